This is an optimization exercise on Yosys and OpenROAD, whose aim is small area, not a production implementation.
Where RTL was checked, it was by simulation tests only, not by an equivalence proof against the original.
The runs stand in the order in which they began. Some may have run side by side, so a run need not build on the results above it, and the first need not be the original design.
Not every run is shown, and edits may drop behaviour that the tests do not exercise.
No functional check of the RTL was part of runs 3 to 6 and 8 to 10.

==> config.mk <==
export PLATFORM = sky130hd
export DESIGN_NAME = data_loader
export DESIGN_NICKNAME = data_loader
export VERILOG_FILES = /design/flow/design.v
export SDC_FILE = /design/flow/constraint.sdc
export NUM_CORES = 4
export LEC_CHECK = 0
export CAP_MARGIN = 20
export CORE_MARGIN = 2
export CORE_UTILIZATION = 40
export SLEW_MARGIN = 20
==> constraint.sdc <==
create_clock -name core_clock -period 10.0 [get_ports {CLK}]
set_input_delay 2.0000 -clock core_clock [delete_from_list [all_inputs] [get_ports {CLK}]]
set_output_delay 2.0000 -clock core_clock [all_outputs]
set_load 0.01 [all_outputs]
==> design.v <==
`timescale 1 ns / 1 ps
module DflopX4(
    input wire CLK,
    input wire [7:0] a,
    output reg [7:0] x
    );
    always @(posedge CLK) begin
        x <= a;
    end
endmodule
`timescale 1 ns / 1 ps
module matrix(
    input  wire [15:0] acc,
    input  wire [7:0]  a,
    input  wire [7:0]  b,
    output wire [15:0] sum
);
    assign sum = acc + a * b;
endmodule
`timescale 1 ns / 1 ps
module data_loader(
    input wire CLK,
    input wire [7:0] data,
    input wire [1:0] ctrl_logic,
    output reg [255:0] res_mat
);
    wire [7:0] data_out;
    DflopX4 data_flop(CLK, data, data_out);
    reg n4, n3;
    reg [1:0] row, col;
    reg       phb;
    reg       done;
    wire cmd_data  = (ctrl_logic == 2'd0);
    wire cmd_head  = (ctrl_logic == 2'd1);
    wire cmd_clear = (ctrl_logic == 2'd2);
    wire [1:0] nm1 = n4 ? 2'd3 : (n3 ? 2'd2 : 2'd1);
    wire col_last = (col == nm1);
    wire row_last = (row == nm1);
    always @(posedge CLK) begin
        if (cmd_head) begin
            n4 <= data_out[2];
            n3 <= data_out[1] & data_out[0];
        end
    end
    always @(posedge CLK) begin
        done <= cmd_data & phb & col_last & row_last;
        if (cmd_clear) begin
            row <= 2'd0;
            col <= 2'd0;
            phb <= 1'b0;
        end else if (cmd_data) begin
            if (col_last) begin
                col <= 2'd0;
                if (row_last) begin
                    row <= 2'd0;
                    phb <= 1'b1;
                end else begin
                    row <= row + 2'd1;
                end
            end else begin
                col <= col + 2'd1;
            end
        end
    end
    reg [7:0] a [0:15];
    wire sh_a = cmd_data & (~phb | col_last);
    integer p;
    always @(posedge CLK) begin
        if (sh_a) begin
            for (p = 0; p < 15; p = p + 1)
                a[p] <= a[p + 1];
            a[15] <= data_out;
            if (n3) a[8] <= data_out;
            if (~n4 & ~n3) a[3] <= data_out;
        end
    end
    reg [15:0] ps [0:15];
    wire [7:0] a0 = a[0];
    wire [7:0] a1 = n4 ? a[4] : (n3 ? a[3] : a[2]);
    wire [7:0] a2 = n4 ? a[8] : a[6];
    wire [7:0] a3 = a[12];
    wire [15:0] t0 = n4 ? ps[15] : (n3 ? ps[8] : ps[3]);
    wire [15:0] t1 = n4 ? ps[11] : (n3 ? ps[5] : ps[1]);
    wire [15:0] t2 = n4 ? ps[7] : ps[2];
    wire [15:0] t3 = ps[3];
    wire first = (row == 2'd0);
    wire [15:0] s0, s1, s2, s3;
    matrix mac0(first ? 16'd0 : t0, a0, data_out, s0);
    matrix mac1(first ? 16'd0 : t1, a1, data_out, s1);
    matrix mac2(first ? 16'd0 : t2, a2, data_out, s2);
    matrix mac3(first ? 16'd0 : t3, a3, data_out, s3);
    wire sh_p = cmd_data & phb;
    always @(posedge CLK) begin
        if (sh_p) begin
            for (p = 1; p < 16; p = p + 1)
                ps[p] <= ps[p - 1];
            ps[0]  <= n4 ? s3 : (n3 ? s2 : s1);
            if (~n4 & ~n3) ps[2] <= s0;
            if (n3) ps[3] <= s1;
            if (n4) ps[4] <= s2;
            if (n3) ps[6] <= s0;
            if (n4) ps[8] <= s1;
            ps[12] <= s0;
        end
    end
    integer s;
    always @(posedge CLK) begin
        if (done) begin
            for (s = 0; s < 4; s = s + 1)
                res_mat[16 * s +: 16] <= ps[s];
            if (n4 | n3)
                for (s = 4; s < 9; s = s + 1)
                    res_mat[16 * s +: 16] <= ps[s];
            if (n4)
                for (s = 9; s < 16; s = s + 1)
                    res_mat[16 * s +: 16] <= ps[s];
        end
    end
endmodule
==> run.sh <==
#!/bin/bash
# synth_recipe.tcl (not shown) runs the flow's synth.tcl, then flattens the netlist and writes it again
# the make line also repeats each setting of config.mk as NAME=value (left out here)
make -C /OpenROAD-flow-scripts/flow DESIGN_CONFIG=/design/flow/config.mk WORK_HOME=/design/flow/orfs CLKGATE_MAP_FILE= SYNTH_SCRIPT=/design/flow/synth_recipe.tcl finish
==> results of run 1 <==
==> synthesized netlist by cell type, types with 7 or more instances <==
library cell	number	area, sq um
o21a_1	10	75.1
a21oi_1	49	245
xor2_1	10	87.6
edfxtp_1	642	19300
dfxtp_1	14	280
mux2_2	93	1050
nor3_1	14	70.1
mux2i_1	74	741
fa_1	200	4000
and2_1	123	769
buf_2	16	80.1
nand2_1	147	552
o21ai_1	10	50.1
o21ai_0	49	245
inv_1	328	1230
or2_2	11	68.8
nor2b_1	51	319
xnor2_1	36	315
clkbuf_1	44	165
a211oi_1	7	52.6
nor2_1	70	263
a21o_1	9	67.6
ha_1	141	1760
nand2b_1	50	313
==> worst min path at each step <==
stage               end  depth (start not counted)
2_1_floorplan   a[0][0]                          0
3_3_place_gp   a[13][1]                          0
3_5_place_dp    a[0][4]                          0
4_1_cts         a[9][2]                          0
5_1_grt         a[9][2]                          0
6_report        a[9][2]                          0
==> sequential cells by signal, indices dropped and copies added (netlist names) <==
signal / count
data_flop.x: 8
done: 1
n4: 1
n3: 1
res_mat: 256
col: 2
a: 128
ps: 256
row: 2
phb: 1
==> cells by family after synthesis <==
family | Yosys count
muxes | 168
xor gates and xnor gates | 47
DFF | 656
adders and majority gates | 341
and+or+nand+nor | 482
buffers and inverters | 394
AOI/OAI and AO/OA | 176
==> layout make-up <==
type / count / area share, %
flip-flops and latches: 656 / 49.9
multi-input cells: 1214 / 29.7
repair buffers: 293 / 7.39
clock buffers: 85 / 5.02
well taps: 1060 / 3.39
clock inverters: 50 / 1.41
inverters: 328 / 3.14
==> worst max-delay path: cells and delay by family (launching register included) <==
family	cells	cell delay (ns)
adder cells (fa/ha/maj)	5	2.19
AO/OA/AOI/OAI	6	1.50
buffers and inverters	4	0.85
AND/OR/NAND/NOR	3	0.60
flip-flops	1	0.34
multiplexers	1	0.26
XOR/XNOR	1	0.22
==> stage by stage <==
stage / setup WS, ns / hold slack (ns) / area [sq um] / util, % / cells
floorplan: 1.11 / 0.400 / 32700 / - / 2264
global placement: 3.73 / 0.401 / 36600 / 45.4 / 3551
detailed placement: 3.74 / 0.405 / 36600 / 45.4 / 3551
CTS: 3.71 / 0.403 / 39200 / 48.5 / 3686
global route: 3.30 / 0.405 / 39200 / 48.5 / 3686
finish: 3.74 / 0.407 / 39200 / 48.5 / 3686
==> per-layer routing <==
layer  part of all wire [%]  vias up  GRT usage [%]
li1                       -     8318              -
met1                     44     9270           25.0
met5                      0        -              0
met3                    4.0      124           2.94
met2                     50      377           32.7
met4                    2.5        0           5.86
==> summary.md, run 1 <==
| Metric | Value |
|---|---|
| Result of the run | `finished clean` |
| Syn_nets | `between 2k and 3k` |
| Clock tree from TritonCTS | `done` |
| Max-Slew Margin vs Limit | `roughly 37%` |
| Max Clock Skew | `0.0196 ns` |
| Leading cell type in the layout, fill and taps excluded | `edfxtp_1` |
| Sum of routed wire length over all layers | `just under 80000 um` |
| Reg2Reg Launch Point | `n3` |
| Share of cells above drive strength 1 | `a little over a tenth` |
| Register cell area after layout | `approximately 20000 sq um` |
| Layout overhead on the synthesized area | `19.8%` |
| Synthesized flop and latch total | `between 600 and 700` |
| Max Transition Viols Final | `0` |
| Capturing element of the worst setup path | `ps[0][15]` |
| Total of max-cap violations | `0` |
| Instance count of the mapped netlist | `~2.3k` |
| Cell-by-cell trace of the critical path | `buf_4 -> mux2i_1 -> nor2_1 -> a21oi_1 -> nand2b_1 -> fa_1 -> inv_1 -> fa_1 -> fa_1 -> inv_1 -> fa_1 -> inv_1 -> ha_1 -> o21a_1 -> o31a_2 -> o211ai_2 -> a21oi_1 -> nor2_1 -> xnor2_1 -> a221o_1` |
| NumNets Final | `about 3k` |
| Number of fill cells | `between 6k and 7k` |
| Xor-xnor portion of the synthesized cell area | `1.28%` |
| Overall Global Routing Usage | `19.1%` |
| Final ANT Viol Nets | `0` |
| Worst r2r dst | `ps[0][15]` |
| Asr flop ratio synth | `0%` |
| Worst Max-Slew Pin Slew | `0.925 ns` |
| Setup crit start | `n3` |
| Hold Violations, Final | `0` |
| DRC violation count after routing | `0` |
| Final Cycle Share | `62.6%` |
| Count of cells resized by post-cts repair | `0` |
| Largest incremental delay on the critical path | `approximately 0.67 ns` |
| Clk buf depth | `3` |
| Setup slack of the worst register-to-register path | `3.74 ns` |
| Worst Reg-to-Reg Cells | `20` |
| Crit path time final | `about 6.3 ns` |
| Initial Utilization | `roughly two fifths` |
| Worst Path Max Fanout | `43` |
| Largest family of logic cells by synthesized area | `adder cells` |
| Number of design-rule violations left by the first detailed-router iteration | `approximately 1.1k` |
| Post-synthesis average cell area | `between 10 and 15 sq um` |
| Min-Delay Startpoint | `a[10][2]` |
| Wire length of the first global-routing pass | `about 120000 um` |
| Initial DRT Pass Iterations | `5` |
| Total grt overflow | `0` |
| Type of the tightest min-delay check | `reg2reg` |
| Placeable core area | `between 80000 and 90000 sq um` |
| Estimated wirelength of the detail-placed design | `~57000 um` |
| TritonCTS Buffers | `between 70 and 80` |
| Number of global-route vias before repair | `a little under 20k` |
| Antenna violations before repair | `2` |
| Most Frequent Cell on Critical Path | `fa_1` |
| Sequential-to-total area share from yosys stat | `59.8%` |
| Setup repair after global routing missed its margin | `false` |
| Clk pin slew, worst setup/hold paths | `around 0.06 ns` |
| Type of the setup path with the least slack | `reg2reg` |
| Commonest cells after routing, fill and taps aside | `642 x edfxtp_1, 328 x inv_1, 266 x clkdlybuf4s50_1, 200 x fa_1, 147 x nand2_1` |
| Die Outline Area | `84000 sq um` |
| Cell area after technology mapping | `around 33000 sq um` |
| Master of the slowest instance on the critical path | `buf_4` |
| Share of the synthesized area in compound gates (AO/OA/AOI/OAI) | `around 3.5%` |
| Number of placed I/O pins | `267` |
| Highest Clock Rate | `0.160 GHz` |
| Post-synthesis share of cell area spent on full adders, half adders and majority gates | `~18%` |
| Die height | `just under 300 um` |
| Startpoint Class | `flop` |
| Clock tree sinks | `between 600 and 700` |
| Synthesis warning total | `4` |
| Post-synth EDFFs | `642` |
| Number of antenna repair diodes | `0` |
| Width of the die | `290 um` |
| Number of levels in the clock H-tree | `3` |
| Most instantiated flip-flop cell in the synthesis netlist | `edfxtp_1` |
| Per-cell via count in the routed design | `between 4 and 5` |
| Endpoint class of the critical path | `flop` |
| Count of hold buffers inserted by post-cts repair | `0` |
| Gp weighted congestion | `approximately 0.84` |
| Required arrival time at the worst endpoint | `10.37 ns` |
| Placement row count | `between 100 and 150` |
| Number of buffers inserted by port buffering | `266` |
| Vias after detailed routing | `roughly 18k` |
| Average wire per cell in the routed design | `21.6 um` |
| Share of synthesized area spent on multiplexers | `approximately 5.5%` |
| Area of combinational cells with multiple inputs | `11600 sq um` |
| Count of different cell masters after synthesis | `65` |
| Master cell of the clock root buffer | `clkbuf_16` |
| Setup Fix Bufs, Post-CTS | `0` |
| Simple-gate share of the synthesized area | `between 7 and 8%` |
| Final setup fails | `0` |
| Arrival @ worst endpoint | `6.63 ns` |
| Clock insertion delay at the later pin of the skew report | `0.63 ns` |
| Pin count of the biggest net entering global routing | `143` |
| Final total negative setup slack | `0 ns` |
Power of run 1 is not shown: the default activity estimate is doubtful for this run.
==> run 2: changes to the inputs <==
--- a/config.mk
+++ b/config.mk
@@ -6,4 +6,5 @@
 export NUM_CORES = 4
 export LEC_CHECK = 0
+export ABC_AREA = 1
 export CAP_MARGIN = 20
 export CORE_MARGIN = 2
==> run 2 against run 1 <==
Largest cell class unchanged. Critical endpoint is now ps[8][13]. Hold slack improved by 0.0057 ns. Clock-buffer cell count grew 6. Register-to-register slack worse by 0.43 ns. Highest routed layer is now met5. Still clean on timing, DRC and antenna. Final cell count up 16%. Critical path depth rose by 1.
==> summary.md, run 2 <==
| Metric | Value |
|---|---|
| Result of the run | `finished clean` |
| Sum of routed wire length over all layers | `84800 um (+6.8%)` |
| Layout overhead on the synthesized area | `18.5%` |
| Max Clock Skew | `0.0216 ns (+0.00197 ns)` |
| Number of buffers inserted by port buffering | `266 (unchanged)` |
| Leading cell type in the layout, fill and taps excluded | `nand2_1` |
| Vias after detailed routing | `20.9k (+16%)` |
| Die height | `292 um (+0.77%)` |
| Initial Utilization | `40.4% (-0.084 points)` |
| Final total negative setup slack | `0 ns (unchanged)` |
| Number of placed I/O pins | `267 (unchanged)` |
| Clk pin slew, worst setup/hold paths | `0.06 ns (about the same)` |
| Total of max-cap violations | `0 (unchanged)` |
| Clk buf depth | `3 (unchanged)` |
| Synthesis warning total | `4 (unchanged)` |
| Endpoint class of the critical path | `flop` |
| Simple-gate share of the synthesized area | `11.7% (+4.1 points)` |
| Syn_nets | `3220 (+23%)` |
| Wire length of the first global-routing pass | `129000 um (+6.4%)` |
| Antenna violations before repair | `2 (unchanged)` |
| Estimated wirelength of the detail-placed design | `61600 um (+7.9%)` |
| Clock tree sinks | `656 (unchanged)` |
| Setup slack of the worst register-to-register path | `3.31 ns (-0.43 ns)` |
| Largest registers | `ps: 256 flops, res_mat: 256 flops, a: 128 flops` |
| Largest family of logic cells by synthesized area | `adder cells` |
| Share of the synthesized area in compound gates (AO/OA/AOI/OAI) | `3.45% (-0.039 points)` |
| Final core utilization | `47.9% (-0.63 points)` |
| Xor-xnor portion of the synthesized cell area | `0.547% (-0.74 points)` |
| Worst-case setup slack after placement | `3.29 ns (-0.450 ns)` |
| Post-synthesis average cell area | `11.6 sq um (-20%)` |
| Initial DRT Pass Iterations | `5 (unchanged)` |
| Gp weighted congestion | `0.891 (+5.8%)` |
| Max-Slew Margin vs Limit | `29.8% (-6.8 points)` |
| Cell area after technology mapping | `33200 sq um (+1.6%)` |
| Required arrival time at the worst endpoint | `10.33 ns (-0.04 ns)` |
| Hold Violations, Final | `0 (unchanged)` |
| Share of synthesized area spent on multiplexers | `0% (-5.5 points)` |
| Most instantiated flip-flop cell in the synthesis netlist | `edfxtp_1` |
| Cell types with the largest area share after synthesis | `edfxtp_1 58%, fa_1 12%, nand2_1 7.5%` |
| TritonCTS Buffers | `70 (-5.4%)` |
| Pin count of the biggest net entering global routing | `142 (-0.70%)` |
| Synthesized flop and latch total | `656 (unchanged)` |
| DRC violation count after routing | `0 (unchanged)` |
| Count of hold buffers inserted by post-cts repair | `0 (unchanged)` |
| Capturing element of the worst setup path | `ps[8][13]` |
| Average wire per cell in the routed design | `19.9 um (-7.7%)` |
| Worst Reg-to-Reg Cells | `21 (+5.0%)` |
| NumNets Final | `3489 (+20%)` |
| Area fraction of the dominant cell type after synthesis | `58.1% (-0.91 points)` |
| Reg2Reg Launch Point | `n4` |
| Synth area leader | `edfxtp_1` |
| Final setup fails | `0 (unchanged)` |
| Setup repair after global routing missed its margin | `false` |
| Width of the die | `292 um (+0.77%)` |
| Crit path time final | `6.69 ns (+0.432 ns)` |
| Setup crit start | `n4` |
| Cell area after layout | `39300 sq um (+0.45%)` |
| Setup Fix Bufs, Post-CTS | `0 (unchanged)` |
| Max Transition Viols Final | `0 (unchanged)` |
| Largest incremental delay on the critical path | `0.59 ns (-0.08 ns)` |
| Number of design-rule violations left by the first detailed-router iteration | `1758 (+54%)` |
| Worst r2r dst | `ps[8][13]` |
| Arrival @ worst endpoint | `7.02 ns (+0.39 ns)` |
| Per-cell via count in the routed design | `4.91 (about the same)` |
| Final Cycle Share | `66.9% (+4.3 points)` |
| Post-synthesis share of cell area spent on full adders, half adders and majority gates | `17.4% (-0.27 points)` |
| Startpoint Class | `flop` |
| Count of different cell masters after synthesis | `45 (-31%)` |
| Master cell of the clock root buffer | `clkbuf_16` |
| Commonest cells after routing, fill and taps aside | `662 x nand2_1, 642 x edfxtp_1, 592 x inv_1, 266 x clkdlybuf4s50_1, 200 x fa_1` |
| Type of the tightest min-delay check | `reg2reg` |
| Share of cells above drive strength 1 | `5.14% (-5.3 points)` |
| Post-synth EDFFs | `642 (unchanged)` |
| Slack of the critical path | `3.31 ns (-0.432 ns)` |
| Worst Path Max Fanout | `37 (-14%)` |
| Most instantiated library cell after synthesis | `nand2_1` |
| Overall Global Routing Usage | `20.1% (+1.0 points)` |
| Clock insertion delay at the later pin of the skew report | `0.61 ns (-0.02 ns)` |
| Final ANT Viol Nets | `0 (unchanged)` |
| Placeable core area | `82100 sq um (+1.8%)` |
| Highest Clock Rate | `0.150 GHz (-6.5%)` |
| Number of global-route vias before repair | `21.0k (+8.6%)` |
| Type of the setup path with the least slack | `reg2reg` |
| Worst Max-Slew Pin Slew | `1.05 ns (+0.128 ns)` |
| Area of placed instances | `37000 sq um (+1.1%)` |
| Total grt overflow | `0 (unchanged)` |
| Instance count of the mapped netlist | `2868 (+27%)` |
| Placement row count | `105 (+0.96%)` |
| Sequential-to-total area share from yosys stat | `58.9% (-0.92 points)` |
| Die Outline Area | `85300 sq um (+1.5%)` |
| Master of the slowest instance on the critical path | `inv_2` |
| Count of cells resized by post-cts repair | `0 (unchanged)` |
| Clock tree from TritonCTS | `done` |
| Cell-by-cell trace of the critical path | `inv_2 -> nand2_2 -> inv_2 -> buf_4 -> nand2_1 -> nand2_1 -> nand2_1 -> fa_1 -> inv_1 -> fa_1 -> fa_1 -> inv_1 -> fa_1 -> inv_1 -> ha_1 -> nand2_1 -> a21oi_1 -> o21ai_0 -> nand4_1 -> nand3_1 -> o21ai_0` |
| Asr flop ratio synth | `0% (unchanged)` |
| Number of levels in the clock H-tree | `3 (unchanged)` |
| Most instantiated cells after synthesis | `662 x nand2_1, 642 x edfxtp_1, 594 x inv_1` |
==> run 2: how the worst min path moves through the flow <==
stage          endpoint      from  slack (ns)  cells after the start
6_report       a[10][1]  a[11][1]        0.41                      0
5_1_grt        a[10][1]  a[11][1]        0.41                      0
4_1_cts        a[10][1]  a[11][1]        0.41                      0
3_5_place_dp   a[12][3]  a[13][3]        0.40                      0
3_3_place_gp    a[4][7]   a[5][7]        0.40                      0
2_1_floorplan   a[0][0]   a[1][0]        0.40                      0
==> run 2: stage by stage <==
| stage | instances | hold slack (ns) |
|---|---|---|
| floorplan | 2868 | 0.400 |
| global placement | 4135 | 0.400 |
| detailed placement | 4135 | 0.405 |
| CTS | 4261 | 0.410 |
| global route | 4261 | 0.414 |
| finish | 4262 | 0.413 |
==> run 2: cells by family after synthesis <==
kind of cell / Yosys count
fa+ha+maj: 341
xor+xnor: 19
simple gates: 957
compound gates: 202
flops: 656
buf+inv: 693
==> run 2: layout make-up <==
type | count | area (sq um)
diodes | 1 | 2.50
clock buffers | 91 | 1930
clock inverters | 35 | 372
fillers | 7408 | 42800
inverters | 600 | 2250
multi-input cells | 1519 | 11000
flip-flops and latches | 656 | 19600
well taps | 1070 | 1340
repair buffers | 290 | 2880
==> run 2: metal layers <==
metal | vias to the layer above | track usage, % | routed length [um]
li1 | 9740 | - | -
met1 | 10390 | 27.5 | 36900
met2 | 666 | 33.5 | 41100
met3 | 109 | 3.02 | 5160
met4 | 2 | 5.10 | 1680
met5 | - | 0 | 13
==> run 2: critical path: cells and delay by family, from the launching register on <==
family,cells,cell delay [ns]
flops,1,0.49
compound gates,3,0.42
fa+ha+maj,5,2.37
buf+inv,6,1.61
simple gates,7,1.49
Power of run 2 is not shown: the default activity estimate is doubtful for this run.
==> run 3: changes to the inputs <==
--- a/design.v
+++ b/design.v
@@ -16,5 +16,229 @@
     output wire [15:0] sum
 );
-    assign sum = acc + a * b;
+    wire pp0_0 = a[0] & b[0];
+    wire pp0_1 = a[0] & b[1];
+    wire pp0_2 = a[0] & b[2];
+    wire pp0_3 = a[0] & b[3];
+    wire pp0_4 = a[0] & b[4];
+    wire pp0_5 = a[0] & b[5];
+    wire pp0_6 = a[0] & b[6];
+    wire pp0_7 = a[0] & b[7];
+    wire pp1_0 = a[1] & b[0];
+    wire pp1_1 = a[1] & b[1];
+    wire pp1_2 = a[1] & b[2];
+    wire pp1_3 = a[1] & b[3];
+    wire pp1_4 = a[1] & b[4];
+    wire pp1_5 = a[1] & b[5];
+    wire pp1_6 = a[1] & b[6];
+    wire pp1_7 = a[1] & b[7];
+    wire pp2_0 = a[2] & b[0];
+    wire pp2_1 = a[2] & b[1];
+    wire pp2_2 = a[2] & b[2];
+    wire pp2_3 = a[2] & b[3];
+    wire pp2_4 = a[2] & b[4];
+    wire pp2_5 = a[2] & b[5];
+    wire pp2_6 = a[2] & b[6];
+    wire pp2_7 = a[2] & b[7];
+    wire pp3_0 = a[3] & b[0];
+    wire pp3_1 = a[3] & b[1];
+    wire pp3_2 = a[3] & b[2];
+    wire pp3_3 = a[3] & b[3];
+    wire pp3_4 = a[3] & b[4];
+    wire pp3_5 = a[3] & b[5];
+    wire pp3_6 = a[3] & b[6];
+    wire pp3_7 = a[3] & b[7];
+    wire pp4_0 = a[4] & b[0];
+    wire pp4_1 = a[4] & b[1];
+    wire pp4_2 = a[4] & b[2];
+    wire pp4_3 = a[4] & b[3];
+    wire pp4_4 = a[4] & b[4];
+    wire pp4_5 = a[4] & b[5];
+    wire pp4_6 = a[4] & b[6];
+    wire pp4_7 = a[4] & b[7];
+    wire pp5_0 = a[5] & b[0];
+    wire pp5_1 = a[5] & b[1];
+    wire pp5_2 = a[5] & b[2];
+    wire pp5_3 = a[5] & b[3];
+    wire pp5_4 = a[5] & b[4];
+    wire pp5_5 = a[5] & b[5];
+    wire pp5_6 = a[5] & b[6];
+    wire pp5_7 = a[5] & b[7];
+    wire pp6_0 = a[6] & b[0];
+    wire pp6_1 = a[6] & b[1];
+    wire pp6_2 = a[6] & b[2];
+    wire pp6_3 = a[6] & b[3];
+    wire pp6_4 = a[6] & b[4];
+    wire pp6_5 = a[6] & b[5];
+    wire pp6_6 = a[6] & b[6];
+    wire pp6_7 = a[6] & b[7];
+    wire pp7_0 = a[7] & b[0];
+    wire pp7_1 = a[7] & b[1];
+    wire pp7_2 = a[7] & b[2];
+    wire pp7_3 = a[7] & b[3];
+    wire pp7_4 = a[7] & b[4];
+    wire pp7_5 = a[7] & b[5];
+    wire pp7_6 = a[7] & b[6];
+    wire pp7_7 = a[7] & b[7];
+    wire w1, w2, w3, w4, w5, w6, w7, w8, w9, w10, w11, w12, w13, w14, w15, w16, w17, w18, w19, w20, w21, w22, w23, w24, w25, w26, w27, w28, w29, w30, w31, w32, w33, w34, w35, w36, w37, w38, w39, w40, w41, w42, w43, w44, w45, w46, w47, w48, w49, w50, w51, w52, w53, w54, w55, w56, w57, w58, w59, w60, w61, w62, w63, w64, w65, w66, w67, w68, w69, w70, w71, w72, w73, w74, w75, w76, w77, w78, w79, w80, w81, w82, w83, w84, w85, w86, w87, w88, w89, w90, w91, w92, w93, w94, w95, w96, w97, w98, w99, w100, w101, w102, w103, w104, w105, w106, w107, w108, w109, w110, w111, w112, w113, w114, w115, w116, w117, w118, w119, w120, w121, w122, w123, w124, w125, w126, w127, w128, w129, w130, w131, w132, w133, w134, w135, w136, w137, w138, w139, w140, w141, w142, w143, w144;
+    assign w1 = pp0_0 ^ acc[0];
+    assign w2 = pp0_0 & acc[0];
+    assign sum[0] = w1;
+    assign w3 = pp0_1 ^ pp1_0 ^ acc[1];
+    assign w4 = (pp0_1 & pp1_0) | (pp0_1 & acc[1]) | (pp1_0 & acc[1]);
+    assign w5 = w2 ^ w3;
+    assign w6 = w2 & w3;
+    assign sum[1] = w5;
+    assign w7 = pp0_2 ^ pp1_1 ^ pp2_0;
+    assign w8 = (pp0_2 & pp1_1) | (pp0_2 & pp2_0) | (pp1_1 & pp2_0);
+    assign w9 = acc[2] ^ w7 ^ w4;
+    assign w10 = (acc[2] & w7) | (acc[2] & w4) | (w7 & w4);
+    assign w11 = w6 ^ w9;
+    assign w12 = w6 & w9;
+    assign sum[2] = w11;
+    assign w13 = pp0_3 ^ pp1_2 ^ pp2_1;
+    assign w14 = (pp0_3 & pp1_2) | (pp0_3 & pp2_1) | (pp1_2 & pp2_1);
+    assign w15 = pp3_0 ^ acc[3] ^ w8;
+    assign w16 = (pp3_0 & acc[3]) | (pp3_0 & w8) | (acc[3] & w8);
+    assign w17 = w13 ^ w15 ^ w10;
+    assign w18 = (w13 & w15) | (w13 & w10) | (w15 & w10);
+    assign w19 = w12 ^ w17;
+    assign w20 = w12 & w17;
+    assign sum[3] = w19;
+    assign w21 = pp0_4 ^ pp1_3 ^ pp2_2;
+    assign w22 = (pp0_4 & pp1_3) | (pp0_4 & pp2_2) | (pp1_3 & pp2_2);
+    assign w23 = pp3_1 ^ pp4_0 ^ acc[4];
+    assign w24 = (pp3_1 & pp4_0) | (pp3_1 & acc[4]) | (pp4_0 & acc[4]);
+    assign w25 = w14 ^ w21 ^ w23;
+    assign w26 = (w14 & w21) | (w14 & w23) | (w21 & w23);
+    assign w27 = w16 ^ w25 ^ w18;
+    assign w28 = (w16 & w25) | (w16 & w18) | (w25 & w18);
+    assign w29 = w20 ^ w27;
+    assign w30 = w20 & w27;
+    assign sum[4] = w29;
+    assign w31 = pp0_5 ^ pp1_4 ^ pp2_3;
+    assign w32 = (pp0_5 & pp1_4) | (pp0_5 & pp2_3) | (pp1_4 & pp2_3);
+    assign w33 = pp3_2 ^ pp4_1 ^ pp5_0;
+    assign w34 = (pp3_2 & pp4_1) | (pp3_2 & pp5_0) | (pp4_1 & pp5_0);
+    assign w35 = acc[5] ^ w22 ^ w31;
+    assign w36 = (acc[5] & w22) | (acc[5] & w31) | (w22 & w31);
+    assign w37 = w33 ^ w24 ^ w35;
+    assign w38 = (w33 & w24) | (w33 & w35) | (w24 & w35);
+    assign w39 = w26 ^ w37 ^ w28;
+    assign w40 = (w26 & w37) | (w26 & w28) | (w37 & w28);
+    assign w41 = w30 ^ w39;
+    assign w42 = w30 & w39;
+    assign sum[5] = w41;
+    assign w43 = pp0_6 ^ pp1_5 ^ pp2_4;
+    assign w44 = (pp0_6 & pp1_5) | (pp0_6 & pp2_4) | (pp1_5 & pp2_4);
+    assign w45 = pp3_3 ^ pp4_2 ^ pp5_1;
+    assign w46 = (pp3_3 & pp4_2) | (pp3_3 & pp5_1) | (pp4_2 & pp5_1);
+    assign w47 = pp6_0 ^ acc[6] ^ w32;
+    assign w48 = (pp6_0 & acc[6]) | (pp6_0 & w32) | (acc[6] & w32);
+    assign w49 = w34 ^ w43 ^ w45;
+    assign w50 = (w34 & w43) | (w34 & w45) | (w43 & w45);
+    assign w51 = w36 ^ w47 ^ w49;
+    assign w52 = (w36 & w47) | (w36 & w49) | (w47 & w49);
+    assign w53 = w38 ^ w51 ^ w40;
+    assign w54 = (w38 & w51) | (w38 & w40) | (w51 & w40);
+    assign w55 = w42 ^ w53;
+    assign w56 = w42 & w53;
+    assign sum[6] = w55;
+    assign w57 = pp0_7 ^ pp1_6 ^ pp2_5;
+    assign w58 = (pp0_7 & pp1_6) | (pp0_7 & pp2_5) | (pp1_6 & pp2_5);
+    assign w59 = pp3_4 ^ pp4_3 ^ pp5_2;
+    assign w60 = (pp3_4 & pp4_3) | (pp3_4 & pp5_2) | (pp4_3 & pp5_2);
+    assign w61 = pp6_1 ^ pp7_0 ^ acc[7];
+    assign w62 = (pp6_1 & pp7_0) | (pp6_1 & acc[7]) | (pp7_0 & acc[7]);
+    assign w63 = w44 ^ w46 ^ w57;
+    assign w64 = (w44 & w46) | (w44 & w57) | (w46 & w57);
+    assign w65 = w59 ^ w61 ^ w48;
+    assign w66 = (w59 & w61) | (w59 & w48) | (w61 & w48);
+    assign w67 = w50 ^ w63 ^ w65;
+    assign w68 = (w50 & w63) | (w50 & w65) | (w63 & w65);
+    assign w69 = w52 ^ w67 ^ w54;
+    assign w70 = (w52 & w67) | (w52 & w54) | (w67 & w54);
+    assign w71 = w56 ^ w69;
+    assign w72 = w56 & w69;
+    assign sum[7] = w71;
+    assign w73 = pp1_7 ^ pp2_6 ^ pp3_5;
+    assign w74 = (pp1_7 & pp2_6) | (pp1_7 & pp3_5) | (pp2_6 & pp3_5);
+    assign w75 = pp4_4 ^ pp5_3 ^ pp6_2;
+    assign w76 = (pp4_4 & pp5_3) | (pp4_4 & pp6_2) | (pp5_3 & pp6_2);
+    assign w77 = pp7_1 ^ acc[8] ^ w58;
+    assign w78 = (pp7_1 & acc[8]) | (pp7_1 & w58) | (acc[8] & w58);
+    assign w79 = w60 ^ w73 ^ w75;
+    assign w80 = (w60 & w73) | (w60 & w75) | (w73 & w75);
+    assign w81 = w62 ^ w64 ^ w77;
+    assign w82 = (w62 & w64) | (w62 & w77) | (w64 & w77);
+    assign w83 = w79 ^ w66 ^ w81;
+    assign w84 = (w79 & w66) | (w79 & w81) | (w66 & w81);
+    assign w85 = w68 ^ w83 ^ w70;
+    assign w86 = (w68 & w83) | (w68 & w70) | (w83 & w70);
+    assign w87 = w72 ^ w85;
+    assign w88 = w72 & w85;
+    assign sum[8] = w87;
+    assign w89 = pp2_7 ^ pp3_6 ^ pp4_5;
+    assign w90 = (pp2_7 & pp3_6) | (pp2_7 & pp4_5) | (pp3_6 & pp4_5);
+    assign w91 = pp5_4 ^ pp6_3 ^ pp7_2;
+    assign w92 = (pp5_4 & pp6_3) | (pp5_4 & pp7_2) | (pp6_3 & pp7_2);
+    assign w93 = acc[9] ^ w74 ^ w76;
+    assign w94 = (acc[9] & w74) | (acc[9] & w76) | (w74 & w76);
+    assign w95 = w89 ^ w91 ^ w78;
+    assign w96 = (w89 & w91) | (w89 & w78) | (w91 & w78);
+    assign w97 = w80 ^ w93 ^ w82;
+    assign w98 = (w80 & w93) | (w80 & w82) | (w93 & w82);
+    assign w99 = w95 ^ w84 ^ w97;
+    assign w100 = (w95 & w84) | (w95 & w97) | (w84 & w97);
+    assign w101 = w99 ^ w86 ^ w88;
+    assign w102 = (w99 & w86) | (w99 & w88) | (w86 & w88);
+    assign sum[9] = w101;
+    assign w103 = pp3_7 ^ pp4_6 ^ pp5_5;
+    assign w104 = (pp3_7 & pp4_6) | (pp3_7 & pp5_5) | (pp4_6 & pp5_5);
+    assign w105 = pp6_4 ^ pp7_3 ^ acc[10];
+    assign w106 = (pp6_4 & pp7_3) | (pp6_4 & acc[10]) | (pp7_3 & acc[10]);
+    assign w107 = w90 ^ w92 ^ w103;
+    assign w108 = (w90 & w92) | (w90 & w103) | (w92 & w103);
+    assign w109 = w105 ^ w94 ^ w107;
+    assign w110 = (w105 & w94) | (w105 & w107) | (w94 & w107);
+    assign w111 = w96 ^ w109 ^ w98;
+    assign w112 = (w96 & w109) | (w96 & w98) | (w109 & w98);
+    assign w113 = w100 ^ w111 ^ w102;
+    assign w114 = (w100 & w111) | (w100 & w102) | (w111 & w102);
+    assign sum[10] = w113;
+    assign w115 = pp4_7 ^ pp5_6 ^ pp6_5;
+    assign w116 = (pp4_7 & pp5_6) | (pp4_7 & pp6_5) | (pp5_6 & pp6_5);
+    assign w117 = pp7_4 ^ acc[11] ^ w104;
+    assign w118 = (pp7_4 & acc[11]) | (pp7_4 & w104) | (acc[11] & w104);
+    assign w119 = w115 ^ w106 ^ w108;
+    assign w120 = (w115 & w106) | (w115 & w108) | (w106 & w108);
+    assign w121 = w117 ^ w110 ^ w119;
+    assign w122 = (w117 & w110) | (w117 & w119) | (w110 & w119);
+    assign w123 = w121 ^ w112 ^ w114;
+    assign w124 = (w121 & w112) | (w121 & w114) | (w112 & w114);
+    assign sum[11] = w123;
+    assign w125 = pp5_7 ^ pp6_6 ^ pp7_5;
+    assign w126 = (pp5_7 & pp6_6) | (pp5_7 & pp7_5) | (pp6_6 & pp7_5);
+    assign w127 = acc[12] ^ w116 ^ w125;
+    assign w128 = (acc[12] & w116) | (acc[12] & w125) | (w116 & w125);
+    assign w129 = w118 ^ w127 ^ w120;
+    assign w130 = (w118 & w127) | (w118 & w120) | (w127 & w120);
+    assign w131 = w122 ^ w129 ^ w124;
+    assign w132 = (w122 & w129) | (w122 & w124) | (w129 & w124);
+    assign sum[12] = w131;
+    assign w133 = pp6_7 ^ pp7_6 ^ acc[13];
+    assign w134 = (pp6_7 & pp7_6) | (pp6_7 & acc[13]) | (pp7_6 & acc[13]);
+    assign w135 = w126 ^ w133 ^ w128;
+    assign w136 = (w126 & w133) | (w126 & w128) | (w133 & w128);
+    assign w137 = w135 ^ w130 ^ w132;
+    assign w138 = (w135 & w130) | (w135 & w132) | (w130 & w132);
+    assign sum[13] = w137;
+    assign w139 = pp7_7 ^ acc[14] ^ w134;
+    assign w140 = (pp7_7 & acc[14]) | (pp7_7 & w134) | (acc[14] & w134);
+    assign w141 = w139 ^ w136 ^ w138;
+    assign w142 = (w139 & w136) | (w139 & w138) | (w136 & w138);
+    assign sum[14] = w141;
+    assign w143 = acc[15] ^ w140;
+    assign w144 = w143 ^ w142;
+    assign sum[15] = w144;
 endmodule
 `timescale 1 ns / 1 ps
@@ -28,4 +252,5 @@
     DflopX4 data_flop(CLK, data, data_out);
     reg n4, n3;
+    wire n2 = ~n4 & ~n3;
     reg [1:0] row, col;
     reg       phb;
@@ -68,33 +293,31 @@
     always @(posedge CLK) begin
         if (sh_a) begin
-            for (p = 0; p < 15; p = p + 1)
-                a[p] <= a[p + 1];
-            a[15] <= data_out;
-            if (n3) a[8] <= data_out;
-            if (~n4 & ~n3) a[3] <= data_out;
+            a[0] <= data_out;
+            for (p = 1; p < 16; p = p + 1)
+                a[p] <= a[p - 1];
         end
     end
     reg [15:0] ps [0:15];
-    wire [7:0] a0 = a[0];
-    wire [7:0] a1 = n4 ? a[4] : (n3 ? a[3] : a[2]);
-    wire [7:0] a2 = n4 ? a[8] : a[6];
-    wire [7:0] a3 = a[12];
-    wire [15:0] t0 = n4 ? ps[15] : (n3 ? ps[8] : ps[3]);
-    wire [15:0] t1 = n4 ? ps[11] : (n3 ? ps[5] : ps[1]);
-    wire [15:0] t2 = n4 ? ps[7] : ps[2];
-    wire [15:0] t3 = ps[3];
+    wire [7:0] a0 = n4 ? a[15] : a[8];
+    wire [7:0] a1 = n4 ? a[11] : a[5];
+    wire [7:0] a2 = n4 ? a[7] : (n3 ? a[2] : a[1]);
+    wire [7:0] a3 = a[3];
     wire first = (row == 2'd0);
+    wire [15:0] t0 = first ? 16'd0 : (n4 ? ps[15] : ps[8]);
+    wire [15:0] t1 = first ? 16'd0 : (n4 ? ps[11] : ps[5]);
+    wire [15:0] t2 = first ? 16'd0 : (n4 ? ps[7] : (n3 ? ps[2] : ps[1]));
+    wire [15:0] t3 = first ? 16'd0 : ps[3];
     wire [15:0] s0, s1, s2, s3;
-    matrix mac0(first ? 16'd0 : t0, a0, data_out, s0);
-    matrix mac1(first ? 16'd0 : t1, a1, data_out, s1);
-    matrix mac2(first ? 16'd0 : t2, a2, data_out, s2);
-    matrix mac3(first ? 16'd0 : t3, a3, data_out, s3);
+    matrix mac0(t0, a0, data_out, s0);
+    matrix mac1(t1, a1, data_out, s1);
+    matrix mac2(t2, a2, data_out, s2);
+    matrix mac3(t3, a3, data_out, s3);
     wire sh_p = cmd_data & phb;
     always @(posedge CLK) begin
         if (sh_p) begin
+            ps[0] <= n4 ? s3 : s2;
             for (p = 1; p < 16; p = p + 1)
                 ps[p] <= ps[p - 1];
-            ps[0]  <= n4 ? s3 : (n3 ? s2 : s1);
-            if (~n4 & ~n3) ps[2] <= s0;
+            if (n2) ps[2] <= s3;
             if (n3) ps[3] <= s1;
             if (n4) ps[4] <= s2;
@@ -109,5 +332,5 @@
             for (s = 0; s < 4; s = s + 1)
                 res_mat[16 * s +: 16] <= ps[s];
-            if (n4 | n3)
+            if (~n2)
                 for (s = 4; s < 9; s = s + 1)
                     res_mat[16 * s +: 16] <= ps[s];
--- a/config.mk
+++ b/config.mk
@@ -6,5 +6,4 @@
 export NUM_CORES = 4
 export LEC_CHECK = 0
-export ABC_AREA = 1
 export CAP_MARGIN = 20
 export CORE_MARGIN = 2
==> run 3 against run 2 <==
Clock skew increased by 0.0021 ns. Design area shrank 7.7%. Utilization is 0.85 points higher. Non-clock buffer count is 5 higher. Wire length fell by 17%. Synthesized area shrank 9.4%. Global-route usage shrank 1.4 points. Clock-buffer cell count shrank 10. Highest routed layer unchanged. Via count down 26%. Hold slack about the same.
==> summary.md, run 3 <==
| Metric | Value |
|---|---|
| Result of the run | `finished clean` |
| Asr flop ratio synth | `0% (unchanged)` |
| Max Clock Skew | `0.0237 ns (+0.00214 ns)` |
| Number of design-rule violations left by the first detailed-router iteration | `1146 (-35%)` |
| Share of cells above drive strength 1 | `12.2% (+7.1 points)` |
| Layout overhead on the synthesized area | `20.7%` |
| Total of max-cap violations | `0 (unchanged)` |
| Final setup fails | `0 (unchanged)` |
| Synth area leader | `edfxtp_1` |
| Initial Utilization | `40.4% (about the same)` |
| Number of placed I/O pins | `267 (unchanged)` |
| Clock tree sinks | `656 (unchanged)` |
| Share of the synthesized area in compound gates (AO/OA/AOI/OAI) | `0.973% (-2.5 points)` |
| TritonCTS Buffers | `72 (+2.9%)` |
| Hold Violations, Final | `0 (unchanged)` |
| Endpoint class of the critical path | `flop` |
| Number of fill cells | `6258 (-16%)` |
| Synthesis warning total | `4 (unchanged)` |
| Placeable core area | `74400 sq um (-9.3%)` |
| CP top delay family | `adder cells` |
| Largest registers | `ps: 256 flops, res_mat: 256 flops, a: 128 flops` |
| Clk pin slew, worst setup/hold paths | `0.06 ns (about the same)` |
| Worst Path Max Fanout | `16 (-57%)` |
| Clk buf depth | `3 (unchanged)` |
| Per-cell via count in the routed design | `4.88 (-0.42%)` |
| Clock tree from TritonCTS | `done` |
| Sequential-to-total area share from yosys stat | `65.0% (+6.1 points)` |
| Highest Clock Rate | `0.118 GHz (-21%)` |
| Setup Fix Bufs, Post-CTS | `0 (unchanged)` |
| Initial DRT Pass Iterations | `5 (unchanged)` |
| Pin count of the biggest net entering global routing | `156 (+9.9%)` |
| Largest incremental delay on the critical path | `0.49 ns (-0.10 ns)` |
| Cell types with the largest area share after synthesis | `edfxtp_1 64%, fa_1 17%, mux2_2 3.3%` |
| Syn_nets | `2109 (-35%)` |
| Arrival @ worst endpoint | `8.81 ns (+1.79 ns)` |
| Number of antenna repair diodes | `0 (-1)` |
| Most instantiated flip-flop cell in the synthesis netlist | `edfxtp_1` |
| Count of cells resized by post-cts repair | `0 (unchanged)` |
| Leading cell type in the layout, fill and taps excluded | `edfxtp_1` |
| Die height | `278 um (-4.7%)` |
| NumNets Final | `2420 (-31%)` |
| Crit path buf inv count | `9 (+3)` |
| Master of the slowest instance on the critical path | `edfxtp_1` |
| Simple-gate share of the synthesized area | `6.65% (-5.1 points)` |
| Type of the setup path with the least slack | `reg2reg` |
| Number of buffers inserted by port buffering | `266 (unchanged)` |
| Most instantiated cells after synthesis | `642 x edfxtp_1, 248 x fa_1, 219 x inv_1` |
| Average wire per cell in the routed design | `22.5 um (+13%)` |
| Antenna violations before repair | `3 (+1)` |
| Count of hold buffers inserted by post-cts repair | `0 (unchanged)` |
| Max Transition Viols Final | `0 (unchanged)` |
| Required arrival time at the worst endpoint | `10.33 ns (about the same)` |
| Final Cycle Share | `84.8% (+18 points)` |
| Startpoint Class | `flop` |
| Share of synthesized area spent on multiplexers | `5.33% (+5.3 points)` |
| Instance count of the mapped netlist | `1813 (-37%)` |
| Xor-xnor portion of the synthesized cell area | `0.262% (-0.28 points)` |
| Most instantiated library cell after synthesis | `edfxtp_1` |
| Master cell of the clock root buffer | `clkbuf_16` |
| Type of the tightest min-delay check | `reg2reg` |
| Post-synthesis average cell area | `16.6 sq um (+43%)` |
| Post-synthesis share of cell area spent on full adders, half adders and majority gates | `18.0% (+0.67 points)` |
| Most Frequent Cell on Critical Path | `fa_1` |
| Width of the die | `278 um (-4.7%)` |
| Die Outline Area | `77400 sq um (-9.2%)` |
| Number of global-route vias before repair | `16.6k (-21%)` |
| Count of different cell masters after synthesis | `36 (-20%)` |
| Final total negative setup slack | `0 ns (unchanged)` |
| Post-synth EDFFs | `642 (unchanged)` |
| Total grt overflow | `0 (unchanged)` |
| DRC violation count after routing | `0 (unchanged)` |
| Worst Max-Slew Pin Slew | `1.08 ns (+0.0261 ns)` |
| Overall Global Routing Usage | `18.7% (-1.4 points)` |
| Number of levels in the clock H-tree | `3 (unchanged)` |
| Placement row count | `100 (-4.8%)` |
| Vias after detailed routing | `15.4k (-26%)` |
| Cell area after technology mapping | `30100 sq um (-9.4%)` |
| Commonest cells after routing, fill and taps aside | `642 x edfxtp_1, 266 x clkdlybuf4s50_1, 248 x fa_1, 219 x inv_1, 125 x and2_1` |
| Crit path time final | `8.48 ns (+1.79 ns)` |
| Setup repair after global routing missed its margin | `false` |
| Final ANT Viol Nets | `0 (unchanged)` |
| Wire length of the first global-routing pass | `107000 um (-17%)` |
| Gp weighted congestion | `0.837 (-6.1%)` |
| Synthesized flop and latch total | `656 (unchanged)` |
| Max-Slew Margin vs Limit | `28.1% (-1.7 points)` |
| Sum of routed wire length over all layers | `70700 um (-17%)` |
| Area fraction of the dominant cell type after synthesis | `64.1% (+6.0 points)` |
| Clock insertion delay at the later pin of the skew report | `0.62 ns (about the same)` |
| Estimated wirelength of the detail-placed design | `51300 um (-17%)` |
| Largest family of logic cells by synthesized area | `adder cells` |
[run 3: path summary, 6_finish.rpt]
check | slack, ns | startpoint | to | cells after the start
max | 1.52 | n3 | ps[4][15] | 31
min | 0.41 | a[4][1] | a[5][1] | 0
max reg2reg | 1.52 | n3 | ps[4][15] | 31
min reg2reg | 0.41 | a[4][1] | a[5][1] | 0
[run 3: cell families (layout without fill, tap and decap cells)]
group	Yosys count	count (layout)
and+or+nand+nor	386	386
muxes	149	149
xor gates and xnor gates	9	9
buffers and inverters	277	644
DFF	656	656
adders and majority gates	285	285
AOI/OAI and AO/OA	51	51
[run 3: through the flow]
stage	worst slack [ns]	utilization (%)	instances	area, sq um	hold slack [ns]
after floorplan	1.28	-	1813	30100	0.400
after global placement	1.58	45.6	3019	33900	0.400
after detailed placement	1.47	45.6	3019	33900	0.405
after CTS	1.43	48.8	3149	36300	0.415
after global routing	0.997	48.8	3149	36300	0.422
final	1.52	48.8	3149	36300	0.413
[run 3: cell type report]
class,count,area [sq um],area share (%)
Inverter,219,822,2.26
Clock inverter,49,479,1.32
Timing Repair Buffer,295,2890,7.97
Sequential cell,656,19600,53.9
Clock buffer,81,1900,5.23
Tap cell,969,1210,3.34
Multi-Input combinational cell,880,9440,26.0
[run 3: layer usage]
layer	vias up	wire length (um)	track usage [%]
li1	6783	-	-
met1	8086	30200	24.7
met2	410	35400	31.5
met3	99	3090	3.11
met4	4	2060	6.40
met5	-	24	0
Power of run 3 is not shown: the default activity estimate is doubtful for this run.
==> run 4: changes to the inputs <==
--- a/config.mk
+++ b/config.mk
@@ -8,4 +8,5 @@
 export CAP_MARGIN = 20
 export CORE_MARGIN = 2
-export CORE_UTILIZATION = 40
+export CORE_UTILIZATION = 60
+export CTS_BUF_LIST = sky130_fd_sc_hd__clkbuf_4
 export SLEW_MARGIN = 20
==> run 4 against run 3 <==
Utilization is 23 points higher. Global-route usage is 9.0 points higher. Hold slack worse by 0.034 ns. Maximum frequency is 2.9% higher. Critical path depth is 3 lower. Clock skew is 0.030 ns higher. Critical path type unchanged. Critical endpoint unchanged. Highest routed layer is now met4.
==> summary.md, run 4 <==
| Metric | Value |
|---|---|
| Number of global-route vias before repair | `17.1k (+3.4%)` |
| Final total negative setup slack | `0 ns (unchanged)` |
| Final ANT Viol Nets | `0 (unchanged)` |
| Leading cell type in the layout, fill and taps excluded | `edfxtp_1` |
| Clock tree sinks | `656 (unchanged)` |
| Worst Path Max Fanout | `13 (-3)` |
| Cell types with the largest area share after synthesis | `edfxtp_1 64%, fa_1 17%, mux2_2 3.3%` |
| Initial DRT Pass Iterations | `5 (unchanged)` |
| Most instantiated library cell after synthesis | `edfxtp_1` |
| Per-cell via count in the routed design | `5.30 (+8.4%)` |
| Count of different cell masters after synthesis | `36 (unchanged)` |
| Synth area leader | `edfxtp_1` |
| Crit path buf inv count | `8 (-1)` |
| Commonest cells after routing, fill and taps aside | `642 x edfxtp_1, 266 x clkdlybuf4s50_1, 248 x fa_1, 240 x clkbuf_4, 219 x inv_1` |
| Result of the run | `finished clean` |
| Clk pin slew, worst setup/hold paths | `0.07 ns (about the same)` |
| Synthesized flop and latch total | `656 (unchanged)` |
| Instance count of the mapped netlist | `1813 (unchanged)` |
| Most instantiated flip-flop cell in the synthesis netlist | `edfxtp_1` |
| Worst Max-Slew Pin Slew | `1.03 ns (-0.0534 ns)` |
| Post-synth EDFFs | `642 (unchanged)` |
| Hold worst-path end | `a[14][4]` |
| Placeable core area | `49900 sq um (-33%)` |
| DRC violation count after routing | `0 (unchanged)` |
| Crit path time final | `8.24 ns (-0.241 ns)` |
| Master cell of the clock root buffer | `clkbuf_4` |
| Required arrival time at the worst endpoint | `10.71 ns (+0.38 ns)` |
| Setup repair after global routing missed its margin | `false` |
| Final Cycle Share | `82.4% (-2.4 points)` |
| Clock tree from TritonCTS | `done` |
| Worst r2r dst | `ps[4][15]` |
| Final setup fails | `0 (unchanged)` |
| Post-synthesis share of cell area spent on full adders, half adders and majority gates | `18.0% (unchanged)` |
| Estimated wirelength of the detail-placed design | `49100 um (-4.3%)` |
| Most instantiated cells after synthesis | `642 x edfxtp_1, 248 x fa_1, 219 x inv_1` |
| Share of synthesized area spent on multiplexers | `5.33% (unchanged)` |
| Setup crit start | `n3` |
| Largest incremental delay on the critical path | `0.55 ns (+0.06 ns)` |
| Number of buffers inserted by port buffering | `266 (unchanged)` |
| Synthesis warning total | `4 (unchanged)` |
| Share of the synthesized area in compound gates (AO/OA/AOI/OAI) | `0.973% (unchanged)` |
| Cell area after technology mapping | `30100 sq um (unchanged)` |
| Wire length of the first global-routing pass | `104000 um (-2.4%)` |
| Width of the die | `228 um (-18%)` |
| CP top delay family | `adder cells` |
| Xor-xnor portion of the synthesized cell area | `0.262% (unchanged)` |
| Endpoint class of the critical path | `flop` |
| Number of levels in the clock H-tree | `4 (+1)` |
| Sequential-to-total area share from yosys stat | `65.0% (unchanged)` |
| Placement row count | `82 (-18%)` |
| Total grt overflow | `0 (unchanged)` |
| Setup Fix Bufs, Post-CTS | `0 (unchanged)` |
| Pin count of the biggest net entering global routing | `163 (+4.5%)` |
| Clk buf depth | `3 (unchanged)` |
| Asr flop ratio synth | `0% (unchanged)` |
| Simple-gate share of the synthesized area | `6.65% (unchanged)` |
| Type of the tightest min-delay check | `reg2reg` |
| Clock insertion delay at the later pin of the skew report | `1.01 ns (+0.39 ns)` |
| Min-Delay Startpoint | `a[13][4]` |
| Die Outline Area | `51900 sq um (-33%)` |
| NumNets Final | `2514 (+3.9%)` |
| Reg2Reg Launch Point | `n3` |
| Count of cells resized by post-cts repair | `0 (unchanged)` |
| TritonCTS Buffers | `165 (+130%)` |
| Layout overhead on the synthesized area | `18.5%` |
| Master of the slowest instance on the critical path | `fa_1` |
| Type of the setup path with the least slack | `reg2reg` |
| Overall Global Routing Usage | `27.8% (+9.0 points)` |
| Largest registers | `ps: 256 flops, res_mat: 256 flops, a: 128 flops` |
| Max Clock Skew | `0.0538 ns (+0.0301 ns)` |
| Number of placed I/O pins | `267 (unchanged)` |
| Highest Clock Rate | `0.121 GHz (+2.9%)` |
| Arrival @ worst endpoint | `8.95 ns (+0.14 ns)` |
| Post-synthesis average cell area | `16.6 sq um (unchanged)` |
| Count of hold buffers inserted by post-cts repair | `0 (unchanged)` |
| Syn_nets | `2109 (unchanged)` |
| Worst Reg-to-Reg Cells | `28 (-9.7%)` |
| Vias after detailed routing | `16.0k (+3.8%)` |
| Setup slack of the worst register-to-register path | `1.76 ns (+0.24 ns)` |
| Initial Utilization | `60.3% (+20 points)` |
| Antenna violations before repair | `2 (-1)` |
| Most Frequent Cell on Critical Path | `fa_1` |
| Hold Violations, Final | `0 (unchanged)` |
| Startpoint Class | `flop` |
| Total of max-cap violations | `0 (unchanged)` |
| Share of cells above drive strength 1 | `17.5% (+5.2 points)` |
| Die height | `228 um (-18%)` |
| Area fraction of the dominant cell type after synthesis | `64.1% (unchanged)` |
| Max Transition Viols Final | `0 (unchanged)` |
| Max-Slew Margin vs Limit | `31.6% (+3.6 points)` |
| Largest family of logic cells by synthesized area | `adder cells` |
| Hold depth | `0 (unchanged)` |
| Gp weighted congestion | `0.870 (+4.0%)` |
| Number of design-rule violations left by the first detailed-router iteration | `1180 (+3.0%)` |
| Sum of routed wire length over all layers | `68700 um (-2.8%)` |
| Average wire per cell in the routed design | `22.8 um (+1.5%)` |
[run 4: cell counts after synthesis]
Identical to the previous run, type by type.
[run 4: worst max-delay path by stage]
stage                     slack [ns]   endpoint  depth (start not counted)
after floorplan                 1.28   ps[0][0]                          2
after detailed placement        1.74  ps[0][15]                         28
after CTS                       1.75  ps[4][15]                         28
after global routing            1.31  ps[0][15]                         28
after global placement          1.86  ps[8][14]                         26
final                           1.76  ps[4][15]                         28
[run 4: per-layer routing]
| metal | vias up | wire (um) | track usage (%) | part of all wire [%] |
|---|---|---|---|---|
| met5 | - | 0 | 0 | 0 |
| met3 | 122 | 4650 | 6.90 | 6.8 |
| met2 | 537 | 33700 | 43.9 | 49 |
| met4 | 0 | 1940 | 10.9 | 2.8 |
| li1 | 7083 | - | - | - |
| met1 | 8228 | 28400 | 37.7 | 41 |
[run 4: area by class of cell]
type | count | area, sq um
sequential | 656 | 19600
tap | 672 | 841
inverter | 219 | 822
multi-input combinational | 880 | 9440
fill | 3408 | 14200
clock buffer | 240 | 1800
clock inverter | 47 | 256
timing repair buffer | 296 | 2910
antenna | 5 | 12.5
[run 4: worst reg2reg max path, delay by kind of cell, from the launching register on]
| kind | cells | cell delay, ns |
|---|---|---|
| and+or+nand+nor | 1 | 0.16 |
| DFF | 1 | 0.50 |
| muxes | 1 | 0.12 |
| AOI/OAI and AO/OA | 2 | 0.56 |
| xor gates and xnor gates | 2 | 0.45 |
| adders and majority gates | 14 | 5.38 |
| buffers and inverters | 8 | 0.82 |
[run 4: kinds of logic (layout without fill, tap and decap cells)]
| kind of cell | after synthesis | in the layout |
|---|---|---|
| xor gates and xnor gates | 9 | 9 |
| adders and majority gates | 285 | 285 |
| muxes | 149 | 149 |
| DFF | 656 | 656 |
| buffers and inverters | 277 | 802 |
| AOI/OAI and AO/OA | 51 | 51 |
| and+or+nand+nor | 386 | 386 |
| other | 0 | 5 |
[run 4: metrics by stage]
step | hold WS (ns) | cells | cell area, sq um | utilization (%) | worst slack, ns
final | 0.379 | 3015 | 35600 | 71.5 | 1.76
after CTS | 0.361 | 3010 | 35600 | 71.5 | 1.75
after global placement | 0.401 | 2723 | 33600 | 67.3 | 1.86
after global routing | 0.359 | 3014 | 35600 | 71.5 | 1.31
after detailed placement | 0.405 | 2723 | 33600 | 67.3 | 1.74
after floorplan | 0.400 | 1813 | 30100 | - | 1.28
Power of run 4 is not shown: the default activity estimate is doubtful for this run.
==> run 5: changes to the inputs <==
==> flow/run.sh (new file) <==
#!/bin/bash
# The standard layout, with three changes to how it is made:
#  - ports are buffered with buf_1 rather than the resizer's default buffer;
#  - clock tree synthesis inserts no dummy loads and builds from clkbuf_4;
#  - after global routing, cells off the critical paths are downsized.
set -euo pipefail
bash standard.sh \
  "BUFFER_PORTS_ARGS=-buffer_cell sky130_fd_sc_hd__buf_1" \
  "CTS_ARGS=-sink_clustering_enable -repair_clock_nets -dont_use_dummy_load -buf_list sky130_fd_sc_hd__clkbuf_4" \
  "RECOVER_POWER=100" \
  finish > make.log 2>&1
==> standard.sh (new file) <==
#!/bin/bash
# synth_recipe.tcl (not shown) runs the flow's synth.tcl, then flattens the netlist and writes it again
# the make line also repeats each setting of config.mk as NAME=value (left out here)
make -C /OpenROAD-flow-scripts/flow DESIGN_CONFIG=/design/flow/config.mk WORK_HOME=/design/flow/orfs CLKGATE_MAP_FILE= SYNTH_SCRIPT=/design/flow/synth_recipe.tcl "${@:-finish}"
--- a/config.mk
+++ b/config.mk
@@ -8,5 +8,4 @@
 export CAP_MARGIN = 20
 export CORE_MARGIN = 2
-export CORE_UTILIZATION = 60
-export CTS_BUF_LIST = sky130_fd_sc_hd__clkbuf_4
+export CORE_UTILIZATION = 40
 export SLEW_MARGIN = 20
removed: run.sh
==> run 5 against run 4 <==
Now fails the layout checks on capacitance limit, slew limit. Synthesized cell count stayed put. Via count is 1.6% lower. Design area is 6.1% lower. Critical path depth is 1 lower. Clock-buffer cell count is 72 lower. Worst setup slack worse by 0.43 ns. First-iteration DRC count is 8.3% lower. Largest cell class unchanged.
==> summary.md, run 5 <==
| Metric | Value |
|---|---|
| CP top delay family | `adder cells` |
| Met3 track utilization from global routing | `4.21% (-2.7 points)` |
| Layout check fault list | `capacitance limit, slew limit` |
| Sum of routed wire length over all layers | `70400 um (+2.4%)` |
| Die Outline Area | `77400 sq um (+49%)` |
| Post-synthesis average cell area | `16.6 sq um (unchanged)` |
| Max-Slew Margin vs Limit | `-196% (-230 points)` |
| Cell types with the largest area share after synthesis | `edfxtp_1 64%, fa_1 17%, mux2_2 3.3%` |
| Largest registers | `ps: 256 flops, res_mat: 256 flops, a: 128 flops` |
| Max Transition Viols Final | `729 (+729)` |
| Arrival @ worst endpoint | `9.36 ns (+0.41 ns)` |
| Highest Clock Rate | `0.115 GHz (-4.9%)` |
| Synthesized flop and latch total | `656 (unchanged)` |
| Layout overhead on the synthesized area | `11.2%` |
| Count of hold buffers inserted by post-cts repair | `0 (unchanged)` |
| Cell area after technology mapping | `30100 sq um (unchanged)` |
| Number of global-route vias before repair | `17.1k (-0.070%)` |
| Final core utilization | `44.9% (-27 points)` |
| Area of placed instances | `32300 sq um (-3.9%)` |
| Startpoint Class | `flop` |
| Final ANT Viol Nets | `0 (unchanged)` |
| Count of cells resized by post-cts repair | `0 (unchanged)` |
| Final total negative setup slack | `0 ns (unchanged)` |
| Leading cell type in the layout, fill and taps excluded | `edfxtp_1` |
| Type of the tightest min-delay check | `reg2reg` |
| Most instantiated cells after synthesis | `642 x edfxtp_1, 248 x fa_1, 219 x inv_1` |
| Max Clock Skew | `0.128 ns (+0.0744 ns)` |
| Number of design-rule violations left by the first detailed-router iteration | `1082 (-8.3%)` |
| Placeable core area | `74400 sq um (+49%)` |
| Share of cells above drive strength 1 | `13.1% (-4.3 points)` |
| Crit path time final | `8.66 ns (+0.426 ns)` |
| Die height | `278 um (+22%)` |
| Instance count of the mapped netlist | `1813 (unchanged)` |
| Routing layer with the top usage in global route | `met2` |
| DRC violation count after routing | `0 (unchanged)` |
| Post-synth EDFFs | `642 (unchanged)` |
| Cell area after layout | `33500 sq um (-6.1%)` |
| Clk buf depth | `3 (unchanged)` |
| Pin count of the biggest net entering global routing | `129 (-21%)` |
| Synthesis warning total | `4 (unchanged)` |
| Total of max-cap violations | `13 (+13)` |
| Estimated wirelength of the detail-placed design | `50800 um (+3.5%)` |
| Master of the slowest instance on the critical path | `edfxtp_1` |
| Most Frequent Cell on Critical Path | `fa_1` |
| Placement row count | `100 (+22%)` |
| Area fraction of the dominant cell type after synthesis | `64.1% (unchanged)` |
| Clock tree sinks | `656 (unchanged)` |
| Gp weighted congestion | `0.828 (-4.8%)` |
| Clock insertion delay at the later pin of the skew report | `0.98 ns (-0.03 ns)` |
| Average wire per cell in the routed design | `22.0 um (-3.3%)` |
| Number of placed I/O pins | `267 (unchanged)` |
| Clock tree from TritonCTS | `done` |
| Required arrival time at the worst endpoint | `10.70 ns (about the same)` |
| Setup Fix Bufs, Post-CTS | `0 (unchanged)` |
| Met1 capacity usage during global routing | `23.9% (-14 points)` |
| Number of levels in the clock H-tree | `4 (unchanged)` |
| Most instantiated library cell after synthesis | `edfxtp_1` |
| Worst Path Max Fanout | `34 (+21)` |
| Endpoint class of the critical path | `flop` |
| Initial DRT Pass Iterations | `5 (unchanged)` |
| NumNets Final | `2517 (+0.12%)` |
| Width of the die | `278 um (+22%)` |
| Clk pin slew, worst setup/hold paths | `0.07 ns (about the same)` |
| Setup repair after global routing missed its margin | `false` |
| Count of different cell masters after synthesis | `36 (unchanged)` |
| Grt met2 use | `30.7% (-13 points)` |
| Final setup fails | `0 (unchanged)` |
| Initial Utilization | `40.4% (-20 points)` |
| Antenna violations before repair | `2 (unchanged)` |
| Vias after detailed routing | `15.7k (-1.6%)` |
| Commonest cells after routing, fill and taps aside | `642 x edfxtp_1, 264 x buf_1, 248 x fa_1, 219 x inv_1, 168 x clkbuf_4` |
| Total grt overflow | `0 (unchanged)` |
| Hold Violations, Final | `0 (unchanged)` |
| Synth area leader | `edfxtp_1` |
| Most instantiated flip-flop cell in the synthesis netlist | `edfxtp_1` |
| Master cell of the clock root buffer | `clkbuf_4` |
| Type of the setup path with the least slack | `reg2reg` |
| Per-cell via count in the routed design | `4.92 (-7.1%)` |
| Wire length of the first global-routing pass | `107000 um (+2.0%)` |
| Sequential-to-total area share from yosys stat | `65.0% (unchanged)` |
| Worst Max-Slew Pin Slew | `4.44 ns (+3.42 ns)` |
| Overall Global Routing Usage | `18.8% (-9.0 points)` |
| Result of the run | `failed layout checks` |
| Asr flop ratio synth | `0% (unchanged)` |
| Number of buffers inserted by port buffering | `266 (unchanged)` |
| Crit path buf inv count | `8 (unchanged)` |
| Largest incremental delay on the critical path | `0.80 ns (+0.25 ns)` |
| Syn_nets | `2109 (unchanged)` |
| Final Cycle Share | `86.6% (+4.3 points)` |
| TritonCTS Buffers | `168 (+1.8%)` |
run 5: final timing paths:
| kind | cells after the start | to | start | slack (ns) |
|---|---|---|---|---|
| hold reg to reg | 0 | a[13][2] | a[12][2] | 0.32 |
| setup / recovery | 27 | ps[4][15] | n4 | 1.34 |
| setup reg to reg | 27 | ps[4][15] | n4 | 1.34 |
| hold / removal | 0 | a[13][2] | a[12][2] | 0.32 |
run 5: cells by family (layout without fill, tap and decap cells):
logic type / count (synthesis) / count (layout) / synth area share [%]
compound gates: 51 / 51 / 0.973
buf+inv: 277 / 683 / 3.73
fa+ha+maj: 285 / 285 / 18.0
other cells: 0 / 5 / 0
simple gates: 386 / 386 / 6.65
xor+xnor: 9 / 9 / 0.262
mux: 149 / 149 / 5.33
flops: 656 / 656 / 65.0
run 5: final cells by class:
type / instances / area [sq um]
Antenna cell: 5 / 12.5
Fill cell: 6631 / 41000
Inverter: 219 / 822
Clock buffer: 168 / 1260
Timing Repair Buffer: 296 / 1180
Multi-Input combinational cell: 880 / 9410
Sequential cell: 656 / 19600
Tap cell: 969 / 1210
run 5: per-stage QoR:
stage	hold WS (ns)	std cells	worst slack (ns)
after CTS	0.298	3188	1.41
after detailed placement	0.405	3020	1.40
after global routing	0.312	3193	0.785
after floorplan	0.400	1813	1.28
after global placement	0.400	3020	1.50
final	0.315	3193	1.34
run 5: metal layers:
layer	share of wire, %	vias up
met2	49	492
met1	41	8124
met4	4.1	0
met5	0	-
met3	5.2	122
li1	-	6977
Power of run 5 is not shown: the default activity estimate is doubtful for this run.
==> run 6: changes to the inputs <==
==> flow/run.sh (replaced) <==
#!/bin/bash
# The standard layout, with two changes to how it is made:
#  - ports are buffered with buf_1 rather than the resizer's default buffer;
#  - clock tree synthesis inserts no dummy loads and builds from clkbuf_4;
set -euo pipefail
bash standard.sh \
  "BUFFER_PORTS_ARGS=-buffer_cell sky130_fd_sc_hd__buf_1" \
  "CTS_ARGS=-sink_clustering_enable -repair_clock_nets -dont_use_dummy_load -buf_list sky130_fd_sc_hd__clkbuf_4" \
  finish > make.log 2>&1
==> run 6 against run 5 <==
The run now finishes clean. Critical path type unchanged. Worst setup slack better by 0.16 ns. Design area up 0.27%. Sequential share of layout area down 0.15 points.
==> summary.md, run 6 <==
| Metric | Value |
|---|---|
| Grt met2 use | `30.7% (unchanged)` |
| Arrival @ worst endpoint | `9.21 ns (-0.15 ns)` |
| Final setup fails | `0 (unchanged)` |
| Hold Violations, Final | `0 (unchanged)` |
| Largest registers | `ps: 256 flops, res_mat: 256 flops, a: 128 flops` |
| Endpoint class of the critical path | `flop` |
| Result of the run | `finished clean` |
| Startpoint Class | `flop` |
| Most Frequent Cell on Critical Path | `fa_1` |
| Number of levels in the clock H-tree | `4 (unchanged)` |
| Average wire per cell in the routed design | `22.0 um (-0.10%)` |
| Initial Utilization | `40.4% (unchanged)` |
| Estimated wirelength of the detail-placed design | `50800 um (unchanged)` |
| Clk buf depth | `3 (unchanged)` |
| Crit path time final | `8.50 ns (-0.160 ns)` |
| Area fraction of the dominant cell type after synthesis | `64.1% (unchanged)` |
| Most instantiated library cell after synthesis | `edfxtp_1` |
| Total of max-cap violations | `0 (-13)` |
| Number of placed I/O pins | `267 (unchanged)` |
| Clk pin slew, worst setup/hold paths | `0.07 ns (about the same)` |
| Post-synthesis average cell area | `16.6 sq um (unchanged)` |
| Die height | `278 um (unchanged)` |
| Master cell of the clock root buffer | `clkbuf_4` |
| Final total negative setup slack | `0 ns (unchanged)` |
| Routing layer with the top usage in global route | `met2` |
| Count of hold buffers inserted by post-cts repair | `0 (unchanged)` |
| Setup repair after global routing missed its margin | `false` |
| Gp weighted congestion | `0.828 (unchanged)` |
| Clock tree sinks | `656 (unchanged)` |
| Cell area after technology mapping | `30100 sq um (unchanged)` |
| Layout overhead on the synthesized area | `11.5%` |
| NumNets Final | `2517 (unchanged)` |
| Post-synth EDFFs | `642 (unchanged)` |
| Antenna violations before repair | `2 (unchanged)` |
| Number of global-route vias before repair | `17.1k (unchanged)` |
| Synthesized flop and latch total | `656 (unchanged)` |
| Synthesis warning total | `4 (unchanged)` |
| Syn_nets | `2109 (unchanged)` |
| Share of cells above drive strength 1 | `14.4% (+1.3 points)` |
| Die Outline Area | `77400 sq um (unchanged)` |
| Initial DRT Pass Iterations | `5 (unchanged)` |
| DRC violation count after routing | `0 (unchanged)` |
| Met1 capacity usage during global routing | `23.9% (unchanged)` |
| Per-cell via count in the routed design | `4.93 (about the same)` |
| Placement row count | `100 (unchanged)` |
| Synth area leader | `edfxtp_1` |
| Number of buffers inserted by port buffering | `266 (unchanged)` |
| Worst Path Max Fanout | `34 (unchanged)` |
| Pin count of the biggest net entering global routing | `129 (unchanged)` |
| Largest incremental delay on the critical path | `1.03 ns (+0.23 ns)` |
| Required arrival time at the worst endpoint | `10.70 ns (about the same)` |
| Final Cycle Share | `85.0% (-1.6 points)` |
| Worst Max-Slew Pin Slew | `1.06 ns (-3.38 ns)` |
| Count of different cell masters after synthesis | `36 (unchanged)` |
| Most instantiated flip-flop cell in the synthesis netlist | `edfxtp_1` |
| Clock insertion delay at the later pin of the skew report | `0.99 ns (about the same)` |
| Sequential-to-total area share from yosys stat | `65.0% (unchanged)` |
| Type of the setup path with the least slack | `reg2reg` |
| Clock tree from TritonCTS | `done` |
| Max Transition Viols Final | `0 (-100%)` |
| Overall Global Routing Usage | `18.8% (unchanged)` |
| Instance count of the mapped netlist | `1813 (unchanged)` |
| Final ANT Viol Nets | `0 (unchanged)` |
| Final core utilization | `45.1% (+0.12 points)` |
| Number of fill cells | `6620 (-0.17%)` |
| Vias after detailed routing | `15.7k (+0.038%)` |
| Total grt overflow | `0 (unchanged)` |
| Highest Clock Rate | `0.118 GHz (+1.9%)` |
| Commonest cells after routing, fill and taps aside | `642 x edfxtp_1, 266 x buf_1, 248 x fa_1, 219 x inv_1, 168 x clkbuf_4` |
| Asr flop ratio synth | `0% (unchanged)` |
| Max Clock Skew | `0.130 ns (+0.00149 ns)` |
| Width of the die | `278 um (unchanged)` |
| Number of design-rule violations left by the first detailed-router iteration | `1168 (+7.9%)` |
| Max-Slew Margin vs Limit | `29.5% (+230 points)` |
| Type of the tightest min-delay check | `reg2reg` |
| Sum of routed wire length over all layers | `70300 um (-0.13%)` |
| Fin Hold WS | `0.315 ns (-0.000219 ns)` |
| Placeable core area | `74400 sq um (unchanged)` |
| Count of cells resized by post-cts repair | `0 (unchanged)` |
| Leading cell type in the layout, fill and taps excluded | `edfxtp_1` |
| Most instantiated cells after synthesis | `642 x edfxtp_1, 248 x fa_1, 219 x inv_1` |
| Wire length of the first global-routing pass | `107000 um (unchanged)` |
| Cell types with the largest area share after synthesis | `edfxtp_1 64%, fa_1 17%, mux2_2 3.3%` |
| Master of the slowest instance on the critical path | `edfxtp_1` |
| Setup Fix Bufs, Post-CTS | `0 (unchanged)` |
| Met3 track utilization from global routing | `4.21% (unchanged)` |
| TritonCTS Buffers | `168 (unchanged)` |
[run 6: logic make-up (layout without fill, tap and decap cells)]
| family | after synthesis | after routing | share of synthesized area (%) |
|---|---|---|---|
| flip-flops | 656 | 656 | 65.0 |
| adder cells (fa/ha/maj) | 285 | 285 | 18.0 |
| buffers and inverters | 277 | 683 | 3.73 |
| AO/OA/AOI/OAI | 51 | 51 | 0.973 |
| AND/OR/NAND/NOR | 386 | 386 | 6.65 |
| other | 0 | 4 | 0 |
| XOR/XNOR | 9 | 9 | 0.262 |
| multiplexers | 149 | 149 | 5.33 |
[run 6: worst paths after layout]
check           start        end  slack [ns]  cells after the start
min reg2reg  a[12][2]   a[13][2]        0.32                      0
max reg2reg        n4  ps[4][15]        1.50                     28
min          a[12][2]   a[13][2]        0.32                      0
max                n4  ps[4][15]        1.50                     28
[run 6: cell type report]
cell class                 instances  area [sq um]  share of cell area [%]
clock buffer                     168          1260                    3.76
antenna                            4          10.0                  0.0298
tap                              969          1210                    3.61
multi-input combinational        880          9440                    28.1
inverter                         219           822                    2.45
timing repair buffer             296          1250                    3.72
sequential                       656         19600                    58.3
[run 6: metrics by stage]
stage          cells  worst slack [ns]  area, sq um
6_report        3192              1.50        33600
5_1_grt         3192             0.925        33600
4_1_cts         3188              1.41        33500
3_5_place_dp    3020              1.40        32300
3_3_place_gp    3020              1.50        32300
2_1_floorplan   1813              1.28        30100
[run 6: routing by layer]
metal / wire length, um / vias up / part of all wire, %
met5: 0 / - / 0
met4: 2890 / 0 / 4.1
met2: 34900 / 505 / 50
met1: 28800 / 8124 / 41
met3: 3650 / 123 / 5.2
li1: - / 6969 / -
[run 6: critical path, delay by kind of cell, from the launching register on]
kind	cells	cell delay, ns
buffers and inverters	8	0.80
adder cells (fa/ha/maj)	14	5.35
AND/OR/NAND/NOR	2	0.25
flip-flops	1	1.03
AO/OA/AOI/OAI	2	0.37
XOR/XNOR	2	0.47
Power of run 6 is not shown: the default activity estimate is doubtful for this run.
==> run 7: changes to the inputs <==
==> design.v (replaced) <==
`timescale 1 ns / 1 ps
module DflopX4(
    input wire CLK,
    input wire [7:0] a,
    output reg [7:0] x
    );
    always @(posedge CLK) begin
        x <= a;
    end
endmodule
`timescale 1 ns / 1 ps
module matrix(
    input  wire [15:0] acc,
    input  wire [7:0]  a,
    input  wire [7:0]  b,
    output wire [15:0] sum
);
    wire pp0_0 = a[0] & b[0];
    wire pp0_1 = a[0] & b[1];
    wire pp0_2 = a[0] & b[2];
    wire pp0_3 = a[0] & b[3];
    wire pp0_4 = a[0] & b[4];
    wire pp0_5 = a[0] & b[5];
    wire pp0_6 = a[0] & b[6];
    wire pp0_7 = a[0] & b[7];
    wire pp1_0 = a[1] & b[0];
    wire pp1_1 = a[1] & b[1];
    wire pp1_2 = a[1] & b[2];
    wire pp1_3 = a[1] & b[3];
    wire pp1_4 = a[1] & b[4];
    wire pp1_5 = a[1] & b[5];
    wire pp1_6 = a[1] & b[6];
    wire pp1_7 = a[1] & b[7];
    wire pp2_0 = a[2] & b[0];
    wire pp2_1 = a[2] & b[1];
    wire pp2_2 = a[2] & b[2];
    wire pp2_3 = a[2] & b[3];
    wire pp2_4 = a[2] & b[4];
    wire pp2_5 = a[2] & b[5];
    wire pp2_6 = a[2] & b[6];
    wire pp2_7 = a[2] & b[7];
    wire pp3_0 = a[3] & b[0];
    wire pp3_1 = a[3] & b[1];
    wire pp3_2 = a[3] & b[2];
    wire pp3_3 = a[3] & b[3];
    wire pp3_4 = a[3] & b[4];
    wire pp3_5 = a[3] & b[5];
    wire pp3_6 = a[3] & b[6];
    wire pp3_7 = a[3] & b[7];
    wire pp4_0 = a[4] & b[0];
    wire pp4_1 = a[4] & b[1];
    wire pp4_2 = a[4] & b[2];
    wire pp4_3 = a[4] & b[3];
    wire pp4_4 = a[4] & b[4];
    wire pp4_5 = a[4] & b[5];
    wire pp4_6 = a[4] & b[6];
    wire pp4_7 = a[4] & b[7];
    wire pp5_0 = a[5] & b[0];
    wire pp5_1 = a[5] & b[1];
    wire pp5_2 = a[5] & b[2];
    wire pp5_3 = a[5] & b[3];
    wire pp5_4 = a[5] & b[4];
    wire pp5_5 = a[5] & b[5];
    wire pp5_6 = a[5] & b[6];
    wire pp5_7 = a[5] & b[7];
    wire pp6_0 = a[6] & b[0];
    wire pp6_1 = a[6] & b[1];
    wire pp6_2 = a[6] & b[2];
    wire pp6_3 = a[6] & b[3];
    wire pp6_4 = a[6] & b[4];
    wire pp6_5 = a[6] & b[5];
    wire pp6_6 = a[6] & b[6];
    wire pp6_7 = a[6] & b[7];
    wire pp7_0 = a[7] & b[0];
    wire pp7_1 = a[7] & b[1];
    wire pp7_2 = a[7] & b[2];
    wire pp7_3 = a[7] & b[3];
    wire pp7_4 = a[7] & b[4];
    wire pp7_5 = a[7] & b[5];
    wire pp7_6 = a[7] & b[6];
    wire pp7_7 = a[7] & b[7];
    wire w1, w2, w3, w4, w5, w6, w7, w8, w9, w10, w11, w12, w13, w14, w15, w16, w17, w18, w19, w20, w21, w22, w23, w24, w25, w26, w27, w28, w29, w30, w31, w32, w33, w34, w35, w36, w37, w38, w39, w40, w41, w42, w43, w44, w45, w46, w47, w48, w49, w50, w51, w52, w53, w54, w55, w56, w57, w58, w59, w60, w61, w62, w63, w64, w65, w66, w67, w68, w69, w70, w71, w72, w73, w74, w75, w76, w77, w78, w79, w80, w81, w82, w83, w84, w85, w86, w87, w88, w89, w90, w91, w92, w93, w94, w95, w96, w97, w98, w99, w100, w101, w102, w103, w104, w105, w106, w107, w108, w109, w110, w111, w112, w113, w114, w115, w116, w117, w118, w119, w120, w121, w122, w123, w124, w125, w126, w127, w128, w129, w130, w131, w132, w133, w134, w135, w136, w137, w138, w139, w140, w141, w142, w143, w144;
    hadd h1(pp0_0, acc[0], w1, w2);
    assign sum[0] = w1;
    fadd f1(pp0_1, pp1_0, acc[1], w3, w4);
    hadd h2(w2, w3, w5, w6);
    assign sum[1] = w5;
    fadd f2(pp0_2, pp1_1, pp2_0, w7, w8);
    fadd f3(acc[2], w7, w4, w9, w10);
    hadd h3(w6, w9, w11, w12);
    assign sum[2] = w11;
    fadd f4(pp0_3, pp1_2, pp2_1, w13, w14);
    fadd f5(pp3_0, acc[3], w8, w15, w16);
    fadd f6(w13, w15, w10, w17, w18);
    hadd h4(w12, w17, w19, w20);
    assign sum[3] = w19;
    fadd f7(pp0_4, pp1_3, pp2_2, w21, w22);
    fadd f8(pp3_1, pp4_0, acc[4], w23, w24);
    fadd f9(w14, w21, w23, w25, w26);
    fadd f10(w16, w25, w18, w27, w28);
    hadd h5(w20, w27, w29, w30);
    assign sum[4] = w29;
    fadd f11(pp0_5, pp1_4, pp2_3, w31, w32);
    fadd f12(pp3_2, pp4_1, pp5_0, w33, w34);
    fadd f13(acc[5], w22, w31, w35, w36);
    fadd f14(w33, w24, w35, w37, w38);
    fadd f15(w26, w37, w28, w39, w40);
    hadd h6(w30, w39, w41, w42);
    assign sum[5] = w41;
    fadd f16(pp0_6, pp1_5, pp2_4, w43, w44);
    fadd f17(pp3_3, pp4_2, pp5_1, w45, w46);
    fadd f18(pp6_0, acc[6], w32, w47, w48);
    fadd f19(w34, w43, w45, w49, w50);
    fadd f20(w36, w47, w49, w51, w52);
    fadd f21(w38, w51, w40, w53, w54);
    hadd h7(w42, w53, w55, w56);
    assign sum[6] = w55;
    fadd f22(pp0_7, pp1_6, pp2_5, w57, w58);
    fadd f23(pp3_4, pp4_3, pp5_2, w59, w60);
    fadd f24(pp6_1, pp7_0, acc[7], w61, w62);
    fadd f25(w44, w46, w57, w63, w64);
    fadd f26(w59, w61, w48, w65, w66);
    fadd f27(w50, w63, w65, w67, w68);
    fadd f28(w52, w67, w54, w69, w70);
    hadd h8(w56, w69, w71, w72);
    assign sum[7] = w71;
    fadd f29(pp1_7, pp2_6, pp3_5, w73, w74);
    fadd f30(pp4_4, pp5_3, pp6_2, w75, w76);
    fadd f31(pp7_1, acc[8], w58, w77, w78);
    fadd f32(w60, w73, w75, w79, w80);
    fadd f33(w62, w64, w77, w81, w82);
    fadd f34(w79, w66, w81, w83, w84);
    fadd f35(w68, w83, w70, w85, w86);
    hadd h9(w72, w85, w87, w88);
    assign sum[8] = w87;
    fadd f36(pp2_7, pp3_6, pp4_5, w89, w90);
    fadd f37(pp5_4, pp6_3, pp7_2, w91, w92);
    fadd f38(acc[9], w74, w76, w93, w94);
    fadd f39(w89, w91, w78, w95, w96);
    fadd f40(w80, w93, w82, w97, w98);
    fadd f41(w95, w84, w97, w99, w100);
    fadd f42(w99, w86, w88, w101, w102);
    assign sum[9] = w101;
    fadd f43(pp3_7, pp4_6, pp5_5, w103, w104);
    fadd f44(pp6_4, pp7_3, acc[10], w105, w106);
    fadd f45(w90, w92, w103, w107, w108);
    fadd f46(w105, w94, w107, w109, w110);
    fadd f47(w96, w109, w98, w111, w112);
    fadd f48(w100, w111, w102, w113, w114);
    assign sum[10] = w113;
    fadd f49(pp4_7, pp5_6, pp6_5, w115, w116);
    fadd f50(pp7_4, acc[11], w104, w117, w118);
    fadd f51(w115, w106, w108, w119, w120);
    fadd f52(w117, w110, w119, w121, w122);
    fadd f53(w121, w112, w114, w123, w124);
    assign sum[11] = w123;
    fadd f54(pp5_7, pp6_6, pp7_5, w125, w126);
    fadd f55(acc[12], w116, w125, w127, w128);
    fadd f56(w118, w127, w120, w129, w130);
    fadd f57(w122, w129, w124, w131, w132);
    assign sum[12] = w131;
    fadd f58(pp6_7, pp7_6, acc[13], w133, w134);
    fadd f59(w126, w133, w128, w135, w136);
    fadd f60(w135, w130, w132, w137, w138);
    assign sum[13] = w137;
    fadd f61(pp7_7, acc[14], w134, w139, w140);
    fadd f62(w139, w136, w138, w141, w142);
    assign sum[14] = w141;
    assign w143 = acc[15] ^ w140;
    assign w144 = w143 ^ w142;
    assign sum[15] = w144;
endmodule
module fadd(input wire x, input wire y, input wire z, output wire s, output wire c);
    assign {c, s} = x + y + z;
endmodule
module hadd(input wire x, input wire y, output wire s, output wire c);
    assign {c, s} = x + y;
endmodule
`timescale 1 ns / 1 ps
module data_loader(
    input wire CLK,
    input wire [7:0] data,
    input wire [1:0] ctrl_logic,
    output reg [255:0] res_mat
);
    wire [7:0] data_out;
    DflopX4 data_flop(CLK, data, data_out);
    reg n4, n3;
    wire n2 = ~n4 & ~n3;
    reg [1:0] row, col;
    reg       phb;
    reg       done;
    wire cmd_data  = (ctrl_logic == 2'd0);
    wire cmd_head  = (ctrl_logic == 2'd1);
    wire cmd_clear = (ctrl_logic == 2'd2);
    wire [1:0] nm1 = n4 ? 2'd3 : (n3 ? 2'd2 : 2'd1);
    wire col_last = (col == nm1);
    wire row_last = (row == nm1);
    always @(posedge CLK) begin
        if (cmd_head) begin
            n4 <= data_out[2];
            n3 <= data_out[1] & data_out[0];
        end
    end
    always @(posedge CLK) begin
        done <= cmd_data & phb & col_last & row_last;
        if (cmd_clear) begin
            row <= 2'd0;
            col <= 2'd0;
            phb <= 1'b0;
        end else if (cmd_data) begin
            if (col_last) begin
                col <= 2'd0;
                if (row_last) begin
                    row <= 2'd0;
                    phb <= 1'b1;
                end else begin
                    row <= row + 2'd1;
                end
            end else begin
                col <= col + 2'd1;
            end
        end
    end
    reg [7:0] a [0:15];
    wire sh_a = cmd_data & (~phb | col_last);
    integer p;
    always @(posedge CLK) begin
        if (sh_a) begin
            a[0] <= data_out;
            for (p = 1; p < 16; p = p + 1)
                a[p] <= a[p - 1];
        end
    end
    reg [15:0] ps [0:15];
    wire [7:0] a0 = n4 ? a[15] : a[8];
    wire [7:0] a1 = n4 ? a[11] : a[5];
    wire [7:0] a2 = n4 ? a[7] : (n3 ? a[2] : a[1]);
    wire [7:0] a3 = a[3];
    wire first = (row == 2'd0);
    wire [15:0] t0 = first ? 16'd0 : (n4 ? ps[15] : ps[8]);
    wire [15:0] t1 = first ? 16'd0 : (n4 ? ps[11] : ps[5]);
    wire [15:0] t2 = first ? 16'd0 : (n4 ? ps[7] : (n3 ? ps[2] : ps[1]));
    wire [15:0] t3 = first ? 16'd0 : ps[3];
    wire [15:0] s0, s1, s2, s3;
    matrix mac0(t0, a0, data_out, s0);
    matrix mac1(t1, a1, data_out, s1);
    matrix mac2(t2, a2, data_out, s2);
    matrix mac3(t3, a3, data_out, s3);
    wire sh_p = cmd_data & phb;
    always @(posedge CLK) begin
        if (sh_p) begin
            ps[0] <= n4 ? s3 : s2;
            for (p = 1; p < 16; p = p + 1)
                ps[p] <= ps[p - 1];
            if (n2) ps[2] <= s3;
            if (n3) ps[3] <= s1;
            if (n4) ps[4] <= s2;
            if (n3) ps[6] <= s0;
            if (n4) ps[8] <= s1;
            ps[12] <= s0;
        end
    end
    integer s;
    always @(posedge CLK) begin
        if (done) begin
            for (s = 0; s < 4; s = s + 1)
                res_mat[16 * s +: 16] <= ps[s];
            if (~n2)
                for (s = 4; s < 9; s = s + 1)
                    res_mat[16 * s +: 16] <= ps[s];
            if (n4)
                for (s = 9; s < 16; s = s + 1)
                    res_mat[16 * s +: 16] <= ps[s];
        end
    end
endmodule
--- a/config.mk
+++ b/config.mk
@@ -10,2 +10,3 @@
 export CORE_UTILIZATION = 40
 export SLEW_MARGIN = 20
+export SYNTH_HIERARCHICAL = 1
==> run 7 against run 6 <==
Still clean. Non-clock buffer count is 2 lower. Design area is 1.4% lower. Flip-flop and latch count stayed put. Hold slack better by 0.051 ns. Via count is 5.4% lower. Final cell count is 8.0% lower.
==> summary.md, run 7 <==
| Metric | Value |
|---|---|
| Average wire per cell in the routed design | `23.6 um (+7.1%)` |
| Simple-gate share of the synthesized area | `7.00% (+0.35 points)` |
| Final ANT Viol Nets | `0 (unchanged)` |
| Die Outline Area | `77100 sq um (-0.45%)` |
| Max Clock Skew | `0.0878 ns (-0.0419 ns)` |
| Post-synthesis average cell area | `18.8 sq um (+13%)` |
| Gp weighted congestion | `0.849 (+2.5%)` |
| Pin count of the biggest net entering global routing | `166 (+29%)` |
| Required arrival time at the worst endpoint | `10.66 ns (-0.04 ns)` |
| Setup repair after global routing missed its margin | `false` |
| Share of synthesized area spent on multiplexers | `6.77% (+1.4 points)` |
| Syn_nets | `1891 (-10%)` |
| Master cell of the clock root buffer | `clkbuf_4` |
| Final setup fails | `0 (unchanged)` |
| Total of max-cap violations | `0 (unchanged)` |
| Clk buf depth | `3 (unchanged)` |
| Number of design-rule violations left by the first detailed-router iteration | `1077 (-7.8%)` |
| Highest Clock Rate | `0.114 GHz (-2.9%)` |
| Commonest cells after routing, fill and taps aside | `642 x edfxtp_1, 266 x buf_1, 258 x and2_1, 248 x fa_1, 169 x clkbuf_4` |
| Final total negative setup slack | `0 ns (unchanged)` |
| Clk pin slew, worst setup/hold paths | `0.06 ns (about the same)` |
| Sum of routed wire length over all layers | `69300 um (-1.5%)` |
| Per-cell via count in the routed design | `5.07 (+2.8%)` |
| Wire length of the first global-routing pass | `104000 um (-2.1%)` |
| Total grt overflow | `0 (unchanged)` |
| Clock tree sinks | `656 (unchanged)` |
| Setup Fix Bufs, Post-CTS | `0 (unchanged)` |
| Asr flop ratio synth | `0% (unchanged)` |
| Sequential-to-total area share from yosys stat | `65.3% (+0.29 points)` |
| Initial DRT Pass Iterations | `5 (unchanged)` |
| Number of placed I/O pins | `267 (unchanged)` |
| Synthesis warning total | `10 (+6)` |
| TritonCTS Buffers | `169 (+0.60%)` |
| Width of the die | `278 um (-0.22%)` |
| Area fraction of the dominant cell type after synthesis | `64.4% (+0.29 points)` |
| Antenna violations before repair | `7 (+5)` |
| Cell area after technology mapping | `29900 sq um (-0.45%)` |
| Type of the tightest min-delay check | `reg2reg` |
| DRC violation count after routing | `0 (unchanged)` |
| Post-synth EDFFs | `642 (unchanged)` |
| Share of cells above drive strength 1 | `16.2% (+1.9 points)` |
| Estimated wirelength of the detail-placed design | `48500 um (-4.5%)` |
| Overall Global Routing Usage | `18.5% (-0.30 points)` |
| Type of the setup path with the least slack | `reg2reg` |
| Vias after detailed routing | `14.9k (-5.4%)` |
| Number of global-route vias before repair | `16.7k (-2.4%)` |
| Initial Utilization | `40.3% (-0.11 points)` |
| Largest family of logic cells by synthesized area | `adder cells` |
| Final Cycle Share | `87.5% (+2.5 points)` |
| Count of cells resized by post-cts repair | `0 (unchanged)` |
| Synthesized flop and latch total | `656 (unchanged)` |
| Synth area leader | `edfxtp_1` |
| Area of combinational cells with multiple inputs | `9770 sq um (+3.5%)` |
| Placed Cells | `2764 (-8.5%)` |
| Worst Max-Slew Pin Slew | `0.998 ns (-0.0595 ns)` |
| Leading cell type in the layout, fill and taps excluded | `edfxtp_1` |
| Placeable core area | `74300 sq um (-0.17%)` |
| Largest registers | `ps: 256 flops, res_mat: 256 flops, a: 128 flops` |
| Instance count of the mapped netlist | `1595 (-12%)` |
| Post-synthesis share of cell area spent on full adders, half adders and majority gates | `18.1% (+0.081 points)` |
| Most instantiated library cell after synthesis | `edfxtp_1` |
| Crit path time final | `8.75 ns (+0.250 ns)` |
| Placement row count | `100 (unchanged)` |
| Final instance count without filler cells | `2936 (-8.0%)` |
| Worst Path Max Fanout | `17 (-50%)` |
| Share of the synthesized area in compound gates (AO/OA/AOI/OAI) | `0.305% (-0.67 points)` |
| Number of levels in the clock H-tree | `4 (unchanged)` |
| Most instantiated flip-flop cell in the synthesis netlist | `edfxtp_1` |
| Slack of the critical path | `1.25 ns (-0.250 ns)` |
| Startpoint Class | `flop` |
| Number of buffers inserted by port buffering | `266 (unchanged)` |
| Layout overhead on the synthesized area | `10.4%` |
| NumNets Final | `2262 (-10%)` |
| Worst-case setup slack after placement | `1.25 ns (-0.151 ns)` |
| Count of hold buffers inserted by post-cts repair | `0 (unchanged)` |
| Clock insertion delay at the later pin of the skew report | `0.97 ns (-0.02 ns)` |
| Count of different cell masters after synthesis | `34 (-5.6%)` |
| Clock tree from TritonCTS | `done` |
| Hold Violations, Final | `0 (unchanged)` |
| Die height | `278 um (-0.22%)` |
| Number of fill cells | `6538 (-1.2%)` |
| Result of the run | `finished clean` |
| Xor-xnor portion of the synthesized cell area | `0.318% (+0.055 points)` |
| Max-Slew Margin vs Limit | `33.4% (+4.0 points)` |
| Cell types with the largest area share after synthesis | `edfxtp_1 64%, fa_1 17%, and2_1 5.4%` |
| Endpoint class of the critical path | `flop` |
| Arrival @ worst endpoint | `9.41 ns (+0.20 ns)` |
| Max Transition Viols Final | `0 (unchanged)` |
| Register cell area after layout | `19600 sq um (about the same)` |
| Most instantiated cells after synthesis | `642 x edfxtp_1, 260 x and2_1, 248 x fa_1` |
==> run 7: cell count changes after synthesis, moves of 9 or more <==
cell	change
inv_1	-217
and2_1	+133
nand2_1	-103
buf_4	+64
a21oi_1	-27
clkbuf_1	-24
nand2b_1	-24
mux2_1	+20
mux2_2	+19
or2_2	-18
nor2b_1	-16
o21ai_0	-9
==> run 7: critical path, cell delays in order (launching register included) <==
cell and delay [ns]:
edfxtp_1 0.87, mux2_2 0.47, and2_1 0.17, fa_1 0.45, fa_1 0.50, fa_1 0.47, fa_1 0.43, fa_1 0.43
fa_1 0.43, fa_1 0.45, fa_1 0.47, ha_1 0.23, fa_1 0.41, fa_1 0.42, fa_1 0.44, fa_1 0.44
fa_1 0.44, fa_1 0.41, xor3_1 0.22, mux2_2 0.28
==> run 7: cells by family after synthesis <==
| group | Yosys count |
|---|---|
| fa+ha+maj | 285 |
| xor+xnor | 4 |
| mux | 186 |
| simple gates | 354 |
| compound gates | 14 |
| buf+inv | 96 |
| flops | 656 |
==> run 7: final cells by class <==
| type | instances | area share (%) |
|---|---|---|
| Sequential cell | 656 | 59.2 |
| Inverter | 2 | 0.0227 |
| Timing Repair Buffer | 294 | 3.77 |
| Tap cell | 969 | 3.67 |
| Clock buffer | 169 | 3.84 |
| Antenna cell | 3 | 0.0227 |
| Multi-Input combinational cell | 843 | 29.5 |
==> run 7: final timing paths <==
check,start,to,slack (ns),depth (start not counted)
worst max register to register,n4,ps[6][15],1.25,19
worst min-delay path,a[6][6],a[7][6],0.37,0
worst max-delay path,n4,ps[6][15],1.25,19
worst min register to register,a[6][6],a[7][6],0.37,0
==> run 7: modules after synthesis (local to each module, per instance) <==
module / cells / copies in the design / cell area [sq um]
DflopX4: 8 / 1 / 160
data_loader: 979 / 1 / 22200
fadd: 1 / 248 / 20.0
matrix: 81 / 4 / 544
hadd: 1 / 36 / 12.5
==> run 7: routing by layer <==
| layer | vias up | GRT usage [%] | part of all wire, % |
|---|---|---|---|
| met4 | 0 | 6.44 | 2.3 |
| met5 | - | 0 | 0 |
| met1 | 7809 | 24.8 | 44 |
| met2 | 518 | 29.3 | 48 |
| met3 | 108 | 4.73 | 5.6 |
| li1 | 6437 | - | - |
==> run 7: metrics by stage <==
stage	util, %	cell area [sq um]	hold slack, ns
finish	44.5	33100	0.366
global route	44.5	33100	0.351
CTS	44.5	33100	0.364
detailed placement	42.8	31800	0.405
global placement	42.8	31800	0.401
floorplan	-	30000	0.400
Power of run 7 is not shown: the default activity estimate is doubtful for this run.
==> run 8: changes to the inputs <==
==> design.v (replaced) <==
`timescale 1 ns / 1 ps
module DflopX4(
    input wire CLK,
    input wire [7:0] a,
    output reg [7:0] x
    );
    always @(posedge CLK) begin
        x <= a;
    end
endmodule
`timescale 1 ns / 1 ps
module matrix(
    input  wire [15:0] accn,
    input  wire [7:0]  a,
    input  wire [7:0]  b,
    output wire [15:0] sum
);
    wire ppn0_0 = ~(a[0] & b[0]);
    wire ppn0_1 = ~(a[0] & b[1]);
    wire ppn0_2 = ~(a[0] & b[2]);
    wire ppn0_3 = ~(a[0] & b[3]);
    wire ppn0_4 = ~(a[0] & b[4]);
    wire ppn0_5 = ~(a[0] & b[5]);
    wire ppn0_6 = ~(a[0] & b[6]);
    wire ppn0_7 = ~(a[0] & b[7]);
    wire ppn1_0 = ~(a[1] & b[0]);
    wire ppn1_1 = ~(a[1] & b[1]);
    wire ppn1_2 = ~(a[1] & b[2]);
    wire ppn1_3 = ~(a[1] & b[3]);
    wire ppn1_4 = ~(a[1] & b[4]);
    wire ppn1_5 = ~(a[1] & b[5]);
    wire ppn1_6 = ~(a[1] & b[6]);
    wire ppn1_7 = ~(a[1] & b[7]);
    wire ppn2_0 = ~(a[2] & b[0]);
    wire ppn2_1 = ~(a[2] & b[1]);
    wire ppn2_2 = ~(a[2] & b[2]);
    wire ppn2_3 = ~(a[2] & b[3]);
    wire ppn2_4 = ~(a[2] & b[4]);
    wire ppn2_5 = ~(a[2] & b[5]);
    wire ppn2_6 = ~(a[2] & b[6]);
    wire ppn2_7 = ~(a[2] & b[7]);
    wire ppn3_0 = ~(a[3] & b[0]);
    wire ppn3_1 = ~(a[3] & b[1]);
    wire ppn3_2 = ~(a[3] & b[2]);
    wire ppn3_3 = ~(a[3] & b[3]);
    wire ppn3_4 = ~(a[3] & b[4]);
    wire ppn3_5 = ~(a[3] & b[5]);
    wire ppn3_6 = ~(a[3] & b[6]);
    wire ppn3_7 = ~(a[3] & b[7]);
    wire ppn4_0 = ~(a[4] & b[0]);
    wire ppn4_1 = ~(a[4] & b[1]);
    wire ppn4_2 = ~(a[4] & b[2]);
    wire ppn4_3 = ~(a[4] & b[3]);
    wire ppn4_4 = ~(a[4] & b[4]);
    wire ppn4_5 = ~(a[4] & b[5]);
    wire ppn4_6 = ~(a[4] & b[6]);
    wire ppn4_7 = ~(a[4] & b[7]);
    wire ppn5_0 = ~(a[5] & b[0]);
    wire ppn5_1 = ~(a[5] & b[1]);
    wire ppn5_2 = ~(a[5] & b[2]);
    wire ppn5_3 = ~(a[5] & b[3]);
    wire ppn5_4 = ~(a[5] & b[4]);
    wire ppn5_5 = ~(a[5] & b[5]);
    wire ppn5_6 = ~(a[5] & b[6]);
    wire ppn5_7 = ~(a[5] & b[7]);
    wire ppn6_0 = ~(a[6] & b[0]);
    wire ppn6_1 = ~(a[6] & b[1]);
    wire ppn6_2 = ~(a[6] & b[2]);
    wire ppn6_3 = ~(a[6] & b[3]);
    wire ppn6_4 = ~(a[6] & b[4]);
    wire ppn6_5 = ~(a[6] & b[5]);
    wire ppn6_6 = ~(a[6] & b[6]);
    wire ppn6_7 = ~(a[6] & b[7]);
    wire ppn7_0 = ~(a[7] & b[0]);
    wire ppn7_1 = ~(a[7] & b[1]);
    wire ppn7_2 = ~(a[7] & b[2]);
    wire ppn7_3 = ~(a[7] & b[3]);
    wire ppn7_4 = ~(a[7] & b[4]);
    wire ppn7_5 = ~(a[7] & b[5]);
    wire ppn7_6 = ~(a[7] & b[6]);
    wire ppn7_7 = ~(a[7] & b[7]);
    wire w1, w2, w3, w4, w5, w6, w7, w8, w9, w10, w11, w12, w13, w14, w15, w16, w17, w18, w19, w20, w21, w22, w23, w24, w25, w26, w27, w28, w29, w30, w31, w32, w33, w34, w35, w36, w37, w38, w39, w40, w41, w42, w43, w44, w45, w46, w47, w48, w49, w50, w51, w52, w53, w54, w55, w56, w57, w58, w59, w60, w61, w62, w63, w64, w65, w66, w67, w68, w69, w70, w71, w72, w73, w74, w75, w76, w77, w78, w79, w80, w81, w82, w83, w84, w85, w86, w87, w88, w89, w90, w91, w92, w93, w94, w95, w96, w97, w98, w99, w100, w101, w102, w103, w104, w105, w106, w107, w108, w109, w110, w111, w112, w113, w114, w115, w116, w117, w118, w119, w120, w121, w122, w123, w124, w125, w126, w127, w128, w129, w130, w131, w132, w133, w134, w135, w136, w137, w138, w139, w140, w141, w142;
    haddn h1(accn[0], ppn0_0, w1, w2);
    assign sum[0] = w1;
    fadd f1(ppn0_1, ppn1_0, accn[1], w3, w4);
    haddn h2(w2, w3, w5, w6);
    assign sum[1] = w5;
    fadd f2(ppn0_2, ppn1_1, ppn2_0, w7, w8);
    fadd f3(accn[2], w7, w4, w9, w10);
    haddn h3(w6, w9, w11, w12);
    assign sum[2] = w11;
    fadd f4(ppn0_3, ppn1_2, ppn2_1, w13, w14);
    fadd f5(ppn3_0, accn[3], w8, w15, w16);
    fadd f6(w13, w15, w10, w17, w18);
    haddn h4(w12, w17, w19, w20);
    assign sum[3] = w19;
    fadd f7(ppn0_4, ppn1_3, ppn2_2, w21, w22);
    fadd f8(ppn3_1, ppn4_0, accn[4], w23, w24);
    fadd f9(w14, w21, w23, w25, w26);
    fadd f10(w16, w25, w18, w27, w28);
    haddn h5(w20, w27, w29, w30);
    assign sum[4] = w29;
    fadd f11(ppn0_5, ppn1_4, ppn2_3, w31, w32);
    fadd f12(ppn3_2, ppn4_1, ppn5_0, w33, w34);
    fadd f13(accn[5], w22, w31, w35, w36);
    fadd f14(w33, w24, w35, w37, w38);
    fadd f15(w26, w37, w28, w39, w40);
    haddn h6(w30, w39, w41, w42);
    assign sum[5] = w41;
    fadd f16(ppn0_6, ppn1_5, ppn2_4, w43, w44);
    fadd f17(ppn3_3, ppn4_2, ppn5_1, w45, w46);
    fadd f18(ppn6_0, accn[6], w32, w47, w48);
    fadd f19(w34, w43, w45, w49, w50);
    fadd f20(w36, w47, w49, w51, w52);
    fadd f21(w38, w51, w40, w53, w54);
    haddn h7(w42, w53, w55, w56);
    assign sum[6] = w55;
    fadd f22(ppn0_7, ppn1_6, ppn2_5, w57, w58);
    fadd f23(ppn3_4, ppn4_3, ppn5_2, w59, w60);
    fadd f24(ppn6_1, ppn7_0, accn[7], w61, w62);
    fadd f25(w44, w46, w57, w63, w64);
    fadd f26(w59, w61, w48, w65, w66);
    fadd f27(w50, w63, w65, w67, w68);
    fadd f28(w52, w67, w54, w69, w70);
    haddn h8(w56, w69, w71, w72);
    assign sum[7] = w71;
    fadd f29(ppn1_7, ppn2_6, ppn3_5, w73, w74);
    fadd f30(ppn4_4, ppn5_3, ppn6_2, w75, w76);
    fadd f31(ppn7_1, accn[8], w58, w77, w78);
    fadd f32(w60, w73, w75, w79, w80);
    fadd f33(w62, w64, w77, w81, w82);
    fadd f34(w79, w66, w81, w83, w84);
    fadd f35(w68, w83, w70, w85, w86);
    haddn h9(w72, w85, w87, w88);
    assign sum[8] = w87;
    fadd f36(ppn2_7, ppn3_6, ppn4_5, w89, w90);
    fadd f37(ppn5_4, ppn6_3, ppn7_2, w91, w92);
    fadd f38(accn[9], w74, w76, w93, w94);
    fadd f39(w89, w91, w78, w95, w96);
    fadd f40(w80, w93, w82, w97, w98);
    fadd f41(w95, w84, w97, w99, w100);
    fadd f42(w99, w86, w88, w101, w102);
    assign sum[9] = ~w101;
    fadd f43(ppn3_7, ppn4_6, ppn5_5, w103, w104);
    fadd f44(ppn6_4, ppn7_3, accn[10], w105, w106);
    fadd f45(w90, w92, w103, w107, w108);
    fadd f46(w105, w94, w107, w109, w110);
    fadd f47(w96, w109, w98, w111, w112);
    fadd f48(w100, w111, w102, w113, w114);
    assign sum[10] = ~w113;
    fadd f49(ppn4_7, ppn5_6, ppn6_5, w115, w116);
    fadd f50(ppn7_4, accn[11], w104, w117, w118);
    fadd f51(w115, w106, w108, w119, w120);
    fadd f52(w117, w110, w119, w121, w122);
    fadd f53(w121, w112, w114, w123, w124);
    assign sum[11] = ~w123;
    fadd f54(ppn5_7, ppn6_6, ppn7_5, w125, w126);
    fadd f55(accn[12], w116, w125, w127, w128);
    fadd f56(w118, w127, w120, w129, w130);
    fadd f57(w122, w129, w124, w131, w132);
    assign sum[12] = ~w131;
    fadd f58(ppn6_7, ppn7_6, accn[13], w133, w134);
    fadd f59(w126, w133, w128, w135, w136);
    fadd f60(w135, w130, w132, w137, w138);
    assign sum[13] = ~w137;
    fadd f61(ppn7_7, accn[14], w134, w139, w140);
    fadd f62(w139, w136, w138, w141, w142);
    assign sum[14] = ~w141;
    assign sum[15] = ~(accn[15] ^ w140 ^ w142);
endmodule
module fadd(input wire x, input wire y, input wire z, output wire s, output wire c);
    assign {c, s} = x + y + z;
endmodule
module haddn(input wire xn, input wire yn, output wire s, output wire cn);
    xor2 x(xn, yn, s);
    or2 o(xn, yn, cn);
endmodule
module xor2(input wire x, input wire y, output wire z);
    assign z = x ^ y;
endmodule
module or2(input wire x, input wire y, output wire z);
    assign z = x | y;
endmodule
`timescale 1 ns / 1 ps
module data_loader(
    input wire CLK,
    input wire [7:0] data,
    input wire [1:0] ctrl_logic,
    output reg [255:0] res_mat
);
    wire [7:0] data_out;
    DflopX4 data_flop(CLK, data, data_out);
    reg n4, n3;
    wire n2 = ~n4 & ~n3;
    reg [1:0] row, col;
    reg       phb;
    reg       done;
    wire cmd_data  = (ctrl_logic == 2'd0);
    wire cmd_head  = (ctrl_logic == 2'd1);
    wire cmd_clear = (ctrl_logic == 2'd2);
    wire [1:0] nm1 = n4 ? 2'd3 : (n3 ? 2'd2 : 2'd1);
    wire col_last = (col == nm1);
    wire row_last = (row == nm1);
    always @(posedge CLK) begin
        if (cmd_head) begin
            n4 <= data_out[2];
            n3 <= data_out[1] & data_out[0];
        end
    end
    always @(posedge CLK) begin
        done <= cmd_data & phb & col_last & row_last;
        if (cmd_clear) begin
            row <= 2'd0;
            col <= 2'd0;
            phb <= 1'b0;
        end else if (cmd_data) begin
            if (col_last) begin
                col <= 2'd0;
                if (row_last) begin
                    row <= 2'd0;
                    phb <= 1'b1;
                end else begin
                    row <= row + 2'd1;
                end
            end else begin
                col <= col + 2'd1;
            end
        end
    end
    reg  [7:0] a   [0:15];
    wire [7:0] a_d [0:15];
    wire sh_a = cmd_data & (~phb | col_last);
    hold2 #(8) ha0(sh_a, ~sh_a, data_out, a[0], a_d[0]);
    genvar g;
    generate
        for (g = 1; g < 16; g = g + 1) begin : ga
            hold2 #(8) h(sh_a, ~sh_a, a[g - 1], a[g], a_d[g]);
        end
    endgenerate
    integer p;
    always @(posedge CLK)
        for (p = 0; p < 16; p = p + 1)
            a[p] <= a_d[p];
    reg  [15:0] ps   [0:15];
    wire [15:0] ps_d [0:15];
    wire [7:0] a0 = n4 ? a[15] : a[8];
    wire [7:0] a1 = n4 ? a[11] : a[5];
    wire [7:0] a2 = n4 ? a[7] : (n3 ? a[2] : a[1]);
    wire [7:0] a3 = a[3];
    wire first = (row == 2'd0);
    wire [15:0] t0n = {16{first}} | ~(n4 ? ps[15] : ps[8]);
    wire [15:0] t1n = {16{first}} | ~(n4 ? ps[11] : ps[5]);
    wire [15:0] t2n = {16{first}} | ~(n4 ? ps[7] : (n3 ? ps[2] : ps[1]));
    wire [15:0] t3n = {16{first}} | ~ps[3];
    wire [15:0] s0, s1, s2, s3;
    matrix mac0(t0n, a0, data_out, s0);
    matrix mac1(t1n, a1, data_out, s1);
    matrix mac2(t2n, a2, data_out, s2);
    matrix mac3(t3n, a3, data_out, s3);
    wire sh_p = cmd_data & phb;
    wire hd_p = ~sh_p;
    hold3 #(16) hp0(sh_p & n4, sh_p & ~n4, hd_p, s3, s2, ps[0], ps_d[0]);
    hold2 #(16) hp1(sh_p, hd_p, ps[0], ps[1], ps_d[1]);
    hold3 #(16) hp2(sh_p & n2, sh_p & ~n2, hd_p, s3, ps[1], ps[2], ps_d[2]);
    hold3 #(16) hp3(sh_p & n3, sh_p & ~n3, hd_p, s1, ps[2], ps[3], ps_d[3]);
    hold3 #(16) hp4(sh_p & n4, sh_p & ~n4, hd_p, s2, ps[3], ps[4], ps_d[4]);
    hold2 #(16) hp5(sh_p, hd_p, ps[4], ps[5], ps_d[5]);
    hold3 #(16) hp6(sh_p & n3, sh_p & ~n3, hd_p, s0, ps[5], ps[6], ps_d[6]);
    hold2 #(16) hp7(sh_p, hd_p, ps[6], ps[7], ps_d[7]);
    hold3 #(16) hp8(sh_p & n4, sh_p & ~n4, hd_p, s1, ps[7], ps[8], ps_d[8]);
    hold2 #(16) hp9(sh_p, hd_p, ps[8], ps[9], ps_d[9]);
    hold2 #(16) hp10(sh_p, hd_p, ps[9], ps[10], ps_d[10]);
    hold2 #(16) hp11(sh_p, hd_p, ps[10], ps[11], ps_d[11]);
    hold2 #(16) hp12(sh_p, hd_p, s0, ps[12], ps_d[12]);
    hold2 #(16) hp13(sh_p, hd_p, ps[12], ps[13], ps_d[13]);
    hold2 #(16) hp14(sh_p, hd_p, ps[13], ps[14], ps_d[14]);
    hold2 #(16) hp15(sh_p, hd_p, ps[14], ps[15], ps_d[15]);
    always @(posedge CLK)
        for (p = 0; p < 16; p = p + 1)
            ps[p] <= ps_d[p];
    wire ld0 = done;
    wire ld1 = done & ~n2;
    wire ld2 = done & n4;
    wire [255:0] res_d;
    generate
        for (g = 0; g < 16; g = g + 1) begin : gr
            if (g < 4)
                hold2 #(16) h(ld0, ~ld0, ps[g], res_mat[16 * g +: 16], res_d[16 * g +: 16]);
            else if (g < 9)
                hold2 #(16) h(ld1, ~ld1, ps[g], res_mat[16 * g +: 16], res_d[16 * g +: 16]);
            else
                hold2 #(16) h(ld2, ~ld2, ps[g], res_mat[16 * g +: 16], res_d[16 * g +: 16]);
        end
    endgenerate
    always @(posedge CLK)
        res_mat <= res_d;
endmodule
module hold2 #(parameter W = 1) (
    input  wire         en,
    input  wire         enb,
    input  wire [W-1:0] x,
    input  wire [W-1:0] q,
    output wire [W-1:0] d
);
    genvar i;
    generate
        for (i = 0; i < W; i = i + 1) begin : b
            hold2b h(en, enb, x[i], q[i], d[i]);
        end
    endgenerate
endmodule
module hold2b(input wire en, input wire enb, input wire x, input wire q, output wire d);
    assign d = (en & x) | (enb & q);
endmodule
module hold3 #(parameter W = 1) (
    input  wire         e1,
    input  wire         e2,
    input  wire         eh,
    input  wire [W-1:0] x1,
    input  wire [W-1:0] x2,
    input  wire [W-1:0] q,
    output wire [W-1:0] d
);
    genvar i;
    generate
        for (i = 0; i < W; i = i + 1) begin : b
            hold3b h(e1, e2, eh, x1[i], x2[i], q[i], d[i]);
        end
    endgenerate
endmodule
module hold3b(input wire e1, input wire e2, input wire eh, input wire x1, input wire x2, input wire q,
              output wire d);
    assign d = (e1 & x1) | (e2 & x2) | (eh & q);
endmodule
==> run 8 against run 7 <==
Utilization up 0.36 points. Wire length up 19%. Non-clock buffer count up 7. Flip-flop and latch count unchanged. Register-to-register slack worse by 0.19 ns. Synthesized area down 5.5%. Highest routed layer is now met5.
==> summary.md, run 8 <==
| Metric | Value |
|---|---|
| Setup Fix Bufs, Post-CTS | `0 (unchanged)` |
| Cell area after technology mapping | `28300 sq um (-5.5%)` |
| Most instantiated flip-flop cell in the synthesis netlist | `dfxtp_1` |
| Result of the run | `finished clean` |
| Worst Max-Slew Pin Slew | `1.12 ns (+0.125 ns)` |
| Total of max-cap violations | `0 (unchanged)` |
| Antenna violations before repair | `5 (-2)` |
| Number of placed I/O pins | `267 (unchanged)` |
| Most Frequent Cell on Critical Path | `fa_1` |
| Commonest cells after routing, fill and taps aside | `652 x dfxtp_1, 544 x a22o_1, 284 x nand2_1, 266 x buf_1, 248 x fa_1` |
| Grt met2 use | `35.9% (+6.7 points)` |
| Initial Utilization | `40.4% (+0.11 points)` |
| Clk buf depth | `3 (unchanged)` |
| Number of design-rule violations left by the first detailed-router iteration | `1977 (+84%)` |
| Pin count of the biggest net entering global routing | `113 (-32%)` |
| Type of the tightest min-delay check | `reg2reg` |
| Vias after detailed routing | `20.8k (+40%)` |
| Endpoint class of the critical path | `flop` |
| Leading cell type in the layout, fill and taps excluded | `dfxtp_1` |
| Estimated wirelength of the detail-placed design | `57400 um (+18%)` |
| Overall Global Routing Usage | `22.6% (+4.1 points)` |
| Share of cells above drive strength 1 | `8.45% (-7.8 points)` |
| Largest incremental delay on the critical path | `0.92 ns (+0.05 ns)` |
| TritonCTS Buffers | `170 (+0.59%)` |
| Syn_nets | `2611 (+38%)` |
| Clock tree from TritonCTS | `done` |
| Highest Clock Rate | `0.112 GHz (-2.1%)` |
| Hold Violations, Final | `0 (unchanged)` |
| Per-cell via count in the routed design | `5.70 (+12%)` |
| Type of the setup path with the least slack | `reg2reg` |
| Clock tree sinks | `656 (unchanged)` |
| Count of cells resized by post-cts repair | `0 (unchanged)` |
| Post-synth EDFFs | `2 (-99.7%)` |
| Sequential-to-total area share from yosys stat | `46.5% (-19 points)` |
| Met1 capacity usage during global routing | `30.1% (+5.3 points)` |
| Startpoint Class | `flop` |
| NumNets Final | `2961 (+31%)` |
| Synthesized flop and latch total | `656 (unchanged)` |
| Total grt overflow | `0 (unchanged)` |
| Die Outline Area | `72900 sq um (-5.4%)` |
| Count of hold buffers inserted by post-cts repair | `0 (unchanged)` |
| Setup slack of the worst register-to-register path | `1.06 ns (-0.19 ns)` |
| Average wire per cell in the routed design | `22.7 um (-3.8%)` |
| Master of the slowest instance on the critical path | `edfxtp_1` |
| Number of buffers inserted by port buffering | `266 (unchanged)` |
| Gp weighted congestion | `0.913 (+7.5%)` |
| Number of global-route vias before repair | `21.5k (+28%)` |
| Placed Cells | `3469 (+26%)` |
| Synthesis warning total | `12 (+2)` |
| Area fraction of the dominant cell type after synthesis | `46.3% (-18 points)` |
| Number of levels in the clock H-tree | `4 (unchanged)` |
| Most instantiated cells after synthesis | `654 x dfxtp_1, 544 x a22o_1, 286 x nand2_1` |
| Master cell of the clock root buffer | `clkbuf_4` |
| Sum of routed wire length over all layers | `82700 um (+19%)` |
| Placement row count | `97 (-3.0%)` |
| Required arrival time at the worst endpoint | `10.87 ns (+0.21 ns)` |
| Placeable core area | `70000 sq um (-5.8%)` |
| Max-Slew Margin vs Limit | `25.0% (-8.4 points)` |
| Initial DRT Pass Iterations | `11 (+6)` |
| Clock insertion delay at the later pin of the skew report | `0.99 ns (+0.02 ns)` |
| Final instance count without filler cells | `3643 (+24%)` |
| Setup repair after global routing missed its margin | `false` |
| Arrival @ worst endpoint | `9.81 ns (+0.40 ns)` |
| Final Cycle Share | `89.4% (+1.9 points)` |
| Worst Path Max Fanout | `16 (-1)` |
| Asr flop ratio synth | `0% (unchanged)` |
| Synth area leader | `dfxtp_1` |
| Most instantiated library cell after synthesis | `dfxtp_1` |
| Max Transition Viols Final | `0 (unchanged)` |
| Layout overhead on the synthesized area | `11.0%` |
| Final ANT Viol Nets | `0 (unchanged)` |
| Count of different cell masters after synthesis | `40 (+18%)` |
| Cell-by-cell trace of the critical path | `mux2i_1 -> o21ai_1 -> nand2_1 -> fa_1 -> fa_1 -> fa_1 -> fa_1 -> fa_1 -> fa_1 -> fa_1 -> fa_1 -> or2_1 -> fa_1 -> fa_1 -> fa_1 -> fa_1 -> fa_1 -> fa_1 -> xnor3_1 -> a222oi_1 -> inv_1` |
| DRC violation count after routing | `0 (unchanged)` |
| Max Clock Skew | `0.117 ns (+0.0288 ns)` |
| Wire length of the first global-routing pass | `128000 um (+23%)` |
| Width of the die | `270 um (-2.8%)` |
| Instance count of the mapped netlist | `2351 (+47%)` |
| Post-synthesis average cell area | `12.0 sq um (-36%)` |
| Largest registers | `ps: 256 flops, res_mat: 256 flops, a: 128 flops` |
| Final total negative setup slack | `0 ns (unchanged)` |
| Fin Hold WS | `0.420 ns (+0.0545 ns)` |
| Met3 track utilization from global routing | `5.41% (+0.68 points)` |
| Cell types with the largest area share after synthesis | `dfxtp_1 46%, fa_1 18%, a22o_1 17%` |
| Routing layer with the top usage in global route | `met2` |
| Final setup fails | `0 (unchanged)` |
| Crit path time final | `8.94 ns (+0.187 ns)` |
| Die height | `270 um (-2.8%)` |
| Clk pin slew, worst setup/hold paths | `0.06 ns (about the same)` |
-- run 8: worst max-delay path: cells and delay by family, from the launching register on --
family,cells,cell delay [ns]
buffers and inverters,1,0.07
AO/OA/AOI/OAI,2,0.82
AND/OR/NAND/NOR,2,0.43
XOR/XNOR,1,0.22
adder cells (fa/ha/maj),14,6.25
flip-flops,1,0.92
multiplexers,1,0.21
-- run 8: layout make-up --
type | count | area, sq um
Multi-Input combinational cell | 1446 | 14000
Clock buffer | 170 | 1280
Tap cell | 940 | 1180
Antenna cell | 4 | 10.0
Fill cell | 6552 | 38600
Sequential cell | 656 | 13200
Inverter | 126 | 479
Timing Repair Buffer | 301 | 1280
-- run 8: modules after synthesis (local to each module, per instance), excerpt --
module       cell area [sq um]  flops+latches  copies in the design  cells
matrix                     433              0                     4     96
data_loader              14800            648                     1    903
hold2b                    8.76              0                   544      1
hold3b                    13.8              0                    96      2
fadd                      20.0              0                   248      1
xor2                      8.76              0                    36      1
or2                       6.26              0                    36      1
DflopX4                    160              8                     1      8
-- run 8: logic make-up after synthesis --
logic type / synth area share, %
AOI/OAI and AO/OA: 20.9
DFF: 46.5
and+or+nand+nor: 6.68
buffers and inverters: 4.23
adders and majority gates: 17.6
muxes: 2.71
xor gates and xnor gates: 1.43
-- run 8: worst paths after layout --
path / startpoint / to / cells after the start
max: n3 / ps[4][15] / 21
min reg2reg: a[12][4] / a[13][4] / 1
max reg2reg: n3 / ps[4][15] / 21
min: a[12][4] / a[13][4] / 1
-- run 8: through the flow --
step           util [%]  instance area, sq um  setup WS (ns)
3_5_place_dp       43.0                 30100          0.992
6_report           44.9                 31400           1.06
2_1_floorplan         -                 28300          0.203
5_1_grt            44.9                 31400          0.642
3_3_place_gp       43.0                 30100           1.07
4_1_cts            44.8                 31400           1.10
-- run 8: layer usage --
metal,up-vias,wire length [um]
li1,9272,-
met1,10512,36100
met2,834,38800
met3,128,6120
met4,4,1620
met5,-,26
Power of run 8 is not shown: the default activity estimate is doubtful for this run.
==> run 9: changes to the inputs <==
==> flow/run.sh (replaced) <==
#!/bin/bash
# The standard layout, with two changes to how it is made:
#  - ports are buffered with buf_1 rather than the resizer's default buffer;
#  - clock tree synthesis inserts no dummy loads and builds from clkbuf_4,
#    with clusters of at most 8 sinks within 60 um.
set -euo pipefail
bash standard.sh \
  "BUFFER_PORTS_ARGS=-buffer_cell sky130_fd_sc_hd__buf_1" \
  "CTS_ARGS=-sink_clustering_enable -repair_clock_nets -dont_use_dummy_load -buf_list sky130_fd_sc_hd__clkbuf_4 -sink_clustering_size 8 -sink_clustering_max_diameter 60" \
  finish > make.log 2>&1
==> run 9 against run 8 <==
Design area decreased by 1.7%. Global-route usage decreased by 0.21 points. Critical path depth unchanged. Utilization decreased by 0.78 points. Die area unchanged. Final cell count decreased by 1.9%. Clock-buffer cell count decreased by 73. Sequential share of layout area increased by 0.74 points. Maximum frequency decreased by 0.22%. Synthesized area unchanged.
==> summary.md, run 9 <==
| Metric | Value |
|---|---|
| DRC violation count after routing | `0 (unchanged)` |
| Routed wire length on met3 | `6040 um (-1.4%)` |
| Final core utilization | `44.1% (-0.78 points)` |
| Pin count of the biggest net entering global routing | `113 (unchanged)` |
| Clock insertion delay at the later pin of the skew report | `0.93 ns (-0.06 ns)` |
| Setup Fix Bufs, Post-CTS | `0 (unchanged)` |
| Max Transition Viols Final | `0 (unchanged)` |
| Post-synthesis average cell area | `12.0 sq um (unchanged)` |
| Gp weighted congestion | `0.913 (unchanged)` |
| Synth area leader | `dfxtp_1` |
| Highest signal layer in the routed design | `met5` |
| Sequential-to-total area share from yosys stat | `46.5% (unchanged)` |
| Synthesized flop and latch total | `656 (unchanged)` |
| Total of max-cap violations | `0 (unchanged)` |
| Required arrival time at the worst endpoint | `10.81 ns (-0.06 ns)` |
| Final ANT Viol Nets | `0 (unchanged)` |
| Wire length of the first global-routing pass | `127000 um (-0.35%)` |
| Layout overhead on the synthesized area | `9.09%` |
| Clk pin slew, worst setup/hold paths | `0.10 ns (+0.04 ns)` |
| Syn_nets | `2611 (unchanged)` |
| Setup crit start | `n3` |
| Initial Utilization | `40.4% (unchanged)` |
| Number of placed I/O pins | `267 (unchanged)` |
| Post-synth EDFFs | `2 (unchanged)` |
| Crit path time final | `8.96 ns (+0.0193 ns)` |
| Final total negative setup slack | `0 ns (unchanged)` |
| Sum of met2 wire segment lengths after detailed routing | `38800 um (-0.17%)` |
| Startpoint Class | `flop` |
| Share of cells above drive strength 1 | `5.90% (-2.5 points)` |
| Placement row count | `97 (unchanged)` |
| NumNets Final | `2888 (-2.5%)` |
| Endpoint class of the critical path | `flop` |
| Highest Clock Rate | `0.112 GHz (-0.22%)` |
| Largest registers | `ps: 256 flops, res_mat: 256 flops, a: 128 flops` |
| Master cell of the clock root buffer | `clkbuf_4` |
| Number of buffers inserted by port buffering | `266 (unchanged)` |
| TritonCTS Buffers | `97 (-43%)` |
| Number of levels in the clock H-tree | `3 (-1)` |
| Clock tree sinks | `656 (unchanged)` |
| Max-Slew Margin vs Limit | `22.3% (-2.8 points)` |
| Initial DRT Pass Iterations | `7 (-4)` |
| Placeable core area | `70000 sq um (unchanged)` |
| Worst r2r dst | `ps[4][15]` |
| Final setup fails | `0 (unchanged)` |
| Detailed-routing wirelength on met1 | `35900 um (-0.45%)` |
| Count of cells resized by post-cts repair | `0 (unchanged)` |
| Overall Global Routing Usage | `22.4% (-0.21 points)` |
| Worst Max-Slew Pin Slew | `1.16 ns (+0.0415 ns)` |
| Asr flop ratio synth | `0% (unchanged)` |
| Number of design-rule violations left by the first detailed-router iteration | `1941 (-1.8%)` |
| Antenna violations before repair | `3 (-2)` |
| Die Outline Area | `72900 sq um (unchanged)` |
| Most instantiated cells after synthesis | `654 x dfxtp_1, 544 x a22o_1, 286 x nand2_1` |
| Final Cycle Share | `89.6% (+0.19 points)` |
| Worst Path Max Fanout | `16 (unchanged)` |
| Area of combinational cells with multiple inputs | `14000 sq um (unchanged)` |
| Reg2Reg Launch Point | `n3` |
| Average wire per cell in the routed design | `23.1 um (+1.7%)` |
| Result of the run | `finished clean` |
| Die height | `270 um (unchanged)` |
| Commonest cells after routing, fill and taps aside | `652 x dfxtp_1, 544 x a22o_1, 284 x nand2_1, 266 x buf_1, 248 x fa_1` |
| Max Clock Skew | `0.160 ns (+0.0430 ns)` |
| Capturing element of the worst setup path | `ps[4][15]` |
| Sum of routed wire length over all layers | `82500 um (-0.24%)` |
| Arrival @ worst endpoint | `9.77 ns (-0.04 ns)` |
| Area fraction of the dominant cell type after synthesis | `46.3% (unchanged)` |
| Clk buf depth | `3 (unchanged)` |
| Setup repair after global routing missed its margin | `false` |
| Total grt overflow | `0 (unchanged)` |
| Type of the tightest min-delay check | `reg2reg` |
| Worst Reg-to-Reg Cells | `21 (unchanged)` |
| Cell types with the largest area share after synthesis | `dfxtp_1 46%, fa_1 18%, a22o_1 17%` |
| Cell area after technology mapping | `28300 sq um (unchanged)` |
| Synthesis warning total | `12 (unchanged)` |
| Estimated wirelength of the detail-placed design | `57400 um (unchanged)` |
| Register cell area after layout | `13200 sq um (unchanged)` |
| Instance count of the mapped netlist | `2351 (unchanged)` |
| Hold Violations, Final | `0 (unchanged)` |
| Vias after detailed routing | `20.5k (-1.2%)` |
| Most instantiated library cell after synthesis | `dfxtp_1` |
| Count of different cell masters after synthesis | `40 (unchanged)` |
| Type of the setup path with the least slack | `reg2reg` |
| Clock tree from TritonCTS | `done` |
| Count of hold buffers inserted by post-cts repair | `0 (unchanged)` |
| Width of the die | `270 um (unchanged)` |
| Per-cell via count in the routed design | `5.74 (+0.71%)` |
| Setup slack of the worst register-to-register path | `1.04 ns (-0.02 ns)` |
| Leading cell type in the layout, fill and taps excluded | `dfxtp_1` |
| Number of global-route vias before repair | `20.8k (-3.0%)` |
| Number of fill cells | `6586 (+0.52%)` |
| Most instantiated flip-flop cell in the synthesis netlist | `dfxtp_1` |
-- run 9: worst min path at each step --
stage                        start  slack, ns       end  depth (start not counted)
after floorplan           a[15][0]       0.44  a[15][0]                          1
after global placement    a[15][6]       0.45  a[15][6]                          1
after detailed placement  a[10][3]       0.45  a[10][3]                          1
after CTS                  a[0][6]       0.38   a[1][6]                          1
after global routing       a[0][6]       0.40   a[1][6]                          1
final                      a[0][6]       0.39   a[1][6]                          1
-- run 9: cells by family (layout without fill, tap and decap cells) --
kind of cell    Yosys count  in the layout  share of synthesized area, %
simple gates            411            411                          6.68
compound gates          672            672                          20.9
mux                      74             74                          2.71
flops                   656            656                          46.5
other cells               0              6                             0
buf+inv                 249            524                          4.23
fa+ha+maj               249            249                          17.6
xor+xnor                 40             40                          1.43
-- run 9: worst max-delay path, cell delays in order, from the launching register on --
cell      delay (ns)
edfxtp_1        0.92
mux2i_1         0.21
o21ai_1         0.48
nand2_1         0.16
fa_1            0.46
fa_1            0.50
fa_1            0.46
fa_1            0.43
fa_1            0.44
fa_1            0.43
fa_1            0.43
fa_1            0.50
or2_1           0.27
fa_1            0.44
fa_1            0.43
fa_1            0.43
fa_1            0.43
fa_1            0.44
fa_1            0.40
xnor3_1         0.22
a222oi_1        0.33
inv_1           0.07
-- run 9: metal layers --
layer	GRT usage (%)	vias up
li1	-	9107
met5	0	-
met2	36.0	822
met1	30.3	10433
met4	6.23	2
met3	4.86	127
-- run 9: layout make-up --
cell class	instances	area share, %
Inverter	126	1.55
Timing Repair Buffer	301	4.16
Antenna cell	6	0.0486
Multi-Input combinational cell	1446	45.5
Clock buffer	97	2.36
Tap cell	940	3.81
Sequential cell	656	42.6
-- run 9: Yosys stat by module, one instance, submodules excluded, a selection --
module	cell area, sq um	flops+latches
DflopX4	160	8
or2	6.26	0
matrix	433	0
fadd	20.0	0
data_loader	14800	648
hold3b	13.8	0
hold2b	8.76	0
xor2	8.76	0
-- run 9: through the flow --
stage                     hold slack, ns  instance area (sq um)  instances  worst slack (ns)
after floorplan                    0.435                  28300       2351             0.203
after CTS                          0.380                  30800       3566              1.02
after detailed placement           0.453                  30100       3469             0.992
after global placement             0.448                  30100       3469              1.07
final                              0.395                  30900       3572              1.04
after global routing               0.397                  30900       3571             0.547
Power of run 9 is not shown: the default activity estimate is doubtful for this run.
==> run 10: changes to the inputs <==
--- a/config.mk
+++ b/config.mk
@@ -8,5 +8,5 @@
 export CAP_MARGIN = 20
 export CORE_MARGIN = 2
-export CORE_UTILIZATION = 40
+export CORE_UTILIZATION = 55
 export SLEW_MARGIN = 20
 export SYNTH_HIERARCHICAL = 1
==> run 10 against run 9 <==
Still clean on timing, DRC and antenna. Worst setup slack lost 0.12 ns. Synthesized cell count is the same. Design area decreased by 1.1%. Register-to-register slack got worse by 0.12 ns. Clock skew shrank 0.062 ns. Global-route usage up 8.0 points. Hold slack better by 0.060 ns. First-iteration DRC count is 3.9% higher. Maximum frequency fell by 1.3%. Die area decreased by 27%. Via count decreased by 0.35%.
==> summary.md, run 10 <==
| Metric | Value |
|---|---|
| Cell-by-cell trace of the critical path | `buf_4 -> o21ai_0 -> nand2_1 -> fa_1 -> fa_1 -> fa_1 -> fa_1 -> fa_1 -> fa_1 -> fa_1 -> or2_1 -> fa_1 -> fa_1 -> fa_1 -> fa_1 -> fa_1 -> fa_1 -> xnor3_1 -> a222oi_1 -> inv_1` |
| Final Cycle Share | `90.8% (+1.2 points)` |
| Placement row count | `83 (-14%)` |
| Clock tree sinks | `656 (unchanged)` |
| Antenna violations before repair | `1 (-2)` |
| Crit path buf inv count | `2 (+1)` |
| Clock insertion delay at the later pin of the skew report | `0.86 ns (-0.07 ns)` |
| Number of levels in the clock H-tree | `3 (unchanged)` |
| Per-cell via count in the routed design | `6.17 (+7.5%)` |
| Final setup fails | `0 (unchanged)` |
| Final instance count without filler cells | `3311 (-7.3%)` |
| Number of placed I/O pins | `267 (unchanged)` |
| TritonCTS Buffers | `94 (-3.1%)` |
| Max-Slew Margin vs Limit | `24.1% (+1.8 points)` |
| Placed Cells | `3215 (-7.3%)` |
| Sequential-to-total area share from yosys stat | `46.5% (unchanged)` |
| Die height | `231 um (-15%)` |
| Result of the run | `finished clean` |
| CP top delay family | `adder cells` |
| NumNets Final | `2891 (+0.10%)` |
| Number of design-rule violations left by the first detailed-router iteration | `2017 (+3.9%)` |
| Post-synth EDFFs | `2 (unchanged)` |
| Total of max-cap violations | `0 (unchanged)` |
| Final total negative setup slack | `0 ns (unchanged)` |
| DRC violation count after routing | `0 (unchanged)` |
| Average wire per cell in the routed design | `24.5 um (+6.1%)` |
| Number of buffers inserted by port buffering | `266 (unchanged)` |
| Count of hold buffers inserted by post-cts repair | `0 (unchanged)` |
| Layout overhead on the synthesized area | `7.90%` |
| Synthesis warning total | `12 (unchanged)` |
| Required arrival time at the worst endpoint | `10.70 ns (-0.11 ns)` |
| Pin count of the biggest net entering global routing | `101 (-11%)` |
| Startpoint Class | `flop` |
| Post-synthesis average cell area | `12.0 sq um (unchanged)` |
| Wire length of the first global-routing pass | `123000 um (-3.4%)` |
| Initial DRT Pass Iterations | `6 (-1)` |
| Cell types with the largest area share after synthesis | `dfxtp_1 46%, fa_1 18%, a22o_1 17%` |
| Master cell of the clock root buffer | `clkbuf_4` |
| Count of cells resized by post-cts repair | `0 (unchanged)` |
| Width of the die | `231 um (-15%)` |
| Share of cells above drive strength 1 | `6.01% (+0.11 points)` |
| Synthesized flop and latch total | `656 (unchanged)` |
| Die Outline Area | `53300 sq um (-27%)` |
| Number of fill cells | `4404 (-33%)` |
| Overall Global Routing Usage | `30.3% (+8.0 points)` |
| Sum of routed wire length over all layers | `81100 um (-1.7%)` |
| Most instantiated library cell after synthesis | `dfxtp_1` |
| Most Frequent Cell on Critical Path | `fa_1` |
| Crit path time final | `9.08 ns (+0.116 ns)` |
| Type of the setup path with the least slack | `reg2reg` |
| Fin Hold WS | `0.455 ns (+0.0600 ns)` |
| Final ANT Viol Nets | `0 (unchanged)` |
| Asr flop ratio synth | `0% (unchanged)` |
| Register cell area after layout | `13200 sq um (unchanged)` |
| Gp weighted congestion | `0.886 (-3.0%)` |
| Cell area after layout | `30500 sq um (-1.1%)` |
| Type of the tightest min-delay check | `reg2reg` |
| Worst Path Max Fanout | `23 (+7)` |
| Area fraction of the dominant cell type after synthesis | `46.3% (unchanged)` |
| Area of combinational cells with multiple inputs | `14000 sq um (unchanged)` |
| Estimated wirelength of the detail-placed design | `56500 um (-1.5%)` |
| Total grt overflow | `0 (unchanged)` |
| Synth area leader | `dfxtp_1` |
| Master of the slowest instance on the critical path | `edfxtp_1` |
| Largest incremental delay on the critical path | `0.82 ns (-0.10 ns)` |
| Vias after detailed routing | `20.4k (-0.35%)` |
| Hold Violations, Final | `0 (unchanged)` |
| Worst Max-Slew Pin Slew | `1.14 ns (-0.0269 ns)` |
| Endpoint class of the critical path | `flop` |
| Commonest cells after routing, fill and taps aside | `652 x dfxtp_1, 544 x a22o_1, 284 x nand2_1, 266 x buf_1, 248 x fa_1` |
| Count of different cell masters after synthesis | `40 (unchanged)` |
| Syn_nets | `2611 (unchanged)` |
| Clk pin slew, worst setup/hold paths | `0.10 ns (about the same)` |
| Area of placed instances | `29800 sq um (-0.98%)` |
| Setup repair after global routing missed its margin | `false` |
| Number of global-route vias before repair | `20.4k (-2.1%)` |
| Highest Clock Rate | `0.110 GHz (-1.3%)` |
| Placeable core area | `51100 sq um (-27%)` |
| Most instantiated flip-flop cell in the synthesis netlist | `dfxtp_1` |
| Max Transition Viols Final | `0 (unchanged)` |
| Instance count of the mapped netlist | `2351 (unchanged)` |
| Most instantiated cells after synthesis | `654 x dfxtp_1, 544 x a22o_1, 286 x nand2_1` |
| Leading cell type in the layout, fill and taps excluded | `dfxtp_1` |
| Setup Fix Bufs, Post-CTS | `0 (unchanged)` |
| Arrival @ worst endpoint | `9.78 ns (about the same)` |
| Largest registers | `ps: 256 flops, res_mat: 256 flops, a: 128 flops` |
| Clk buf depth | `3 (unchanged)` |
| Max Clock Skew | `0.0980 ns (-0.0616 ns)` |
| Initial Utilization | `55.4% (+15 points)` |
| Cell area after technology mapping | `28300 sq um (unchanged)` |
| Clock tree from TritonCTS | `done` |
[run 10: final cells by class]
| class | count | area share (%) |
|---|---|---|
| clock buffer | 94 | 2.31 |
| multi-input combinational | 1446 | 46.0 |
| timing repair buffer | 307 | 4.28 |
| sequential | 656 | 43.1 |
| tap | 680 | 2.79 |
| antenna | 2 | 0.0164 |
| inverter | 126 | 1.57 |
[run 10: worst paths after layout]
check             slack, ns  cells past startpoint         to      from
setup reg to reg       0.92                     20  ps[4][15]        n4
setup / recovery       0.92                     20  ps[4][15]        n4
hold reg to reg        0.45                      1   a[14][2]  a[13][2]
hold / removal         0.45                      1   a[14][2]  a[13][2]
[run 10: kinds of logic after synthesis]
kind of cell | count (synthesis) | share of synthesized area [%]
XOR/XNOR | 40 | 1.43
multiplexers | 74 | 2.71
flip-flops | 656 | 46.5
AND/OR/NAND/NOR | 411 | 6.68
buffers and inverters | 249 | 4.23
adder cells (fa/ha/maj) | 249 | 17.6
AO/OA/AOI/OAI | 672 | 20.9
[run 10: routing by layer]
metal  up-vias  global-route usage, %  wire, um
li1       9111                      -         -
met2       760                   47.1     37300
met3       128                   6.06      6100
met4         0                   9.76      1870
met1     10421                   42.7     35800
met5         -                      0         0
[run 10: metrics by stage]
stage | setup slack (ns) | utilization [%]
floorplan | 0.203 | -
finish | 0.925 | 59.8
CTS | 0.898 | 59.7
global placement | 1.10 | 58.4
global route | 0.520 | 59.8
detailed placement | 0.959 | 58.4
[run 10: Yosys stat by module, one instance, submodules excluded, excerpt]
module | flops+latches | area [sq um] | cells
data_loader | 648 | 14800 | 903
matrix | 0 | 433 | 96
DflopX4 | 8 | 160 | 8
fadd | 0 | 20.0 | 1
hold3b | 0 | 13.8 | 2
hold2b | 0 | 8.76 | 1
xor2 | 0 | 8.76 | 1
or2 | 0 | 6.26 | 1
Power of run 10 is not shown: the default activity estimate is doubtful for this run.
==> run 11: changes to the inputs <==
--- a/design.v
+++ b/design.v
@@ -244,13 +244,15 @@
     reg  [15:0] ps   [0:15];
     wire [15:0] ps_d [0:15];
-    wire [7:0] a0 = n4 ? a[15] : a[8];
-    wire [7:0] a1 = n4 ? a[11] : a[5];
-    wire [7:0] a2 = n4 ? a[7] : (n3 ? a[2] : a[1]);
-    wire [7:0] a3 = a[3];
     wire first = (row == 2'd0);
-    wire [15:0] t0n = {16{first}} | ~(n4 ? ps[15] : ps[8]);
-    wire [15:0] t1n = {16{first}} | ~(n4 ? ps[11] : ps[5]);
-    wire [15:0] t2n = {16{first}} | ~(n4 ? ps[7] : (n3 ? ps[2] : ps[1]));
-    wire [15:0] t3n = {16{first}} | ~ps[3];
+    wire [7:0] a0, a1, a2, a3;
+    sel2 #(8) sa0(n4, ~n4, a[15], a[8], a0);
+    sel2 #(8) sa1(n4, ~n4, a[11], a[5], a1);
+    sel3 #(8) sa2(n4, n3, n2, a[7], a[2], a[1], a2);
+    assign a3 = a[3];
+    wire [15:0] t0n, t1n, t2n, t3n;
+    sel2n #(16) st0(n4 & ~first, ~n4 & ~first, ps[15], ps[8], t0n);
+    sel2n #(16) st1(n4 & ~first, ~n4 & ~first, ps[11], ps[5], t1n);
+    sel3n #(16) st2(n4 & ~first, n3 & ~first, n2 & ~first, ps[7], ps[2], ps[1], t2n);
+    sel1n #(16) st3(~first, ps[3], t3n);
     wire [15:0] s0, s1, s2, s3;
     matrix mac0(t0n, a0, data_out, s0);
@@ -333,2 +335,66 @@
     assign d = (e1 & x1) | (e2 & x2) | (eh & q);
 endmodule
+module sel2 #(parameter W = 1) (
+    input  wire         e1,
+    input  wire         e2,
+    input  wire [W-1:0] x1,
+    input  wire [W-1:0] x2,
+    output wire [W-1:0] y
+);
+    hold2 #(W) h(e1, e2, x1, x2, y);
+endmodule
+module sel3 #(parameter W = 1) (
+    input  wire         e1,
+    input  wire         e2,
+    input  wire         e3,
+    input  wire [W-1:0] x1,
+    input  wire [W-1:0] x2,
+    input  wire [W-1:0] x3,
+    output wire [W-1:0] y
+);
+    hold3 #(W) h(e1, e2, e3, x1, x2, x3, y);
+endmodule
+module sel1n #(parameter W = 1) (
+    input  wire         e1,
+    input  wire [W-1:0] x1,
+    output wire [W-1:0] y
+);
+    assign y = ~({W{e1}} & x1);
+endmodule
+module sel2n #(parameter W = 1) (
+    input  wire         e1,
+    input  wire         e2,
+    input  wire [W-1:0] x1,
+    input  wire [W-1:0] x2,
+    output wire [W-1:0] y
+);
+    genvar i;
+    generate
+        for (i = 0; i < W; i = i + 1) begin : b
+            sel2nb s(e1, e2, x1[i], x2[i], y[i]);
+        end
+    endgenerate
+endmodule
+module sel2nb(input wire e1, input wire e2, input wire x1, input wire x2, output wire y);
+    assign y = ~((e1 & x1) | (e2 & x2));
+endmodule
+module sel3n #(parameter W = 1) (
+    input  wire         e1,
+    input  wire         e2,
+    input  wire         e3,
+    input  wire [W-1:0] x1,
+    input  wire [W-1:0] x2,
+    input  wire [W-1:0] x3,
+    output wire [W-1:0] y
+);
+    genvar i;
+    generate
+        for (i = 0; i < W; i = i + 1) begin : b
+            sel3nb s(e1, e2, e3, x1[i], x2[i], x3[i], y[i]);
+        end
+    endgenerate
+endmodule
+module sel3nb(input wire e1, input wire e2, input wire e3, input wire x1, input wire x2, input wire x3,
+              output wire y);
+    assign y = ~((e1 & x1) | (e2 & x2) | (e3 & x3));
+endmodule
--- a/config.mk
+++ b/config.mk
@@ -8,5 +8,5 @@
 export CAP_MARGIN = 20
 export CORE_MARGIN = 2
-export CORE_UTILIZATION = 55
+export CORE_UTILIZATION = 40
 export SLEW_MARGIN = 20
 export SYNTH_HIERARCHICAL = 1
==> run 11 against run 10 <==
Still clean on timing, DRC and antenna. Critical path depth grew 1. Maximum frequency is 0.47% higher. Design area shrank 0.46%. Synthesized area down 1.9%. Non-clock buffer count decreased by 3. Synthesized cell count is 4.3% lower. Sequential share of layout area up 0.21 points. Clock skew increased by 0.0050 ns. Critical path type unchanged. Highest routed layer is now met5.
==> summary.md, run 11 <==
| Metric | Value |
|---|---|
| Result of the run | `finished clean` |
| Final total negative setup slack | `0 ns (unchanged)` |
| Per-cell via count in the routed design | `5.86 (-5.0%)` |
| CP top delay family | `adder cells` |
| Cell area after layout | `30400 sq um (-0.46%)` |
| Sum of routed wire length over all layers | `86700 um (+6.9%)` |
| Master cell of the clock root buffer | `clkbuf_4` |
| Placeable core area | `68600 sq um (+34%)` |
| Setup slack of the worst register-to-register path | `0.97 ns (+0.04 ns)` |
| Post-synthesis average cell area | `12.3 sq um (+2.5%)` |
| Max-Slew Margin vs Limit | `24.2% (+0.14 points)` |
| Simple-gate share of the synthesized area | `5.27% (-1.4 points)` |
| Largest family of logic cells by synthesized area | `compound AO/OA/AOI/OAI gates` |
| Final core utilization | `44.3% (-15 points)` |
| Share of synthesized area spent on multiplexers | `0.0902% (-2.6 points)` |
| Type of the tightest min-delay check | `reg2reg` |
| Vias after detailed routing | `20.4k (-0.24%)` |
| Total grt overflow | `0 (unchanged)` |
| Synthesis warning total | `12 (unchanged)` |
| Most instantiated cells after synthesis | `654 x dfxtp_1, 560 x a22o_1, 274 x nand2_1` |
| Most Frequent Cell on Critical Path | `fa_1` |
| Count of hold buffers inserted by post-cts repair | `0 (unchanged)` |
| Antenna violations before repair | `2 (+1)` |
| Placement row count | `96 (+16%)` |
| Setup repair after global routing missed its margin | `false` |
| Commonest cells after routing, fill and taps aside | `649 x dfxtp_1, 560 x a22o_1, 272 x nand2_1, 266 x buf_1, 248 x fa_1` |
| NumNets Final | `2806 (-2.9%)` |
| Number of placed I/O pins | `267 (unchanged)` |
| Number of buffers inserted by port buffering | `266 (unchanged)` |
| Endpoint class of the critical path | `flop` |
| Die Outline Area | `71500 sq um (+34%)` |
| Final Cycle Share | `90.3% (-0.43 points)` |
| Most instantiated library cell after synthesis | `dfxtp_1` |
| Synthesized flop and latch total | `656 (unchanged)` |
| Pin count of the biggest net entering global routing | `102 (+0.99%)` |
| Type of the setup path with the least slack | `reg2reg` |
| Clk pin slew, worst setup/hold paths | `0.11 ns (about the same)` |
| Asr flop ratio synth | `0% (unchanged)` |
| Number of global-route vias before repair | `20.5k (+0.58%)` |
| Wire length of the first global-routing pass | `130000 um (+5.9%)` |
| Estimated wirelength of the detail-placed design | `61400 um (+8.6%)` |
| Synth area leader | `dfxtp_1` |
| Post-synth EDFFs | `2 (unchanged)` |
| Clock insertion delay at the later pin of the skew report | `0.89 ns (+0.03 ns)` |
| Cell-by-cell trace of the critical path | `buf_4 -> a22o_1 -> nand2_1 -> fa_1 -> fa_1 -> fa_1 -> fa_1 -> fa_1 -> fa_1 -> fa_1 -> fa_1 -> or2_1 -> fa_1 -> fa_1 -> fa_1 -> fa_1 -> fa_1 -> fa_1 -> xnor3_1 -> a222oi_1 -> inv_1` |
| Worst Max-Slew Pin Slew | `1.14 ns (-0.00212 ns)` |
| Overall Global Routing Usage | `24.1% (-6.2 points)` |
| TritonCTS Buffers | `95 (+1.1%)` |
| Startpoint Class | `flop` |
| Count of cells resized by post-cts repair | `0 (unchanged)` |
| Clk buf depth | `3 (unchanged)` |
| Setup Fix Bufs, Post-CTS | `0 (unchanged)` |
| Highest Clock Rate | `0.111 GHz (+0.47%)` |
| Sequential-to-total area share from yosys stat | `47.4% (+0.92 points)` |
| Required arrival time at the worst endpoint | `10.77 ns (+0.07 ns)` |
| Width of the die | `267 um (+16%)` |
| Leading cell type in the layout, fill and taps excluded | `dfxtp_1` |
| Number of design-rule violations left by the first detailed-router iteration | `2141 (+6.1%)` |
| Max Transition Viols Final | `0 (unchanged)` |
| Initial Utilization | `40.5% (-15 points)` |
| Number of levels in the clock H-tree | `3 (unchanged)` |
| Area of combinational cells with multiple inputs | `13600 sq um (-3.4%)` |
| Final setup fails | `0 (unchanged)` |
| Crit path buf inv count | `2 (unchanged)` |
| Xor-xnor portion of the synthesized cell area | `1.46% (+0.028 points)` |
| Arrival @ worst endpoint | `9.80 ns (+0.02 ns)` |
| Area fraction of the dominant cell type after synthesis | `47.2% (+0.92 points)` |
| Layout overhead on the synthesized area | `9.52%` |
| Post-synthesis share of cell area spent on full adders, half adders and majority gates | `17.9% (+0.35 points)` |
| Final ANT Viol Nets | `0 (unchanged)` |
| Count of different cell masters after synthesis | `41 (+2.5%)` |
| Worst Path Max Fanout | `28 (+22%)` |
| Die height | `267 um (+16%)` |
| Syn_nets | `2509 (-3.9%)` |
| Number of fill cells | `6402 (+45%)` |
| Clock tree from TritonCTS | `done` |
| Largest incremental delay on the critical path | `0.60 ns (-0.22 ns)` |
| Largest registers | `ps: 256 flops, res_mat: 256 flops, a: 128 flops` |
| Register cell area after layout | `13200 sq um (about the same)` |
| Max Clock Skew | `0.103 ns (+0.00502 ns)` |
| Clock tree sinks | `656 (unchanged)` |
| Crit path time final | `9.03 ns (-0.0427 ns)` |
| Share of the synthesized area in compound gates (AO/OA/AOI/OAI) | `23.7% (+2.8 points)` |
| Slack of the critical path | `0.967 ns (+0.0427 ns)` |
| Share of cells above drive strength 1 | `7.78% (+1.8 points)` |
| Initial DRT Pass Iterations | `10 (+4)` |
| Average wire per cell in the routed design | `24.9 um (+1.8%)` |
| DRC violation count after routing | `0 (unchanged)` |
| Area of placed instances | `29700 sq um (-0.49%)` |
| Cell area after technology mapping | `27700 sq um (-1.9%)` |
| Hold Violations, Final | `0 (unchanged)` |
| Cell types with the largest area share after synthesis | `dfxtp_1 47%, fa_1 18%, a22o_1 18%` |
| Master of the slowest instance on the critical path | `edfxtp_1` |
| Most instantiated flip-flop cell in the synthesis netlist | `dfxtp_1` |
| Instance count of the mapped netlist | `2249 (-4.3%)` |
| Worst-case setup slack after placement | `0.964 ns (+0.00567 ns)` |
| Gp weighted congestion | `0.930 (+5.0%)` |
| Total of max-cap violations | `0 (unchanged)` |
## run 11: cell types whose count changed after synthesis, sizes merged, moves of 9 or more
cell	before	now
nand2	286	277
clkbuf	45	36
nand2b	33	1
inv	126	136
buf	78	68
mux2i	57	1
a22oi	0	32
o21ai	28	4
a222oi	96	120
or2	68	36
mux2	17	1
a22o	544	560
## run 11: logic make-up after synthesis
group	after synthesis
adder cells (fa/ha/maj)	249
buffers and inverters	240
XOR/XNOR	40
multiplexers	2
AO/OA/AOI/OAI	721
flip-flops	656
AND/OR/NAND/NOR	341
## run 11: layout make-up
cell class | instances | share of cell area [%]
flip-flops and latches | 656 | 43.3
clock buffers | 95 | 2.35
repair buffers | 304 | 4.22
well taps | 931 | 3.83
multi-input cells | 1353 | 44.6
diodes | 1 | 0.00823
inverters | 136 | 1.69
## run 11: per-module statistics from Yosys, one instance, submodules excluded, a selection
module,area (sq um),cells
sel2nb,12.5,1
hold2b,8.76,1
fadd,20.0,1
sel3nb,10.0,1
xor2,8.76,1
data_loader,13400,703
DflopX4,160,8
matrix,433,96
or2,6.26,1
hold3b,13.8,2
## run 11: worst register-to-register path: stages (launching register included)
cell      delay (ns)
edfxtp_1        0.60
buf_4           0.48
a22o_1          0.40
nand2_1         0.14
fa_1            0.49
fa_1            0.51
fa_1            0.48
fa_1            0.44
fa_1            0.45
fa_1            0.43
fa_1            0.43
fa_1            0.49
or2_1           0.26
fa_1            0.47
fa_1            0.46
fa_1            0.43
fa_1            0.43
fa_1            0.49
fa_1            0.42
xnor3_1         0.22
a222oi_1        0.35
inv_1           0.07
## run 11: worst paths after layout
path,cells past startpoint,to,start
setup reg to reg,21,ps[6][15],n4
hold reg to reg,1,a[14][2],a[13][2]
hold / removal,1,a[14][2],a[13][2]
setup / recovery,21,ps[6][15],n4
## run 11: per-stage QoR
stage,cells,hold WS (ns)
3_3_place_gp,3380,0.450
3_5_place_dp,3380,0.451
6_report,3476,0.421
4_1_cts,3475,0.420
2_1_floorplan,2249,0.440
5_1_grt,3476,0.473
## run 11: routing by layer
layer | GRT usage, % | vias up | wire length, um
li1 | - | 8932 | -
met1 | 32.0 | 10468 | 36700
met2 | 40.0 | 803 | 42100
met3 | 3.38 | 165 | 5170
met4 | 8.94 | 2 | 2780
met5 | 0 | - | 14
Power of run 11 is not shown: the default activity estimate is doubtful for this run.
==> run 12: changes to the inputs <==
--- a/config.mk
+++ b/config.mk
@@ -6,7 +6,7 @@
 export NUM_CORES = 4
 export LEC_CHECK = 0
-export CAP_MARGIN = 20
+export CAP_MARGIN = 0
 export CORE_MARGIN = 2
 export CORE_UTILIZATION = 40
-export SLEW_MARGIN = 20
+export SLEW_MARGIN = 0
 export SYNTH_HIERARCHICAL = 1
==> run 12 against run 11 <==
Flip-flop and latch count unchanged. Wire length unchanged. Register-to-register slack barely moved. Utilization unchanged. Clock skew is the same. Via count unchanged. Maximum frequency did not move.
==> summary.md, run 12 <==
| Metric | Value |
|---|---|
| Result of the run | `finished clean` |
| Cell area after technology mapping | `27700 sq um (unchanged)` |
| Worst Path Max Fanout | `28 (unchanged)` |
| Number of buffers inserted by port buffering | `266 (unchanged)` |
| TritonCTS Buffers | `95 (unchanged)` |
| Initial DRT Pass Iterations | `10 (unchanged)` |
| Endpoint class of the critical path | `flop` |
| Max Clock Skew | `0.103 ns (unchanged)` |
| Fin Hold WS | `0.421 ns (unchanged)` |
| Number of global-route vias before repair | `20.5k (unchanged)` |
| Average wire per cell in the routed design | `24.9 um (unchanged)` |
| Die height | `267 um (unchanged)` |
| Min-Delay Startpoint | `a[13][2]` |
| Gp weighted congestion | `0.930 (unchanged)` |
| Clock tree sinks | `656 (unchanged)` |
| Placeable core area | `68600 sq um (unchanged)` |
| Worst r2r dst | `ps[6][15]` |
| Final ANT Viol Nets | `0 (unchanged)` |
| Most instantiated flip-flop cell in the synthesis netlist | `dfxtp_1` |
| Die Outline Area | `71500 sq um (unchanged)` |
| Placed Cells | `3380 (unchanged)` |
| Post-synthesis average cell area | `12.3 sq um (unchanged)` |
| Crit path buf inv count | `2 (unchanged)` |
| Hold depth | `1 (unchanged)` |
| Setup repair after global routing missed its margin | `false` |
| Wire length of the first global-routing pass | `130000 um (unchanged)` |
| Layout overhead on the synthesized area | `9.52% (unchanged)` |
| Max-Slew Margin vs Limit | `24.2% (unchanged)` |
| Max Transition Viols Final | `0 (unchanged)` |
| Setup slack of the worst register-to-register path | `0.97 ns (about the same)` |
| Synth area leader | `dfxtp_1` |
| Count of hold buffers inserted by post-cts repair | `0 (unchanged)` |
| Most Frequent Cell on Critical Path | `fa_1` |
| Overall Global Routing Usage | `24.1% (unchanged)` |
| Type of the tightest min-delay check | `reg2reg` |
| Master cell of the clock root buffer | `clkbuf_4` |
| Count of cells resized by post-cts repair | `0 (unchanged)` |
| Final core utilization | `44.3% (unchanged)` |
| Master of the slowest instance on the critical path | `edfxtp_1` |
| Final instance count without filler cells | `3476 (unchanged)` |
| Number of placed I/O pins | `267 (unchanged)` |
| Clock insertion delay at the later pin of the skew report | `0.89 ns (about the same)` |
| Total grt overflow | `0 (unchanged)` |
| Largest incremental delay on the critical path | `0.60 ns (about the same)` |
| Number of fill cells | `6402 (unchanged)` |
| Final total negative setup slack | `0 ns (unchanged)` |
| Syn_nets | `2509 (unchanged)` |
| Total of max-cap violations | `0 (unchanged)` |
| Worst Reg-to-Reg Cells | `21 (unchanged)` |
| Required arrival time at the worst endpoint | `10.77 ns (about the same)` |
| Share of cells above drive strength 1 | `7.78% (unchanged)` |
| Most instantiated library cell after synthesis | `dfxtp_1` |
| Vias after detailed routing | `20.4k (unchanged)` |
| Arrival @ worst endpoint | `9.80 ns (about the same)` |
| Clk pin slew, worst setup/hold paths | `0.11 ns (about the same)` |
| Pin count of the biggest net entering global routing | `102 (unchanged)` |
| Width of the die | `267 um (unchanged)` |
| Startpoint Class | `flop` |
| Estimated wirelength of the detail-placed design | `61400 um (unchanged)` |
| CP top delay family | `adder cells` |
| Hold Violations, Final | `0 (unchanged)` |
| Most instantiated cells after synthesis | `654 x dfxtp_1, 560 x a22o_1, 274 x nand2_1` |
| Cell types with the largest area share after synthesis | `dfxtp_1 47%, fa_1 18%, a22o_1 18%` |
| Leading cell type in the layout, fill and taps excluded | `dfxtp_1` |
| NumNets Final | `2806 (unchanged)` |
| Synthesis warning total | `12 (unchanged)` |
| Placement row count | `96 (unchanged)` |
| Largest registers | `ps: 256 flops, res_mat: 256 flops, a: 128 flops` |
| Hold worst-path end | `a[14][2]` |
| Final setup fails | `0 (unchanged)` |
| Type of the setup path with the least slack | `reg2reg` |
| Instance count of the mapped netlist | `2249 (unchanged)` |
| Sum of routed wire length over all layers | `86700 um (unchanged)` |
| Reg2Reg Launch Point | `n4` |
| Area fraction of the dominant cell type after synthesis | `47.2% (unchanged)` |
| Synthesized flop and latch total | `656 (unchanged)` |
| Clk buf depth | `3 (unchanged)` |
| Post-synth EDFFs | `2 (unchanged)` |
| Highest Clock Rate | `0.111 GHz (unchanged)` |
| Clock tree from TritonCTS | `done` |
| Per-cell via count in the routed design | `5.86 (unchanged)` |
| Antenna violations before repair | `2 (unchanged)` |
| Crit path time final | `9.03 ns (unchanged)` |
| Asr flop ratio synth | `0% (unchanged)` |
| Cell-by-cell trace of the critical path | `buf_4 -> a22o_1 -> nand2_1 -> fa_1 -> fa_1 -> fa_1 -> fa_1 -> fa_1 -> fa_1 -> fa_1 -> fa_1 -> or2_1 -> fa_1 -> fa_1 -> fa_1 -> fa_1 -> fa_1 -> fa_1 -> xnor3_1 -> a222oi_1 -> inv_1` |
| Commonest cells after routing, fill and taps aside | `649 x dfxtp_1, 560 x a22o_1, 272 x nand2_1, 266 x buf_1, 248 x fa_1` |
| Worst Max-Slew Pin Slew | `1.14 ns (unchanged)` |
| Final Cycle Share | `90.3% (unchanged)` |
| Sequential-to-total area share from yosys stat | `47.4% (unchanged)` |
| Setup Fix Bufs, Post-CTS | `0 (unchanged)` |
| Number of levels in the clock H-tree | `3 (unchanged)` |
| Count of different cell masters after synthesis | `41 (unchanged)` |
| DRC violation count after routing | `0 (unchanged)` |
| Initial Utilization | `40.5% (unchanged)` |
| Number of design-rule violations left by the first detailed-router iteration | `2141 (unchanged)` |
[run 12: modules after synthesis (local to each module, per instance), excerpt]
module       cells  flops+latches
sel2nb           1              0
or2              1              0
data_loader    703            648
fadd             1              0
xor2             1              0
matrix          96              0
DflopX4          8              8
hold2b           1              0
[run 12: routing by layer]
| layer | track usage [%] | wire [um] | vias to the layer above | share of wire [%] |
|---|---|---|---|---|
| met1 | 32.0 | 36700 | 10468 | 42 |
| met2 | 40.0 | 42100 | 803 | 49 |
| met3 | 3.38 | 5170 | 165 | 6.0 |
| met5 | 0 | 14 | - | 0.016 |
| li1 | - | - | 8932 | - |
| met4 | 8.94 | 2780 | 2 | 3.2 |
[run 12: cells by family (layout without fill, tap and decap cells)]
kind of cell               count (synthesis)  after routing  synth area share [%]
AOI/OAI and AO/OA                        721            721                  23.7
xor gates and xnor gates                  40             40                  1.46
adders and majority gates                249            249                  17.9
buffers and inverters                    240            535                  4.13
DFF                                      656            656                  47.4
muxes                                      2              2                0.0902
other                                      0              1                     0
and+or+nand+nor                          341            341                  5.27
[run 12: area by class of cell]
cell class / count / area [sq um] / area share (%)
diodes: 1 / 2.50 / 0.00823
clock buffers: 95 / 713 / 2.35
inverters: 136 / 514 / 1.69
multi-input cells: 1353 / 13600 / 44.6
flip-flops and latches: 656 / 13200 / 43.3
well taps: 931 / 1160 / 3.83
repair buffers: 304 / 1280 / 4.22
[run 12: worst max path at each step]
stage / cells past startpoint / from / endpoint
final: 21 / n4 / ps[6][15]
after global routing: 22 / n4 / ps[4][15]
after CTS: 22 / n4 / ps[4][15]
after detailed placement: 22 / n4 / ps[4][15]
after global placement: 21 / n4 / ps[6][15]
after floorplan: 22 / n4 / ps[4][15]
[run 12: metrics by stage]
stage,area [sq um],setup slack [ns]
after global placement,29700,1.14
after CTS,30400,0.968
final,30400,0.967
after detailed placement,29700,0.964
after global routing,30400,0.557
after floorplan,27800,0.0940
Power of run 12 is not shown: the default activity estimate is doubtful for this run.
==> run 13: changes to the inputs <==
==> flow/run.sh (replaced) <==
#!/bin/bash
# The standard layout, with three changes to how it is made:
#  - before floorplanning, combinational cells go to drive strength 1
#    (flow/downsize.tcl); the resizer upsizes where needed;
#  - ports are buffered with buf_1 rather than the resizer's default buffer;
#  - clock tree synthesis inserts no dummy loads and builds from clkbuf_4,
#    with clusters of at most 8 sinks within 60 um.
set -euo pipefail
bash standard.sh \
  "PRE_FLOORPLAN_TCL=$PWD/flow/downsize.tcl" \
  "BUFFER_PORTS_ARGS=-buffer_cell sky130_fd_sc_hd__buf_1" \
  "CTS_ARGS=-sink_clustering_enable -repair_clock_nets -dont_use_dummy_load -buf_list sky130_fd_sc_hd__clkbuf_4 -sink_clustering_size 8 -sink_clustering_max_diameter 60" \
  finish > make.log 2>&1
==> flow/downsize.tcl (new file) <==
# Before floorplanning: give every combinational cell that synthesis mapped
# at a drive strength above 1 its drive-strength-1 version. Flip-flops and
# buffers are left alone; the resizer upsizes again wherever slew, capacitance
# or timing need it.
set db [ord::get_db]
set n 0
foreach inst [[ord::get_db_block] getInsts] {
  set name [[$inst getMaster] getName]
  if {![regexp {^(sky130_fd_sc_hd__([a-z0-9]+))_([0-9]+)$} $name -> base fn size]} { continue }
  if {$size <= 1} { continue }
  if {[string match "df*" $fn] || [string match "edf*" $fn] || [string match "*buf*" $fn] || [string match "*dly*" $fn]} { continue }
  set new [$db findMaster ${base}_1]
  if {$new == "NULL"} { continue }
  if {[$inst swapMaster $new]} { incr n }
}
puts "downsize.tcl: $n cells set to drive strength 1"
--- a/config.mk
+++ b/config.mk
@@ -6,7 +6,7 @@
 export NUM_CORES = 4
 export LEC_CHECK = 0
-export CAP_MARGIN = 0
+export CAP_MARGIN = 20
 export CORE_MARGIN = 2
 export CORE_UTILIZATION = 40
-export SLEW_MARGIN = 0
+export SLEW_MARGIN = 20
 export SYNTH_HIERARCHICAL = 1
==> run 13 against run 12 <==
Still clean on timing, DRC and antenna. Utilization down 0.21 points. Maximum frequency down 1.1%. Final cell count down 1.3%. Hold slack worse by 0.0082 ns. Register-to-register slack worse by 0.10 ns. Critical endpoint is now ps[8][15].
==> summary.md, run 13 <==
| Metric | Value |
|---|---|
| Result of the run | `finished clean` |
| Final Cycle Share | `91.3% (+1.0 points)` |
| Width of the die | `266 um (-0.36%)` |
| Yosys stat area | `roughly 28000 sq um` |
| Hold worst-path end | `a[15][6]` |
| Per-cell via count in the routed design | `5.87 (+0.23%)` |
| Largest registers | `ps: 256 flops, res_mat: 256 flops, a: 128 flops` |
| Die Outline Area | `71000 sq um (-0.72%)` |
| Worst r2r dst | `ps[8][15]` |
| Arrival @ worst endpoint | `9.89 ns (+0.09 ns)` |
| Overall Global Routing Usage | `23.7% (-0.43 points)` |
| Clk pin slew, worst setup/hold paths | `0.10 ns (about the same)` |
| Placement row count | `96 (unchanged)` |
| Die height | `266 um (-0.36%)` |
| Crit path time final | `9.13 ns (+0.100 ns)` |
| Count of different cell masters after synthesis | `41 (unchanged)` |
| Leading cell type in the layout, fill and taps excluded | `dfxtp_1` |
| Total grt overflow | `0 (unchanged)` |
| Average wire per cell in the routed design | `24.8 um (-0.61%)` |
| Hold Violations, Final | `0 (unchanged)` |
| Synthesis warning total | `12 (unchanged)` |
| Register cell area after layout | `13200 sq um (unchanged)` |
| Share of cells above drive strength 1 | `6.13% (-1.7 points)` |
| Worst Reg-to-Reg Cells | `22 (+4.8%)` |
| Sequential-to-total area share from yosys stat | `47.4% (unchanged)` |
| Area fraction of the dominant cell type after synthesis | `47.2% (unchanged)` |
| Reg2Reg Launch Point | `n4` |
| Max Clock Skew | `0.105 ns (+0.00179 ns)` |
| Antenna violations before repair | `3 (+1)` |
| Most instantiated flip-flop cell in the synthesis netlist | `dfxtp_1` |
| Clock insertion delay at the later pin of the skew report | `0.90 ns (about the same)` |
| Max Transition Viols Final | `0 (unchanged)` |
| Area of combinational cells with multiple inputs | `13300 sq um (-1.6%)` |
| Final setup fails | `0 (unchanged)` |
| Setup slack of the worst register-to-register path | `0.87 ns (-0.10 ns)` |
| Number of buffers inserted by port buffering | `266 (unchanged)` |
| Clock tree sinks | `656 (unchanged)` |
| Most instantiated library cell after synthesis | `dfxtp_1` |
| Setup crit start | `n4` |
| Synth area leader | `dfxtp_1` |
| NumNets Final | `2807 (+0.036%)` |
| Highest Clock Rate | `0.109 GHz (-1.1%)` |
| Cell types with the largest area share after synthesis | `dfxtp_1 47%, fa_1 18%, a22o_1 18%` |
| Worst Max-Slew Pin Slew | `1.19 ns (+0.0580 ns)` |
| Number of placed I/O pins | `267 (unchanged)` |
| Most instantiated cells after synthesis | `654 x dfxtp_1, 560 x a22o_1, 274 x nand2_1` |
| Number of fill cells | `6372 (-0.47%)` |
| Asr flop ratio synth | `0% (unchanged)` |
| Clock tree from TritonCTS | `done` |
| Count of hold buffers inserted by post-cts repair | `0 (unchanged)` |
| Syn_nets | `2509 (unchanged)` |
| Vias after detailed routing | `20.2k (-1.0%)` |
| Hold depth | `1 (unchanged)` |
| Worst Path Max Fanout | `18 (-36%)` |
| Number of levels in the clock H-tree | `3 (unchanged)` |
| Placeable core area | `68300 sq um (-0.35%)` |
| Total of max-cap violations | `0 (unchanged)` |
| DRC violation count after routing | `0 (unchanged)` |
| Startpoint Class | `flop` |
| Count of cells resized by post-cts repair | `0 (unchanged)` |
| Synthesized flop and latch total | `656 (unchanged)` |
| Sum of routed wire length over all layers | `85100 um (-1.9%)` |
| Wire length of the first global-routing pass | `127000 um (-2.4%)` |
| Final total negative setup slack | `0 ns (unchanged)` |
| Initial Utilization | `40.3% (-0.16 points)` |
| Type of the tightest min-delay check | `reg2reg` |
| Clk buf depth | `3 (unchanged)` |
| Master cell of the clock root buffer | `clkbuf_4` |
| Final ANT Viol Nets | `0 (unchanged)` |
| Type of the setup path with the least slack | `reg2reg` |
| Estimated wirelength of the detail-placed design | `60100 um (-2.0%)` |
| Required arrival time at the worst endpoint | `10.76 ns (about the same)` |
| Min-Delay Startpoint | `a[14][6]` |
| Gp weighted congestion | `0.892 (-4.1%)` |
| Pin count of the biggest net entering global routing | `113 (+11%)` |
| Number of design-rule violations left by the first detailed-router iteration | `2346 (+9.6%)` |
| Commonest cells after routing, fill and taps aside | `649 x dfxtp_1, 560 x a22o_1, 275 x nand2_1, 266 x buf_1, 248 x fa_1` |
| Number of global-route vias before repair | `20.3k (-1.3%)` |
| Post-synth EDFFs | `2 (unchanged)` |
| Endpoint class of the critical path | `flop` |
| Initial DRT Pass Iterations | `9 (-1)` |
| TritonCTS Buffers | `96 (+1.1%)` |
| Max-Slew Margin vs Limit | `20.3% (-3.9 points)` |
| Setup repair after global routing missed its margin | `false` |
| Setup Fix Bufs, Post-CTS | `0 (unchanged)` |
| Instance count of the mapped netlist | `2249 (unchanged)` |
==> run 13: kinds of logic after synthesis <==
group           after synthesis  synth area share [%]
simple gates                341                  5.27
fa+ha+maj                   249                  17.9
buf+inv                     240                  4.13
flops                       656                  47.4
compound gates              721                  23.7
mux                           2                0.0902
xor+xnor                     40                  1.46
==> run 13: per-stage QoR <==
step	utilization [%]	hold WS [ns]	instance area [sq um]	std cells	setup WS (ns)
CTS	44.1	0.422	30100	3427	0.864
global placement	43.0	0.450	29400	3331	0.963
finish	44.1	0.413	30100	3432	0.867
floorplan	-	0.440	27600	2249	0.203
global route	44.1	0.432	30100	3430	0.433
detailed placement	43.0	0.453	29400	3331	0.855
==> run 13: how the worst max path moves through the flow <==
| stage | end | slack, ns | depth (start not counted) |
|---|---|---|---|
| after floorplan | a[0][0] | 0.20 | 2 |
| after global placement | ps[6][15] | 0.96 | 22 |
| after detailed placement | ps[6][15] | 0.85 | 22 |
| after CTS | ps[6][15] | 0.86 | 22 |
| after global routing | ps[8][15] | 0.43 | 22 |
| final | ps[8][15] | 0.87 | 22 |
==> run 13: cell type report <==
class                      instances  area share (%)
clock buffer                      96            2.39
inverter                         136            1.71
timing repair buffer             304            4.27
sequential                       656            43.7
antenna                            5          0.0415
tap                              882            3.66
multi-input combinational       1353            44.3
==> run 13: critical path: stages, from the launching register on <==
cell and delay, ns:
edfxtp_1 0.42, buf_4 0.24, inv_1 0.60, a22o_1 0.39, nand2_1 0.12, fa_1 0.50, fa_1 0.50, fa_1 0.45
fa_1 0.42, fa_1 0.42, fa_1 0.42, fa_1 0.44, fa_1 0.50, or2_1 0.27, fa_1 0.50, fa_1 0.46
fa_1 0.44, fa_1 0.43, fa_1 0.45, fa_1 0.42, xnor3_1 0.22, a222oi_1 0.32, inv_1 0.07
==> run 13: routing by layer <==
metal  GRT usage, %  vias up  wire, um
met5              0        -        12
met4           7.80        2      2320
met3           4.46      154      6360
met2           38.6      868     40600
met1           31.8    10197     35800
li1               -     8937         -
==> run 13: per-module statistics from Yosys (local to each module, per instance), excerpt <==
module / cells inside / copies in the design
matrix: 96 / 4
DflopX4: 8 / 1
fadd: 1 / 248
hold3b: 2 / 104
sel2nb: 1 / 32
xor2: 1 / 36
Power of run 13 is not shown: the default activity estimate is doubtful for this run.
==> run 14: changes to the inputs <==
==> flow/run.sh (replaced) <==
#!/bin/bash
# The standard layout, with three changes to how it is made:
#  - before floorplanning, combinational cells go to drive strength 1
#    (flow/downsize.tcl); the resizer upsizes where needed;
#  - ports are buffered with buf_1 rather than the resizer's default buffer;
#  - clock tree synthesis inserts no dummy loads and builds from clkbuf_4,
#    with clusters of at most 8 sinks within 40 um.
set -euo pipefail
bash standard.sh \
  "PRE_FLOORPLAN_TCL=$PWD/flow/downsize.tcl" \
  "BUFFER_PORTS_ARGS=-buffer_cell sky130_fd_sc_hd__buf_1" \
  "CTS_ARGS=-sink_clustering_enable -repair_clock_nets -dont_use_dummy_load -buf_list sky130_fd_sc_hd__clkbuf_4 -sink_clustering_size 8 -sink_clustering_max_diameter 40" \
  finish > make.log 2>&1
==> run 14 against run 13 <==
Hold slack better by 0.0091 ns. Critical path type unchanged. Via count increased by 0.16%. Flip-flop and latch count is the same. Die area unchanged. Clock skew rose by 0.017 ns. Wire length barely moved.
==> summary.md, run 14 <==
| Metric | Value |
|---|---|
| Commonest cells after routing, fill and taps aside | `649 x dfxtp_1, 560 x a22o_1, 275 x nand2_1, 266 x buf_1, 248 x fa_1` |
| Worst Path Max Fanout | `18 (unchanged)` |
| Leading cell type in the layout, fill and taps excluded | `dfxtp_1` |
| DRC violation count after routing | `0 (unchanged)` |
| Max Clock Skew | `0.121 ns (+0.0166 ns)` |
| Max-Slew Margin vs Limit | `20.8% (+0.50 points)` |
| Number of buffers inserted by port buffering | `266 (unchanged)` |
| Sequential-to-total area share from yosys stat | `47.4% (unchanged)` |
| Clock insertion delay at the later pin of the skew report | `0.92 ns (+0.02 ns)` |
| Crit path time final | `9.10 ns (-0.0364 ns)` |
| Count of different cell masters after synthesis | `41 (unchanged)` |
| Total of max-cap violations | `0 (unchanged)` |
| Width of the die | `266 um (unchanged)` |
| Post-synth EDFFs | `2 (unchanged)` |
| Clock tree from TritonCTS | `done` |
| Synthesized flop and latch total | `656 (unchanged)` |
| Final Cycle Share | `91.0% (-0.36 points)` |
| Initial Utilization | `40.3% (unchanged)` |
| Antenna violations before repair | `2 (-1)` |
| Setup slack of the worst register-to-register path | `0.90 ns (+0.04 ns)` |
| Detailed-routing wirelength on met1 | `36100 um (+0.77%)` |
| Clk buf depth | `3 (unchanged)` |
| Final ANT Viol Nets | `0 (unchanged)` |
| Most instantiated cells after synthesis | `654 x dfxtp_1, 560 x a22o_1, 274 x nand2_1` |
| Number of design-rule violations left by the first detailed-router iteration | `2358 (+0.51%)` |
| NumNets Final | `2816 (+0.32%)` |
| Yosys stat area | `27700 sq um (unchanged)` |
| Wire length of the first global-routing pass | `127000 um (about the same)` |
| Arrival @ worst endpoint | `9.83 ns (-0.06 ns)` |
| Master cell of the clock root buffer | `clkbuf_4` |
| Synthesis warning total | `12 (unchanged)` |
| Startpoint Class | `flop` |
| Routed wire length on met3 | `6120 um (-3.8%)` |
| Highest Clock Rate | `0.110 GHz (+0.40%)` |
| Sum of routed wire length over all layers | `85100 um (about the same)` |
| Share of cells above drive strength 1 | `6.46% (+0.33 points)` |
| Placeable core area | `68300 sq um (unchanged)` |
| Count of cells resized by post-cts repair | `0 (unchanged)` |
| Final setup fails | `0 (unchanged)` |
| Gp weighted congestion | `0.892 (unchanged)` |
| Syn_nets | `2509 (unchanged)` |
| Cell types with the largest area share after synthesis | `dfxtp_1 47%, fa_1 18%, a22o_1 18%` |
| Total grt overflow | `0 (unchanged)` |
| TritonCTS Buffers | `105 (+9.4%)` |
| Number of placed I/O pins | `267 (unchanged)` |
| Final total negative setup slack | `0 ns (unchanged)` |
| Overall Global Routing Usage | `23.7% (+0.024 points)` |
| Placement row count | `96 (unchanged)` |
| Setup repair after global routing missed its margin | `false` |
| Area fraction of the dominant cell type after synthesis | `47.2% (unchanged)` |
| Most instantiated flip-flop cell in the synthesis netlist | `dfxtp_1` |
| Initial DRT Pass Iterations | `9 (unchanged)` |
| Worst Max-Slew Pin Slew | `1.19 ns (-0.00751 ns)` |
| Number of global-route vias before repair | `20.3k (+0.12%)` |
| Pin count of the biggest net entering global routing | `113 (unchanged)` |
| Max Transition Viols Final | `0 (unchanged)` |
| Synth area leader | `dfxtp_1` |
| Result of the run | `finished clean` |
| Per-cell via count in the routed design | `5.87 (about the same)` |
| Average wire per cell in the routed design | `24.8 um (-0.17%)` |
| Die Outline Area | `71000 sq um (unchanged)` |
| Clk pin slew, worst setup/hold paths | `0.08 ns (-0.02 ns)` |
| Number of fill cells | `6378 (+0.094%)` |
| Required arrival time at the worst endpoint | `10.74 ns (-0.02 ns)` |
| Setup Fix Bufs, Post-CTS | `0 (unchanged)` |
| Hold Violations, Final | `0 (unchanged)` |
| Count of hold buffers inserted by post-cts repair | `0 (unchanged)` |
| Sum of met2 wire segment lengths after detailed routing | `40600 um (about the same)` |
| Estimated wirelength of the detail-placed design | `60100 um (unchanged)` |
| Clock tree sinks | `656 (unchanged)` |
| Type of the tightest min-delay check | `reg2reg` |
| Endpoint class of the critical path | `flop` |
| Largest registers | `ps: 256 flops, res_mat: 256 flops, a: 128 flops` |
| Most instantiated library cell after synthesis | `dfxtp_1` |
| Type of the setup path with the least slack | `reg2reg` |
| Instance count of the mapped netlist | `2249 (unchanged)` |
| Asr flop ratio synth | `0% (unchanged)` |
| Vias after detailed routing | `20.2k (+0.16%)` |
| Die height | `266 um (unchanged)` |
| Number of levels in the clock H-tree | `3 (unchanged)` |
| Highest signal layer in the routed design | `met5` |
## run 14: metrics by stage
step / setup slack, ns / utilization, % / cell area [sq um] / cells / hold WS, ns
6_report: 0.903 / 44.2 / 30200 / 3438 / 0.422
5_1_grt: 0.457 / 44.2 / 30200 / 3437 / 0.449
4_1_cts: 0.882 / 44.2 / 30200 / 3436 / 0.422
3_5_place_dp: 0.855 / 43.0 / 29400 / 3331 / 0.453
3_3_place_gp: 0.963 / 43.0 / 29400 / 3331 / 0.450
2_1_floorplan: 0.203 / - / 27600 / 2249 / 0.440
## run 14: final cells by class
class	instances	area, sq um	area share, %
multi-input combinational	1353	13300	44.2
sequential	656	13200	43.6
timing repair buffer	304	1290	4.26
tap	882	1100	3.65
clock buffer	105	788	2.61
inverter	136	514	1.70
antenna	2	5.00	0.0166
## run 14: cell families (layout without fill, tap and decap cells)
group	Yosys count	in the layout	share of synthesized area, %
compound gates	721	721	23.7
xor+xnor	40	40	1.46
fa+ha+maj	249	249	17.9
buf+inv	240	545	4.13
flops	656	656	47.4
mux	2	2	0.0902
other cells	0	2	0
simple gates	341	341	5.27
## run 14: routing by layer
metal	GRT usage [%]	vias to the layer above
met4	8.29	2
met5	0	-
met1	31.7	10213
met2	38.6	847
li1	-	8961
met3	4.24	168
## run 14: worst paths after layout
check | startpoint | to | cells past startpoint
setup / recovery | n4 | ps[8][15] | 22
hold / removal | a[12][7] | a[13][7] | 1
setup reg to reg | n4 | ps[8][15] | 22
hold reg to reg | a[12][7] | a[13][7] | 1
## run 14: critical path, stage by stage, from the launching register on
cell and delay (ns):
edfxtp_1 0.40, buf_4 0.23, inv_1 0.58, a22o_1 0.40
nand2_1 0.13, fa_1 0.57, fa_1 0.46, fa_1 0.42
fa_1 0.42, fa_1 0.42, fa_1 0.42, fa_1 0.44
fa_1 0.50, or2_1 0.27, fa_1 0.50, fa_1 0.46
fa_1 0.44, fa_1 0.43, fa_1 0.45, fa_1 0.42
xnor3_1 0.22, a222oi_1 0.32, inv_1 0.07
## run 14: Yosys stat by module (local to each module, per instance), a selection
| module | cells | area [sq um] |
|---|---|---|
| data_loader | 703 | 13400 |
| matrix | 96 | 433 |
| DflopX4 | 8 | 160 |
| fadd | 1 | 20.0 |
| hold3b | 2 | 13.8 |
| sel2nb | 1 | 12.5 |
| sel3nb | 1 | 10.0 |
| hold2b | 1 | 8.76 |
| xor2 | 1 | 8.76 |
| or2 | 1 | 6.26 |
Power of run 14 is not shown: the default activity estimate is doubtful for this run.
==> run 15: changes to the inputs <==
==> flow/run.sh (replaced) <==
#!/bin/bash
# The standard layout, with three changes to how it is made:
#  - before floorplanning, combinational cells go to drive strength 1
#    (flow/downsize.tcl); the resizer upsizes where needed;
#  - ports are buffered with buf_1 rather than the resizer's default buffer;
#  - clock tree synthesis inserts no dummy loads and builds from clkbuf_4,
#    with clusters of at most 8 sinks within 60 um.
set -euo pipefail
bash standard.sh \
  "PRE_FLOORPLAN_TCL=$PWD/flow/downsize.tcl" \
  "BUFFER_PORTS_ARGS=-buffer_cell sky130_fd_sc_hd__buf_1" \
  "CTS_ARGS=-sink_clustering_enable -repair_clock_nets -dont_use_dummy_load -buf_list sky130_fd_sc_hd__clkbuf_4 -sink_clustering_size 8 -sink_clustering_max_diameter 60" \
  finish > make.log 2>&1
--- a/config.mk
+++ b/config.mk
@@ -8,5 +8,5 @@
 export CAP_MARGIN = 20
 export CORE_MARGIN = 2
-export CORE_UTILIZATION = 40
+export CORE_UTILIZATION = 65
 export SLEW_MARGIN = 20
 export SYNTH_HIERARCHICAL = 1
==> run 15 against run 14 <==
Via count rose by 1.8%. Die area fell by 38%. Design area fell by 1.8%. Final cell count fell by 10%. Maximum frequency fell by 0.60%. Non-clock buffer count fell by 1. Register-to-register slack got worse by 0.06 ns. Critical path depth did not move. Largest cell class unchanged. First-iteration DRC count rose by 29%.
==> summary.md, run 15 <==
| Metric | Value |
|---|---|
| Result of the run | `finished clean` |
| Crit path time final | `9.15 ns (+0.0551 ns)` |
| Placeable core area | `41900 sq um (-39%)` |
| Fin Hold WS | `0.458 ns (+0.0365 ns)` |
| Total of max-cap violations | `0 (unchanged)` |
| Instance count of the mapped netlist | `2249 (unchanged)` |
| Overall Global Routing Usage | `35.3% (+12 points)` |
| Number of global-route vias before repair | `20.1k (-0.91%)` |
| Most instantiated flip-flop cell in the synthesis netlist | `dfxtp_1` |
| Hold Violations, Final | `0 (unchanged)` |
| Type of the setup path with the least slack | `reg2reg` |
| Number of levels in the clock H-tree | `3 (unchanged)` |
| Width of the die | `210 um (-21%)` |
| Hold worst-path end | `a[1][1]` |
| Setup Fix Bufs, Post-CTS | `0 (unchanged)` |
| Master of the slowest instance on the critical path | `edfxtp_1` |
| Max Transition Viols Final | `0 (unchanged)` |
| Syn_nets | `2509 (unchanged)` |
| Worst Reg-to-Reg Cells | `22 (unchanged)` |
| Clock tree sinks | `656 (unchanged)` |
| Antenna violations before repair | `2 (unchanged)` |
| Pin count of the biggest net entering global routing | `104 (-8.0%)` |
| Min-Delay Startpoint | `a[0][1]` |
| Total grt overflow | `0 (unchanged)` |
| Gp weighted congestion | `0.911 (+2.1%)` |
| Largest incremental delay on the critical path | `0.69 ns (+0.11 ns)` |
| Most Frequent Cell on Critical Path | `fa_1` |
| Startpoint Class | `flop` |
| Initial DRT Pass Iterations | `11 (+2)` |
| Area fraction of the dominant cell type after synthesis | `47.2% (unchanged)` |
| Max Clock Skew | `0.0790 ns (-0.0424 ns)` |
| Arrival @ worst endpoint | `9.89 ns (+0.06 ns)` |
| Slack of the critical path | `0.848 ns (-0.0551 ns)` |
| Count of different cell masters after synthesis | `41 (unchanged)` |
| Number of placed I/O pins | `267 (unchanged)` |
| Cell-by-cell trace of the critical path | `nor2_1 -> a222oi_1 -> inv_1 -> nand2_1 -> fa_1 -> fa_1 -> fa_1 -> fa_1 -> fa_1 -> fa_1 -> fa_1 -> fa_1 -> or2_1 -> fa_1 -> fa_1 -> fa_1 -> fa_1 -> fa_1 -> fa_1 -> xnor3_1 -> a222oi_1 -> inv_1` |
| Most instantiated cells after synthesis | `654 x dfxtp_1, 560 x a22o_1, 274 x nand2_1` |
| Final ANT Viol Nets | `0 (unchanged)` |
| Die Outline Area | `44000 sq um (-38%)` |
| Number of design-rule violations left by the first detailed-router iteration | `3043 (+29%)` |
| Type of the tightest min-delay check | `reg2reg` |
| Commonest cells after routing, fill and taps aside | `653 x dfxtp_1, 560 x a22o_1, 275 x nand2_1, 266 x buf_1, 248 x fa_1` |
| Final setup fails | `0 (unchanged)` |
| Final Cycle Share | `91.5% (+0.55 points)` |
| Number of buffers inserted by port buffering | `266 (unchanged)` |
| Die height | `210 um (-21%)` |
| Area of combinational cells with multiple inputs | `13300 sq um (about the same)` |
| Clk buf depth | `3 (unchanged)` |
| Final total negative setup slack | `0 ns (unchanged)` |
| Count of hold buffers inserted by post-cts repair | `0 (unchanged)` |
| Asr flop ratio synth | `0% (unchanged)` |
| Worst Path Max Fanout | `20 (+2)` |
| Required arrival time at the worst endpoint | `10.74 ns (about the same)` |
| Max-Slew Margin vs Limit | `21.6% (+0.77 points)` |
| Average wire per cell in the routed design | `25.2 um (+1.7%)` |
| Reg2Reg Launch Point | `n3` |
| Worst Max-Slew Pin Slew | `1.17 ns (-0.0119 ns)` |
| DRC violation count after routing | `0 (unchanged)` |
| Setup slack of the worst register-to-register path | `0.85 ns (-0.06 ns)` |
| Wire length of the first global-routing pass | `119000 um (-6.3%)` |
| Worst r2r dst | `ps[4][15]` |
| Register cell area after layout | `13200 sq um (about the same)` |
| Setup crit start | `n3` |
| Clock tree from TritonCTS | `done` |
| Leading cell type in the layout, fill and taps excluded | `dfxtp_1` |
| Estimated wirelength of the detail-placed design | `54200 um (-9.8%)` |
| Most instantiated library cell after synthesis | `dfxtp_1` |
| Sequential-to-total area share from yosys stat | `47.4% (unchanged)` |
| Setup repair after global routing missed its margin | `false` |
| NumNets Final | `2803 (-0.46%)` |
| Master cell of the clock root buffer | `clkbuf_4` |
| Largest registers | `ps: 256 flops, res_mat: 256 flops, a: 128 flops` |
| Initial Utilization | `65.8% (+26 points)` |
| Clk pin slew, worst setup/hold paths | `0.10 ns (+0.02 ns)` |
| Vias after detailed routing | `20.6k (+1.8%)` |
| Synth area leader | `dfxtp_1` |
| Number of fill cells | `3173 (-50%)` |
| Post-synth EDFFs | `2 (unchanged)` |
| Synthesized flop and latch total | `656 (unchanged)` |
| Worst-case setup slack after placement | `0.850 ns (-0.00530 ns)` |
| Sum of routed wire length over all layers | `77600 um (-8.8%)` |
| Share of cells above drive strength 1 | `5.79% (-0.68 points)` |
| Hold depth | `1 (unchanged)` |
| Endpoint class of the critical path | `flop` |
| Placement row count | `75 (-22%)` |
| Yosys stat area | `27700 sq um (unchanged)` |
| Synthesis warning total | `12 (unchanged)` |
| Highest Clock Rate | `0.109 GHz (-0.60%)` |
| Per-cell via count in the routed design | `6.67 (+14%)` |
| Clock insertion delay at the later pin of the skew report | `0.86 ns (-0.06 ns)` |
| Count of cells resized by post-cts repair | `0 (unchanged)` |
| Cell types with the largest area share after synthesis | `dfxtp_1 47%, fa_1 18%, a22o_1 18%` |
| TritonCTS Buffers | `93 (-11%)` |
[run 15: changes by cell type in the layout (fill, tap and decap cells not counted)]
| cell | change |
|---|---|
| and3_1 | -1 |
| and3_2 | +1 |
| buf_6 | -1 |
| clkbuf_4 | -12 |
| clkinv_2 | +1 |
| dfxtp_1 | +4 |
| dfxtp_2 | -4 |
| diode_2 | +2 |
| inv_2 | -1 |
| nor2_1 | +1 |
| nor2_2 | -1 |
| nor3_1 | +1 |
| nor3_4 | -1 |
[run 15: per-layer routing]
metal  global-route usage, %  vias to the layer above  share of wire [%]
li1                        -                     8928                  -
met1                    49.7                    10331                 40
met2                    55.3                     1122                 47
met3                    5.93                      179                8.9
met4                    13.5                        0                3.6
met5                       0                        -                  0
[run 15: worst max-delay path: cells and delay by family (launching register included)]
family / cells / cell delay [ns]
XOR/XNOR: 1 / 0.20
buffers and inverters: 2 / 0.33
flip-flops: 1 / 0.69
adder cells (fa/ha/maj): 14 / 6.34
AND/OR/NAND/NOR: 3 / 0.97
AO/OA/AOI/OAI: 2 / 0.52
[run 15: how the worst max path moves through the flow]
| stage | endpoint | slack, ns | cells after the start |
|---|---|---|---|
| after floorplan | a[0][0] | 0.20 | 2 |
| after global placement | ps[4][15] | 0.99 | 22 |
| after detailed placement | ps[4][15] | 0.85 | 22 |
| after CTS | ps[4][15] | 0.85 | 22 |
| after global routing | ps[4][15] | 0.34 | 22 |
| final | ps[4][15] | 0.85 | 22 |
[run 15: final cells by class]
class / count / area share, %
flip-flops and latches: 656 / 44.3
clock buffers: 93 / 2.35
repair buffers: 303 / 4.30
inverters: 136 / 1.74
well taps: 539 / 2.27
diodes: 4 / 0.0337
multi-input cells: 1353 / 44.9
[run 15: cells by family after synthesis]
kind of cell	share of synthesized area, %
compound gates	23.7
xor+xnor	1.46
fa+ha+maj	17.9
buf+inv	4.13
flops	47.4
mux	0.0902
simple gates	5.27
[run 15: stage by stage]
stage / utilization [%] / instance area, sq um / cells
after floorplan: - / 27600 / 2249
after global placement: 69.2 / 29000 / 2987
after detailed placement: 69.2 / 29000 / 2987
after CTS: 70.8 / 29600 / 3080
after global routing: 70.9 / 29700 / 3084
final: 70.9 / 29700 / 3084
[run 15: per-module statistics from Yosys (local to each module, per instance), a selection]
module,cells,cell area [sq um],times used,flip-flops and latches
matrix,96,433,4,0
fadd,1,20.0,248,0
sel3nb,1,10.0,16,0
data_loader,703,13400,1,648
DflopX4,8,160,1,8
hold3b,2,13.8,104,0
xor2,1,8.76,36,0
or2,1,6.26,36,0
sel2nb,1,12.5,32,0
hold2b,1,8.76,560,0
Power of run 15 is not shown: the default activity estimate is doubtful for this run.
==> run 16: changes to the inputs <==
--- a/config.mk
+++ b/config.mk
@@ -8,5 +8,5 @@
 export CAP_MARGIN = 20
 export CORE_MARGIN = 2
-export CORE_UTILIZATION = 65
+export CORE_UTILIZATION = 75
 export SLEW_MARGIN = 20
 export SYNTH_HIERARCHICAL = 1
==> run 16 against run 15 <==
Still clean. Wire length down 0.55%. Maximum frequency down 1.8%. Sequential share of layout area grew 0.16 points. Worst setup slack got worse by 0.17 ns. Design area is 0.35% lower. First-iteration DRC count rose by 0.72%. Global-route usage up 4.9 points. Non-clock buffer count is 4 lower. Clock-buffer cell count stayed put. Utilization grew 10 points.
==> summary.md, run 16 <==
| Metric | Value |
|---|---|
| Worst Reg-to-Reg Cells | `23 (+4.5%)` |
| Number of levels in the clock H-tree | `3 (unchanged)` |
| NumNets Final | `2799 (-0.14%)` |
| Gp weighted congestion | `0.924 (+1.4%)` |
| Sum of routed wire length over all layers | `77200 um (-0.55%)` |
| Cell-by-cell trace of the critical path | `buf_4 -> nor2_1 -> a222oi_1 -> inv_1 -> nand2_1 -> fa_1 -> fa_1 -> fa_1 -> fa_1 -> fa_1 -> fa_1 -> fa_1 -> fa_1 -> or2_1 -> fa_1 -> fa_1 -> fa_1 -> fa_1 -> fa_1 -> fa_1 -> xnor3_1 -> a222oi_1 -> inv_1` |
| Post-synth EDFFs | `2 (unchanged)` |
| Type of the setup path with the least slack | `reg2reg` |
| Area of combinational cells with multiple inputs | `13300 sq um (about the same)` |
| Type of the tightest min-delay check | `reg2reg` |
| Count of hold buffers inserted by post-cts repair | `0 (unchanged)` |
| Area fraction of the dominant cell type after synthesis | `47.2% (unchanged)` |
| Initial DRT Pass Iterations | `13 (+2)` |
| Required arrival time at the worst endpoint | `10.68 ns (-0.06 ns)` |
| Synthesized flop and latch total | `656 (unchanged)` |
| Count of cells resized by post-cts repair | `0 (unchanged)` |
| Most Frequent Cell on Critical Path | `fa_1` |
| Clock insertion delay at the later pin of the skew report | `0.84 ns (-0.02 ns)` |
| Max-Slew Margin vs Limit | `20.1% (-1.5 points)` |
| Count of different cell masters after synthesis | `41 (unchanged)` |
| Worst Max-Slew Pin Slew | `1.20 ns (+0.0221 ns)` |
| Number of buffers inserted by port buffering | `266 (unchanged)` |
| Total of max-cap violations | `0 (unchanged)` |
| Leading cell type in the layout, fill and taps excluded | `dfxtp_1` |
| Die Outline Area | `38300 sq um (-13%)` |
| Clock tree sinks | `656 (unchanged)` |
| Max Transition Viols Final | `0 (unchanged)` |
| Crit path time final | `9.32 ns (+0.169 ns)` |
| Crit path buf inv count | `3 (+1)` |
| Average wire per cell in the routed design | `25.7 um (+2.0%)` |
| Wire length of the first global-routing pass | `118000 um (-1.1%)` |
| Pin count of the biggest net entering global routing | `171 (+64%)` |
| Clk pin slew, worst setup/hold paths | `0.10 ns (about the same)` |
| Width of the die | `196 um (-6.8%)` |
| Clock tree from TritonCTS | `done` |
| Per-cell via count in the routed design | `7.04 (+5.5%)` |
| Most instantiated library cell after synthesis | `dfxtp_1` |
| Hold worst-path end | `a[13][3]` |
| Cell types with the largest area share after synthesis | `dfxtp_1 47%, fa_1 18%, a22o_1 18%` |
| Largest incremental delay on the critical path | `0.63 ns (-0.06 ns)` |
| Startpoint Class | `flop` |
| Die height | `196 um (-6.8%)` |
| Largest registers | `ps: 256 flops, res_mat: 256 flops, a: 128 flops` |
| Number of placed I/O pins | `267 (unchanged)` |
| Endpoint class of the critical path | `flop` |
| Vias after detailed routing | `21.2k (+2.9%)` |
| Instance count of the mapped netlist | `2249 (unchanged)` |
| Estimated wirelength of the detail-placed design | `54000 um (-0.42%)` |
| Setup slack of the worst register-to-register path | `0.68 ns (-0.17 ns)` |
| Yosys stat area | `27700 sq um (unchanged)` |
| Worst Path Max Fanout | `19 (-5.0%)` |
| Total grt overflow | `0 (unchanged)` |
| Min-Delay Startpoint | `a[12][3]` |
| Synthesis warning total | `12 (unchanged)` |
| Master of the slowest instance on the critical path | `nor2_1` |
| Sequential-to-total area share from yosys stat | `47.4% (unchanged)` |
| Synth area leader | `dfxtp_1` |
| Clk buf depth | `3 (unchanged)` |
| Final setup fails | `0 (unchanged)` |
| Share of cells above drive strength 1 | `5.83% (+0.049 points)` |
| Placement row count | `70 (-6.7%)` |
| Arrival @ worst endpoint | `10.00 ns (+0.11 ns)` |
| Number of design-rule violations left by the first detailed-router iteration | `3065 (+0.72%)` |
| Hold Violations, Final | `0 (unchanged)` |
| Initial Utilization | `75.8% (+10 points)` |
| Final ANT Viol Nets | `0 (unchanged)` |
| Final Cycle Share | `93.2% (+1.7 points)` |
| Placeable core area | `36300 sq um (-13%)` |
| Number of fill cells | `2202 (-31%)` |
| CP top delay family | `adder cells` |
| Most instantiated flip-flop cell in the synthesis netlist | `dfxtp_1` |
| Max Clock Skew | `0.0992 ns (+0.0202 ns)` |
| Result of the run | `finished clean` |
| Fin Hold WS | `0.439 ns (-0.0193 ns)` |
| Register cell area after layout | `13200 sq um (about the same)` |
| Number of global-route vias before repair | `20.7k (+3.2%)` |
| Final total negative setup slack | `0 ns (unchanged)` |
| Commonest cells after routing, fill and taps aside | `651 x dfxtp_1, 560 x a22o_1, 275 x nand2_1, 266 x buf_1, 248 x fa_1` |
| Overall Global Routing Usage | `40.2% (+4.9 points)` |
| Hold depth | `1 (unchanged)` |
| Most instantiated cells after synthesis | `654 x dfxtp_1, 560 x a22o_1, 274 x nand2_1` |
| Setup Fix Bufs, Post-CTS | `0 (unchanged)` |
| Worst r2r dst | `ps[4][15]` |
| Master cell of the clock root buffer | `clkbuf_4` |
| DRC violation count after routing | `0 (unchanged)` |
| Highest Clock Rate | `0.107 GHz (-1.8%)` |
| TritonCTS Buffers | `93 (unchanged)` |
| Syn_nets | `2509 (unchanged)` |
| Antenna violations before repair | `2 (unchanged)` |
| Asr flop ratio synth | `0% (unchanged)` |
| Setup repair after global routing missed its margin | `false` |
| Reg2Reg Launch Point | `n4` |
==> run 16: cell counts after synthesis <==
Identical to the previous run, type by type.
==> run 16: cell type report <==
class	instances	share of cell area [%]
Inverter	136	1.74
Timing Repair Buffer	299	4.23
Multi-Input combinational cell	1353	45.1
Clock buffer	93	2.36
Antenna cell	3	0.0254
Sequential cell	656	44.5
Tap cell	468	1.98
==> run 16: routing by layer <==
metal | vias to the layer above | global-route usage (%) | share of wire (%)
met5 | - | 0 | 0
met4 | 0 | 20.8 | 5.0
met3 | 281 | 9.07 | 11
met2 | 1476 | 61.9 | 46
met1 | 10494 | 54.0 | 38
li1 | 8912 | - | -
==> run 16: worst max path at each step <==
stage	start	end	cells past startpoint
2_1_floorplan	ctrl_logic[0]	a[0][0]	2
3_3_place_gp	n4	ps[4][15]	23
3_5_place_dp	n4	ps[4][15]	23
4_1_cts	n4	ps[4][15]	23
5_1_grt	n4	ps[4][15]	23
6_report	n4	ps[4][15]	23
==> run 16: Yosys stat by module (local to each module, per instance), a selection <==
module   flip-flops and latches  area, sq um  copies in the design
matrix                        0          433                     4
DflopX4                       8          160                     1
fadd                          0         20.0                   248
hold3b                        0         13.8                   104
sel2nb                        0         12.5                    32
sel3nb                        0         10.0                    16
xor2                          0         8.76                    36
hold2b                        0         8.76                   560
or2                           0         6.26                    36
==> run 16: metrics by stage <==
stage	utilization (%)	worst slack, ns	cell area, sq um	cells
global route	81.3	0.374	29600	3008
finish	81.3	0.680	29600	3008
detailed placement	79.3	0.813	28800	2912
floorplan	-	0.203	27600	2249
global placement	79.3	1.10	28800	2912
CTS	81.3	0.747	29500	3005
==> run 16: cells by family (layout without fill, tap and decap cells) <==
logic type	after synthesis	in the layout	share of synthesized area, %
buffers and inverters	240	528	4.13
adder cells (fa/ha/maj)	249	249	17.9
multiplexers	2	2	0.0902
AO/OA/AOI/OAI	721	721	23.7
AND/OR/NAND/NOR	341	341	5.27
other	0	3	0
XOR/XNOR	40	40	1.46
flip-flops	656	656	47.4
Power of run 16 is not shown: the default activity estimate is doubtful for this run.

port drivers added, routing unchanged:
The flow's constraints put no driver on any port. The routed layouts listed below were extracted and timed again, unchanged, in two steps.
Step 1, drivers: a clkbuf_16 drives CLK and a buf_2 each remaining input, both assumed.
Step 2, shift: input delay + t, output delay - t, t = (earliest + latest rising clock arrival at the registers) / 2. This alone moves slack from input paths to output paths.
Slacks: ideal ports / drivers / drivers and shift; pairs: ideal ports / drivers.
run	t, ns	slack for setup (ns)	worst setup path after step 2	worst register clock-pin slew, ns	pins driven straight from the clock port
run 1	0.679	3.745 / 3.745 / 3.745	register to register	0.06 / 0.06	1
run 2	0.664	3.312 / 3.312 / 3.312	register to register	0.06 / 0.06	1
run 3	0.672	1.523 / 1.523 / 1.523	register to register	0.06 / 0.06	1
run 4	1.037	1.763 / 1.763 / 1.763	register to register	0.08 / 0.08	1
run 5	0.980	1.338 / 1.338 / 0.979	input to register	0.07 / 0.07	1
run 6	0.986	1.497 / 1.497 / 1.497	register to register	0.07 / 0.07	1
run 7	0.988	1.248 / 1.248 / 1.248	register to register	0.07 / 0.07	1
run 8	0.998	1.060 / 1.060 / 1.060	register to register	0.07 / 0.07	1
run 9	0.909	1.041 / 1.041 / 1.041	register to register	0.11 / 0.11	1
run 10	0.864	0.925 / 0.925 / 0.925	register to register	0.10 / 0.10	1
run 11	0.885	0.967 / 0.967 / 0.967	register to register	0.11 / 0.11	1
run 12	0.885	0.967 / 0.967 / 0.967	register to register	0.11 / 0.11	1
run 13	0.898	0.867 / 0.867 / 0.867	register to register	0.11 / 0.11	1
run 14	0.923	0.903 / 0.903 / 0.903	register to register	0.10 / 0.10	1
run 15	0.881	0.848 / 0.848 / 0.848	register to register	0.10 / 0.10	1
run 16	0.839	0.680 / 0.680 / 0.680	register to register	0.10 / 0.10	1
For run 5, which loses most, drivers alone change the setup slack by 0.000 ns; drivers and shift together by -0.359 ns.
